From an optimization exercise on the open Yosys and OpenROAD flow, aimed at small area, a short achievable clock period and few clock cycles; shortcuts taken in it are not production practice. Where RTL was checked, it was by simulation tests only, not by an equivalence proof against the original. Order is by start time. A run may have started before the one above it ended, and the first run may already hold edits. Some runs may be left out. An edit can pass the tests and still lose a function that they never use. Function not checked in runs 2 to 8, 13, 17 to 21 and 25: the RTL went through the layout flow alone. Power and IR drop assume default switching activity.

`run.sh`:
```
#!/bin/bash
# synth_recipe.tcl (not shown) runs the flow's synth.tcl, then flattens the netlist and writes it again
# the make line also repeats each setting of config.mk as NAME=value (left out here)
make -C /OpenROAD-flow-scripts/flow DESIGN_CONFIG=/design/flow/config.mk WORK_HOME=/design/flow/orfs CLKGATE_MAP_FILE= SYNTH_SCRIPT=/design/flow/synth_recipe.tcl finish
```
`config.mk`:
```
export PLATFORM = sky130hd
export DESIGN_NAME = cache
export DESIGN_NICKNAME = cache
export VERILOG_FILES = /design/flow/design.v
export SDC_FILE = /design/flow/constraint.sdc
export NUM_CORES = 4
export LEC_CHECK = 0
export CAP_MARGIN = 20
export CORE_MARGIN = 2
export CORE_UTILIZATION = 40
export SLEW_MARGIN = 20
```
`constraint.sdc`:
```
create_clock -name core_clock -period 6.0 [get_ports {clk}]
set_input_delay 1.2000 -clock core_clock [delete_from_list [all_inputs] [get_ports {clk}]]
set_output_delay 1.2000 -clock core_clock [all_outputs]
set_load 0.01 [all_outputs]
```
`design.v`:
```
module cache(
    clk,
    proc_reset,
    proc_read,
    proc_write,
    proc_addr,
    proc_rdata,
    proc_wdata,
    proc_stall,
    mem_read,
    mem_write,
    mem_addr,
    mem_rdata,
    mem_wdata,
    mem_ready
);
    input          clk;
    input          proc_reset;
    input          proc_read, proc_write;
    input   [29:0] proc_addr;   
    input   [31:0] proc_wdata;
    output         proc_stall;
    output reg [31:0] proc_rdata;
    input  [127:0] mem_rdata;
    input          mem_ready;
    output         mem_read, mem_write;
    output  [27:0] mem_addr;
    output [127:0] mem_wdata;
    reg [127:0] block0 [0:3]; 
    reg [127:0] block1 [0:3]; 
    reg valid0 [0:3];        
    reg valid1 [0:3];       
    reg dirty0 [0:3];        
    reg dirty1 [0:3];         
    reg [25:0] tag0 [0:3];   
    reg [25:0] tag1 [0:3];   
    reg LRU [0:3];             
    wire [25:0] tag_t;       
    wire [1:0] index;        
    wire [1:0] offset;     
    wire hit0, hit1, hit;   
    wire replace_way;          
    reg [2:0] state, nxt_state;
    reg replace_way_reg;     
    localparam IDLE = 3'b000, CHECK = 3'b001, READ = 3'b010, WRITE = 3'b011, UPDATE = 3'b100;
    always @(*) begin
        case(state)
            IDLE:    nxt_state = (proc_read || proc_write) ? CHECK : IDLE;
            CHECK:   nxt_state = hit ? IDLE : 
                                 (replace_way ? (valid1[index] && dirty1[index]) : 
                                                (valid0[index] && dirty0[index])) ? WRITE : READ;
            READ:    nxt_state = (mem_ready) ? (proc_read ? UPDATE : IDLE) : READ;
            WRITE:   nxt_state = (mem_ready) ? READ : WRITE;
            UPDATE:  nxt_state = IDLE;
            default: nxt_state = state;
        endcase
    end
    always @(posedge clk) begin
        if (proc_reset) begin
            state <= IDLE;
        end
        else begin 
            state <= nxt_state;
        end
    end
    assign tag_t = proc_addr[29:4];    
    assign index = proc_addr[3:2];      
    assign offset = proc_addr[1:0];   
    assign hit0 = valid0[index] && (tag0[index] == tag_t); 
    assign hit1 = valid1[index] && (tag1[index] == tag_t); 
    assign hit = hit0 || hit1;                           
    assign proc_stall = (nxt_state != IDLE);
    assign replace_way = ~LRU[index];  
    assign mem_read = (state == READ);
    assign mem_write = (state == WRITE);
    assign mem_addr = (state == WRITE) ? 
                      (replace_way_reg ? {tag1[index], index} : {tag0[index], index}) : 
                      proc_addr[29:2];
    assign mem_wdata = replace_way_reg ? block1[index] : block0[index];
    integer i;
    always @(posedge clk) begin
        if (proc_reset) begin
            for (i = 0; i < 4; i = i+1) begin
                valid0[i] <= 1'b0;
                valid1[i] <= 1'b0;
            end
        end
        else if (state == READ && mem_ready) begin 
            if (replace_way_reg) valid1[index] <= 1'b1;
            else valid0[index] <= 1'b1;
        end 
    end
    always @(posedge clk) begin
        if (proc_reset) begin
            for (i = 0; i < 4; i = i+1) begin
                dirty0[i] <= 1'b0;
                dirty1[i] <= 1'b0;
            end
        end
        else if (proc_write) begin
            if (state == IDLE && hit0) dirty0[index] <= 1'b1;
            else if (state == IDLE && hit1) dirty1[index] <= 1'b1;
            else if (state == READ && mem_ready) begin
                if (replace_way_reg) dirty1[index] <= 1'b1;
                else dirty0[index] <= 1'b1;
            end
        end
        else if (state == WRITE && mem_ready) begin
            if (replace_way_reg) dirty1[index] <= 1'b0;
            else dirty0[index] <= 1'b0;
        end
    end
    always @(posedge clk) begin
        if (proc_reset) begin
            for (i = 0; i < 4; i = i+1) begin
                tag0[i] <= 26'd0;
                tag1[i] <= 26'd0;
            end
        end
        else if (state == READ && mem_ready) begin
            if (replace_way_reg) tag1[index] <= tag_t;
            else tag0[index] <= tag_t;
        end
    end
    always @(posedge clk) begin
        if (proc_reset) begin
            for (i = 0; i < 4; i = i+1) begin
                LRU[i] <= 1'b0;
            end
        end
        else if (state == CHECK && hit) begin
            LRU[index] <= hit1 ? 1'b1 : 1'b0; 
        end
        else if (state == READ && mem_ready) begin
            LRU[index] <= replace_way_reg ? 1'b1 : 1'b0; 
        end
    end
    always @(posedge clk) begin
        if (proc_reset) begin
            for (i = 0; i < 4; i = i+1) begin
                block0[i] <= 128'd0;
            end
        end
        else if (proc_write && state == IDLE && hit0) begin
            case (offset)
                2'b00: block0[index][31:0] <= proc_wdata;
                2'b01: block0[index][63:32] <= proc_wdata;
                2'b10: block0[index][95:64] <= proc_wdata;
                2'b11: block0[index][127:96] <= proc_wdata;
            endcase
         end
        else if (state == READ && mem_ready && !replace_way_reg) begin
            if (proc_write) begin
                case (offset)
                    2'b00: block0[index] <= {mem_rdata[127:32], proc_wdata};
                    2'b01: block0[index] <= {mem_rdata[127:64], proc_wdata, mem_rdata[31:0]};
                    2'b10: block0[index] <= {mem_rdata[127:96], proc_wdata, mem_rdata[63:0]};
                    2'b11: block0[index] <= {proc_wdata, mem_rdata[95:0]};
                endcase
            end
            else begin
                block0[index] <= mem_rdata;
            end
        end
    end
    always @(posedge clk) begin
        if (proc_reset) begin
            for (i = 0; i < 4; i = i+1) begin
                block1[i] <= 128'd0;
            end
        end
        else if (proc_write && state == IDLE && hit1) begin
            case (offset)
                2'b00: block1[index][31:0] <= proc_wdata;
                2'b01: block1[index][63:32] <= proc_wdata;
                2'b10: block1[index][95:64] <= proc_wdata;
                2'b11: block1[index][127:96] <= proc_wdata;
            endcase
        end
        else if (state == READ && mem_ready && replace_way_reg) begin
            if (proc_write) begin
                case (offset)
                    2'b00: block1[index] <= {mem_rdata[127:32], proc_wdata};
                    2'b01: block1[index] <= {mem_rdata[127:64], proc_wdata, mem_rdata[31:0]};
                    2'b10: block1[index] <= {mem_rdata[127:96], proc_wdata, mem_rdata[63:0]};
                    2'b11: block1[index] <= {proc_wdata, mem_rdata[95:0]};
                endcase
            end
            else begin
                block1[index] <= mem_rdata;
            end
        end
    end
    always @(posedge clk) begin
        if (proc_reset) begin
            proc_rdata <= 32'd0;
        end 
        else if (proc_read && state == IDLE && hit) begin
            case (offset)
                2'b00: proc_rdata <= hit0 ? block0[index][31:0] : block1[index][31:0];
                2'b01: proc_rdata <= hit0 ? block0[index][63:32] : block1[index][63:32];
                2'b10: proc_rdata <= hit0 ? block0[index][95:64] : block1[index][95:64];
                2'b11: proc_rdata <= hit0 ? block0[index][127:96] : block1[index][127:96];
            endcase
        end
        else if (state == READ && mem_ready && proc_read) begin
            case (offset)
                2'b00: proc_rdata <= mem_rdata[31:0];
                2'b01: proc_rdata <= mem_rdata[63:32];
                2'b10: proc_rdata <= mem_rdata[95:64];
                2'b11: proc_rdata <= mem_rdata[127:96];
            endcase
        end
    end
    always @(posedge clk) begin
        if (proc_reset) begin
            replace_way_reg <= 1'b0;
        end
        else if (state == CHECK && !hit) begin
            replace_way_reg <= replace_way;
        end
    end
endmodule
```
==> results of run 1 <==
==> final timing paths <==
kind | from | endpoint | slack (ps)
max | proc_addr[3] | mem_wdata[16] | 540
min | state[1]$_SDFF_PP0_ | state[1]$_SDFF_PP0_ | 610
max reg2reg | replace_way_reg$_SDFFE_PP0P_ | tag1[1][13]$_SDFFCE_PN0P_ | 2000
min reg2reg | state[1]$_SDFF_PP0_ | state[1]$_SDFF_PP0_ | 610
==> metrics by stage <==
step | std cells | area, sq um
floorplan | 4577 | 62000
global placement | 6778 | 69100
detailed placement | 6778 | 69100
CTS | 7038 | 73800
global route | 7041 | 73800
finish | 7047 | 73800
==> synth_stat cells (4+ instances only) <==
cell type     n  area share
nor2b_1       7     0.00071
and3_1      151       0.015
clkbuf_1    309       0.019
buf_4         5     0.00061
nand2b_1     26      0.0026
dfxtp_1      36       0.012
edfxtp_1   1252        0.61
xnor2_2       4      0.0011
mux2i_1     143       0.023
buf_1        48      0.0029
nor3_1       30      0.0024
o2111ai_1     4     0.00057
buf_6        16      0.0029
a31oi_1       9     0.00091
a211oi_1     71      0.0086
nand4_1      12      0.0012
o21ai_0      45      0.0036
a21oi_1      17      0.0014
inv_1       203       0.012
or2_2        10      0.0010
nand2_1     455       0.028
nor2_1      891       0.054
a21o_1       14      0.0017
a32oi_1     160       0.023
mux4_2      400        0.15
xnor2_1      37      0.0052
o31ai_1       4     0.00048
a22oi_1      34      0.0041
and2_1       78      0.0079
o21ai_1      10     0.00081
buf_2        35      0.0028
nand3_1       9     0.00073
==> placed cells by master (no fill, tap or decap), types with 7 or more instances in the layout <==
cell type	count
and3_1	151
o21ai_0	42
mux2i_1	143
nand2_1	448
clkbuf_16	148
nand2b_2	17
and2_1	78
a32oi_1	160
diode_2	9
inv_6	8
clkinv_1	28
a22oi_1	34
clkinv_2	18
clkbuf_1	29
bufinv_16	13
clkbuf_8	11
or2_2	10
dfxtp_1	35
nor3_1	28
a21oi_1	16
mux4_2	400
nand3_1	9
xnor2_1	37
nor2_1	879
nand2b_1	9
a211oi_1	65
buf_4	146
nand2_2	7
edfxtp_1	1252
clkdlybuf4s50_1	379
o21ai_4	14
a21o_2	8
buf_12	41
nor2_4	11
inv_1	202
nand4_1	12
==> kinds of logic (layout without fill, tap and decap cells) <==
family          count (synthesis)  after routing  synth area share
compound gates                397            397            0.0497
xor+xnor                       42             42           0.00642
buf+inv                       619           1036            0.0404
flops                        1288           1288             0.618
mux                           545            545             0.169
other cells                     0              9                 0
simple gates                 1686           1686             0.116
==> cell type report <==
class / instances / area [sq um]
clock buffers: 187 / 3950
inverters: 206 / 778
well taps: 2044 / 2560
repair buffers: 570 / 5760
fillers: 13400 / 80000
clock inverters: 73 / 769
flip-flops and latches: 1288 / 38300
multi-input cells: 2670 / 21700
diodes: 9 / 22.5
==> critical path, delay by kind of cell <==
kind                   cells  cell delay (ps)
multiplexers               1              370
buffers and inverters      4             2230
AND/OR/NAND/NOR            2              340
==> layer usage <==
layer / part of all wire / up-vias / routed length [um]
met5: 0.00032 / - / 77
met3: 0.12 / 633 / 29300
met4: 0.053 / 12 / 12900
met2: 0.46 / 3437 / 111000
li1: - / 17700 / -
met1: 0.37 / 22700 / 89500
==> report_power, final <==
| part | leakage [uW] | total, uW | switching (uW) | internal, uW |
|---|---|---|---|---|
| Combinational | 0.0117 | 2680 | 1650 | 1030 |
| Clock | 0.00231 | 8960 | 3740 | 5220 |
| Sequential | 0.0132 | 10300 | 102 | 10200 |
==> run summary, run 1 <==
- The run finished with no timing, DRC or antenna violations.
- The floorplan has about 140 rows.
- The horizontal die dimension is between 300 and 400 um.
- The number of DRC violations after detailed routing is 0.
- In the finished design, the share of the clock period the worst path needs comes to 0.910.
- The met2 capacity usage during global routing is 0.470.
- Entering global routing, the biggest net connects 120 pins.
- The power consumption is between 20000 and 25000 uW.
- The maximum buffer depth of the clock tree is 3.
- The pin slew with the least headroom to its limit is around 1100 ps.
- The element type at the critical path start is an input port.
- The largest vdd supply drop is about 0.32 mV.
- The delay of the slowest cell on the worst path is just over 700 ps.
- The final net count is around 5100.
- The largest registers in the layout are block0 x512, block1 x512.
- The sequential share of the synthesized area is 0.618.
- Once detailed placement completed, the half-perimeter wirelength came to approximately 150 mm.
- The highest clock frequency the design can meet is around 180 MHz.
- The data arrival at the endpoint of the critical path is 4260 ps.
- In this run, the number of DRC markers left after iteration 0 of detailed routing was 6688.
- Synthesis instantiated 68 different standard cells from the library.
- The path category of the worst min-delay check is flip-flop to flip-flop.
- The routed wire length is 243 mm.
- Across the run, the number of max-cap violations was 0.
- The post-detailed-route via-to-cell ratio is ~6.3.
- Measured against its own limit, the worst slew margin works out to 0.274.
- During I/O placement, the number of pins put on the boundary was ~390.
- The total of cells resized after clock tree synthesis is 0.
- The residual overflow from global routing is 0.
- The maximum fanout count along the critical path is 49.
- For this run, the number of Yosys warnings is 1.
- The per-cell routed wire length is approximately 34 um.
- The clock latency reported for the late side of the worst-skew pair is 800 ps.
- Data on the critical path is required at its endpoint by 4800 ps.
- The max-slew violation count is 0.
- CTS built an H-tree with a depth of 4.
- The setup slack of the critical path after layout is ~540 ps.
- The wire length of the first global-routing pass is 336 mm.
- The cell depth of the worst min-delay path is 2.
- The vertical die dimension is approximately 400 um.
- At the end of routability-driven placement, the weighted congestion stood at 0.870.
- The TritonCTS clock tree is done.
- The count of buffers inserted at the top-level ports is roughly 390.
- The total power density per cell area is 297 mW/mm^2.
- In this run the standard cell core region covers ~0.15 sq mm.
- Synthesis handed over a netlist of between 4000 and 5000 instances.
- The minimum clock period after layout is between 5000 and 6000 ps.
- In this run, synthesis produced a sequential element count of 1288.
- Clock skew on the completed layout was measured at around 33 ps.
- The die area is around 0.16 sq mm.
- Setup repair after global routing left no endpoint under its margin.
- Clock-pin slew was measured on the worst setup and hold paths at around 60 ps.
- In the synthesized netlist the dominant register cell turns out to be edfxtp_1.
- For this run, global-route usage on met1 was measured as 0.404.
- After clock tree synthesis, the setup repair step added 0 buffers.
- The number of iterations in the first detailed-routing pass is 6.
- The overall routing resource usage is 0.304.
- Among all stages on the critical path, the largest delay is contributed by buf_4.
- In this run the static leakage power is between 0.02 and 0.03 uW.
- Relative to the synthesized area, the layout overhead comes to 19.1%.
- Setup violations remaining at the end of the flow were counted as 0.
- The overall via count from detail_route is roughly 44000.
- For the worst flop-to-flop path, the logic depth is 6.
- The tightest hold path in the finished design has a slack of about 600 ps.
- The tree is rooted in a clkbuf_16.
- The critical path goes through buf_8 > buf_4 > buf_4 > mux4_2 > nand2_1 > nand2_1 > clkdlybuf4s50_1.
- Counting the buffers created by CTS gives around 150.
- The setup TNS is 0 ps.
- The post-synth design cell area is 0.0620 sq mm.
- The async set-reset flop share out of synthesis is 0.
- The hold-fix buffer count after cts is 0.
- The pre-CTS setup slack is ~600 ps.
- Once layout is complete, the utilization of the core stands at 0.480.
- In the final layout, the share of cells above drive strength 1 is 0.181.
- The category of the most critical setup path is input port to output pin.
- The number of antenna violations at the first check in global routing is 16.
- The initial core utilization is 0.403.
- The critical path capture point type is an output pin.
- The number of hold violations in the final report is 0.
- In this run the most used layer during global routing was met2.
- The mean area per synthesized cell is ~14 sq um.
- Clock tree synthesis found a total of ~1300 sinks.
- The via count of the first global-routing pass came to approximately 43000.
- For met3 alone, demand over resource in global routing was 0.0732.
- Counting flops with a built-in enable in the synthesized netlist gives between 1000 and 1500.
- The number of antenna-violating nets in the routed design is 0.
Testbench counts, summed over its fixed seeds: cycles 152,918.
==> run 2: changes to the inputs <==
==> design.v (replaced) <==
module cache(
    clk,
    proc_reset,
    proc_read,
    proc_write,
    proc_addr,
    proc_rdata,
    proc_wdata,
    proc_stall,
    mem_read,
    mem_write,
    mem_addr,
    mem_rdata,
    mem_wdata,
    mem_ready
);
    input          clk;
    input          proc_reset;
    input          proc_read, proc_write;
    input   [29:0] proc_addr;   
    input   [31:0] proc_wdata;
    output         proc_stall;
    output  [31:0] proc_rdata;
    input  [127:0] mem_rdata;
    input          mem_ready;
    output         mem_read, mem_write;
    output  [27:0] mem_addr;
    output [127:0] mem_wdata;
    reg [127:0] block0 [0:3];
    reg [127:0] block1 [0:3];
    reg [25:0]  tag0 [0:3];
    reg [25:0]  tag1 [0:3];
    reg [3:0]   valid0, valid1;
    reg [3:0]   dirty0, dirty1;
    reg [3:0]   mru;                
    localparam IDLE = 2'd0, WB = 2'd1, RD = 2'd2;
    reg [1:0] state;
    wire [25:0] tag_t  = proc_addr[29:4];
    wire [1:0]  index  = proc_addr[3:2];
    wire [1:0]  offset = proc_addr[1:0];
    wire        req    = proc_read | proc_write;
    wire [25:0]  tag0_i = tag0[index];
    wire [25:0]  tag1_i = tag1[index];
    wire [127:0] blk0_i = block0[index];
    wire [127:0] blk1_i = block1[index];
    wire hit0 = valid0[index] && (tag0_i == tag_t);
    wire hit1 = valid1[index] && (tag1_i == tag_t);
    wire hit  = hit0 | hit1;
    wire victim   = ~mru[index];                   
    wire vic_dirty = victim ? (valid1[index] & dirty1[index])
                            : (valid0[index] & dirty0[index]);
    wire idle = (state == IDLE);
    wire fill = (state == RD) & mem_ready;
    wire miss = idle & req & ~hit;
    assign mem_write = (state == WB) | (miss & vic_dirty);
    assign mem_read  = (state == RD) | (miss & ~vic_dirty);
    assign proc_stall = idle ? (req & ~hit) : ~fill;
    wire wb_addr = (state == WB) | (idle & vic_dirty);
    assign mem_addr  = wb_addr ? {(victim ? tag1_i : tag0_i), index} : proc_addr[29:2];
    assign mem_wdata = victim ? blk1_i : blk0_i;
    wire [31:0] rd0 = blk0_i[offset*32 +: 32];
    wire [31:0] rd1 = blk1_i[offset*32 +: 32];
    wire [31:0] rdm = mem_rdata[offset*32 +: 32];
    assign proc_rdata = (state == RD) ? rdm : (hit1 ? rd1 : rd0);
    always @(posedge clk) begin
        if (proc_reset) state <= IDLE;
        else case (state)
            IDLE:    if (miss) state <= vic_dirty ? WB : RD;
            WB:      if (mem_ready) state <= RD;
            RD:      if (mem_ready) state <= IDLE;
            default: state <= IDLE;
        endcase
    end
    wire wr_hit = idle & proc_write;
    integer i;
    always @(posedge clk) begin
        if (proc_reset) begin
            valid0 <= 4'd0;
            valid1 <= 4'd0;
            dirty0 <= 4'd0;
            dirty1 <= 4'd0;
            mru    <= 4'd0;
        end else begin
            for (i = 0; i < 4; i = i + 1) begin
                if (index == i) begin
                    if (idle & req & hit) mru[i] <= hit1;
                    else if (fill) mru[i] <= victim;
                    if (fill) begin
                        if (victim) begin
                            valid1[i] <= 1'b1;
                            dirty1[i] <= proc_write;
                        end else begin
                            valid0[i] <= 1'b1;
                            dirty0[i] <= proc_write;
                        end
                    end else if (wr_hit) begin
                        if (hit0) dirty0[i] <= 1'b1;
                        if (hit1) dirty1[i] <= 1'b1;
                    end
                end
            end
        end
    end
    wire [127:0] wdata;
    genvar k;
    generate
        for (k = 0; k < 4; k = k + 1) begin : g_wd
            assign wdata[k*32 +: 32] = ((state == RD) && !(proc_write && offset == k))
                                       ? mem_rdata[k*32 +: 32] : proc_wdata;
        end
    endgenerate
    integer j, w;
    always @(posedge clk) begin
        for (j = 0; j < 4; j = j + 1) begin
            if (index == j) begin
                if (fill & ~victim) tag0[j] <= tag_t;
                if (fill &  victim) tag1[j] <= tag_t;
                for (w = 0; w < 4; w = w + 1) begin
                    if ((fill & ~victim) | (wr_hit & hit0 & (offset == w)))
                        block0[j][w*32 +: 32] <= wdata[w*32 +: 32];
                    if ((fill &  victim) | (wr_hit & hit1 & (offset == w)))
                        block1[j][w*32 +: 32] <= wdata[w*32 +: 32];
                end
            end
        end
    end
endmodule
==> run 2 against run 1 <==
Compared with the run above:
- still clean
- power shrank 6.9%
- hold slack lost 150 ps
- worst setup slack lost 480 ps
- sequential share of layout area grew 4.0 points
- clock-buffer cell count shrank 13
- critical path depth grew 6
- critical endpoint is now proc_rdata[14]
- highest routed layer unchanged
==> run summary, run 2 <==
- The highest clock frequency the design can meet was 168 MHz (-8.1%).
- The per-cell routed wire length came to 33.1 um (-4.0%).
- The setup TNS was 0 ps (unchanged).
- The mean area per synthesized cell is 18.0 sq um (+33%).
- By count the netlist is led by edfxtp_1, mux4_2, mux2_2.
- Setup repair after global routing left no endpoint under its margin.
- The maximum fanout count along the critical path is 22 (-55%).
- In this run the most critical hold path is launched from valid1[0]$_SDFFE_PP0P_.
- The residual overflow from global routing is 0 (unchanged).
- STA classifies the critical path startpoint as an input port.
- The register-to-register setup slack came to 1990 ps (about the same).
- The async set-reset flop share out of synthesis came to 0 (unchanged).
- The run finished with no timing, DRC or antenna violations.
- The overall routing resource usage came to 0.261 (-0.0431).
- The pre-CTS setup slack came to -259 ps (-851 ps).
- The post-detailed-route via-to-cell ratio is 5.96 (-5.5%).
- The half-perimeter wire length after placement is 123 mm (-18%).
- The die area is 0.138 sq mm (-13%).
- On the critical path, the stage with the largest delay is an instance of clkdlybuf4s50_1.
- edfxtp_1 is the most common cell in the netlist.
- The pin slew with the least headroom to its limit came to 1040 ps (-44.2 ps).
- The most instantiated flip-flop cell in the synthesis netlist is edfxtp_1.
- The area overhead of the layout relative to synthesis is 24.4%.
- The area share of and/or/nand/nor cells after synthesis is 0.0485 (-0.0676).
- The data required time of the worst path is 4800 ps (about the same).
- The path category of the worst min-delay check is flip-flop to flip-flop.
- The data arrival at the endpoint of the critical path is 4740 ps (+480 ps).
- The overall via count from detail_route is 32700 (-26%).
- The count of buffers inserted at the top-level ports is 385 (unchanged).
- The tree is rooted in a clkbuf_16.
- The number of distinct library cells after synthesis is 65 (-4.4%).
- The most common cell after layout, fill and taps aside is edfxtp_1.
- The clock edge transition at the registers on the reported setup and hold paths was 60 ps (about the same).
- The number of antenna-violating nets in the routed design is 0 (unchanged).
- The kind of cell with the highest combined delay along the critical path is buffers and inverters.
- The horizontal die dimension came to 371 um (-6.7%).
- The total power density per cell area came to 305 mW/mm^2 (+2.7%).
- The static leakage power is 0.0216 uW (-21%).
- The routed wire length is 182 mm (-25%).
- The final net count is 3803 (-25%).
- The initial detailed-routing violation count was 4336 (-35%).
- The area share of the leading cell type in the synthesized netlist is 0.687 (+0.0805).
- The count of buffer and inverter cells on the critical path is 6 (+2).
- The number of sinks on the clock net is 1254 (-2.6%).
- After synthesis, the largest family of logic cells by area is multiplexers.
- The worst slew margin relative to its limit is 0.302 (+0.0280).
- The number of enable-type register cells in the synthesized netlist is 1232 (-1.6%).
- The deepest level of the CTS H-tree is 4 (unchanged).
- The final critical-path share of the clock period is 0.990 (+0.0799).
- The count of warnings emitted by yosys is 5 (+4).
- The count of final setup violators came to 0 (unchanged).
- The critical path goes through buf_12 > mux4_2 > nor2b_1 > a2111o_1 > nor4_2 > buf_4 > nand4_4 > buf_12 > buf_12 > clkbuf_16 > a31oi_1 > nand4_1 > clkdlybuf4s50_1.
- The total I/O pin count is 386 (unchanged).
- The share of the synthesized netlist area taken by xor and xnor gates came to 0.00732 (+0.000900).
- The number of antenna violations at the first check in global routing is 27 (+11).
- The clock latency reported for the late side of the worst-skew pair is 760 ps (-40 ps).
- The standard cell core area is 0.133 sq mm (-13%).
- The TritonCTS clock tree is done.
- The vertical die dimension came to 371 um (-6.7%).
- The total number of placement rows is 134 (-6.9%).
- The library cells used most frequently in the layout, excluding fill and tap cells, are edfxtp_1, clkdlybuf4s50_1, mux4_2.
- The critical path capture point type is an output pin.
- The post-synth design cell area was 0.0538 sq mm (-13%).
- The pin count of the biggest net entering global routing is 105 (-13%).
- The number of DRC violations after detailed routing is 0 (unchanged).
- The biggest area contributor in the post-synthesis netlist is edfxtp_1.
- The minimum clock period after layout is 5940 ps (+480 ps).
- The sequential share of the synthesized area is 0.695 (+0.0770).
- The largest vdd supply drop is 0.249 mV (-22%).
- The number of buffers created by CTS is 136 (-6.2%).
- The max-capacitance violation count is 0 (unchanged).
- The most repeated library cell on the critical path is buf_12.
- In this run the worst setup path begins at proc_addr[3].
- The category of the most critical setup path is input port to output pin.
- The worst-case clock skew is 42.3 ps (+9.39 ps).
- The share of cells above drive strength 1 was 0.301 (+0.119).
- The worst hold slack came to 464 ps (-147 ps).
- The total of fill cells in the finished design is 11000 (-18%).
- The startpoint identified for the worst register-to-register timing path is tag0[3][5]$_DFFE_PP_.
- The multiplexer share of the synthesized area is 0.192 (+0.0228).
- By area the synthesized netlist is led by edfxtp_1, mux4_2, mux2_2.
- The setup slack of the critical path after layout is 60.5 ps (-480 ps).
- The max-slew violation count came to 0 (unchanged).
- The initial core utilization is 0.403 (+0.000671).
- The delay of the slowest cell on the worst path is 580 ps (-140 ps).
- The number of iterations in the first detailed-routing pass is 6 (unchanged).
- The number of cells produced by synthesis came to 2992 (-35%).
- The synthesis-stage register bit count is 1254 (-2.6%).
- The wire length of the first global-routing pass came to 250 mm (-26%).
- The number of hold violations in the final report came to 0 (unchanged).
- The via count of the first global-routing pass is 32000 (-26%).
- The post-synthesis share of cell area spent on full adders, half adders and majority gates is 0 (unchanged).
- The maximum buffer depth of the clock tree is 3 (unchanged).
- The routability-driven placement congestion ratio is 0.923 (+6.1%).
- The largest registers in the layout are block0 x512, block1 x512.
- The post-synthesis compound-gate area fraction is 0.0380 (-0.0118).
-- run 2: changes by cell type after synthesis, sizes merged, moves of 43 or more --
cell	previous run	this run
nor2	892	175
nand2	458	131
mux2	2	260
inv	204	12
clkbuf	309	120
a32oi	160	1
and3	151	34
mux4	400	298
mux2i	143	62
a31oi	9	89
and2	78	11
a211oi	71	9
a21oi	17	60
-- run 2: logic make-up (layout without fill, tap and decap cells) --
family	count (synthesis)	after routing
xor+xnor	45	45
mux	620	620
other cells	0	8
flops	1254	1254
simple gates	547	547
compound gates	313	313
buf+inv	213	936
-- run 2: path summary, 6_finish.rpt --
check,endpoint,depth (start not counted)
max,proc_rdata[14],13
min,valid1[0]$_SDFFE_PP0P_,2
max reg2reg,block0[0][86]$_DFFE_PP_,10
min reg2reg,valid1[0]$_SDFFE_PP0P_,2
-- run 2: area by class of cell --
type / instances / area, sq um / area share
Sequential cell: 1254 / 37400 / 0.559
Multi-Input combinational cell: 1525 / 15900 / 0.237
Inverter: 12 / 45.0 / 0.000673
Clock buffer: 174 / 3590 / 0.0536
Timing Repair Buffer: 679 / 6950 / 0.104
Clock inverter: 71 / 795 / 0.0119
Antenna cell: 8 / 20.0 / 0.000299
Tap cell: 1768 / 2210 / 0.0330
-- run 2: power breakdown --
group | total [uW] | switching [uW] | internal [uW]
clock network | 8260 | 3550 | 4710
logic | 2290 | 1350 | 943
registers | 9860 | 20.5 | 9840
total | 20400 | 4920 | 15500
-- run 2: repair_timing --
action / in CTS / in global routing
endpoints found under the setup margin: 32 / 31
gates cloned: 0 / 2
pin swaps: 1 / 0
gates resized for setup: 16 / 36
hold buffers: 0 / 0
buffers inserted: 1 / 0
-- run 2: routing by layer --
layer	GRT usage	vias up	share of wire
li1	-	13500	-
met1	0.349	16900	0.38
met2	0.416	1929	0.47
met3	0.0648	306	0.11
met4	0.0932	28	0.036
met5	0	-	0.00095
-- run 2: worst reg2reg max path, cell delays in order (launching register included) --
cell and delay [ps]:
edfxtp_1 390, mux4_2 530, and2b_1 180, or4_4 490, a2111oi_4 320, nand4b_2 230, buf_4 210, nor3_4 310
a21oi_1 380, nor2_4 400, buf_4 260
-- run 2: through the flow --
stage	std cells	area, sq um	total power (uW)	utilization
floorplan	2992	53800	11100	-
global placement	5235	62300	12300	0.467
CTS	5481	66700	20500	0.500
detailed placement	5235	62300	12300	0.467
global route	5484	66900	20900	0.502
finish	5491	66900	20400	0.502
==> run 3: changes to the inputs <==
--- a/config.mk
+++ b/config.mk
@@ -9,3 +9,4 @@
 export CORE_MARGIN = 2
 export CORE_UTILIZATION = 40
+export SETUP_SLACK_MARGIN = 1.8
 export SLEW_MARGIN = 20
==> run 3 against run 2 <==
Compared with the run above:
- still clean
- synthesized cell count unchanged
- hold slack improved by 6.5 ps
- via count increased by 5.6%
- critical path depth increased by 4
- largest cell class unchanged
- largest power group unchanged
==> run summary, run 3 <==
- The cell depth of the worst flop-to-flop path is 16 (+6).
- The deepest level of the CTS H-tree was 4 (unchanged).
- The max-capacitance violation count is 0 (unchanged).
- The number of DRC violations after detailed routing is 0 (unchanged).
- The largest registers in the layout are block0 x512, block1 x512.
- In this design, the critical path's most frequently occurring cell is buf_12.
- The routability-driven placement congestion ratio was 0.900 (-2.5%).
- The sequential share of the synthesized area was 0.695 (unchanged).
- The number of cells in the design after placement is 5211 (-0.46%).
- The die area came to 0.138 sq mm (unchanged).
- By area the synthesized netlist is led by edfxtp_1, mux4_2, mux2_2.
- The total I/O pin count is 386 (unchanged).
- The clock edge transition at the registers on the reported setup and hold paths is 60 ps (about the same).
- Setup repair after global routing could not meet its margin everywhere.
- The final design instance area without fill is 0.0714 sq mm (+6.7%).
- The delay of the slowest cell on the worst path is 570 ps (about the same).
- The cell area reported after detailed placement is 0.0628 sq mm (+0.92%).
- The number of cells produced by synthesis is 2992 (unchanged).
- The number of distinct library cells after synthesis is 65 (unchanged).
- In this run the critical register-to-register path is captured at block1[1][99]$_DFFE_PP_.
- The post-detailed-route via-to-cell ratio is 6.10 (+2.3%).
- The pin count of the biggest net entering global routing is 76 (-28%).
- The data arrival at the endpoint of the critical path came to 4590 ps (-150 ps).
- The initial core utilization is 0.403 (unchanged).
- In the layout the commonest cells are edfxtp_1, mux4_2, buf_4.
- The mean area per synthesized cell came to 18.0 sq um (unchanged).
- The horizontal die dimension is 371 um (unchanged).
- Among cell families on the critical path, the largest total delay comes from buffers and inverters.
- The highest clock frequency the design can meet came to 173 MHz (+2.6%).
- The data required time of the worst path is 4800 ps (about the same).
- Leaving out fill and tap cells, the most frequent cell in the layout is edfxtp_1.
- The vertical die dimension was 371 um (unchanged).
- The signal on the critical path passes through buf_16 > buf_6 > mux2i_1 > o2bb2ai_1 > a2111o_1 > nor4_4 > buf_4 > nand4_4 > buf_12 > buf_12 > buf_12 > buf_12 > buf_8 > nand3_2 > o21ai_1 > or4b_4 > buf_6.
- The number of antenna violations at the first check in global routing is 43 (+59%).
- STA classifies the critical path startpoint as an input port.
- The worst slew margin relative to its limit came to 0.352 (+0.0504).
- The startpoint identified for the worst register-to-register timing path is tag1[3][13]$_DFFE_PP_.
- The switching share of power was 0.248 (+0.00636).
- The power share of the sequential group is 0.481 (-0.002).
- The residual overflow from global routing was 0 (unchanged).
- The initial detailed-routing violation count came to 4722 (+8.9%).
- The number of hold violations in the final report is 0 (unchanged).
- The async set-reset flop share out of synthesis is 0 (unchanged).
- The portion of total power attributed to the clock network was 0.396 (-0.009).
- The count of non-filler cells in the finished layout was 5668 (+3.2%).
- The path category of the worst min-delay check is flip-flop to flip-flop.
- The total power density per cell area is 287 mW/mm^2 (-5.8%).
- The total of fill cells in the finished design is 10700 (-3.2%).
- The per-cell routed wire length is 35.3 um (+6.6%).
- The register-to-register setup slack is 1920 ps (-70 ps).
- The maximum fanout count along the critical path is 14 (-36%).
- The maximum buffer depth of the clock tree is 3 (unchanged).
- The clock latency reported for the late side of the worst-skew pair is 780 ps (+20 ps).
- In the post-synthesis netlist, the cell with the most instances is edfxtp_1.
- The count of final setup violators came to 0 (unchanged).
- The cell depth of the worst min-delay path is 2 (unchanged).
- The count of warnings emitted by yosys came to 5 (unchanged).
- The net switching power figure is 5080 uW (+3.2%).
- The number of sinks on the clock net came to 1254 (unchanged).
- The overall routing resource usage was 0.279 (+0.0176).
- The count of buffer and inverter cells on the critical path was 9 (+3).
- The pin slew with the least headroom to its limit is 968 ps (-73.7 ps).
- Among all flip-flop cells after synthesis, the most frequent one is edfxtp_1.
- The via count of the first global-routing pass is 33200 (+3.8%).
- The minimum clock period after layout is 5790 ps (-149 ps).
- The run finished with no timing, DRC or antenna violations.
- The static leakage power came to 0.0239 uW (+11%).
- The routed wire length is 200 mm (+10%).
- The path with the worst hold slack has its endpoint at valid0[1]$_SDFFE_PP0P_.
- The number of buffers created by CTS was 136 (unchanged).
- The overall via count from detail_route is 34600 (+5.6%).
- The final critical-path share of the clock period was 0.965 (-0.0248).
- The internal power component was 15400 uW (-0.34%).
- The final net count is 3972 (+4.4%).
- The standard cell core area is 0.133 sq mm (unchanged).
- By count the netlist is led by edfxtp_1, mux4_2, mux2_2.
- The count of buffers inserted at the top-level ports came to 385 (unchanged).
- The number of iterations in the first detailed-routing pass is 8 (+2).
- The share of cells above drive strength 1 is 0.419 (+0.118).
- The synthesis-stage register bit count came to 1254 (unchanged).
- The beginning of the worst hold path is valid0[1]$_SDFFE_PP0P_.
- The worst-case clock skew is 47.8 ps (+5.51 ps).
- The power consumption was 20500 uW (+0.51%).
- The total number of placement rows is 134 (unchanged).
- The half-perimeter wire length after placement was 123 mm (-0.23%).
- The worst setup path is of the input port to output pin kind.
- The area share of the leading cell type in the synthesized netlist is 0.687 (unchanged).
- The slowest cell on the critical path is or4b_4.
- The number of antenna-violating nets in the routed design is 0 (unchanged).
- The TritonCTS clock tree is done.
- The tree is rooted in a clkbuf_16.
- The worst hold slack is 470 ps (+6.54 ps).
- The biggest area contributor in the post-synthesis netlist is edfxtp_1.
- The combinational share of power is 0.124 (+0.012).
- The max-slew violation count is 0 (unchanged).
- The area overhead of the layout relative to synthesis is 32.7%.
- The largest vdd supply drop is 0.254 mV (+2.0%).
- The post-synth design cell area is 0.0538 sq mm (unchanged).
- The critical path capture point type is an output pin.
- The wire length of the first global-routing pass is 264 mm (+5.7%).
- The number of enable-type register cells in the synthesized netlist came to 1232 (unchanged).
- The end-of-flow core utilization is 0.535 (+0.0335).
run 3: cell families (layout without fill, tap and decap cells):
logic type,after synthesis,in the layout,synth area share
DFF,1254,1254,0.695
muxes,620,620,0.192
and+or+nand+nor,547,547,0.0485
AOI/OAI and AO/OA,313,313,0.0380
buffers and inverters,213,1109,0.0191
xor gates and xnor gates,45,45,0.00732
other,0,12,0
run 3: how the worst max path moves through the flow:
stage	from	endpoint	cells after the start
2_1_floorplan	proc_addr[3]	proc_rdata[20]	12
3_3_place_gp	proc_addr[3]	proc_rdata[12]	16
3_5_place_dp	proc_addr[3]	proc_rdata[12]	15
4_1_cts	proc_addr[3]	proc_rdata[12]	15
5_1_grt	proc_addr[3]	proc_rdata[23]	17
6_report	proc_addr[3]	proc_rdata[20]	17
run 3: metrics by stage:
stage	setup slack, ps	setup TNS (ps)
after floorplan	973	0
after global placement	-317	-1630
after detailed placement	-332	-1930
after CTS	249	0
after global routing	126	0
final	209	0
run 3: layout make-up:
class / instances / area, sq um / area share
Clock inverter: 77 / 712 / 0.00997
Sequential cell: 1254 / 37400 / 0.524
Multi-Input combinational cell: 1525 / 17500 / 0.245
Tap cell: 1768 / 2210 / 0.0310
Clock buffer: 172 / 3590 / 0.0503
Antenna cell: 12 / 30.0 / 0.000420
Timing Repair Buffer: 848 / 9910 / 0.139
Inverter: 12 / 45.0 / 0.000631
run 3: per-layer routing:
metal | wire length, um | vias up | share of wire | GRT usage
met5 | 362 | - | 0.0018 | 0
met4 | 11300 | 54 | 0.057 | 0.125
met3 | 21200 | 468 | 0.11 | 0.0670
met2 | 93900 | 2138 | 0.47 | 0.449
met1 | 73200 | 18000 | 0.37 | 0.358
li1 | - | 13900 | - | -
run 3: what timing repair did:
action | CTS | global route
gates cloned | 28 | 30
setup endpoints to repair | 863 | 874
pin swaps | 19 | 47
buffers inserted | 39 | 99
hold buffers | 0 | 0
gates resized for setup | 341 | 657
run 3: power groups by stage:
stage          registers, uW  logic (uW)  clock network [uW]
4_1_cts                 9860        2400                8210
3_3_place_gp           10000        2280                   0
2_1_floorplan          10000        1150                   0
5_1_grt                 9860        2620                8540
3_5_place_dp           10000        2280                   0
6_report                9860        2540                8120
run 3: worst register-to-register path: cells and delay by family (launching register included):
family | cells | cell delay (ps)
AND/OR/NAND/NOR | 5 | 870
buffers and inverters | 8 | 1290
multiplexers | 1 | 500
flip-flops | 1 | 390
AO/OA/AOI/OAI | 2 | 580
==> run 4: changes to the inputs <==
--- a/design.v
+++ b/design.v
@@ -44,6 +44,14 @@
     wire [127:0] blk0_i = block0[index];
     wire [127:0] blk1_i = block1[index];
-    wire hit0 = valid0[index] && (tag0_i == tag_t);
-    wire hit1 = valid1[index] && (tag1_i == tag_t);
+    wire [3:0] eq0, eq1;
+    genvar s;
+    generate
+        for (s = 0; s < 4; s = s + 1) begin : g_cmp
+            assign eq0[s] = valid0[s] && (tag0[s] == tag_t);
+            assign eq1[s] = valid1[s] && (tag1[s] == tag_t);
+        end
+    endgenerate
+    wire hit0 = eq0[index];
+    wire hit1 = eq1[index];
     wire hit  = hit0 | hit1;
     wire victim   = ~mru[index];                   
==> run 4 against run 3 <==
Compared with the run above:
- cell count shrank 3.0%
- first-iteration DRC count grew 23%
- highest routed layer unchanged
- largest power group unchanged
- worst setup slack gained 510 ps
- hold slack better by 53 ps
- clock power grew 2%
- still clean
- routed wire length grew 6.1%
==> run summary, run 4 <==
- The final critical-path share of the clock period is 0.880 (-0.0856).
- The via count of the first global-routing pass came to 33400 (+0.63%).
- The horizontal die dimension is 374 um (+0.89%).
- The number of DRC violations after detailed routing is 0 (unchanged).
- The net switching power figure is 5390 uW (+6.1%).
- The largest vdd supply drop is 0.228 mV (-10%).
- Leaving out fill and tap cells, the most frequent cell in the layout is edfxtp_1.
- The number of cells produced by synthesis came to 2902 (-3.0%).
- Setup repair after global routing could not meet its margin everywhere.
- The pre-CTS setup slack was -431 ps (-98.7 ps).
- TritonCTS built the clock tree.
- The residual overflow from global routing is 0 (unchanged).
- The minimum clock period after layout was 5280 ps (-514 ps).
- The deepest level of the CTS H-tree is 4 (unchanged).
- The post-synth design cell area is 0.0548 sq mm (+1.8%).
- The half-perimeter wire length after placement came to 133 mm (+8.1%).
- The vertical die dimension is 374 um (+0.89%).
- The launching point of the worst reg2reg path is tag1[3][8]$_DFFE_PP_.
- The hold-fix buffer count after cts is 0 (unchanged).
- The count of warnings emitted by yosys is 5 (unchanged).
- The overall routing resource usage came to 0.283 (+0.00398).
- The register-to-register setup slack came to 2230 ps (+310 ps).
- The number of enable-type register cells in the synthesized netlist is 1232 (unchanged).
- The number of iterations in the first detailed-routing pass is 7 (-1).
- The max-slew violation count is 0 (unchanged).
- The pin count of the biggest net entering global routing was 127 (+67%).
- The die area is 0.140 sq mm (+1.8%).
- The post-detailed-route via-to-cell ratio came to 6.37 (+4.6%).
- The switching share of power is 0.254 (+0.00693).
- The top cell types in the final layout, fill and taps aside, are edfxtp_1, mux4_2, mux2_2.
- The standard cell core area is 0.136 sq mm (+1.6%).
- The per-cell routed wire length came to 38.6 um (+9.3%).
- The multi-input logic area came to 0.0191 sq mm (+9.4%).
- The sequential share of the synthesized area was 0.683 (-0.0123).
- After synthesis, the cell types taking the most area are edfxtp_1, mux4_2, mux2_2.
- The final net count is 3790 (-4.6%).
- The element type at the critical path start is an input port.
- The clock edge transition at the registers on the reported setup and hold paths is 60 ps (about the same).
- The combinational share of power is 0.140 (+0.016).
- The cell depth of the worst flop-to-flop path is 12 (-4).
- The most instantiated flip-flop cell in the synthesis netlist is edfxtp_1.
- The data required time of the worst path is 4800 ps (about the same).
- The number of sinks on the clock net is 1254 (unchanged).
- In this run the most critical hold path is launched from dirty1[2]$_SDFFE_PP0P_.
- The number of distinct library cells after synthesis was 48 (-26%).
- The clock latency reported for the late side of the worst-skew pair is 780 ps (about the same).
- The total I/O pin count came to 386 (unchanged).
- The async set-reset flop share out of synthesis came to 0 (unchanged).
- The critical path capture point type is an output pin.
- The tightest min-delay check is of the flip-flop to flip-flop type.
- The routed wire length was 212 mm (+6.1%).
- The worst slew margin relative to its limit is 0.256 (-0.0966).
- The share of cells above drive strength 1 is 0.446 (+0.0270).
- The worst-case clock skew came to 48.2 ps (+0.412 ps).
- The largest registers in the layout are block0 x512, block1 x512.
- The synthesis-stage register bit count is 1254 (unchanged).
- The most frequent cell after synthesis is edfxtp_1.
- The number of hold violations in the final report is 0 (unchanged).
- The number of buffers created by CTS is 135 (-0.74%).
- The power share of the sequential group is 0.468 (-0.013).
- The maximum fanout count along the critical path is 22 (+8).
- The initial core utilization is 0.404 (+0.000662).
- The total number of placement rows is 135 (+0.75%).
- The cell depth of the worst min-delay path is 2 (unchanged).
- The flow ran to the end and the layout has no timing, DRC or antenna violations.
- The area of all sequential standard cells is 0.0374 sq mm (unchanged).
- The initial detailed-routing violation count came to 5798 (+23%).
- The critical path is of the input port to output pin type.
- The mean area per synthesized cell is 18.9 sq um (+5.0%).
- The endpoint of the most critical register-to-register path is block1[1][86]$_DFFE_PP_.
- The setup slack of the critical path after layout came to 723 ps (+514 ps).
- The count of final setup violators is 0 (unchanged).
- The number of antenna-violating nets in the routed design was 0 (unchanged).
- Counting instances in the post-synthesis netlist gives the leading cell types as edfxtp_1, mux4_2, mux2_2.
- The routability-driven placement congestion ratio is 0.902 (+0.21%).
- The pin slew with the least headroom to its limit came to 1110 ps (+146 ps).
- Compared with the post-synthesis result, the final layout area differs by 30.7%.
- The internal power component is 15800 uW (+2.3%).
- The highest clock frequency the design can meet is 189 MHz (+9.7%).
- The maximum buffer depth of the clock tree came to 3 (unchanged).
- The overall via count from detail_route is 35100 (+1.5%).
- The data arrival at the endpoint of the critical path is 4080 ps (-510 ps).
- The max-capacitance violation count was 0 (unchanged).
- The count of buffers inserted at the top-level ports is 385 (unchanged).
- The static leakage power is 0.0235 uW (-1.7%).
- The number of antenna violations at the first check in global routing is 21 (-51%).
- The total power density per cell area is 296 mW/mm^2 (+3.0%).
- The total of fill cells in the finished design is 10600 (-1.1%).
- edfxtp_1 takes more of the synthesized area than any other cell.
- The portion of total power attributed to the clock network was 0.392 (-0.004).
- The area share of the leading cell type in the synthesized netlist is 0.675 (-0.0121).
- Clock tree synthesis selected as its root buffer the cell clkbuf_16.
- The hold path endpoint is dirty1[2]$_SDFFE_PP0P_.
- The setup TNS came to 0 ps (unchanged).
- The wire length of the first global-routing pass is 274 mm (+3.9%).
## run 4: layer usage
layer / global-route usage / vias to the layer above / share of wire
li1: - / 13600 / -
met1: 0.389 / 18700 / 0.39
met2: 0.433 / 2406 / 0.46
met3: 0.0770 / 329 / 0.12
met4: 0.101 / 4 / 0.036
met5: 0 / - / 0.00013
## run 4: per-stage QoR
step           total power, uW  instance area, sq um  hold slack (ps)  instances   util
2_1_floorplan            11400                 56000              462       2902      -
3_3_place_gp             12700                 63200              498       5074  0.466
3_5_place_dp             12700                 63200              494       5074  0.466
4_1_cts                  21000                 69600              522       5388  0.513
5_1_grt                  21700                 71600              534       5490  0.528
6_report                 21200                 71600              523       5500  0.528
## run 4: worst max-delay path, cell delays in order
cell and delay (ps):
buf_6 100, buf_6 150, xor2_1 170, nor4_2 370
nand4_1 190, o22ai_2 260, a22oi_2 110, buf_12 170
buf_16 170, buf_12 170, buf_12 170, o221a_2 250
a22oi_2 250, o2111ai_2 140, buf_2 170
## run 4: how the worst max path moves through the flow
| stage | endpoint | start |
|---|---|---|
| 6_report | proc_rdata[26] | proc_addr[11] |
| 5_1_grt | proc_rdata[20] | proc_addr[17] |
| 4_1_cts | proc_rdata[17] | proc_addr[11] |
| 3_5_place_dp | proc_rdata[21] | proc_addr[7] |
| 3_3_place_gp | proc_rdata[21] | proc_addr[7] |
| 2_1_floorplan | block0[0][32]$_DFFE_PP_ | proc_addr[2] |
## run 4: timing repair
action,in CTS,in global routing
gates resized for setup,533,555
setup endpoints to repair,1140,341
pin swaps,104,69
gates cloned,11,38
setup buffers,59,57
## run 4: layout make-up
class | instances | area share
multi-input combinational | 1407 | 0.267
timing repair buffer | 766 | 0.116
inverter | 31 | 0.00162
sequential | 1254 | 0.523
antenna | 17 | 0.000594
tap | 1781 | 0.0311
clock inverter | 83 | 0.0119
clock buffer | 161 | 0.0488
## run 4: cells by family (layout without fill, tap and decap cells)
family	after synthesis	in the layout	share of synthesized area
other	0	17	0
muxes	593	593	0.185
AOI/OAI and AO/OA	377	377	0.0582
buffers and inverters	241	1041	0.0192
and+or+nand+nor	229	229	0.0215
DFF	1254	1254	0.683
xor gates and xnor gates	208	208	0.0332
## run 4: power groups by stage
stage	Combinational (uW)	Sequential, uW	Clock, uW
2_1_floorplan	1320	10100	0
3_3_place_gp	2570	10100	0
3_5_place_dp	2610	10100	0
4_1_cts	2750	9920	8350
5_1_grt	3060	9920	8680
6_report	2970	9920	8300
==> run 5: changes to the inputs <==
--- a/design.v
+++ b/design.v
@@ -70,5 +70,5 @@
     wire [31:0] rd1 = blk1_i[offset*32 +: 32];
     wire [31:0] rdm = mem_rdata[offset*32 +: 32];
-    assign proc_rdata = (state == RD) ? rdm : (hit1 ? rd1 : rd0);
+    assign proc_rdata = (state == RD) ? rdm : (hit0 ? rd0 : rd1);
     always @(posedge clk) begin
         if (proc_reset) state <= IDLE;
@@ -103,6 +103,6 @@
                         end
                     end else if (wr_hit) begin
-                        if (hit0) dirty0[i] <= 1'b1;
-                        if (hit1) dirty1[i] <= 1'b1;
+                        if (eq0[i]) dirty0[i] <= 1'b1;
+                        if (eq1[i]) dirty1[i] <= 1'b1;
                     end
                 end
@@ -125,7 +125,7 @@
                 if (fill &  victim) tag1[j] <= tag_t;
                 for (w = 0; w < 4; w = w + 1) begin
-                    if ((fill & ~victim) | (wr_hit & hit0 & (offset == w)))
+                    if ((fill & ~victim) | (wr_hit & eq0[j] & (offset == w)))
                         block0[j][w*32 +: 32] <= wdata[w*32 +: 32];
-                    if ((fill &  victim) | (wr_hit & hit1 & (offset == w)))
+                    if ((fill &  victim) | (wr_hit & eq1[j] & (offset == w)))
                         block1[j][w*32 +: 32] <= wdata[w*32 +: 32];
                 end
==> run 5 against run 4 <==
Compared with the run above:
- still clean on timing, DRC and antenna
- utilization rose by 2.1 points
- clock power fell by 2.7%
- global-route usage rose by 0.85 points
- clock skew fell by 2.6 ps
- first-iteration DRC count fell by 4.3%
- power fell by 1.1%
- sequential share of layout area fell by 2.8 points
- critical path type unchanged
- critical endpoint unchanged
==> run summary, run 5 <==
- The highest clock frequency the design can meet came to 181 MHz (-4.6%).
- The half-perimeter wire length after placement came to 141 mm (+6.1%).
- The multiplexer share of the synthesized area was 0.182 (-0.00237).
- The worst-case clock skew is 45.6 ps (-2.61 ps).
- In the layout the commonest cells are edfxtp_1, buf_4, mux4_2.
- The worst slew margin relative to its limit was 0.344 (+0.0878).
- The beginning of the worst hold path is mru[2]$_SDFFE_PP0P_.
- The routed wire length was 221 mm (+4.4%).
- The maximum fanout count along the critical path is 7 (-68%).
- The number of antenna-violating nets in the routed design is 0 (unchanged).
- The flow ran to the end and the layout has no timing, DRC or antenna violations.
- The number of DRC violations after detailed routing is 0 (unchanged).
- The final critical-path share of the clock period is 0.922 (+0.0420).
- The number of buffers created by CTS is 138 (+2.2%).
- The pre-CTS setup slack is -282 ps (+149 ps).
- The post-synth design cell area is 0.0557 sq mm (+1.6%).
- The number of hold violations in the final report is 0 (unchanged).
- In this run the clock root is driven by a clkbuf_16.
- The async set-reset flop share out of synthesis was 0 (unchanged).
- The post-synthesis compound-gate area fraction is 0.0533 (-0.00483).
- The number of distinct library cells after synthesis is 55 (+15%).
- The initial detailed-routing violation count is 5550 (-4.3%).
- The count of warnings emitted by yosys was 5 (unchanged).
- Setup repair after global routing could not meet its margin everywhere.
- By count the netlist is led by edfxtp_1, mux4_2, mux2_2.
- The cell area reported after detailed placement is 0.0655 sq mm (+3.6%).
- The max-capacitance violation count is 0 (unchanged).
- The vertical die dimension is 377 um (+0.81%).
- The clock latency reported for the late side of the worst-skew pair is 790 ps (about the same).
- The number of antenna violations at the first check in global routing is 51 (+140%).
- The delay of the slowest cell on the worst path is 380 ps (about the same).
- For this run, the leading register cell type out of synthesis is edfxtp_1.
- The post-detailed-route via-to-cell ratio was 6.33 (-0.68%).
- Yosys attributes the largest share of cell area to edfxtp_1, mux4_2, mux2_2.
- The number of enable-type register cells in the synthesized netlist came to 1232 (unchanged).
- The most frequent cell after synthesis is edfxtp_1.
- The power consumption is 21000 uW (-1.1%).
- The count of buffer and inverter cells on the critical path is 8 (+1).
- The overall routing resource usage was 0.291 (+0.00849).
- The via count of the first global-routing pass was 34600 (+3.7%).
- The final net count is 4220 (+11%).
- The horizontal die dimension is 377 um (+0.81%).
- The deepest level of the CTS H-tree is 4 (unchanged).
- The mean area per synthesized cell was 18.5 sq um (-2.1%).
- Broken down by cell family, the worst path's largest delay share belongs to buffers and inverters.
- The total number of placement rows is 136 (+0.74%).
- The slowest cell on the critical path is nor4_4.
- The critical path capture point type is an output pin.
- The largest vdd supply drop is 0.261 mV (+14%).
- The routability-driven placement congestion ratio is 0.994 (+10%).
- The area share of the leading cell type in the synthesized netlist is 0.664 (-0.0109).
- The share of the synthesized netlist area taken by xor and xnor gates is 0.0332 (-0.0000899).
- The most numerous cell type found on the critical path is buf_6.
- The residual overflow from global routing is 0 (unchanged).
- The wire length of the first global-routing pass is 285 mm (+3.7%).
- The total power density per cell area is 277 mW/mm^2 (-6.5%).
- The pin slew with the least headroom to its limit is 983 ps (-131 ps).
- The count of buffers inserted at the top-level ports came to 385 (unchanged).
- The overall via count from detail_route was 37600 (+7.3%).
- In the final layout, the registers with the most flip-flops are block0 x512, block1 x512.
- The final design instance area without fill is 0.0757 sq mm (+5.7%).
- The standard cell core area is 0.138 sq mm (+1.6%).
- The data required time of the worst path came to 4800 ps (about the same).
- The number of iterations in the first detailed-routing pass is 7 (unchanged).
- The initial core utilization is 0.404 (about the same).
- The number of sinks on the clock net is 1254 (unchanged).
- The synthesis-stage register bit count is 1254 (unchanged).
- TritonCTS built the clock tree.
- The hold-fix buffer count after cts is 0 (unchanged).
- Traced cell by cell, the critical path runs through buf_6 > buf_8 > xnor2_4 > buf_6 > nand4_1 > nor4_4 > a32oi_2 > o22a_4 > buf_12 > buf_12 > buf_6 > o221a_4 > a22oi_2 > buf_4 > o211ai_1 > buf_2.
- The most critical setup path has its startpoint at proc_addr[4].
- The area of all sequential standard cells is 0.0374 sq mm (unchanged).
- The multi-input logic area is 0.0201 sq mm (+5.2%).
- The tightest min-delay check is of the flip-flop to flip-flop type.
- The area overhead of the layout relative to synthesis is 35.9%.
- The total of fill cells in the finished design came to 10700 (+1.7%).
- The count of final setup violators was 0 (unchanged).
- The per-cell routed wire length came to 37.3 um (-3.3%).
- The maximum buffer depth of the clock tree was 3 (unchanged).
- The area share of and/or/nand/nor cells after synthesis is 0.0395 (+0.0180).
- The setup slack of the critical path after layout is 471 ps (-252 ps).
- The static leakage power came to 0.0258 uW (+9.7%).
- The category of the most critical setup path is input port to output pin.
- The share of cells above drive strength 1 is 0.465 (+0.0187).
- The launching point of the worst reg2reg path is tag0[1][18]$_DFFE_PP_.
- The minimum clock period after layout is 5530 ps (+252 ps).
- The number of cells produced by synthesis was 3014 (+3.9%).
- The data arrival at the endpoint of the critical path is 4330 ps (+250 ps).
- The library cell used most frequently in the layout, excluding fill and tap cells, is edfxtp_1.
- After synthesis, the largest family of logic cells by area is multiplexers.
- The post-synthesis share of cell area spent on full adders, half adders and majority gates is 0 (unchanged).
- The die area came to 0.142 sq mm (+1.6%).
- The total I/O pin count is 386 (unchanged).
- The sequential share of the synthesized area was 0.672 (-0.0111).
- STA classifies the critical path startpoint as an input port.
- The clock edge transition at the registers on the reported setup and hold paths was 60 ps (about the same).
- The cell type with the highest aggregate area in the netlist is edfxtp_1.
- The pin count of the biggest net entering global routing is 108 (-15%).
- The max-slew violation count is 0 (unchanged).
-- run 5: changes by cell type after synthesis, moves of 31 or more --
cell	before	now
nand4_1	9	91
or2_1	0	31
o221a_2	69	33
xnor2_1	12	186
and4b_1	0	32
xor2_1	196	23
o21ai_0	40	74
-- run 5: worst register-to-register path: cells and delay by family, from the launching register on --
| family | cells | cell delay [ps] |
|---|---|---|
| XOR/XNOR | 1 | 160 |
| buffers and inverters | 25 | 3290 |
| AO/OA/AOI/OAI | 1 | 240 |
| flip-flops | 1 | 430 |
| AND/OR/NAND/NOR | 4 | 710 |
-- run 5: through the flow --
step,std cells,utilization,hold slack [ps],setup TNS (ps)
finish,5940,0.549,464,0
global placement,5390,0.475,449,-3050
detailed placement,5390,0.475,454,-2440
global route,5930,0.549,481,0
CTS,5766,0.527,467,0
floorplan,3014,-,437,0
-- run 5: final timing paths --
| check | end | slack [ps] | depth (start not counted) |
|---|---|---|---|
| hold reg to reg | mru[2]$_SDFFE_PP0P_ | 460 | 1 |
| setup / recovery | proc_rdata[26] | 470 | 16 |
| setup reg to reg | block0[1][84]$_DFFE_PP_ | 830 | 31 |
| hold / removal | mru[2]$_SDFFE_PP0P_ | 460 | 1 |
-- run 5: timing repair --
item	4_1_cts	5_1_grt
pin swaps	141	59
endpoints found under the setup margin	189	318
setup buffers	117	115
resized for setup	613	540
cloned	14	43
-- run 5: power breakdown --
| group | internal (uW) | total, uW | switching [uW] | leakage (uW) |
|---|---|---|---|---|
| clock | 4540 | 8080 | 3540 | 0.00206 |
| combinational | 1300 | 2990 | 1690 | 0.0125 |
| sequential | 9850 | 9880 | 32.1 | 0.0113 |
| total | 15700 | 21000 | 5270 | 0.0258 |
-- run 5: logic make-up after synthesis --
logic type	Yosys count
compound gates	370
xor+xnor	210
buf+inv	219
flops	1254
mux	594
simple gates	367
-- run 5: cell type report --
type | instances | share of cell area
Timing Repair Buffer | 1081 | 0.154
Clock buffer | 174 | 0.0481
Antenna cell | 16 | 0.000529
Multi-Input combinational cell | 1541 | 0.266
Tap cell | 1794 | 0.0296
Clock inverter | 71 | 0.00780
Sequential cell | 1254 | 0.494
Inverter | 9 | 0.000446
-- run 5: per-layer routing --
metal  global-route usage  routed length (um)  vias to the layer above
met1                0.415               85500                    19600
met3               0.0888               29500                      423
li1                     -                   -                    14800
met4                0.100                8800                       32
met2                0.423               97500                     2743
met5                    0                 199                        -
==> run 6: changes to the inputs <==
--- a/config.mk
+++ b/config.mk
@@ -8,5 +8,7 @@
 export CAP_MARGIN = 20
 export CORE_MARGIN = 2
-export CORE_UTILIZATION = 40
+export CORE_UTILIZATION = 60
+export CTS_BUF_LIST = sky130_fd_sc_hd__clkbuf_8
+export CTS_CLUSTER_SIZE = 30
 export SETUP_SLACK_MARGIN = 1.8
 export SLEW_MARGIN = 20
==> run 6 against run 5 <==
Compared with the run above:
- clock power decreased by 11%
- power decreased by 3.8%
- die area decreased by 33%
- register-to-register slack improved by 470 ps
- clock-buffer cell count increased by 23
- worst setup slack got worse by 74 ps
- combinational power increased by 4%
- first-iteration DRC count increased by 29%
- critical path type unchanged
- critical endpoint is now proc_rdata[4]
- largest cell class unchanged
==> run summary, run 6 <==
- The largest total area in the synthesized netlist belongs to edfxtp_1.
- The element type at the critical path start is an input port.
- The post-synth design cell area is 0.0557 sq mm (unchanged).
- The path with the worst hold slack has its endpoint at mru[1]$_SDFFE_PP0P_.
- The residual overflow from global routing is 0 (unchanged).
- The half-perimeter wire length after placement is 137 mm (-2.9%).
- The largest registers in the layout are block0 x512, block1 x512.
- The TritonCTS clock tree is done.
- The share of the synthesized netlist area taken by xor and xnor gates is 0.0332 (unchanged).
- In the layout the commonest cells are edfxtp_1, buf_4, mux4_2.
- The most frequent cell after synthesis is edfxtp_1.
- The cell depth of the worst min-delay path was 1 (unchanged).
- The count of final setup violators came to 0 (unchanged).
- The pin count of the biggest net entering global routing is 99 (-8.3%).
- The multiplexer share of the synthesized area is 0.182 (unchanged).
- The largest vdd supply drop is 0.255 mV (-2.0%).
- The number of sinks on the clock net is 1254 (unchanged).
- The wire length of the first global-routing pass was 275 mm (-3.3%).
- The post-synthesis compound-gate area fraction is 0.0533 (unchanged).
- The highest clock frequency the design can meet is 178 MHz (-1.3%).
- The initial detailed-routing violation count came to 7133 (+29%).
- The critical path goes through buf_2 > buf_4 > xnor2_4 > nand4_1 > nor4_4 > a32oi_2 > o22a_4 > buf_12 > buf_16 > or2_1 > a311oi_2 > buf_4 > o211ai_1 > buf_2.
- The die area is 0.0953 sq mm (-33%).
- The initial core utilization is 0.607 (+0.203).
- STA classifies the critical path endpoint as an output pin.
- The max-slew violation count is 0 (unchanged).
- The total I/O pin count came to 386 (unchanged).
- The number of antenna-violating nets in the routed design is 0 (unchanged).
- The slowest cell on the critical path is nor4_4.
- The area overhead of the layout relative to synthesis is 35.6%.
- The static leakage power is 0.0264 uW (+2.5%).
- The async set-reset flop share out of synthesis came to 0 (unchanged).
- The run finished with no timing, DRC or antenna violations.
- The final net count is 4311 (+2.2%).
- The clock latency reported for the late side of the worst-skew pair came to 960 ps (+170 ps).
- The cell area reported after detailed placement is 0.0647 sq mm (-1.2%).
- The number of buffers created by CTS is 196 (+42%).
- The worst-case clock skew is 81.6 ps (+36.0 ps).
- The end-of-flow core utilization came to 0.823 (+0.273).
- The count of buffers inserted at the top-level ports is 385 (unchanged).
- The final design instance area without fill was 0.0755 sq mm (-0.27%).
- The via count of the first global-routing pass is 35800 (+3.2%).
- The launching point of the worst reg2reg path is tag0[1][3]$_DFFE_PP_.
- The delay of the slowest cell on the worst path was 400 ps (+20 ps).
- The per-cell routed wire length is 40.4 um (+8.4%).
- The final critical-path share of the clock period is 0.934 (+0.0124).
- The area share of the leading cell type in the synthesized netlist was 0.664 (unchanged).
- The standard cell core area was 0.0918 sq mm (-33%).
- Setup repair after global routing could not meet its margin everywhere.
- The post-synthesis share of cell area spent on full adders, half adders and majority gates was 0 (unchanged).
- The register-to-register setup slack is 1300 ps (+470 ps).
- Among all flip-flop cells after synthesis, the most frequent one is edfxtp_1.
- The number of antenna violations at the first check in global routing is 27 (-47%).
- The pre-CTS setup slack was -687 ps (-405 ps).
- The overall via count from detail_route is 39900 (+6.1%).
- The max-capacitance violation count is 0 (unchanged).
- The data required time of the worst path is 4800 ps (about the same).
- The vertical die dimension came to 309 um (-18%).
- The deepest level of the CTS H-tree is 4 (unchanged).
- Leaving out fill and tap cells, the most frequent cell in the layout is edfxtp_1.
- The share of cells above drive strength 1 was 0.470 (+0.00582).
- The number of cells on the critical path came to 14 (-2).
- The cell depth of the worst flop-to-flop path is 25 (-19%).
- The synthesis-stage register bit count is 1254 (unchanged).
- The number of cells produced by synthesis is 3014 (unchanged).
- The mean area per synthesized cell is 18.5 sq um (unchanged).
- The root cell of the clock tree is clkbuf_8.
- The total number of placement rows came to 111 (-18%).
- In the post-synthesis netlist, the biggest area contributors are edfxtp_1, mux4_2, mux2_2.
- The detailed-routing wirelength on met1 is 73.4 mm (-14%).
- In this run the top signal layer used is met5.
- The number of DRC violations after detailed routing came to 0 (unchanged).
- The total power density per cell area is 267 mW/mm^2 (-3.5%).
- The number of enable-type register cells in the synthesized netlist came to 1232 (unchanged).
- The maximum fanout count along the critical path is 5 (-2).
- The count of buffer and inverter cells on the critical path is 6 (-2).
- The endpoint of the most critical register-to-register path is block0[1][35]$_DFFE_PP_.
- The routed length on met2 came to 97.5 mm (about the same).
- The wire length on met3 came to 38.0 mm (+29%).
- The pin slew with the least headroom to its limit is 1140 ps (+160 ps).
- The post-detailed-route via-to-cell ratio is 7.21 (+14%).
- The minimum clock period after layout is 5600 ps (+74.4 ps).
- The count of warnings emitted by yosys came to 5 (unchanged).
- The setup TNS is 0 ps (unchanged).
- The routability-driven placement congestion ratio came to 1.02 (+2.5%).
- In this run the worst hold path is classified as flip-flop to flip-flop.
- The routed wire length is 224 mm (+1.1%).
- The cell family contributing the most delay on the critical path is buffers and inverters.
- The worst slew margin relative to its limit was 0.236 (-0.107).
- The horizontal die dimension is 309 um (-18%).
- The maximum buffer depth of the clock tree is 3 (unchanged).
- The number of distinct library cells after synthesis is 55 (unchanged).
- The sequential share of the synthesized area came to 0.672 (unchanged).
- The overall routing resource usage is 0.424 (+0.133).
- The total of fill cells in the finished design is 4320 (-60%).
- After synthesis, the most frequently instantiated cells are edfxtp_1, mux4_2, mux2_2.
- The category of the most critical setup path is input port to output pin.
- The number of iterations in the first detailed-routing pass is 8 (+1).
- The data arrival at the endpoint of the critical path was 4400 ps (+70 ps).
- The number of hold violations in the final report is 0 (unchanged).
- The clock edge transition at the registers on the reported setup and hold paths is 60 ps (about the same).
- The area share of and/or/nand/nor cells after synthesis is 0.0395 (unchanged).
- The startpoint identified for the worst hold timing path is mru[1]$_SDFFE_PP0P_.
- The setup slack of the critical path after layout is 397 ps (-74.4 ps).
- After synthesis, the largest family of logic cells by area is multiplexers.
## run 6: cell counts after synthesis
No cell type changed its count.
## run 6: stage by stage
| step | std cells | total power, uW | hold WS, ps |
|---|---|---|---|
| 2_1_floorplan | 3014 | 11300 | 437 |
| 3_3_place_gp | 4817 | 12500 | 445 |
| 3_5_place_dp | 4818 | 12600 | 460 |
| 4_1_cts | 5243 | 19600 | 474 |
| 5_1_grt | 5523 | 20500 | 537 |
| 6_report | 5536 | 20200 | 506 |
## run 6: timing repair
action,4_1_cts,5_1_grt
gates cloned,12,51
buffers inserted,65,215
hold endpoints to repair,0,0
setup endpoints to repair,349,318
hold buffers,0,0
pin swaps,80,105
gates resized for setup,436,618
## run 6: logic make-up after synthesis
kind of cell    after synthesis
mux                         594
buf+inv                     219
xor+xnor                    210
compound gates              370
simple gates                367
flops                      1254
## run 6: how the worst max path moves through the flow
| stage | slack, ps | from | endpoint |
|---|---|---|---|
| final | 400 | proc_addr[13] | proc_rdata[4] |
| after global routing | 420 | tag0[3][24]$_DFFE_PP_ | proc_rdata[4] |
| after CTS | 510 | tag0[1][12]$_DFFE_PP_ | proc_rdata[22] |
| after detailed placement | -690 | proc_addr[16] | proc_rdata[4] |
| after global placement | -780 | proc_addr[16] | proc_rdata[4] |
| after floorplan | 1010 | proc_addr[4] | block0[0][0]$_DFFE_PP_ |
## run 6: final cells by class
class                      count  area (sq um)  area share
antenna                       27          67.6    0.000895
sequential                  1254         37400       0.496
inverter                       9          33.8    0.000447
multi-input combinational   1543         20700       0.275
timing repair buffer        1112         11900       0.158
clock buffer                 197          2710      0.0359
tap                         1243          1560      0.0206
clock inverter               151          1060      0.0140
## run 6: per-layer routing
layer / GRT usage / vias up
li1: - / 15000
met1: 0.572 / 20100
met2: 0.604 / 4106
met3: 0.162 / 692
met4: 0.223 / 18
met5: 0 / -
## run 6: power by group
group          total [uW]  internal (uW)  switching [uW]
clock network        7180           3580            3600
registers            9890           9850            39.2
logic                3100           1330            1770
total               20200          14800            5410
## run 6: worst reg2reg max path: cells and delay by family (launching register included)
kind                      cells  cell delay (ps)
DFF                           1              480
xor gates and xnor gates      1              300
and+or+nand+nor               4              770
AOI/OAI and AO/OA             1              280
buffers and inverters        19             2570
==> run 7: changes to the inputs <==
==> design.v (replaced) <==
module cache(
    clk,
    proc_reset,
    proc_read,
    proc_write,
    proc_addr,
    proc_rdata,
    proc_wdata,
    proc_stall,
    mem_read,
    mem_write,
    mem_addr,
    mem_rdata,
    mem_wdata,
    mem_ready
);
    input          clk;
    input          proc_reset;
    input          proc_read, proc_write;
    input   [29:0] proc_addr;   
    input   [31:0] proc_wdata;
    output         proc_stall;
    output  [31:0] proc_rdata;
    input  [127:0] mem_rdata;
    input          mem_ready;
    output         mem_read, mem_write;
    output  [27:0] mem_addr;
    output [127:0] mem_wdata;
    reg [127:0] block0 [0:3];
    reg [127:0] block1 [0:3];
    reg [25:0]  tag0 [0:3];
    reg [25:0]  tag1 [0:3];
    reg [3:0]   valid0, valid1;
    reg [3:0]   dirty0, dirty1;
    reg [3:0]   mru;                
    reg s_wb, s_rd, s_done;
    reg hit_r, way_r;               
    reg [31:0]  rdata_r;
    reg [27:0]  maddr_r;
    reg [127:0] mwdata_r;
    wire s_idle = ~(s_wb | s_rd | s_done);
    wire [25:0] tag_t  = proc_addr[29:4];
    wire [1:0]  index  = proc_addr[3:2];
    wire [1:0]  offset = proc_addr[1:0];
    wire        req    = proc_read | proc_write;
    wire [3:0] eq0, eq1;
    genvar s;
    generate
        for (s = 0; s < 4; s = s + 1) begin : g_cmp
            assign eq0[s] = valid0[s] && (tag0[s] == tag_t);
            assign eq1[s] = valid1[s] && (tag1[s] == tag_t);
        end
    endgenerate
    wire hit0 = eq0[index];
    wire hit1 = eq1[index];
    wire hit  = hit0 | hit1;
    wire [25:0]  tag0_i = tag0[index];
    wire [25:0]  tag1_i = tag1[index];
    wire [127:0] blk0_i = block0[index];
    wire [127:0] blk1_i = block1[index];
    wire victim    = ~mru[index];                  
    wire vic_dirty = victim ? (valid1[index] & dirty1[index])
                            : (valid0[index] & dirty0[index]);
    wire fill = s_rd & mem_ready;
    assign proc_stall = ~s_done;
    assign proc_rdata = rdata_r;
    assign mem_write  = s_wb;
    assign mem_read   = s_rd;
    assign mem_addr   = maddr_r;
    assign mem_wdata  = mwdata_r;
    wire look = s_idle & req;
    always @(posedge clk) begin
        if (proc_reset) begin
            s_wb   <= 1'b0;
            s_rd   <= 1'b0;
            s_done <= 1'b0;
        end else begin
            s_wb   <= s_wb ? ~mem_ready : (look & ~hit & vic_dirty);
            s_rd   <= s_rd ? ~mem_ready : ((look & ~hit & ~vic_dirty) | (s_wb & mem_ready));
            s_done <= (look & hit) | fill;
        end
    end
    always @(posedge clk) begin
        hit_r <= s_idle & hit;
        way_r <= hit1;
    end
    wire [31:0] rd0 = blk0_i[offset*32 +: 32];
    wire [31:0] rd1 = blk1_i[offset*32 +: 32];
    wire [31:0] rdm = mem_rdata[offset*32 +: 32];
    always @(posedge clk) begin
        rdata_r  <= s_rd ? rdm : (hit0 ? rd0 : rd1);
        maddr_r  <= ((s_idle & vic_dirty) | (s_wb & ~mem_ready))
                    ? {(victim ? tag1_i : tag0_i), index} : proc_addr[29:2];
        mwdata_r <= victim ? blk1_i : blk0_i;
    end
    wire wr_hit = s_done & hit_r & proc_write;
    integer i;
    always @(posedge clk) begin
        if (proc_reset) begin
            valid0 <= 4'd0;
            valid1 <= 4'd0;
            dirty0 <= 4'd0;
            dirty1 <= 4'd0;
            mru    <= 4'd0;
        end else begin
            for (i = 0; i < 4; i = i + 1) begin
                if (index == i) begin
                    if (s_done & hit_r) mru[i] <= way_r;
                    else if (fill) mru[i] <= victim;
                    if (fill) begin
                        if (victim) begin
                            valid1[i] <= 1'b1;
                            dirty1[i] <= proc_write;
                        end else begin
                            valid0[i] <= 1'b1;
                            dirty0[i] <= proc_write;
                        end
                    end else if (wr_hit) begin
                        if (~way_r) dirty0[i] <= 1'b1;
                        if ( way_r) dirty1[i] <= 1'b1;
                    end
                end
            end
        end
    end
    wire [127:0] wdata;
    genvar k;
    generate
        for (k = 0; k < 4; k = k + 1) begin : g_wd
            assign wdata[k*32 +: 32] = (s_rd && !(proc_write && offset == k))
                                       ? mem_rdata[k*32 +: 32] : proc_wdata;
        end
    endgenerate
    integer j, w;
    always @(posedge clk) begin
        for (j = 0; j < 4; j = j + 1) begin
            if (index == j) begin
                if (fill & ~victim) tag0[j] <= tag_t;
                if (fill &  victim) tag1[j] <= tag_t;
                for (w = 0; w < 4; w = w + 1) begin
                    if ((fill & ~victim) | (wr_hit & ~way_r & (offset == w)))
                        block0[j][w*32 +: 32] <= wdata[w*32 +: 32];
                    if ((fill &  victim) | (wr_hit &  way_r & (offset == w)))
                        block1[j][w*32 +: 32] <= wdata[w*32 +: 32];
                end
            end
        end
    end
endmodule
--- a/config.mk
+++ b/config.mk
@@ -8,7 +8,5 @@
 export CAP_MARGIN = 20
 export CORE_MARGIN = 2
-export CORE_UTILIZATION = 60
-export CTS_BUF_LIST = sky130_fd_sc_hd__clkbuf_8
-export CTS_CLUSTER_SIZE = 30
-export SETUP_SLACK_MARGIN = 1.8
+export CORE_UTILIZATION = 40
+export SETUP_SLACK_MARGIN = 3.2
 export SLEW_MARGIN = 20
==> run 7 against run 6 <==
Compared with the run above:
- still clean on timing, DRC and antenna
- non-clock buffer count down 534
- clock power up 31%
- critical path depth unchanged
- cell count increased by 9.6%
- critical endpoint is now rdata_r[11]$_DFF_P_
==> run summary, run 7 <==
- CTS placed an instance of clkbuf_16 at the clock tree root.
- The most common cell after layout, fill and taps aside is edfxtp_1.
- The overall via count from detail_route was 36800 (-7.8%).
- The number of antenna-violating nets in the routed design was 0 (unchanged).
- The count of warnings emitted by yosys is 5 (unchanged).
- The routability-driven placement congestion ratio is 0.914 (-10%).
- From synthesis to final layout, the design area changed by 24.6%.
- The horizontal die dimension is 388 um (+26%).
- The TritonCTS clock tree is done.
- The number of buffers created by CTS was 154 (-21%).
- The data arrival at the endpoint of the critical path was 3850 ps (-550 ps).
- The most numerous cell type found on the critical path is buf_12.
- The final critical-path share of the clock period is 0.528 (-0.406).
- The deepest level of the CTS H-tree is 4 (unchanged).
- Setup repair after global routing could not meet its margin everywhere.
- The area share of the leading cell type in the synthesized netlist was 0.626 (-0.0378).
- The maximum buffer depth of the clock tree is 3 (unchanged).
- The slowest stage of the critical path is the o22a_4 cell.
- The share of cells above drive strength 1 is 0.268 (-0.202).
- Sorting the synthesized cells by area gives the leading types as edfxtp_1, mux4_2, dfxtp_1.
- The pin count of the biggest net entering global routing is 98 (-1.0%).
- The worst setup path is launched from an input port.
- The post-detailed-route via-to-cell ratio is 6.06 (-16%).
- The total I/O pin count is 386 (unchanged).
- The initial core utilization is 0.401 (-0.205).
- Sorting the synthesized cells by how often they occur yields edfxtp_1, mux4_2, o21ai_0.
- The setup TNS was 0 ps (unchanged).
- The vertical die dimension is 388 um (+26%).
- The count of non-filler cells in the finished layout is 6070 (+9.6%).
- The total power density per cell area is 314 mW/mm^2 (+18%).
- The synthesis-stage register bit count is 1445 (+15%).
- The clock latency reported for the late side of the worst-skew pair is 790 ps (-170 ps).
- The data required time of the worst path was 6680 ps (+1880 ps).
- The number of antenna violations at the first check in global routing came to 17 (-37%).
- STA classifies the critical path endpoint as a flip-flop.
- The count of final setup violators is 0 (unchanged).
- The highest clock frequency the design can meet came to 315 MHz (+77%).
- The number of distinct library cells after synthesis is 48 (-13%).
- The total number of placement rows was 141 (+27%).
- The die area is 0.151 sq mm (+58%).
- The number of hold violations in the final report is 0 (unchanged).
- The total of fill cells in the finished design is 12200 (+180%).
- The largest vdd supply drop is 0.245 mV (-4.1%).
- The mean area per synthesized cell is 17.0 sq um (-8.2%).
- In the final layout, the registers with the most flip-flops are block0 x512, block1 x512, mwdata_r x128.
- The number of cells produced by synthesis is 3482 (+16%).
- The cell type with the highest aggregate area in the netlist is edfxtp_1.
- The residual overflow from global routing is 0 (unchanged).
- The max-capacitance violation count came to 0 (unchanged).
- The post-synth design cell area is 0.0591 sq mm (+6.0%).
- The overall routing resource usage is 0.275 (-0.149).
- Walking the worst path, the cells encountered are buf_6 > buf_8 > xor2_1 > nor2_1 > nand4_1 > o22a_4 > a2bb2oi_4 > buf_12 > buf_12 > buf_12 > buf_16 > o211ai_1 > nand4_1 > or2_1.
- The number of sinks on the clock net is 1445 (+15%).
- The delay of the slowest cell on the worst path came to 340 ps (-60 ps).
- The initial detailed-routing violation count is 4887 (-31%).
- The final net count is 4202 (-2.5%).
- The per-cell routed wire length came to 34.7 um (-14%).
- The async set-reset flop share out of synthesis is 0 (unchanged).
- The standard cell core area is 0.147 sq mm (+60%).
- The sequential share of the synthesized area is 0.699 (+0.0265).
- The max-slew violation count is 0 (unchanged).
- The library cells used most frequently in the layout, excluding fill and tap cells, are edfxtp_1, mux4_2, dfxtp_1.
- The hold-fix buffer count after cts is 0 (unchanged).
- The worst-case clock skew is 34.1 ps (-47.6 ps).
- The worst slew margin relative to its limit is 0.370 (+0.134).
- The routed wire length is 211 mm (-5.8%).
- The most frequent cell after synthesis is edfxtp_1.
- The pin slew with the least headroom to its limit is 935 ps (-208 ps).
- The maximum fanout count along the critical path is 8 (+3).
- The number of enable-type register cells in the synthesized netlist is 1232 (unchanged).
- The wire length of the first global-routing pass is 288 mm (+4.5%).
- The minimum clock period after layout came to 3170 ps (-2430 ps).
- The path category of the worst min-delay check is flip-flop to flip-flop.
- The clock edge transition at the registers on the reported setup and hold paths is 60 ps (about the same).
- The count of buffers inserted at the top-level ports is 385 (unchanged).
- The half-perimeter wire length after placement is 127 mm (-7.5%).
- The via count of the first global-routing pass is 36200 (+1.4%).
- The static leakage power is 0.0247 uW (-6.5%).
- The number of cells in the design after placement is 5682 (+18%).
- The number of DRC violations after detailed routing was 0 (unchanged).
- The category of the most critical setup path is input port to flip-flop.
- The number of iterations in the first detailed-routing pass came to 6 (-2).
- For this run, the leading register cell type out of synthesis is edfxtp_1.
- The flow ran to the end and the layout has no timing, DRC or antenna violations.
run 7: cell count changes after synthesis, moves of 34 or more:
cell      before  now
o221ai_1      94    0
nand2_1       54  143
dfxtp_1       22  213
xnor2_1      186    6
nand4_1       91   43
mux2_2       256  160
inv_1          9  134
xor2_1        23  202
o21ai_0       74  253
a21oi_1        9  148
nor2_1        35   69
o211ai_1      32  124
run 7: power breakdown:
part	leakage, uW	switching, uW	internal, uW	total, uW
combinational	0.00940	1450	818	2270
clock	0.00242	4070	5360	9430
sequential	0.0129	119	11300	11400
total	0.0247	5640	17500	23100
run 7: path summary, 6_finish.rpt:
check                                             from                endpoint  slack [ps]  depth (start not counted)
worst min-delay path            valid0[1]$_SDFFE_PP0P_  valid0[1]$_SDFFE_PP0P_         510                          2
worst max register to register   tag0[3][19]$_DFFE_PP_     rdata_r[11]$_DFF_P_        2920                         12
worst min register to register  valid0[1]$_SDFFE_PP0P_  valid0[1]$_SDFFE_PP0P_         510                          2
worst max-delay path                     proc_addr[21]     rdata_r[11]$_DFF_P_        2830                         14
run 7: per-layer routing:
metal | track usage | routed length [um]
met1 | 0.358 | 78100
met2 | 0.434 | 98400
met3 | 0.0685 | 22800
met4 | 0.131 | 11400
met5 | 0 | 120
run 7: area by class of cell:
class | count | area, sq um | area share
clock inverters | 84 | 818 | 0.0111
inverters | 134 | 507 | 0.00688
well taps | 1930 | 2410 | 0.0328
multi-input cells | 1694 | 17600 | 0.239
repair buffers | 578 | 6800 | 0.0924
diodes | 5 | 12.5 | 0.000170
clock buffers | 200 | 4160 | 0.0565
flip-flops and latches | 1445 | 41300 | 0.561
run 7: through the flow:
stage / total power (uW) / hold slack (ps) / setup slack (ps) / util / area (sq um)
final: 23100 / 513 / 2830 / 0.500 / 73600
after global routing: 23700 / 534 / 2780 / 0.500 / 73600
after CTS: 23200 / 510 / 2900 / 0.497 / 73100
after detailed placement: 13800 / 498 / 826 / 0.448 / 65900
after global placement: 13800 / 488 / 858 / 0.448 / 65900
after floorplan: 12700 / 453 / 2610 / - / 60100
run 7: cells by family after synthesis:
logic type / count (synthesis) / share of synthesized area
buf+inv: 346 / 0.0259
xor+xnor: 208 / 0.0308
mux: 499 / 0.154
flops: 1445 / 0.699
compound gates: 590 / 0.0586
simple gates: 394 / 0.0325
run 7: timing repair:
action                                  in CTS  in global routing
endpoints found under the setup margin    2482               1280
hold endpoints to repair                     0                  0
gates cloned                                40                  2
resized for setup                          605                116
buffers inserted                            51                  6
pin swaps                                   92                 49
run 7: critical path, delay by kind of cell:
kind            cells  cell delay, ps
xor+xnor            1             150
simple gates        4             770
buf+inv             6             840
compound gates      3             850
==> run 8: changes to the inputs <==
--- a/config.mk
+++ b/config.mk
@@ -9,4 +9,4 @@
 export CORE_MARGIN = 2
 export CORE_UTILIZATION = 40
-export SETUP_SLACK_MARGIN = 3.2
+export SETUP_SLACK_MARGIN = 3.6
 export SLEW_MARGIN = 20
==> run 8 against run 7 <==
Compared with the run above:
- die area stayed put
- worst setup slack worse by 180 ps
- highest routed layer unchanged
- critical endpoint is now rdata_r[29]$_DFF_P_
- global-route usage is 5.8 points higher
==> run summary, run 8 <==
- The end-of-flow core utilization was 0.560 (+0.0599).
- The routed wire length came to 264 mm (+25%).
- The count of warnings emitted by yosys was 5 (unchanged).
- The final net count is 4539 (+8.0%).
- The largest vdd supply drop was 0.377 mV (+54%).
- The post-detailed-route via-to-cell ratio was 6.43 (+6.1%).
- The most repeated library cell on the critical path is buf_12.
- The overall via count from detail_route came to 41300 (+12%).
- The pin slew with the least headroom to its limit is 1150 ps (+219 ps).
- The library cells used most frequently in the layout, excluding fill and tap cells, are edfxtp_1, mux4_2, buf_6.
- The clock latency reported for the late side of the worst-skew pair is 850 ps (+60 ps).
- The mean area per synthesized cell was 17.0 sq um (unchanged).
- The critical path is of the input port to flip-flop type.
- The worst-case clock skew is 47.0 ps (+12.9 ps).
- The delay of the slowest cell on the worst path is 360 ps (+20 ps).
- The number of enable-type register cells in the synthesized netlist is 1232 (unchanged).
- The share of cells above drive strength 1 is 0.425 (+0.156).
- The max-capacitance violation count is 0 (unchanged).
- The worst setup path is captured at a flip-flop.
- The worst slew margin relative to its limit was 0.231 (-0.140).
- For this run, the leading register cell type out of synthesis is edfxtp_1.
- The number of iterations in the first detailed-routing pass was 8 (+2).
- The pin count of the biggest net entering global routing is 75 (-23%).
- The hold-fix buffer count after cts is 0 (unchanged).
- STA classifies the critical path startpoint as an input port.
- The cell family contributing the most delay on the critical path is compound AO/OA/AOI/OAI gates.
- The synthesis-stage register bit count is 1445 (unchanged).
- The number of hold violations in the final report was 0 (unchanged).
- The setup TNS is 0 ps (unchanged).
- CTS placed an instance of clkbuf_16 at the clock tree root.
- The number of antenna violations at the first check in global routing is 33 (+16).
- The total number of placement rows is 141 (unchanged).
- The number of buffers created by CTS was 157 (+1.9%).
- Ranked by total cell area, the synthesized netlist is headed by edfxtp_1, mux4_2, dfxtp_1.
- The area overhead of the layout relative to synthesis is 39.5%.
- The die area is 0.151 sq mm (unchanged).
- The number of cells produced by synthesis is 3482 (unchanged).
- The count of buffer and inverter cells on the critical path is 5 (-1).
- The number of distinct library cells after synthesis is 48 (unchanged).
- The flow ran to the end and the layout has no timing, DRC or antenna violations.
- The count of final setup violators is 0 (unchanged).
- The share of the synthesized netlist area taken by xor and xnor gates is 0.0308 (unchanged).
- Leaving out fill and tap cells, the most frequent cell in the layout is edfxtp_1.
- The initial core utilization was 0.401 (unchanged).
- The post-synthesis compound-gate area fraction is 0.0586 (unchanged).
- The minimum clock period after layout was 3350 ps (+176 ps).
- The area share of the leading cell type in the synthesized netlist is 0.626 (unchanged).
- Counting instances in the post-synthesis netlist gives the leading cell types as edfxtp_1, mux4_2, o21ai_0.
- The final critical-path share of the clock period is 0.558 (+0.0294).
- The overall routing resource usage is 0.333 (+0.0581).
- The cell type with the highest aggregate area in the netlist is edfxtp_1.
- The data required time of the worst path is 6730 ps (+50 ps).
- The number of sinks on the clock net is 1445 (unchanged).
- The maximum fanout count along the critical path is 9 (+1).
- The deepest level of the CTS H-tree is 4 (unchanged).
- The post-synth design cell area is 0.0591 sq mm (unchanged).
- The most frequent cell after synthesis is edfxtp_1.
- Setup repair after global routing could not meet its margin everywhere.
- The clock edge transition at the registers on the reported setup and hold paths is 70 ps (about the same).
- The async set-reset flop share out of synthesis came to 0 (unchanged).
- The slowest cell on the critical path is nor4_4.
- The wire length of the first global-routing pass was 338 mm (+18%).
- The routability-driven placement congestion ratio was 0.930 (+1.8%).
- The horizontal die dimension is 388 um (unchanged).
- The multiplexer share of the synthesized area is 0.154 (unchanged).
- The cell area reported after detailed placement came to 0.0667 sq mm (+1.2%).
- The number of DRC violations after detailed routing was 0 (unchanged).
- The data arrival at the endpoint of the critical path is 4070 ps (+220 ps).
- The per-cell routed wire length was 41.1 um (+18%).
- The post-synthesis share of cell area spent on full adders, half adders and majority gates was 0 (unchanged).
- The final design instance area without fill is 0.0824 sq mm (+12%).
- The total I/O pin count is 386 (unchanged).
- The number of antenna-violating nets in the routed design is 0 (unchanged).
- The worst hold path belongs to the class flip-flop to flip-flop.
- The critical path goes through buf_12 > xor2_4 > nor4_4 > nand4_1 > o22a_1 > a2bb2oi_4 > buf_12 > buf_16 > buf_12 > buf_16 > o21ai_1 > a41oi_1 > or2_1.
- The total power density per cell area was 293 mW/mm^2 (-6.8%).
- The residual overflow from global routing is 0 (unchanged).
- The vertical die dimension is 388 um (unchanged).
- The area share of and/or/nand/nor cells after synthesis is 0.0325 (unchanged).
- TritonCTS built the clock tree.
- The highest clock frequency the design can meet is 299 MHz (-5.3%).
- The count of buffers inserted at the top-level ports came to 385 (unchanged).
- The half-perimeter wire length after placement was 137 mm (+8.0%).
- The maximum buffer depth of the clock tree was 3 (unchanged).
- The initial detailed-routing violation count is 7110 (+45%).
- The dominant combinational cell family by area after synthesis is multiplexers.
- The static leakage power is 0.0283 uW (+14%).
- The via count of the first global-routing pass came to 38900 (+7.3%).
- The sequential share of the synthesized area is 0.699 (unchanged).
- In the final layout, the registers with the most flip-flops are block0 x512, block1 x512, mwdata_r x128.
- The max-slew violation count was 0 (unchanged).
- The standard cell core area came to 0.147 sq mm (unchanged).
run 8: cell counts after synthesis:
No cell type changed its count.
run 8: worst register-to-register path, stage by stage, from the launching register on:
cell and delay [ps]:
edfxtp_1 470, xor2_4 200, nor4_4 360, nand4_1 190, o22a_1 300, a2bb2oi_4 230
buf_12 200, buf_16 180, buf_12 160, buf_16 130, o21ai_1 280, a41oi_1 240
or2_1 290
run 8: final cells by class:
class,count,area [sq um]
Sequential cell,1445,41500
Multi-Input combinational cell,1694,19000
Antenna cell,12,30.0
Tap cell,1930,2410
Fill cell,11000,64700
Inverter,134,503
Clock buffer,215,4400
Clock inverter,76,702
Timing Repair Buffer,912,13900
run 8: metal layers:
metal,global-route usage,part of all wire
met5,0.0147,0.0017
met3,0.135,0.16
met1,0.426,0.34
met4,0.187,0.075
met2,0.479,0.42
run 8: final timing paths:
kind	from	endpoint	slack, ps	depth (start not counted)
worst max-delay path	proc_addr[27]	rdata_r[29]$_DFF_P_	2650	13
worst min-delay path	valid1[2]$_SDFFE_PP0P_	valid1[2]$_SDFFE_PP0P_	520	2
worst max register to register	tag0[2][23]$_DFFE_PP_	rdata_r[29]$_DFF_P_	2680	12
worst min register to register	valid1[2]$_SDFFE_PP0P_	valid1[2]$_SDFFE_PP0P_	520	2
run 8: timing repair:
action,in CTS,in global routing
gates resized for setup,1873,259
gates cloned,145,26
setup buffers,212,46
pin swaps,117,84
setup endpoints to repair,2658,2025
run 8: logic make-up after synthesis:
logic type             count (synthesis)
AO/OA/AOI/OAI                        590
multiplexers                         499
AND/OR/NAND/NOR                      394
buffers and inverters                346
XOR/XNOR                             208
flip-flops                          1445
run 8: power breakdown:
part	internal (uW)	switching (uW)	leakage, uW
Combinational	1160	1780	0.0129
Clock	5520	4200	0.00249
Sequential	11300	158	0.0129
Total	18000	6130	0.0283
run 8: per-stage QoR:
stage | cells | hold slack [ps] | total power, uW | setup slack, ps
global route | 6411 | 545 | 24600 | 2740
floorplan | 3482 | 453 | 12900 | 2610
finish | 6418 | 519 | 24100 | 2650
global placement | 5685 | 487 | 14000 | 1240
CTS | 6334 | 508 | 23900 | 2960
detailed placement | 5686 | 491 | 14000 | 1190
==> run 9: changes to the inputs <==
--- a/design.v
+++ b/design.v
@@ -88,6 +88,8 @@
     wire [31:0] rd1 = blk1_i[offset*32 +: 32];
     wire [31:0] rdm = mem_rdata[offset*32 +: 32];
+    wire [31:0] cand0 = s_rd ? rdm : rd0;
+    wire [31:0] cand1 = s_rd ? rdm : rd1;
     always @(posedge clk) begin
-        rdata_r  <= s_rd ? rdm : (hit0 ? rd0 : rd1);
+        rdata_r  <= hit0 ? cand0 : cand1;
         maddr_r  <= ((s_idle & vic_dirty) | (s_wb & ~mem_ready))
                     ? {(victim ? tag1_i : tag0_i), index} : proc_addr[29:2];
--- a/config.mk
+++ b/config.mk
@@ -9,4 +9,4 @@
 export CORE_MARGIN = 2
 export CORE_UTILIZATION = 40
-export SETUP_SLACK_MARGIN = 3.6
+export SETUP_SLACK_MARGIN = 3.4
 export SLEW_MARGIN = 20
==> run 9 against run 8 <==
Compared with the run above:
- still clean
- critical path depth decreased by 8
- first-iteration DRC count decreased by 52%
- register-to-register slack improved by 740 ps
- area after synthesis decreased by 1.3%
- via count decreased by 24%
- cell count decreased by 14%
==> run summary, run 9 <==
- The residual overflow from global routing is 0 (unchanged).
- The half-perimeter wire length after placement is 109 mm (-20%).
- The count of buffer and inverter cells on the critical path is 3 (-2).
- Leaving out fill and tap cells, the most frequent cells in the layout are edfxtp_1, mux4_2, mux2_2.
- The async set-reset flop share out of synthesis is 0 (unchanged).
- The post-synth design cell area is 0.0583 sq mm (-1.3%).
- The worst register-to-register path begins at mru[0]$_SDFFE_PP0P_.
- The area of all sequential standard cells came to 0.0414 sq mm (-0.41%).
- The multi-input logic area is 0.0172 sq mm (-9.2%).
- The sequential share of the synthesized area is 0.708 (+0.00907).
- The number of antenna violations at the first check in global routing is 1 (-97%).
- The total power density per cell area was 323 mW/mm^2 (+10%).
- The share of cells above drive strength 1 is 0.398 (-0.0269).
- The beginning of the worst hold path is valid1[2]$_SDFFE_PP0P_.
- The per-cell routed wire length is 32.6 um (-21%).
- The worst setup path is launched from an input port.
- The number of buffers created by CTS was 154 (-1.9%).
- The final net count is 3653 (-20%).
- The kind of cell adding the most delay to the critical path is multiplexers.
- The overall routing resource usage is 0.238 (-0.0957).
- The flow ran to the end and the layout has no timing, DRC or antenna violations.
- The data required time of the worst path came to 6640 ps (-90 ps).
- The static leakage power was 0.0238 uW (-16%).
- The final critical-path share of the clock period came to 0.458 (-0.100).
- The initial detailed-routing violation count came to 3381 (-52%).
- The number of cells produced by synthesis is 2904 (-17%).
- The pre-CTS setup slack came to 1170 ps (-21.2 ps).
- The count of final setup violators is 0 (unchanged).
- The setup TNS came to 0 ps (unchanged).
- The largest registers in the layout are block0 x512, block1 x512, mwdata_r x128.
- The worst slew margin relative to its limit was 0.330 (+0.0991).
- The count of non-filler cells in the finished layout is 5508 (-14%).
- By area the synthesized netlist is led by edfxtp_1, mux4_2, dfxtp_1.
- The maximum buffer depth of the clock tree is 3 (unchanged).
- The signal on the critical path passes through buf_16 > mux4_4 > buf_4 > buf_12 > mux2_2.
- The via count of the first global-routing pass is 31700 (-18%).
- The root cell of the clock tree is clkbuf_16.
- The total number of placement rows was 140 (-0.71%).
- The wire length of the first global-routing pass was 245 mm (-28%).
- The count of warnings emitted by yosys is 5 (unchanged).
- By instance count, the leading cell after synthesis is edfxtp_1.
- The data arrival at the endpoint of the critical path is 3390 ps (-680 ps).
- The register-to-register setup slack is 3420 ps (+740 ps).
- The max-capacitance violation count is 0 (unchanged).
- The synthesis-stage register bit count is 1445 (unchanged).
- The cell depth of the worst flop-to-flop path was 4 (-8).
- The category of the most critical setup path is input port to flip-flop.
- The number of antenna-violating nets in the routed design was 0 (unchanged).
- The highest clock frequency the design can meet is 364 MHz (+22%).
- The die area is 0.149 sq mm (-1.3%).
- The pin count of the biggest net entering global routing came to 97 (+29%).
- The minimum clock period after layout is 2750 ps (-600 ps).
- The standard cell core area is 0.145 sq mm (-1.3%).
- The pin slew with the least headroom to its limit is 1010 ps (-149 ps).
- The largest vdd supply drop is 0.198 mV (-47%).
- The max-slew violation count is 0 (unchanged).
- Of all cell types, the one taking the most synthesized area is edfxtp_1.
- The total I/O pin count is 386 (unchanged).
- The cell depth of the worst min-delay path was 2 (unchanged).
- The total of fill cells in the finished design is 11700 (+6.6%).
- The worst hold slack is 498 ps (-21.0 ps).
- The mean area per synthesized cell came to 20.1 sq um (+18%).
- The area share of the leading cell type in the synthesized netlist is 0.634 (+0.00813).
- The worst register-to-register path ends at mwdata_r[42]$_DFF_P_.
- In this run the worst hold path is classified as flip-flop to flip-flop.
- By count the netlist is led by edfxtp_1, mux4_2, mux2_2.
- The initial core utilization was 0.402 (about the same).
- The worst-case clock skew is 45.4 ps (-1.54 ps).
- Setup repair after global routing could not meet its margin everywhere.
- The number of iterations in the first detailed-routing pass is 6 (-2).
- The number of sinks on the clock net came to 1445 (unchanged).
- The number of enable-type register cells in the synthesized netlist came to 1232 (unchanged).
- STA classifies the critical path endpoint as a flip-flop.
- The post-detailed-route via-to-cell ratio is 5.66 (-12%).
- The clock edge transition at the registers on the reported setup and hold paths came to 50 ps (-20 ps).
- Compared with the post-synthesis result, the final layout area differs by 23.8%.
- The routed wire length is 179 mm (-32%).
- The slowest cell on the critical path is mux4_4.
- The deepest level of the CTS H-tree was 4 (unchanged).
- The count of buffers inserted at the top-level ports came to 385 (unchanged).
- The delay of the slowest cell on the worst path was 730 ps (+370 ps).
- The vertical die dimension is 386 um (-0.64%).
- The horizontal die dimension came to 386 um (-0.64%).
- The routability-driven placement congestion ratio is 0.865 (-6.9%).
- The hold-fix buffer count after cts is 0 (unchanged).
- The overall via count from detail_route was 31200 (-24%).
- The path with the worst hold slack has its endpoint at valid1[2]$_SDFFE_PP0P_.
- The maximum fanout count along the critical path is 96 (+87).
- The most common cell after layout, fill and taps aside is edfxtp_1.
- The number of hold violations in the final report is 0 (unchanged).
- Among all flip-flop cells after synthesis, the most frequent one is edfxtp_1.
- The clock latency reported for the late side of the worst-skew pair was 820 ps (-30 ps).
- TritonCTS built the clock tree.
- The number of distinct library cells after synthesis is 36 (-25%).
- The number of cells in the design after placement is 5118 (-10%).
- The setup slack of the critical path after layout was 3250 ps (+600 ps).
- The number of DRC violations after detailed routing is 0 (unchanged).
==> run 9: power by group <==
part	switching, uW	internal (uW)	total (uW)	leakage, uW
Clock	4100	5410	9510	0.00245
Sequential	109	11300	11400	0.0129
Combinational	1360	988	2350	0.00847
Total	5570	17700	23300	0.0238
==> run 9: cell type report <==
cell class | instances | area share
flip-flops and latches | 1445 | 0.573
multi-input cells | 1283 | 0.239
repair buffers | 570 | 0.0837
clock buffers | 212 | 0.0581
well taps | 1917 | 0.0332
clock inverters | 76 | 0.0130
inverters | 4 | 0.000208
diodes | 1 | 0.0000347
==> run 9: worst max path at each step <==
stage            startpoint                 endpoint  slack [ps]  cells after the start
2_1_floorplan  proc_addr[2]   block0[0][0]$_DFFE_PP_        2790                      5
3_3_place_gp   proc_addr[2]  block0[0][57]$_DFFE_PP_        1210                      6
3_5_place_dp   proc_addr[2]  block0[0][57]$_DFFE_PP_        1170                      6
4_1_cts        proc_addr[2]       rdata_r[6]$_DFF_P_        3330                      7
5_1_grt        proc_addr[2]       maddr_r[3]$_DFF_P_        3330                     11
6_report       proc_addr[2]     mwdata_r[42]$_DFF_P_        3250                      5
==> run 9: repair_timing <==
item / in CTS / in global routing
endpoints found under the setup margin: 2658 / 641
pin swaps: 30 / 11
cloned: 16 / 11
gates resized for setup: 966 / 99
setup buffers: 65 / 9
==> run 9: logic make-up (layout without fill, tap and decap cells) <==
logic type	count (synthesis)	in the layout	share of synthesized area
other	0	1	0
multiplexers	722	723	0.216
XOR/XNOR	208	208	0.0312
AND/OR/NAND/NOR	246	246	0.0196
AO/OA/AOI/OAI	106	106	0.0101
buffers and inverters	177	862	0.0150
flip-flops	1445	1445	0.708
==> run 9: per-stage QoR <==
stage	cell area (sq um)	total power (uW)	util
floorplan	59400	12800	-
global placement	65100	13900	0.448
detailed placement	65100	13900	0.448
CTS	71600	23400	0.493
global route	72200	24000	0.497
finish	72200	23300	0.497
==> run 9: tightest hold or removal path: cells and delay by family (launching register included) <==
| kind | cells | cell delay, ps |
|---|---|---|
| AND/OR/NAND/NOR | 2 | 120 |
| flip-flops | 1 | 340 |
==> run 9: per-layer routing <==
metal | part of all wire | wire length [um] | global-route usage
met5 | 0 | 0 | 0
met4 | 0.030 | 5360 | 0.0728
met3 | 0.062 | 11200 | 0.0412
met2 | 0.50 | 89200 | 0.393
met1 | 0.41 | 73800 | 0.322
Testbench counts for the RTL of run 9, summed over its fixed seeds: cycles 145,525.
==> run 10: changes to the inputs <==
--- a/config.mk
+++ b/config.mk
@@ -9,4 +9,7 @@
 export CORE_MARGIN = 2
 export CORE_UTILIZATION = 40
+export CTS_CLUSTER_DIAMETER = 80
+export CTS_CLUSTER_SIZE = 20
 export SETUP_SLACK_MARGIN = 3.4
 export SLEW_MARGIN = 20
+export TNS_END_PERCENT = 10
==> run 10 against run 9 <==
Compared with the run above:
- global-route usage increased by 0.13 points
- cell count decreased by 1.1%
- non-clock buffer count increased by 48
- clock-buffer cell count decreased by 71
- fmax decreased by 3.4%
- combinational power increased by 5%
- largest cell class unchanged
- area after synthesis unchanged
- synthesized cell count unchanged
- die area unchanged
- sequential share of layout area increased by 0.69 points
- first-iteration DRC count increased by 21%
- highest routed layer is now met5
==> run summary, run 10 <==
- The clock latency reported for the late side of the worst-skew pair is 740 ps (-80 ps).
- The deepest level of the CTS H-tree was 3 (-1).
- The max-slew violation count is 0 (unchanged).
- The maximum buffer depth of the clock tree is 3 (unchanged).
- The final critical-path share of the clock period was 0.473 (+0.0159).
- The endpoint of the most critical register-to-register path is maddr_r[4]$_DFF_P_.
- The most instantiated flip-flop cell in the synthesis netlist is edfxtp_1.
- The count of buffers inserted at the top-level ports was 385 (unchanged).
- The number of antenna-violating nets in the routed design is 0 (unchanged).
- The mean area per synthesized cell is 20.1 sq um (unchanged).
- The highest clock frequency the design can meet was 352 MHz (-3.4%).
- The count of final setup violators was 0 (unchanged).
- The number of antenna violations at the first check in global routing is 11 (+10).
- Setup repair after global routing could not meet its margin everywhere.
- The pin slew with the least headroom to its limit is 1260 ps (+256 ps).
- The library cell used most frequently in the layout, excluding fill and tap cells, is edfxtp_1.
- Compared with the post-synthesis result, the final layout area differs by 22.1%.
- The worst setup path is captured at a flip-flop.
- The initial core utilization came to 0.402 (unchanged).
- The horizontal die dimension came to 386 um (unchanged).
- The setup path with the least slack is of type input port to flip-flop.
- The most frequent cell after synthesis is edfxtp_1.
- The largest registers in the layout are block0 x512, block1 x512, mwdata_r x128.
- The wire length of the first global-routing pass is 247 mm (+0.82%).
- TritonCTS built the clock tree.
- The total number of placement rows is 140 (unchanged).
- The static leakage power is 0.0231 uW (-3.0%).
- The run finished with no timing, DRC or antenna violations.
- The area share of the leading cell type in the synthesized netlist is 0.634 (unchanged).
- The initial detailed-routing violation count is 4077 (+21%).
- The data required time of the worst path is 6580 ps (-60 ps).
- The number of hold violations in the final report came to 0 (unchanged).
- The number of cells produced by synthesis is 2904 (unchanged).
- The via count of the first global-routing pass was 31300 (-1.2%).
- After synthesis, the cell types taking the most area are edfxtp_1, mux4_2, dfxtp_1.
- The per-cell routed wire length is 33.7 um (+3.3%).
- The worst slew margin relative to its limit is 0.152 (-0.177).
- The sequential share of the synthesized area came to 0.708 (unchanged).
- The register-to-register setup slack was 3200 ps (-220 ps).
- The die area is 0.149 sq mm (unchanged).
- The cell depth of the worst flop-to-flop path is 6 (+2).
- The biggest area contributor in the post-synthesis netlist is edfxtp_1.
- The worst-case clock skew was 60.0 ps (+14.6 ps).
- The number of buffers created by CTS is 89 (-42%).
- The top cell types in the final layout, fill and taps aside, are edfxtp_1, mux4_2, clkdlybuf4s50_1.
- The maximum fanout count along the critical path is 12 (-88%).
- The overall routing resource usage was 0.239 (+0.00133).
- The final net count was 3642 (-0.30%).
- The pin count of the biggest net entering global routing is 62 (-36%).
- The largest vdd supply drop is 0.196 mV (-1.0%).
- The minimum clock period after layout is 2840 ps (+95.3 ps).
- The element type at the critical path start is an input port.
- The total power density per cell area came to 286 mW/mm^2 (-11%).
- The standard cell core area is 0.145 sq mm (unchanged).
- In this run the clock root is driven by a clkbuf_16.
- The half-perimeter wire length after placement is 109 mm (-0.36%).
- The max-capacitance violation count is 0 (unchanged).
- The launching point of the worst reg2reg path is s_rd$_SDFF_PP0_.
- The routed wire length is 183 mm (+2.1%).
- The min-delay analysis places its worst path in the category flip-flop to flip-flop.
- The async set-reset flop share out of synthesis is 0 (unchanged).
- The share of cells above drive strength 1 is 0.340 (-0.0580).
- The count of warnings emitted by yosys is 5 (unchanged).
- The synthesis-stage register bit count is 1445 (unchanged).
- The total of fill cells in the finished design came to 11600 (-0.85%).
- The cell depth of the worst min-delay path is 2 (unchanged).
- The routability-driven placement congestion ratio is 0.939 (+8.5%).
- The post-detailed-route via-to-cell ratio came to 5.85 (+3.3%).
- The number of distinct library cells after synthesis was 36 (unchanged).
- The number of enable-type register cells in the synthesized netlist is 1232 (unchanged).
- The number of cells in the design after placement came to 5119 (+0.020%).
- The clock edge transition at the registers on the reported setup and hold paths is 90 ps (+40 ps).
- The setup TNS was 0 ps (unchanged).
- The area of all sequential standard cells is 0.0413 sq mm (-0.14%).
- The data arrival at the endpoint of the critical path is 3420 ps (+30 ps).
- The total I/O pin count was 386 (unchanged).
- For hold timing, the worst endpoint is valid1[2]$_SDFFE_PP0P_.
- The post-synth design cell area came to 0.0583 sq mm (unchanged).
- The count of non-filler cells in the finished layout is 5445 (-1.1%).
- The number of DRC violations after detailed routing came to 0 (unchanged).
- The residual overflow from global routing came to 0 (unchanged).
- The number of iterations in the first detailed-routing pass is 6 (unchanged).
- The number of sinks on the clock net is 1445 (unchanged).
- The vertical die dimension came to 386 um (unchanged).
- The beginning of the worst hold path is valid1[2]$_SDFFE_PP0P_.
- The overall via count from detail_route was 31900 (+2.1%).
- The multi-input logic area is 0.0173 sq mm (+0.40%).
- By count the netlist is led by edfxtp_1, mux4_2, mux2_2.
run 10: cell counts after synthesis:
Identical to the previous run, type by type.
run 10: cell type report:
type	count	area share
Multi-Input combinational cell	1289	0.243
Sequential cell	1445	0.580
Inverter	4	0.000211
Antenna cell	5	0.000176
Clock inverter	26	0.00423
Clock buffer	141	0.0355
Timing Repair Buffer	618	0.103
Tap cell	1917	0.0337
run 10: stage by stage:
step | area [sq um] | setup WS, ps | hold slack (ps) | utilization | power [uW]
6_report | 71200 | 3160 | 517 | 0.490 | 20400
5_1_grt | 71200 | 3130 | 532 | 0.490 | 21000
4_1_cts | 70600 | 3130 | 516 | 0.486 | 20400
3_5_place_dp | 65000 | 1290 | 503 | 0.448 | 13900
3_3_place_gp | 65000 | 1090 | 495 | 0.447 | 13900
2_1_floorplan | 58700 | 2790 | 454 | - | 12800
run 10: cells by family after synthesis:
| group | Yosys count | share of synthesized area |
|---|---|---|
| AND/OR/NAND/NOR | 246 | 0.0196 |
| AO/OA/AOI/OAI | 106 | 0.0101 |
| XOR/XNOR | 208 | 0.0312 |
| buffers and inverters | 177 | 0.0150 |
| multiplexers | 722 | 0.216 |
| flip-flops | 1445 | 0.708 |
run 10: worst max-delay path, stage by stage:
cell     delay [ps]
buf_16          120
mux4_4          740
buf_12          180
o21ai_4         320
a21oi_4         110
buf_12          220
o21ai_0         520
run 10: worst max path at each step:
stage,cells after the start,slack [ps],to,startpoint
global route,2,3130,proc_stall,s_done$_SDFF_PP0_
global placement,9,1090,rdata_r[18]$_DFF_P_,proc_addr[20]
CTS,1,3130,mem_wdata[100],mwdata_r[100]$_DFF_P_
finish,7,3160,maddr_r[4]$_DFF_P_,proc_addr[2]
detailed placement,7,1290,rdata_r[5]$_DFF_P_,proc_addr[3]
floorplan,8,2790,block0[0][0]$_DFFE_PP_,proc_addr[3]
run 10: per-layer routing:
| metal | vias to the layer above | wire length (um) | global-route usage |
|---|---|---|---|
| met4 | 6 | 5460 | 0.0685 |
| met3 | 238 | 16500 | 0.0436 |
| met2 | 1740 | 88100 | 0.387 |
| met5 | - | 36 | 0 |
| li1 | 12900 | - | - |
| met1 | 17000 | 73200 | 0.332 |
run 10: where the power goes:
part           switching (uW)  total, uW  internal, uW  leakage [uW]
sequential                104      11400         11300        0.0129
clock                    3460       6510          3040       0.00136
combinational            1380       2460          1080       0.00886
run 10: what timing repair did:
action                                  in CTS  in global routing
endpoints found under the setup margin    2652               2107
pin swaps                                   58                  7
gates resized for setup                    409                 44
buffers inserted                            96                 15
hold endpoints to repair                     0                  0
gates cloned                                31                 12
hold buffers                                 0                  0
==> run 11: changes to the inputs <==
--- a/design.v
+++ b/design.v
@@ -55,11 +55,17 @@
     wire hit1 = eq1[index];
     wire hit  = hit0 | hit1;
-    wire [25:0]  tag0_i = tag0[index];
-    wire [25:0]  tag1_i = tag1[index];
     wire [127:0] blk0_i = block0[index];
     wire [127:0] blk1_i = block1[index];
-    wire victim    = ~mru[index];                  
-    wire vic_dirty = victim ? (valid1[index] & dirty1[index])
-                            : (valid0[index] & dirty0[index]);
+    wire [3:0]  vdirty_s;
+    wire [25:0] vtag_s [0:3];
+    generate
+        for (s = 0; s < 4; s = s + 1) begin : g_vic
+            assign vdirty_s[s] = mru[s] ? (valid0[s] & dirty0[s]) : (valid1[s] & dirty1[s]);
+            assign vtag_s[s]   = mru[s] ? tag0[s] : tag1[s];
+        end
+    endgenerate
+    wire        victim    = ~mru[index];           
+    wire        vic_dirty = vdirty_s[index];
+    wire [25:0] vtag_i    = vtag_s[index];
     wire fill = s_rd & mem_ready;
     assign proc_stall = ~s_done;
@@ -93,5 +99,5 @@
         rdata_r  <= hit0 ? cand0 : cand1;
         maddr_r  <= ((s_idle & vic_dirty) | (s_wb & ~mem_ready))
-                    ? {(victim ? tag1_i : tag0_i), index} : proc_addr[29:2];
+                    ? {vtag_i, index} : proc_addr[29:2];
         mwdata_r <= victim ? blk1_i : blk0_i;
     end
@@ -109,7 +115,7 @@
                 if (index == i) begin
                     if (s_done & hit_r) mru[i] <= way_r;
-                    else if (fill) mru[i] <= victim;
+                    else if (fill) mru[i] <= ~mru[i];
                     if (fill) begin
-                        if (victim) begin
+                        if (~mru[i]) begin
                             valid1[i] <= 1'b1;
                             dirty1[i] <= proc_write;
@@ -138,10 +144,10 @@
         for (j = 0; j < 4; j = j + 1) begin
             if (index == j) begin
-                if (fill & ~victim) tag0[j] <= tag_t;
-                if (fill &  victim) tag1[j] <= tag_t;
+                if (fill &  mru[j]) tag0[j] <= tag_t;
+                if (fill & ~mru[j]) tag1[j] <= tag_t;
                 for (w = 0; w < 4; w = w + 1) begin
-                    if ((fill & ~victim) | (wr_hit & ~way_r & (offset == w)))
+                    if ((fill &  mru[j]) | (wr_hit & ~way_r & (offset == w)))
                         block0[j][w*32 +: 32] <= wdata[w*32 +: 32];
-                    if ((fill &  victim) | (wr_hit &  way_r & (offset == w)))
+                    if ((fill & ~mru[j]) | (wr_hit &  way_r & (offset == w)))
                         block1[j][w*32 +: 32] <= wdata[w*32 +: 32];
                 end
--- a/config.mk
+++ b/config.mk
@@ -13,3 +13,2 @@
 export SETUP_SLACK_MARGIN = 3.4
 export SLEW_MARGIN = 20
-export TNS_END_PERCENT = 10
==> run 11 against run 10 <==
Compared with the run above:
- largest power group unchanged
- critical endpoint is now tag0[3][8]$_DFFE_PP_
- cell area increased by 2.3%
- clock skew decreased by 12 ps
- non-clock buffer count increased by 35
==> run summary, run 11 <==
- The count of final setup violators is 0 (unchanged).
- The max-capacitance violation count is 0 (unchanged).
- The total number of placement rows is 141 (+0.71%).
- The number of antenna violations at the first check in global routing is 13 (+2).
- The overall via count from detail_route came to 35300 (+11%).
- The library cells used most frequently in the layout, excluding fill and tap cells, are edfxtp_1, mux4_2, mux2_2.
- The most critical setup path has its endpoint at tag0[3][8]$_DFFE_PP_.
- The data required time of the worst path is 6280 ps (-300 ps).
- The setup TNS is 0 ps (unchanged).
- The number of cells in the design after placement came to 5438 (+6.2%).
- The vertical die dimension is 389 um (+0.89%).
- The maximum fanout count along the critical path was 13 (+1).
- The post-synthesis compound-gate area fraction is 0.0339 (+0.0238).
- The pin slew with the least headroom to its limit is 1020 ps (-245 ps).
- Setup repair after global routing could not meet its margin everywhere.
- The number of cells produced by synthesis was 3237 (+11%).
- The count of warnings emitted by yosys is 5 (unchanged).
- The final net count came to 3985 (+9.4%).
- The routed wire length came to 212 mm (+16%).
- The area growth from synthesis to layout is 22.8%.
- The number of hold violations in the final report was 0 (unchanged).
- The total I/O pin count is 386 (unchanged).
- The number of DRC violations after detailed routing is 0 (unchanged).
- The worst-case clock skew was 48.1 ps (-11.9 ps).
- The multiplexer share of the synthesized area is 0.189 (-0.0278).
- The mean area per synthesized cell is 18.3 sq um (-8.7%).
- The minimum clock period after layout came to 2670 ps (-173 ps).
- After synthesis, the most frequently instantiated cells are edfxtp_1, mux4_2, mux2_2.
- The number of iterations in the first detailed-routing pass was 5 (-1).
- The pin count of the biggest net entering global routing is 70 (+13%).
- For this run, the leading register cell type out of synthesis is edfxtp_1.
- The via count of the first global-routing pass is 34600 (+10%).
- The wire length of the first global-routing pass is 284 mm (+15%).
- The post-detailed-route via-to-cell ratio is 6.09 (+4.1%).
- By area the synthesized netlist is led by edfxtp_1, mux4_2, dfxtp_1.
- The worst register-to-register path begins at mru[3]$_SDFFE_PP0P_.
- The worst hold slack came to 473 ps (-44.5 ps).
- The maximum buffer depth of the clock tree is 3 (unchanged).
- The data arrival at the endpoint of the critical path is 2940 ps (-480 ps).
- The area share of the leading cell type in the synthesized netlist is 0.623 (-0.0112).
- The share of the synthesized netlist area taken by xor and xnor gates is 0.0307 (-0.000552).
- In this run the worst hold path is classified as flip-flop to flip-flop.
- The static leakage power came to 0.0237 uW (+2.4%).
- In the final layout, the registers with the most flip-flops are block0 x512, block1 x512, mwdata_r x128.
- The initial detailed-routing violation count is 5067 (+24%).
- The clock edge transition at the registers on the reported setup and hold paths is 80 ps (about the same).
- The number of antenna-violating nets in the routed design was 0 (unchanged).
- The worst setup path is launched from an input port.
- The initial core utilization is 0.402 (+0.000923).
- The category of the most critical setup path is input port to flip-flop.
- The critical path capture point type is a flip-flop.
- TritonCTS built the clock tree.
- The per-cell routed wire length is 36.6 um (+8.8%).
- The share of cells above drive strength 1 is 0.333 (-0.00669).
- The number of sinks on the clock net is 1445 (unchanged).
- The hold-fix buffer count after cts is 0 (unchanged).
- The final critical-path share of the clock period is 0.445 (-0.0288).
- The power consumption came to 20500 uW (+0.66%).
- The cell depth of the worst flop-to-flop path is 5 (-1).
- The synthesis-stage register bit count is 1445 (unchanged).
- The end-of-flow core utilization is 0.494 (+0.00368).
- After synthesis, the largest family of logic cells by area is multiplexers.
- The register-to-register setup slack was 3410 ps (+210 ps).
- The die area is 0.151 sq mm (+1.8%).
- The number of distinct library cells after synthesis is 50 (+39%).
- The residual overflow from global routing is 0 (unchanged).
- edfxtp_1 is the most common cell in the netlist.
- edfxtp_1 takes more of the synthesized area than any other cell.
- The half-perimeter wire length after placement is 121 mm (+11%).
- The flow ran to the end and the layout has no timing, DRC or antenna violations.
- The async set-reset flop share out of synthesis is 0 (unchanged).
- The clock latency reported for the late side of the worst-skew pair came to 740 ps (about the same).
- The largest vdd supply drop is 0.222 mV (+13%).
- The number of enable-type register cells in the synthesized netlist is 1232 (unchanged).
- The horizontal die dimension is 389 um (+0.89%).
- The overall routing resource usage is 0.272 (+0.0327).
- The root cell of the clock tree is clkbuf_16.
- The critical path launch point is mem_ready.
- The sequential share of the synthesized area is 0.695 (-0.0125).
- The deepest level of the CTS H-tree came to 3 (unchanged).
- The post-synth design cell area is 0.0594 sq mm (+1.8%).
- The worst slew margin relative to its limit came to 0.320 (+0.168).
- The post-synthesis share of cell area spent on full adders, half adders and majority gates is 0 (unchanged).
- The standard cell core area is 0.147 sq mm (+1.6%).
- The number of buffers created by CTS is 92 (+3.4%).
- The total power density per cell area is 281 mW/mm^2 (-1.6%).
- In this run the critical register-to-register path is captured at mwdata_r[43]$_DFF_P_.
- The area share of and/or/nand/nor cells after synthesis is 0.0319 (+0.0123).
- The count of buffers inserted at the top-level ports came to 385 (unchanged).
- The count of non-filler cells in the finished layout is 5800 (+6.5%).
- Leaving out fill and tap cells, the most frequent cell in the layout is edfxtp_1.
- The max-slew violation count was 0 (unchanged).
- The routability-driven placement congestion ratio is 0.948 (+0.95%).
- The highest clock frequency the design can meet is 375 MHz (+6.5%).
==> run 11: cell count changes after synthesis, moves of 32 or more <==
cell	change
a22o_1	+32
mux2i_1	+47
mux4_2	-84
nand2b_1	+33
nor3_1	+35
o21ai_1	-35
o22ai_1	+50
==> run 11: layer usage <==
metal	vias up	global-route usage	part of all wire
met3	315	0.0433	0.095
li1	14100	-	-
met4	6	0.0856	0.032
met1	18700	0.388	0.41
met2	2153	0.429	0.47
met5	-	0	0.00021
==> run 11: what timing repair did <==
item	CTS	global route
endpoints found under the setup margin	2551	603
pin swaps	54	29
gates resized for setup	694	87
cloned	35	13
buffers inserted	111	29
==> run 11: logic make-up (layout without fill, tap and decap cells) <==
family                    Yosys count  count (layout)
muxes                             685             686
buffers and inverters             248             877
and+or+nand+nor                   385             385
AOI/OAI and AO/OA                 266             266
DFF                              1445            1445
xor gates and xnor gates          208             208
other                               0               3
==> run 11: metrics by stage <==
| stage | area (sq um) | worst slack (ps) |
|---|---|---|
| global placement | 66300 | 1390 |
| global route | 72900 | 3320 |
| CTS | 72000 | 3330 |
| finish | 72900 | 3330 |
| floorplan | 60400 | 2920 |
| detailed placement | 66300 | 1340 |
==> run 11: how the worst min path moves through the flow <==
stage / from / to / cells after the start
floorplan: valid0[2]$_SDFFE_PP0P_ / valid0[2]$_SDFFE_PP0P_ / 2
global placement: valid0[2]$_SDFFE_PP0P_ / valid0[2]$_SDFFE_PP0P_ / 2
detailed placement: valid0[2]$_SDFFE_PP0P_ / valid0[2]$_SDFFE_PP0P_ / 2
CTS: valid0[2]$_SDFFE_PP0P_ / valid0[2]$_SDFFE_PP0P_ / 2
global route: valid0[2]$_SDFFE_PP0P_ / valid0[2]$_SDFFE_PP0P_ / 2
finish: valid0[2]$_SDFFE_PP0P_ / valid0[2]$_SDFFE_PP0P_ / 2
==> run 11: final cells by class <==
type / count / area (sq um)
Fill cell: 12100 / 74600
Antenna cell: 3 / 7.51
Clock inverter: 28 / 307
Tap cell: 1930 / 2410
Sequential cell: 1445 / 41400
Inverter: 45 / 199
Timing Repair Buffer: 653 / 7590
Multi-Input combinational cell: 1545 / 18300
Timing Repair inverter: 8 / 60.1
Clock buffer: 143 / 2560
==> run 11: report_power, final <==
part / internal (uW) / switching [uW]
Sequential: 11300 / 141
Clock: 3040 / 3570
Combinational: 1050 / 1440
==> run 11: worst max-delay path, cell delays in order <==
cell	delay, ps
clkdlybuf4s15_1	390
and2_2	440
nand3_4	280
clkinvlp_4	600
Testbench counts for the RTL of run 11, summed over its fixed seeds: cycles 145,525.
==> run 12: changes to the inputs <==
--- a/config.mk
+++ b/config.mk
@@ -8,7 +8,7 @@
 export CAP_MARGIN = 20
 export CORE_MARGIN = 2
-export CORE_UTILIZATION = 40
+export CORE_UTILIZATION = 50
 export CTS_CLUSTER_DIAMETER = 80
 export CTS_CLUSTER_SIZE = 20
-export SETUP_SLACK_MARGIN = 3.4
+export SETUP_SLACK_MARGIN = 3.5
 export SLEW_MARGIN = 20
==> run 12 against run 11 <==
Compared with the run above:
- clock-buffer cell count up 1
- sequential power about the same
- global-route usage up 7.2 points
- non-clock buffer count up 31
- hold slack better by 16 ps
- clock skew down 19 ps
- sequential share of layout area down 0.24 points
- register-to-register slack better by 110 ps
- sequential cell count unchanged
- die area down 20%
- power down 2.1%
- via count up 0.50%
- largest cell class unchanged
- highest routed layer unchanged
==> run summary, run 12 <==
- The flow ran to the end and the layout has no timing, DRC or antenna violations.
- The area share of the leading cell type in the synthesized netlist was 0.623 (unchanged).
- The number of antenna violations at the first check in global routing is 16 (+3).
- The async set-reset flop share out of synthesis is 0 (unchanged).
- For this run, the leading register cell type out of synthesis is edfxtp_1.
- The die area came to 0.121 sq mm (-20%).
- The critical path ends at mem_read.
- The number of hold violations in the final report is 0 (unchanged).
- The clock edge transition at the registers on the reported setup and hold paths was 90 ps (about the same).
- For this design, the slowest cell found on the critical path is dfxtp_4.
- The horizontal die dimension is 349 um (-10%).
- The cell depth of the worst min-delay path is 2 (unchanged).
- TritonCTS built the clock tree.
- The total power density per cell area is 274 mW/mm^2 (-2.4%).
- The wire length of the first global-routing pass is 285 mm (+0.29%).
- The sequential share of the synthesized area came to 0.695 (unchanged).
- The final critical-path share of the clock period came to 0.442 (-0.00279).
- By area the synthesized netlist is led by edfxtp_1, mux4_2, dfxtp_1.
- The share of cells above drive strength 1 is 0.358 (+0.0250).
- The total I/O pin count is 386 (unchanged).
- The most frequent cell after synthesis is edfxtp_1.
- The count of buffers inserted at the top-level ports came to 385 (unchanged).
- In the final layout, the registers with the most flip-flops are block0 x512, block1 x512, mwdata_r x128.
- The setup TNS is 0 ps (unchanged).
- The top routing layer in use is met5.
- The register-to-register setup slack is 3520 ps (+110 ps).
- The cell sitting at the root of the clock tree is a clkbuf_16.
- The most repeated library cell on the critical path is buf_12.
- The half-perimeter wire length after placement is 126 mm (+3.9%).
- The mean area per synthesized cell is 18.3 sq um (unchanged).
- The number of iterations in the first detailed-routing pass is 6 (+1).
- The number of enable-type register cells in the synthesized netlist came to 1232 (unchanged).
- The final net count is 4011 (+0.65%).
- The vertical die dimension is 349 um (-10%).
- The number of antenna-violating nets in the routed design came to 0 (unchanged).
- The residual overflow from global routing came to 0 (unchanged).
- The count of warnings emitted by yosys is 5 (unchanged).
- Setup repair after global routing could not meet its margin everywhere.
- The number of distinct library cells after synthesis is 50 (unchanged).
- The overall via count from detail_route is 35500 (+0.50%).
- The post-synth design cell area is 0.0594 sq mm (unchanged).
- The data required time of the worst path is 4800 ps (-1480 ps).
- The post-detailed-route via-to-cell ratio came to 6.54 (+7.4%).
- The minimum clock period after layout came to 2650 ps (-16.8 ps).
- The via count of the first global-routing pass was 34600 (+0.16%).
- The number of buffers created by CTS is 83 (-9.8%).
- The max-slew violation count is 0 (unchanged).
- The delay of the slowest cell on the worst path came to 360 ps (-240 ps).
- The most critical setup path has its startpoint at s_rd$_SDFF_PP0_.
- The critical path capture point type is an output pin.
- The initial core utilization was 0.503 (+0.101).
- The worst slew margin relative to its limit is 0.317 (-0.00329).
- The count of final setup violators is 0 (unchanged).
- The clock latency reported for the late side of the worst-skew pair is 700 ps (-40 ps).
- The max-capacitance violation count is 0 (unchanged).
- The pin count of the biggest net entering global routing is 61 (-13%).
- The pin slew with the least headroom to its limit is 1020 ps (+4.92 ps).
- The routed wire length came to 212 mm (-0.27%).
- The cell depth of the worst flop-to-flop path is 7 (+2).
- The initial detailed-routing violation count is 4677 (-7.7%).
- The category of the most critical setup path is flip-flop to output pin.
- The number of sinks on the clock net is 1445 (unchanged).
- The most common cell after layout, fill and taps aside is edfxtp_1.
- By count the netlist is led by edfxtp_1, mux4_2, mux2_2.
- From synthesis to final layout, the design area changed by 23.1%.
- The largest vdd supply drop was 0.211 mV (-5.1%).
- The total number of placement rows is 126 (-11%).
- The worst register-to-register path begins at s_rd$_SDFF_PP0_.
- The signal on the critical path passes through buf_12 > buf_12 > buf_6.
- The static leakage power is 0.0239 uW (+1.2%).
- The data arrival at the endpoint of the critical path came to 1450 ps (-1490 ps).
- The maximum fanout count along the critical path is 2 (-11).
- The number of DRC violations after detailed routing is 0 (unchanged).
- The worst-case clock skew is 29.3 ps (-18.9 ps).
- The total of fill cells in the finished design is 8368 (-31%).
- The routability-driven placement congestion ratio was 0.925 (-2.3%).
- The deepest level of the CTS H-tree was 3 (unchanged).
- The standard cell core area is 0.118 sq mm (-20%).
- The number of cells produced by synthesis is 3237 (unchanged).
- The power consumption is 20100 uW (-2.1%).
- The highest clock frequency the design can meet is 377 MHz (+0.63%).
- The synthesis-stage register bit count is 1445 (unchanged).
- The maximum buffer depth of the clock tree is 3 (unchanged).
- In the layout the commonest cells are edfxtp_1, mux4_2, mux2_2.
- The per-cell routed wire length is 39.0 um (+6.6%).
- The worst setup path is launched from a flip-flop.
- The overall routing resource usage is 0.344 (+0.0717).
- The routed length on met2 came to 100 mm (+1.4%).
- The detailed-routing wirelength on met1 is 83.5 mm (-3.5%).
- The wire length on met3 is 20.5 mm (+1.7%).
- The worst hold path belongs to the class flip-flop to flip-flop.
- The hold-fix buffer count after cts is 0 (unchanged).
- The cell type with the highest aggregate area in the netlist is edfxtp_1.
- The endpoint of the most critical register-to-register path is block1[3][7]$_DFFE_PP_.
run 12: final cells by class:
| class | instances | area (sq um) | area share |
|---|---|---|---|
| tap | 1536 | 1920 | 0.0263 |
| multi-input combinational | 1549 | 18900 | 0.259 |
| clock inverter | 7 | 90.1 | 0.00123 |
| timing repair inverter | 8 | 60.1 | 0.000822 |
| inverter | 45 | 203 | 0.00277 |
| clock buffer | 144 | 2340 | 0.0320 |
| sequential | 1445 | 41300 | 0.566 |
| antenna | 10 | 25.0 | 0.000342 |
| timing repair buffer | 684 | 8170 | 0.112 |
run 12: cell families after synthesis:
kind of cell | count (synthesis) | share of synthesized area
AO/OA/AOI/OAI | 266 | 0.0339
flip-flops | 1445 | 0.695
buffers and inverters | 248 | 0.0198
XOR/XNOR | 208 | 0.0307
AND/OR/NAND/NOR | 385 | 0.0319
multiplexers | 685 | 0.189
run 12: per-layer routing:
layer,vias to the layer above,track usage
met1,18900,0.474
met4,14,0.114
met5,-,0
met2,2078,0.547
li1,14100,-
met3,345,0.0739
run 12: how the worst min path moves through the flow:
stage / end / slack [ps] / startpoint
after CTS: valid0[3]$_SDFFE_PP0P_ / 490 / valid0[3]$_SDFFE_PP0P_
after detailed placement: valid0[3]$_SDFFE_PP0P_ / 460 / valid0[3]$_SDFFE_PP0P_
final: valid0[3]$_SDFFE_PP0P_ / 490 / valid0[3]$_SDFFE_PP0P_
after global placement: valid0[3]$_SDFFE_PP0P_ / 460 / valid0[3]$_SDFFE_PP0P_
after global routing: valid0[3]$_SDFFE_PP0P_ / 510 / valid0[3]$_SDFFE_PP0P_
after floorplan: valid0[2]$_SDFFE_PP0P_ / 440 / valid0[2]$_SDFFE_PP0P_
run 12: repair_timing:
item | CTS | global route
gates cloned | 45 | 6
endpoints found under the setup margin | 2658 | 639
pin swaps | 76 | 38
resized for setup | 958 | 117
buffers inserted | 139 | 41
run 12: power by group:
part / internal, uW / total [uW] / switching [uW]
sequential: 11300 / 11300 / 95.8
combinational: 1150 / 2720 / 1560
clock: 2720 / 6000 / 3280
run 12: stage by stage:
step                 util  instances  area [sq um]  hold slack [ps]  worst slack (ps)
CTS                 0.610       5371         72000              490              3320
finish              0.620       5428         73100              489              3350
global placement    0.558       5035         65800              463              1140
global route        0.620       5424         73100              511              3320
floorplan               -       3237         60700              439              2920
detailed placement  0.559       5036         65900              465              1110
run 12: worst max-delay path: cells and delay by family, from the launching register on:
kind | cells | cell delay [ps]
buffers and inverters | 3 | 390
flip-flops | 1 | 360
==> run 13: changes to the inputs <==
--- a/design.v
+++ b/design.v
@@ -68,5 +68,5 @@
     wire        vic_dirty = vdirty_s[index];
     wire [25:0] vtag_i    = vtag_s[index];
-    wire fill = s_rd & mem_ready;
+    wire fill = s_done & ~hit_r;
     assign proc_stall = ~s_done;
     assign proc_rdata = rdata_r;
@@ -84,5 +84,5 @@
             s_wb   <= s_wb ? ~mem_ready : (look & ~hit & vic_dirty);
             s_rd   <= s_rd ? ~mem_ready : ((look & ~hit & ~vic_dirty) | (s_wb & mem_ready));
-            s_done <= (look & hit) | fill;
+            s_done <= (look & hit) | (s_rd & mem_ready);
         end
     end
@@ -100,5 +100,5 @@
         maddr_r  <= ((s_idle & vic_dirty) | (s_wb & ~mem_ready))
                     ? {vtag_i, index} : proc_addr[29:2];
-        mwdata_r <= victim ? blk1_i : blk0_i;
+        mwdata_r <= s_rd ? mem_rdata : (victim ? blk1_i : blk0_i);
     end
     wire wr_hit = s_done & hit_r & proc_write;
@@ -136,6 +136,6 @@
     generate
         for (k = 0; k < 4; k = k + 1) begin : g_wd
-            assign wdata[k*32 +: 32] = (s_rd && !(proc_write && offset == k))
-                                       ? mem_rdata[k*32 +: 32] : proc_wdata;
+            assign wdata[k*32 +: 32] = (!hit_r && !(proc_write && offset == k))
+                                       ? mwdata_r[k*32 +: 32] : proc_wdata;
         end
     endgenerate
--- a/config.mk
+++ b/config.mk
@@ -8,7 +8,7 @@
 export CAP_MARGIN = 20
 export CORE_MARGIN = 2
-export CORE_UTILIZATION = 50
+export CORE_UTILIZATION = 40
 export CTS_CLUSTER_DIAMETER = 80
 export CTS_CLUSTER_SIZE = 20
-export SETUP_SLACK_MARGIN = 3.5
+export SETUP_SLACK_MARGIN = 3.4
 export SLEW_MARGIN = 20
==> run 13 against run 12 <==
Compared with the run above:
- still clean on timing, DRC and antenna
- sequential share of layout area up 0.080 points
- sequential cell count unchanged
- sequential power about the same
- global-route usage down 6.7 points
- worst setup slack worse by 86 ps
- fmax down 3.1%
- critical path type is now input port to flip-flop
==> run summary, run 13 <==
- The total I/O pin count came to 386 (unchanged).
- The total number of placement rows came to 142 (+13%).
- The count of non-filler cells in the finished layout is 6045 (+11%).
- The setup slack of the critical path after layout is 3260 ps (-85.9 ps).
- The most instantiated flip-flop cell in the synthesis netlist is edfxtp_1.
- The area share of the leading cell type in the synthesized netlist is 0.615 (-0.00839).
- The worst slew margin relative to its limit is 0.319 (+0.00204).
- Clock tree synthesis selected as its root buffer the cell clkbuf_16.
- The data required time of the worst path is 6590 ps (+1790 ps).
- The TritonCTS clock tree is done.
- The total power density per cell area was 281 mW/mm^2 (+2.3%).
- The initial core utilization is 0.402 (-0.101).
- The cell depth of the worst flop-to-flop path is 8 (+1).
- The final critical-path share of the clock period is 0.456 (+0.0143).
- The via count of the first global-routing pass is 35300 (+1.8%).
- The half-perimeter wire length after placement is 139 mm (+10%).
- The worst-case clock skew was 61.0 ps (+31.7 ps).
- The routability-driven placement congestion ratio is 0.972 (+5.1%).
- The switching share of power is 0.253 (+0.00684).
- The sequential share of the synthesized area came to 0.686 (-0.00935).
- The minimum clock period after layout is 2740 ps (+85.9 ps).
- The layer with the highest usage is met2.
- The met2 capacity usage during global routing is 0.433 (-0.114).
- The vertical die dimension was 392 um (+12%).
- The final design instance area without fill is 0.0733 sq mm (+0.21%).
- The count of final setup violators came to 0 (unchanged).
- The number of distinct library cells after synthesis is 54 (+8.0%).
- The horizontal die dimension is 392 um (+12%).
- The portion of total power attributed to the clock network was 0.318 (+0.019).
- In this run the worst hold path is classified as flip-flop to flip-flop.
- The number of cells in the design after placement is 5734 (+14%).
- Setup repair after global routing could not meet its margin everywhere.
- The setup TNS came to 0 ps (unchanged).
- The combinational share of power was 0.121 (-0.014).
- The cell type with the highest aggregate area in the netlist is edfxtp_1.
- The data arrival at the endpoint of the critical path is 3330 ps (+1880 ps).
- The number of buffers created by CTS is 89 (+7.2%).
- The share of cells above drive strength 1 is 0.312 (-0.0458).
- The max-capacitance violation count is 0 (unchanged).
- The die area was 0.154 sq mm (+26%).
- The initial detailed-routing violation count is 4668 (-0.19%).
- The async set-reset flop share out of synthesis is 0 (unchanged).
- The number of hold violations in the final report was 0 (unchanged).
- The clock latency reported for the late side of the worst-skew pair is 760 ps (+60 ps).
- The largest vdd supply drop is 0.222 mV (+5.4%).
- The pin slew with the least headroom to its limit is 1020 ps (-3.62 ps).
- The number of antenna violations at the first check in global routing came to 17 (+1).
- The number of iterations in the first detailed-routing pass is 5 (-1).
- The standard cell core area is 0.150 sq mm (+27%).
- The net switching power figure is 5200 uW (+5.4%).
- The post-synth design cell area is 0.0602 sq mm (+1.4%).
- The max-slew violation count came to 0 (unchanged).
- The highest clock frequency the design can meet is 365 MHz (-3.1%).
- The number of cells produced by synthesis is 3469 (+7.2%).
- The run finished with no timing, DRC or antenna violations.
- Sorting the synthesized cells by how often they occur yields edfxtp_1, mux4_2, mux2i_1.
- The critical path capture point type is a flip-flop.
- The area overhead of the layout relative to synthesis is 21.7%.
- The pre-CTS setup slack is 1400 ps (+284 ps).
- The cell area reported after detailed placement was 0.0672 sq mm (+2.1%).
- The category of the most critical setup path is input port to flip-flop.
- The residual overflow from global routing was 0 (unchanged).
- The power share of the sequential group is 0.561 (-0.005).
- The cell depth of the worst min-delay path was 2 (unchanged).
- The final net count is 4148 (+3.4%).
- The number of enable-type register cells in the synthesized netlist is 1232 (unchanged).
- The synthesis-stage register bit count is 1445 (unchanged).
- The library cells used most frequently in the layout, excluding fill and tap cells, are edfxtp_1, mux4_2, mux2i_1.
- The post-detailed-route via-to-cell ratio is 6.05 (-7.5%).
- The internal power component is 15400 uW (+1.6%).
- After synthesis, the cell types taking the most area are edfxtp_1, mux4_2, dfxtp_1.
- The met1 usage came to 0.393 (-0.0808).
- The routed wire length is 217 mm (+2.3%).
- Among all cell types in the netlist, the one instantiated most often is edfxtp_1.
- The per-cell routed wire length is 35.9 um (-8.1%).
- The element type at the critical path start is an input port.
- The most common cell after layout, fill and taps aside is edfxtp_1.
- The maximum fanout count along the critical path is 5 (+3).
- The global-route met3 utilization came to 0.0482 (-0.0257).
- The deepest level of the CTS H-tree is 3 (unchanged).
- The wire length of the first global-routing pass came to 292 mm (+2.5%).
- The overall via count from detail_route is 36500 (+3.0%).
- The count of buffers inserted at the top-level ports is 385 (unchanged).
- The pin count of the biggest net entering global routing is 175 (+190%).
- The clock edge transition at the registers on the reported setup and hold paths is 90 ps (about the same).
- The number of sinks on the clock net is 1445 (unchanged).
- The mean area per synthesized cell is 17.3 sq um (-5.4%).
- The static leakage power is 0.0234 uW (-2.4%).
- The count of warnings emitted by yosys came to 5 (unchanged).
- The hold-fix buffer count after cts is 0 (unchanged).
- The number of antenna-violating nets in the routed design was 0 (unchanged).
- The maximum buffer depth of the clock tree is 3 (unchanged).
- The number of DRC violations after detailed routing was 0 (unchanged).
- The overall routing resource usage was 0.277 (-0.0667).
- In the final layout, the registers with the most flip-flops are block0 x512, block1 x512, mwdata_r x128.
==> run 13: cell types whose count changed in the layout (fill, tap and decap cells not counted), moves of 43 or more <==
cell	change
mux2i_1	+128
o21ai_0	+122
mux2_4	-83
nand2_1	+70
xor2_1	-69
clkdlybuf4s15_1	-59
a221oi_1	+50
dfxtp_1	-45
mux2_2	-45
xnor2_2	+43
==> run 13: cell families (layout without fill, tap and decap cells) <==
kind of cell / after synthesis / in the layout / share of synthesized area
flops: 1445 / 1445 / 0.686
buf+inv: 244 / 793 / 0.0206
other cells: 0 / 4 / 0
xor+xnor: 211 / 211 / 0.0307
mux: 654 / 655 / 0.172
simple gates: 486 / 488 / 0.0396
compound gates: 429 / 433 / 0.0515
==> run 13: layer usage <==
layer  wire (um)  up-vias
li1            -    14900
met3       19900      281
met1       88600    19400
met2      101000     1967
met4        7400        2
met5          10        -
==> run 13: timing repair <==
| action | in CTS | in global routing |
|---|---|---|
| gates resized for setup | 1011 | 52 |
| cloned | 29 | 7 |
| setup endpoints to repair | 2641 | 365 |
| buffers inserted | 93 | 15 |
| hold endpoints to repair | 0 | 0 |
| pin swaps | 54 | 28 |
==> run 13: final cells by class <==
cell class / instances / area [sq um]
Clock buffer: 135 / 2430
Clock inverter: 28 / 379
Inverter: 14 / 85.1
Fill cell: 12500 / 76300
Multi-Input combinational cell: 1787 / 19700
Tap cell: 2016 / 2520
Timing Repair Buffer: 609 / 6610
Antenna cell: 4 / 10.0
Sequential cell: 1445 / 41500
Timing Repair inverter: 7 / 52.6
==> run 13: power by group through the flow <==
stage                     combinational (uW)  clock (uW)  sequential, uW
final                                   2500        6530           11500
after CTS                               2440        6620           11500
after global routing                    2620        6970           11600
after floorplan                         1190           0           11700
after detailed placement                2340           0           11800
after global placement                  2310           0           11800
==> run 13: final timing paths <==
check | startpoint | to | slack [ps]
worst max-delay path | proc_addr[7] | s_rd$_SDFF_PP0_ | 3260
worst min register to register | valid0[2]$_SDFFE_PP0P_ | valid0[2]$_SDFFE_PP0P_ | 490
worst max register to register | tag0[2][15]$_DFFE_PP_ | rdata_r[5]$_DFF_P_ | 3460
worst min-delay path | valid0[2]$_SDFFE_PP0P_ | valid0[2]$_SDFFE_PP0P_ | 490
==> run 13: through the flow <==
stage	util	power [uW]	hold WS, ps
3_3_place_gp	0.449	14100	463
4_1_cts	0.486	20600	487
5_1_grt	0.490	21100	508
2_1_floorplan	-	12900	434
6_report	0.490	20600	489
3_5_place_dp	0.450	14100	471
==> run 13: worst max-delay path, stage by stage <==
cell and delay [ps]:
buf_2 130, buf_12 150, buf_4 150, xor2_1 190, nor4_1 690, nand4bb_1 210
o22ai_1 200, a311o_1 290, o32ai_1 120
==> run 14: changes to the inputs <==
--- a/design.v
+++ b/design.v
@@ -68,5 +68,5 @@
     wire        vic_dirty = vdirty_s[index];
     wire [25:0] vtag_i    = vtag_s[index];
-    wire fill = s_done & ~hit_r;
+    wire fill = s_rd & mem_ready;
     assign proc_stall = ~s_done;
     assign proc_rdata = rdata_r;
@@ -84,5 +84,5 @@
             s_wb   <= s_wb ? ~mem_ready : (look & ~hit & vic_dirty);
             s_rd   <= s_rd ? ~mem_ready : ((look & ~hit & ~vic_dirty) | (s_wb & mem_ready));
-            s_done <= (look & hit) | (s_rd & mem_ready);
+            s_done <= (look & hit) | fill;
         end
     end
@@ -100,5 +100,5 @@
         maddr_r  <= ((s_idle & vic_dirty) | (s_wb & ~mem_ready))
                     ? {vtag_i, index} : proc_addr[29:2];
-        mwdata_r <= s_rd ? mem_rdata : (victim ? blk1_i : blk0_i);
+        mwdata_r <= victim ? blk1_i : blk0_i;
     end
     wire wr_hit = s_done & hit_r & proc_write;
@@ -136,6 +136,6 @@
     generate
         for (k = 0; k < 4; k = k + 1) begin : g_wd
-            assign wdata[k*32 +: 32] = (!hit_r && !(proc_write && offset == k))
-                                       ? mwdata_r[k*32 +: 32] : proc_wdata;
+            assign wdata[k*32 +: 32] = (s_rd && !(proc_write && offset == k))
+                                       ? mem_rdata[k*32 +: 32] : proc_wdata;
         end
     endgenerate
==> flow/run.sh (new file) <==
#!/bin/bash
# The standard layout, with plain buf_2 cells as the port buffers instead of
# the delay cells buffer_ports picks by default.
set -euo pipefail
export BUFFER_PORTS_ARGS="-buffer_cell sky130_fd_sc_hd__buf_2"
bash standard.sh finish > orfs_make.log 2>&1
==> standard.sh (new file) <==
#!/bin/bash
# synth_recipe.tcl (not shown) runs the flow's synth.tcl, then flattens the netlist and writes it again
# the make line also repeats each setting of config.mk as NAME=value (left out here)
make -C /OpenROAD-flow-scripts/flow DESIGN_CONFIG=/design/flow/config.mk WORK_HOME=/design/flow/orfs CLKGATE_MAP_FILE= SYNTH_SCRIPT=/design/flow/synth_recipe.tcl "${@:-finish}"
removed: run.sh
==> run 14 against run 13 <==
Compared with the run above:
- via count fell by 5.4%
- non-clock buffer count fell by 59
- highest routed layer unchanged
- synthesized cell count fell by 6.7%
- clock-buffer cell count did not move
- area after synthesis fell by 1.3%
- routed wire length fell by 6.0%
- critical path depth fell by 3
- register-to-register slack got worse by 40 ps
- fmax rose by 2.4%
- utilization fell by 2.0 points
- sequential power barely moved
- cell count fell by 5.8%
==> run summary, run 14 <==
- The launching point of the worst reg2reg path is s_rd$_SDFF_PP0_.
- The async set-reset flop share out of synthesis is 0 (unchanged).
- In the layout the commonest cells are edfxtp_1, buf_2, mux4_2.
- In the synthesized netlist the dominant register cell turns out to be edfxtp_1.
- Traced cell by cell, the critical path runs through buf_4 > nor2b_4 > buf_6 > a21boi_4 > buf_4 > mux2_2.
- The setup path with the least slack is of type input port to flip-flop.
- The number of iterations in the first detailed-routing pass was 5 (unchanged).
- In the post-synthesis netlist, the biggest area contributors are edfxtp_1, mux4_2, dfxtp_1.
- The wire length of the first global-routing pass came to 274 mm (-6.2%).
- The overall routing resource usage was 0.262 (-0.0145).
- The horizontal die dimension came to 389 um (-0.67%).
- The slowest stage of the critical path is the mux2_2 cell.
- The number of cells produced by synthesis was 3237 (-6.7%).
- The maximum fanout count along the critical path is 18 (+13).
- The sequential share of the synthesized area is 0.695 (+0.00935).
- The static leakage power is 0.0226 uW (-3.2%).
- The library cell used most frequently in the layout, excluding fill and tap cells, is edfxtp_1.
- The element type at the critical path start is an input port.
- The critical path launch point is proc_addr[1].
- In the final layout, the registers with the most flip-flops are block0 x512, block1 x512, mwdata_r x128.
- The number of hold violations in the final report is 0 (unchanged).
- Compared with the post-synthesis result, the final layout area differs by 16.8%.
- The setup slack of the critical path after layout is 3330 ps (+64.3 ps).
- The max-slew violation count is 0 (unchanged).
- The routed wire length is 204 mm (-6.0%).
- The delay of the slowest cell on the worst path is 430 ps (-260 ps).
- The critical path ends at block0[0][67]$_DFFE_PP_.
- The final net count was 3879 (-6.5%).
- The via count of the first global-routing pass came to 33400 (-5.4%).
- The synthesis-stage register bit count is 1445 (unchanged).
- The number of antenna violations at the first check in global routing came to 15 (-2).
- The worst-case clock skew is 47.3 ps (-13.7 ps).
- The total number of placement rows is 141 (-0.70%).
- The number of buffers created by CTS came to 91 (+2.2%).
- The tightest min-delay check is of the flip-flop to flip-flop type.
- The count of buffers inserted at the top-level ports is 385 (unchanged).
- The deepest level of the CTS H-tree is 3 (unchanged).
- The pin slew with the least headroom to its limit came to 876 ps (-142 ps).
- Among all cell types in the netlist, the one instantiated most often is edfxtp_1.
- The number of enable-type register cells in the synthesized netlist is 1232 (unchanged).
- The max-capacitance violation count is 0 (unchanged).
- The biggest area contributor in the post-synthesis netlist is edfxtp_1.
- The final critical-path share of the clock period is 0.445 (-0.0107).
- The most numerous cell type found on the critical path is buf_4.
- The data arrival at the endpoint of the critical path is 3120 ps (-210 ps).
- The number of antenna-violating nets in the routed design was 0 (unchanged).
- The setup TNS is 0 ps (unchanged).
- The maximum buffer depth of the clock tree is 3 (unchanged).
- By count the netlist is led by edfxtp_1, mux4_2, mux2_2.
- The per-cell routed wire length is 35.8 um (-0.28%).
- The overall via count from detail_route is 34600 (-5.4%).
- The clock edge transition at the registers on the reported setup and hold paths came to 80 ps (about the same).
- The area share of the leading cell type in the synthesized netlist is 0.623 (+0.00839).
- TritonCTS built the clock tree.
- The initial core utilization is 0.402 (about the same).
- The worst hold slack came to 471 ps (-18.4 ps).
- The endpoint of the most critical register-to-register path is block0[1][75]$_DFFE_PP_.
- The flow ran to the end and the layout has no timing, DRC or antenna violations.
- The pin count of the biggest net entering global routing is 67 (-62%).
- The pre-CTS setup slack was 1580 ps (+182 ps).
- The root cell of the clock tree is clkbuf_16.
- The residual overflow from global routing is 0 (unchanged).
- The number of distinct library cells after synthesis came to 50 (-7.4%).
- The vertical die dimension is 389 um (-0.67%).
- The end-of-flow core utilization is 0.470 (-0.0197).
- The minimum clock period after layout came to 2670 ps (-64.3 ps).
- The standard cell core area is 0.147 sq mm (-1.4%).
- The initial detailed-routing violation count came to 4782 (+2.4%).
- Setup repair after global routing could not meet its margin everywhere.
- The highest clock frequency the design can meet is 374 MHz (+2.4%).
- The count of warnings emitted by yosys is 5 (unchanged).
- The clock latency reported for the late side of the worst-skew pair came to 750 ps (about the same).
- The mean area per synthesized cell is 18.3 sq um (+5.7%).
- The total power density per cell area is 294 mW/mm^2 (+4.5%).
- The routability-driven placement congestion ratio is 0.899 (-7.5%).
- The number of DRC violations after detailed routing is 0 (unchanged).
- The total I/O pin count is 386 (unchanged).
- The share of cells above drive strength 1 is 0.381 (+0.0683).
- The register-to-register setup slack is 3420 ps (-40 ps).
- The post-detailed-route via-to-cell ratio is 6.07 (+0.36%).
- The number of sinks on the clock net was 1445 (unchanged).
- The half-perimeter wire length after placement is 117 mm (-15%).
- STA classifies the critical path endpoint as a flip-flop.
- The largest vdd supply drop is 0.261 mV (+17%).
- The die area was 0.151 sq mm (-1.3%).
- The post-synth design cell area is 0.0594 sq mm (-1.3%).
- The data required time of the worst path is 6450 ps (-140 ps).
- The count of final setup violators is 0 (unchanged).
- The cell depth of the worst flop-to-flop path is 5 (-3).
- The worst slew margin relative to its limit is 0.416 (+0.0970).
- The hold-fix buffer count after cts was 0 (unchanged).
[run 14: changes by cell type after synthesis, sizes merged, moves of 30 or more]
cell,change
o221ai,+31
xor2,+88
mux4,+31
nand4,-38
nor2b,-33
nand2,-64
mux2i,-128
o21ai,-122
a22o,-33
a21oi,+32
a221oi,-62
xnor2,-91
mux2,+128
nand2b,+30
[run 14: per-layer routing]
| metal | track usage | vias to the layer above | wire length [um] |
|---|---|---|---|
| met4 | 0.0765 | 6 | 6530 |
| met3 | 0.0466 | 284 | 18500 |
| met2 | 0.411 | 1915 | 94200 |
| li1 | - | 13900 | - |
| met1 | 0.376 | 18500 | 84400 |
| met5 | 0 | - | 34 |
[run 14: per-stage QoR]
stage,area [sq um],power [uW],cells
floorplan,60400,12800,3237
global placement,64100,13700,5426
detailed placement,64100,13700,5427
CTS,68900,20400,5678
global route,69300,20900,5692
finish,69300,20300,5696
[run 14: layout make-up]
type,instances,area [sq um]
antenna,6,15.0
tap,1930,2410
clock buffer,135,2580
clock inverter,34,388
inverter,45,199
multi-input combinational,1547,17900
timing repair inverter,4,30.0
timing repair buffer,550,4450
fill,12500,78200
sequential,1445,41300
[run 14: where the power goes]
group	switching [uW]	internal (uW)
Sequential	131	11200
Combinational	1390	856
Clock	3560	3160
Total	5080	15300
[run 14: worst min-delay path by stage]
stage                           start                      to  slack [ps]  cells past startpoint
2_1_floorplan  valid0[2]$_SDFFE_PP0P_  valid0[2]$_SDFFE_PP0P_         440                      2
3_3_place_gp   valid0[3]$_SDFFE_PP0P_  valid0[3]$_SDFFE_PP0P_         460                      2
3_5_place_dp   valid0[3]$_SDFFE_PP0P_  valid0[3]$_SDFFE_PP0P_         460                      2
4_1_cts        valid0[3]$_SDFFE_PP0P_  valid0[3]$_SDFFE_PP0P_         470                      2
5_1_grt        valid0[1]$_SDFFE_PP0P_  valid0[1]$_SDFFE_PP0P_         500                      2
6_report       valid0[3]$_SDFFE_PP0P_  valid0[3]$_SDFFE_PP0P_         470                      2
[run 14: cells by family after synthesis]
kind of cell / Yosys count / share of synthesized area
xor gates and xnor gates: 208 / 0.0307
DFF: 1445 / 0.695
buffers and inverters: 248 / 0.0198
muxes: 685 / 0.189
and+or+nand+nor: 385 / 0.0319
AOI/OAI and AO/OA: 266 / 0.0339
[run 14: critical path: cells and delay by family]
kind	cells	cell delay, ps
buffers and inverters	3	960
muxes	1	430
and+or+nand+nor	1	290
AOI/OAI and AO/OA	1	170
[run 14: what timing repair did]
item,4_1_cts,5_1_grt
setup endpoints to repair,2466,206
pin swaps,27,13
gates resized for setup,157,47
buffers inserted,64,5
gates cloned,18,7
Testbench counts for the RTL of run 14, summed over its fixed seeds: cycles 145,525.
==> run 15: changes to the inputs <==
--- a/config.mk
+++ b/config.mk
@@ -9,6 +9,6 @@
 export CORE_MARGIN = 2
 export CORE_UTILIZATION = 40
-export CTS_CLUSTER_DIAMETER = 80
-export CTS_CLUSTER_SIZE = 20
+export CTS_CLUSTER_DIAMETER = 100
+export CTS_CLUSTER_SIZE = 25
 export SETUP_SLACK_MARGIN = 3.4
 export SLEW_MARGIN = 20
==> run 15 against run 14 <==
Compared with the run above:
- area after synthesis did not move
- sequential cell count did not move
- synthesized cell count did not move
- critical path type unchanged
- largest cell class unchanged
- highest routed layer unchanged
==> run summary, run 15 <==
- The total I/O pin count was 386 (unchanged).
- The overall via count from detail_route is 34400 (-0.32%).
- The half-perimeter wire length after placement is 117 mm (unchanged).
- The vertical die dimension was 389 um (unchanged).
- The data required time of the worst path is 6430 ps (-20 ps).
- The count of final setup violators came to 0 (unchanged).
- The residual overflow from global routing is 0 (unchanged).
- The data arrival at the endpoint of the critical path was 3110 ps (about the same).
- The synthesis-stage register bit count was 1445 (unchanged).
- The number of enable-type register cells in the synthesized netlist is 1232 (unchanged).
- The cell area reported after detailed placement is 0.0641 sq mm (unchanged).
- The maximum buffer depth of the clock tree is 3 (unchanged).
- The setup TNS is 0 ps (unchanged).
- The static leakage power was 0.0223 uW (-1.5%).
- The TritonCTS clock tree is done.
- The hold-fix buffer count after cts came to 0 (unchanged).
- The wire length of the first global-routing pass is 274 mm (about the same).
- The share of cells above drive strength 1 came to 0.377 (-0.00311).
- In the layout the commonest cells are edfxtp_1, buf_2, mux4_2.
- The initial core utilization came to 0.402 (unchanged).
- The overall routing resource usage is 0.263 (+0.000419).
- The worst slew margin relative to its limit is 0.415 (-0.000845).
- The worst-case clock skew is 40.7 ps (-6.64 ps).
- The minimum clock period after layout is 2680 ps (+5.13 ps).
- The sequential share of the synthesized area is 0.695 (unchanged).
- The per-cell routed wire length is 36.1 um (+0.88%).
- The run finished with no timing, DRC or antenna violations.
- The initial detailed-routing violation count is 4609 (-3.6%).
- The routed wire length is 204 mm (+0.35%).
- The most common cell in the synthesized netlist is edfxtp_1.
- The area share of the leading cell type in the synthesized netlist came to 0.623 (unchanged).
- The final design instance area without fill came to 0.0687 sq mm (-0.94%).
- The number of distinct library cells after synthesis is 50 (unchanged).
- The number of DRC violations after detailed routing is 0 (unchanged).
- The max-capacitance violation count is 0 (unchanged).
- The die area came to 0.151 sq mm (unchanged).
- The number of cells produced by synthesis came to 3237 (unchanged).
- Sorting the synthesized cells by area gives the leading types as edfxtp_1, mux4_2, dfxtp_1.
- The max-slew violation count was 0 (unchanged).
- The post-detailed-route via-to-cell ratio is 6.08 (+0.21%).
- The power consumption is 19300 uW (-5.2%).
- The routability-driven placement congestion ratio came to 0.899 (unchanged).
- The deepest level of the CTS H-tree is 3 (unchanged).
- The most instantiated flip-flop cell in the synthesis netlist is edfxtp_1.
- The path category of the worst min-delay check is flip-flop to flip-flop.
- The commonest cells after synthesis are edfxtp_1, mux4_2, mux2_2.
- The total power density per cell area is 281 mW/mm^2 (-4.3%).
- The number of buffers created by CTS came to 70 (-23%).
- The standard cell core area is 0.147 sq mm (unchanged).
- The number of antenna violations at the first check in global routing was 15 (unchanged).
- The total number of placement rows is 141 (unchanged).
- The area overhead of the layout relative to synthesis is 15.7%.
- The setup path with the least slack is of type input port to flip-flop.
- edfxtp_1 takes more of the synthesized area than any other cell.
- Setup repair after global routing could not meet its margin everywhere.
- The number of hold violations in the final report is 0 (unchanged).
- The final critical-path share of the clock period is 0.446 (+0.000855).
- The clock latency reported for the late side of the worst-skew pair is 730 ps (-20 ps).
- The highest clock frequency the design can meet is 373 MHz (-0.19%).
- The maximum fanout count along the critical path is 18 (unchanged).
- The count of warnings emitted by yosys is 5 (unchanged).
- The largest registers in the layout are block0 x512, block1 x512, mwdata_r x128.
- The number of antenna-violating nets in the routed design is 0 (unchanged).
- The via count of the first global-routing pass is 33100 (-0.82%).
- The number of iterations in the first detailed-routing pass is 5 (unchanged).
- The critical path capture point type is a flip-flop.
- The setup slack of the critical path after layout is 3320 ps (-5.13 ps).
- The final net count is 3868 (-0.28%).
- The library cell used most frequently in the layout, excluding fill and tap cells, is edfxtp_1.
- The root cell of the clock tree is clkbuf_16.
- The horizontal die dimension was 389 um (unchanged).
- The largest vdd supply drop was 0.178 mV (-32%).
- The number of sinks on the clock net was 1445 (unchanged).
- The clock edge transition at the registers on the reported setup and hold paths is 100 ps (+20 ps).
- The count of buffers inserted at the top-level ports is 385 (unchanged).
- The pin count of the biggest net entering global routing was 67 (unchanged).
- The pre-CTS setup slack is 1580 ps (unchanged).
- The post-synth design cell area is 0.0594 sq mm (unchanged).
- The pin slew with the least headroom to its limit came to 877 ps (+1.27 ps).
- The async set-reset flop share out of synthesis is 0 (unchanged).
- The mean area per synthesized cell is 18.3 sq um (unchanged).
- The element type at the critical path start is an input port.
run 15: layer usage:
metal | track usage | routed length [um] | vias to the layer above
li1 | - | - | 13800
met5 | 0 | 61 | -
met2 | 0.411 | 93600 | 1970
met1 | 0.377 | 83800 | 18400
met3 | 0.0485 | 19700 | 290
met4 | 0.0749 | 7250 | 10
run 15: report_power, final:
part           total, uW  leakage (uW)  switching, uW  internal, uW
registers          11400        0.0129            127         11200
logic               2260       0.00838           1400           862
clock network       5650       0.00103           3300          2360
total              19300        0.0223           4820         14500
run 15: worst paths after layout:
check                           slack (ps)                       to                    from  cells past startpoint
worst max-delay path                  3320  block0[0][67]$_DFFE_PP_            proc_addr[1]                      6
worst min-delay path                   480   valid0[3]$_SDFFE_PP0P_  valid0[3]$_SDFFE_PP0P_                      2
worst max register to register        3390       maddr_r[5]$_DFF_P_     mru[0]$_SDFFE_PP0P_                      7
worst min register to register         480   valid0[3]$_SDFFE_PP0P_  valid0[3]$_SDFFE_PP0P_                      2
run 15: worst max-delay path, stage by stage:
cell      delay, ps
buf_4           300
nor2b_4         290
buf_6           390
a21boi_4        170
buf_4           250
mux2_2          430
run 15: logic make-up (layout without fill, tap and decap cells):
family,count (synthesis),after routing,synth area share
and+or+nand+nor,385,385,0.0319
AOI/OAI and AO/OA,266,267,0.0339
muxes,685,687,0.189
xor gates and xnor gates,208,208,0.0307
DFF,1445,1445,0.695
other,0,6,0
buffers and inverters,248,738,0.0198
run 15: per-stage QoR:
step	utilization	std cells	hold slack (ps)
global route	0.465	5661	509
finish	0.465	5666	475
CTS	0.462	5639	476
detailed placement	0.435	5427	462
floorplan	-	3237	439
global placement	0.435	5426	456
run 15: repair_timing:
item	in CTS	in global routing
gates cloned	20	7
setup buffers	63	14
pin swaps	31	12
gates resized for setup	169	49
setup endpoints to repair	2465	581
run 15: cell type report:
type,instances,area [sq um]
Fill cell,12500,78800
Sequential cell,1445,41300
Multi-Input combinational cell,1547,18000
Timing Repair Buffer,558,4530
Tap cell,1930,2410
Clock buffer,115,1980
Inverter,45,199
Clock inverter,14,181
Timing Repair inverter,6,45.0
Antenna cell,6,15.0
==> run 16: changes to the inputs <==
==> flow/run.sh (replaced) <==
#!/bin/bash
# The standard layout, with plain buf_2 cells as the port buffers instead of
# the delay cells buffer_ports picks by default, and with timing repair free
# to resize a cell to any drive strength (not only to the same footprint).
set -euo pipefail
export BUFFER_PORTS_ARGS="-buffer_cell sky130_fd_sc_hd__buf_2"
bash standard.sh MATCH_CELL_FOOTPRINT=0 finish > orfs_make.log 2>&1
--- a/config.mk
+++ b/config.mk
@@ -9,6 +9,6 @@
 export CORE_MARGIN = 2
 export CORE_UTILIZATION = 40
-export CTS_CLUSTER_DIAMETER = 100
-export CTS_CLUSTER_SIZE = 25
+export CTS_CLUSTER_DIAMETER = 80
+export CTS_CLUSTER_SIZE = 20
 export SETUP_SLACK_MARGIN = 3.4
 export SLEW_MARGIN = 20
==> run 16 against run 15 <==
Compared with the run above:
- still clean
- combinational power hardly changed
- die area stayed put
- hold slack better by 32 ps
- global-route usage is 0.62 points lower
- power is 4.6% higher
- sequential share of layout area is 0.93 points lower
- largest cell class unchanged
==> run summary, run 16 <==
- The run finished with no timing, DRC or antenna violations.
- The TritonCTS clock tree is done.
- The power share of the sequential group is 0.563 (-0.027).
- The max-slew violation count is 0 (unchanged).
- The multi-input logic area is 0.0184 sq mm (+2.2%).
- The number of antenna violations at the first check in global routing is 12 (-3).
- The number of cells produced by synthesis is 3237 (unchanged).
- The cell depth of the worst min-delay path is 2 (unchanged).
- The residual overflow from global routing is 0 (unchanged).
- In the final layout, the registers with the most flip-flops are block0 x512, block1 x512, mwdata_r x128.
- The maximum buffer depth of the clock tree is 3 (unchanged).
- The deepest level of the CTS H-tree is 3 (unchanged).
- The static leakage power came to 0.0228 uW (+2.0%).
- The vertical die dimension is 389 um (unchanged).
- The data required time of the worst path is 6600 ps (+170 ps).
- The worst-case clock skew is 57.0 ps (+16.3 ps).
- The path category of the worst min-delay check is flip-flop to flip-flop.
- The standard cell core area is 0.147 sq mm (unchanged).
- The post-detailed-route via-to-cell ratio is 6.08 (about the same).
- The routed wire length is 200 mm (-2.4%).
- Setup repair after global routing could not meet its margin everywhere.
- The element type at the critical path start is an input port.
- In the layout the commonest cells are edfxtp_1, buf_2, mux4_2.
- The register-to-register setup slack is 3290 ps (-100 ps).
- The delay of the slowest cell on the worst path is 360 ps (-70 ps).
- The overall via count from detail_route was 34700 (+0.64%).
- By instance count, the leading cell after synthesis is edfxtp_1.
- Walking the worst path, the cells encountered are buf_16 > xor2_4 > nor4_4 > nand4_1 > o22ai_4 > buf_6 > buf_6 > buf_6 > buf_6 > a22o_4 > clkbuf_16 > a21oi_2.
- The internal power component is 15100 uW (+4.4%).
- The wire length of the first global-routing pass is 271 mm (-1.2%).
- The number of sinks on the clock net is 1445 (unchanged).
- The power consumption was 20200 uW (+4.6%).
- The share of cells above drive strength 1 came to 0.391 (+0.0138).
- The launching point of the worst reg2reg path is tag0[0][18]$_DFFE_PP_.
- The highest clock frequency the design can meet was 358 MHz (-4.2%).
- The net switching power figure is 5080 uW (+5.3%).
- The number of hold violations in the final report is 0 (unchanged).
- The number of distinct library cells after synthesis is 50 (unchanged).
- The number of DRC violations after detailed routing is 0 (unchanged).
- The cell type with the highest aggregate area in the netlist is edfxtp_1.
- The pin count of the biggest net entering global routing is 123 (+84%).
- By area the synthesized netlist is led by edfxtp_1, mux4_2, dfxtp_1.
- The combinational share of power is 0.114 (-0.003).
- The half-perimeter wire length after placement was 119 mm (+1.4%).
- The final net count is 3889 (+0.54%).
- The portion of total power attributed to the clock network is 0.323 (+0.030).
- The mean area per synthesized cell is 18.3 sq um (unchanged).
- The number of iterations in the first detailed-routing pass is 7 (+2).
- The initial detailed-routing violation count is 4437 (-3.7%).
- The total number of placement rows is 141 (unchanged).
- The number of antenna-violating nets in the routed design came to 0 (unchanged).
- The area of all sequential standard cells is 0.0413 sq mm (about the same).
- The die area is 0.151 sq mm (unchanged).
- The clock latency reported for the late side of the worst-skew pair is 730 ps (about the same).
- The endpoint of the most critical register-to-register path is rdata_r[20]$_DFF_P_.
- The overall routing resource usage is 0.257 (-0.00615).
- The count of buffer and inverter cells on the critical path was 6 (+3).
- In this run the most critical hold path is launched from valid0[2]$_SDFFE_PP0P_.
- The pin slew with the least headroom to its limit is 826 ps (-51.1 ps).
- The total of fill cells in the finished design is 12400 (-0.73%).
- The routability-driven placement congestion ratio is 0.904 (+0.49%).
- The worst slew margin relative to its limit came to 0.448 (+0.0329).
- The maximum fanout count along the critical path is 8 (-10).
- The synthesis-stage register bit count is 1445 (unchanged).
- The horizontal die dimension came to 389 um (unchanged).
- Grouping stages by cell kind, the critical path spends the most delay in buffers and inverters.
- The minimum clock period after layout is 2800 ps (+117 ps).
- The via count of the first global-routing pass is 33400 (+1.1%).
- The cell depth of the worst flop-to-flop path is 11 (+4).
- The total I/O pin count is 386 (unchanged).
- The largest individual stage delay along the critical path comes from the cell nor4_4.
- The count of buffers inserted at the top-level ports is 385 (unchanged).
- The area share of the leading cell type in the synthesized netlist is 0.623 (unchanged).
- Clock tree synthesis selected as its root buffer the cell clkbuf_16.
- The per-cell routed wire length was 35.0 um (-3.0%).
- After synthesis, the most frequently instantiated cells are edfxtp_1, mux4_2, mux2_2.
- The data arrival at the endpoint of the critical path was 3400 ps (+290 ps).
- The count of warnings emitted by yosys is 5 (unchanged).
- The count of final setup violators is 0 (unchanged).
- The number of buffers created by CTS came to 90 (+29%).
- The final critical-path share of the clock period is 0.466 (+0.0195).
- The clock edge transition at the registers on the reported setup and hold paths came to 90 ps (about the same).
- The setup TNS is 0 ps (unchanged).
- The number of enable-type register cells in the synthesized netlist came to 1232 (unchanged).
- The post-synth design cell area came to 0.0594 sq mm (unchanged).
- The category of the most critical setup path is input port to flip-flop.
- The sequential share of the synthesized area is 0.695 (unchanged).
- The largest vdd supply drop is 0.222 mV (+25%).
- The most instantiated flip-flop cell in the synthesis netlist is edfxtp_1.
- STA classifies the critical path endpoint as a flip-flop.
- The async set-reset flop share out of synthesis is 0 (unchanged).
- The switching share of power is 0.252 (+0.00170).
- The area overhead of the layout relative to synthesis is 17.4%.
- The initial core utilization came to 0.402 (unchanged).
- The max-capacitance violation count was 0 (unchanged).
- The total power density per cell area is 289 mW/mm^2 (+3.0%).
- For hold timing, the worst endpoint is valid0[2]$_SDFFE_PP0P_.
- Counting stages on the worst path, the most repeated cell is buf_6.
- The most common cell after layout, fill and taps aside is edfxtp_1.
## run 16: cell counts after synthesis
Identical to the previous run, type by type.
## run 16: final cells by class
cell class / instances / area share
Timing Repair inverter: 6 / 0.000646
Clock buffer: 144 / 0.0360
Antenna cell: 2 / 0.0000718
Clock inverter: 24 / 0.00458
Inverter: 45 / 0.00285
Timing Repair Buffer: 561 / 0.0652
Tap cell: 1930 / 0.0346
Sequential cell: 1445 / 0.592
Multi-Input combinational cell: 1545 / 0.264
## run 16: power by group through the flow
stage | logic [uW] | registers, uW | clock network (uW)
final | 2290 | 11400 | 6530
after CTS | 2230 | 11400 | 6610
after floorplan | 1200 | 11600 | 0
after detailed placement | 2090 | 11600 | 0
after global routing | 2390 | 11400 | 6950
after global placement | 2080 | 11600 | 0
## run 16: worst max-delay path by stage
stage                  startpoint                       end  slack, ps  cells past startpoint
finish              proc_addr[22]       rdata_r[20]$_DFF_P_       3200                     12
detailed placement   proc_addr[1]   block1[0][18]$_DFFE_PP_       1520                      5
floorplan            proc_addr[2]    block0[0][0]$_DFFE_PP_       2950                      7
CTS                  proc_addr[3]       rdata_r[16]$_DFF_P_       3230                      8
global placement     proc_addr[1]  block1[3][106]$_DFFE_PP_       1420                      5
global route        proc_addr[22]       rdata_r[26]$_DFF_P_       3200                     12
## run 16: tightest hold or removal path: cells and delay by family (launching register included)
| kind | cells | cell delay (ps) |
|---|---|---|
| flip-flops | 1 | 350 |
| buffers and inverters | 1 | 60 |
| AO/OA/AOI/OAI | 1 | 50 |
## run 16: repair_timing
action / CTS / global route
gates cloned: 22 / 5
hold buffers: 0 / 0
gates resized for setup: 233 / 71
endpoints found under the setup margin: 2464 / 365
buffers inserted: 69 / 9
pin swaps: 45 / 21
## run 16: cell families (layout without fill, tap and decap cells)
group / Yosys count / in the layout / synth area share
muxes: 685 / 686 / 0.189
and+or+nand+nor: 385 / 385 / 0.0319
xor gates and xnor gates: 208 / 208 / 0.0307
DFF: 1445 / 1445 / 0.695
AOI/OAI and AO/OA: 266 / 266 / 0.0339
buffers and inverters: 248 / 780 / 0.0198
other: 0 / 2 / 0
## run 16: metrics by stage
step	cells	setup WS (ps)	hold slack (ps)	util	area, sq um
2_1_floorplan	3237	2950	439	-	60400
3_3_place_gp	5424	1420	486	0.436	64300
3_5_place_dp	5427	1520	486	0.436	64400
4_1_cts	5686	3230	499	0.469	69200
5_1_grt	5701	3200	514	0.473	69700
6_report	5702	3200	508	0.473	69700
## run 16: metal layers
metal / track usage / wire length (um) / up-vias
met4: 0.0660 / 5130 / 10
li1: - / - / 13900
met2: 0.392 / 90800 / 2082
met3: 0.0529 / 20900 / 234
met1: 0.375 / 82700 / 18500
met5: 0 / 68 / -
==> run 17: changes to the inputs <==
--- a/design.v
+++ b/design.v
@@ -89,5 +89,5 @@
     always @(posedge clk) begin
         hit_r <= s_idle & hit;
-        way_r <= hit1;
+        way_r <= s_rd ? victim : hit1;
     end
     wire [31:0] rd0 = blk0_i[offset*32 +: 32];
@@ -102,5 +102,5 @@
         mwdata_r <= victim ? blk1_i : blk0_i;
     end
-    wire wr_hit = s_done & hit_r & proc_write;
+    wire wr_done = s_done & proc_write;
     integer i;
     always @(posedge clk) begin
@@ -119,10 +119,10 @@
                         if (~mru[i]) begin
                             valid1[i] <= 1'b1;
-                            dirty1[i] <= proc_write;
+                            dirty1[i] <= 1'b0;
                         end else begin
                             valid0[i] <= 1'b1;
-                            dirty0[i] <= proc_write;
+                            dirty0[i] <= 1'b0;
                         end
-                    end else if (wr_hit) begin
+                    end else if (wr_done) begin
                         if (~way_r) dirty0[i] <= 1'b1;
                         if ( way_r) dirty1[i] <= 1'b1;
@@ -132,12 +132,5 @@
         end
     end
-    wire [127:0] wdata;
-    genvar k;
-    generate
-        for (k = 0; k < 4; k = k + 1) begin : g_wd
-            assign wdata[k*32 +: 32] = (s_rd && !(proc_write && offset == k))
-                                       ? mem_rdata[k*32 +: 32] : proc_wdata;
-        end
-    endgenerate
+    wire [127:0] wdata = s_rd ? mem_rdata : {4{proc_wdata}};
     integer j, w;
     always @(posedge clk) begin
@@ -147,7 +140,7 @@
                 if (fill & ~mru[j]) tag1[j] <= tag_t;
                 for (w = 0; w < 4; w = w + 1) begin
-                    if ((fill &  mru[j]) | (wr_hit & ~way_r & (offset == w)))
+                    if ((fill &  mru[j]) | (wr_done & ~way_r & (offset == w)))
                         block0[j][w*32 +: 32] <= wdata[w*32 +: 32];
-                    if ((fill & ~mru[j]) | (wr_hit &  way_r & (offset == w)))
+                    if ((fill & ~mru[j]) | (wr_done &  way_r & (offset == w)))
                         block1[j][w*32 +: 32] <= wdata[w*32 +: 32];
                 end
==> flow/run.sh (replaced) <==
#!/bin/bash
# The standard layout, with plain buf_2 cells as the port buffers instead of
# the delay cells buffer_ports picks by default.
set -euo pipefail
export BUFFER_PORTS_ARGS="-buffer_cell sky130_fd_sc_hd__buf_2"
bash standard.sh finish > orfs_make.log 2>&1
==> run 17 against run 16 <==
Compared with the run above:
- still clean
- sequential share of layout area increased by 1.2 points
- die area shrank 1.0%
- synthesized cell count rose by 6.4%
- cell area fell by 1.9%
- critical path type unchanged
==> run summary, run 17 <==
- The flow ran to the end and the layout has no timing, DRC or antenna violations.
- The routed wire length is 196 mm (-1.5%).
- The routability-driven placement congestion ratio is 1.01 (+12%).
- The post-detailed-route via-to-cell ratio is 5.99 (-1.5%).
- The layer with the highest usage is met2.
- In the final layout, the registers with the most flip-flops are block0 x512, block1 x512, mwdata_r x128.
- The post-synthesis share of cell area spent on full adders, half adders and majority gates is 0 (unchanged).
- The area share of and/or/nand/nor cells after synthesis came to 0.0533 (+0.0214).
- The worst hold slack was 485 ps (-23.0 ps).
- The data required time of the worst path came to 6620 ps (+20 ps).
- The count of buffers inserted at the top-level ports is 385 (unchanged).
- The vertical die dimension is 387 um (-0.50%).
- TritonCTS built the clock tree.
- The end-of-flow core utilization is 0.469 (-0.00340).
- The largest vdd supply drop came to 0.213 mV (-4.1%).
- The clock latency reported for the late side of the worst-skew pair is 750 ps (+20 ps).
- The horizontal die dimension came to 387 um (-0.50%).
- The share of cells above drive strength 1 is 0.320 (-0.0712).
- The data arrival at the endpoint of the critical path came to 3370 ps (-30 ps).
- The pre-CTS setup slack is 1330 ps (-197 ps).
- The async set-reset flop share out of synthesis came to 0 (unchanged).
- Leaving out fill and tap cells, the most frequent cell in the layout is edfxtp_1.
- The top cell types in the final layout, fill and taps aside, are edfxtp_1, nand2_1, buf_2.
- The pin count of the biggest net entering global routing came to 93 (-24%).
- The overall via count from detail_route is 35200 (+1.5%).
- The post-synth design cell area is 0.0588 sq mm (-1.0%).
- The die area is 0.150 sq mm (-1.0%).
- The max-slew violation count was 0 (unchanged).
- The maximum buffer depth of the clock tree is 3 (unchanged).
- By instance count, the leading cell after synthesis is edfxtp_1.
- The initial detailed-routing violation count came to 4907 (+11%).
- The power share of the sequential group is 0.563 (about the same).
- The worst slew margin relative to its limit came to 0.285 (-0.163).
- The element type at the critical path start is an input port.
- The overall routing resource usage is 0.256 (-0.000915).
- The multiplexer share of the synthesized area is 0.154 (-0.0345).
- The count of warnings emitted by yosys is 5 (unchanged).
- The half-perimeter wire length after placement was 122 mm (+2.7%).
- The setup slack of the critical path after layout is 3240 ps (+38.4 ps).
- The per-cell routed wire length is 33.5 um (-4.4%).
- The mean area per synthesized cell is 17.1 sq um (-7.0%).
- The met1 usage came to 0.344 (-0.0312).
- The number of iterations in the first detailed-routing pass is 5 (-2).
- The max-capacitance violation count is 0 (unchanged).
- The met2 capacity usage during global routing was 0.411 (+0.0189).
- The critical path capture point type is a flip-flop.
- The synthesis-stage register bit count is 1445 (unchanged).
- The pin slew with the least headroom to its limit is 1070 ps (+247 ps).
- The clock edge transition at the registers on the reported setup and hold paths came to 90 ps (about the same).
- The deepest level of the CTS H-tree is 3 (unchanged).
- Setup repair after global routing could not meet its margin everywhere.
- The combinational share of power is 0.126 (+0.012).
- The wire length of the first global-routing pass is 269 mm (-0.77%).
- The global-route met3 utilization came to 0.0569 (+0.00399).
- The dominant combinational cell family by area after synthesis is multiplexers.
- The final critical-path share of the clock period is 0.459 (-0.00640).
- The post-synthesis compound-gate area fraction is 0.0425 (+0.00859).
- The number of antenna violations at the first check in global routing is 11 (-1).
- The category of the most critical setup path is input port to flip-flop.
- The standard cell core area is 0.146 sq mm (-1.2%).
- Relative to the synthesized area, the layout overhead comes to 16.4%.
- The share of the synthesized netlist area taken by xor and xnor gates is 0.0310 (+0.000312).
- The worst-case clock skew was 43.8 ps (-13.2 ps).
- The number of hold violations in the final report is 0 (unchanged).
- The residual overflow from global routing is 0 (unchanged).
- The total number of placement rows was 140 (-0.71%).
- The number of buffers created by CTS is 88 (-2.2%).
- The final net count came to 4074 (+4.8%).
- By area the synthesized netlist is led by edfxtp_1, mux4_2, dfxtp_1.
- The number of distinct library cells after synthesis was 47 (-6.0%).
- The net switching power figure is 5350 uW (+5.4%).
- The initial core utilization came to 0.403 (+0.000720).
- The portion of total power attributed to the clock network is 0.311 (-0.012).
- The total of fill cells in the finished design is 12400 (+0.18%).
- The tightest min-delay check is of the flip-flop to flip-flop type.
- The number of cells produced by synthesis is 3445 (+6.4%).
- The number of DRC violations after detailed routing is 0 (unchanged).
- The cell type with the highest aggregate area in the netlist is edfxtp_1.
- The number of sinks on the clock net was 1445 (unchanged).
- The number of enable-type register cells in the synthesized netlist is 1232 (unchanged).
- The area share of the leading cell type in the synthesized netlist is 0.630 (+0.00634).
- The highest clock frequency the design can meet is 363 MHz (+1.4%).
- The root cell of the clock tree is clkbuf_16.
- The static leakage power is 0.0229 uW (+0.43%).
- The sequential share of the synthesized area is 0.702 (+0.00708).
- The internal power component is 15300 uW (+1.2%).
- The total I/O pin count came to 386 (unchanged).
- The minimum clock period after layout is 2760 ps (-38.4 ps).
- The number of antenna-violating nets in the routed design is 0 (unchanged).
- The count of final setup violators came to 0 (unchanged).
- The maximum fanout count along the critical path is 17 (+9).
- Ranked by instance count, the synthesized netlist is headed by edfxtp_1, nand2_1, mux4_2.
- The most used flip-flop cell after synthesis is edfxtp_1.
- The hold-fix buffer count after cts came to 0 (unchanged).
- The switching share of power was 0.259 (+0.00765).
- The total power density per cell area came to 302 mW/mm^2 (+4.3%).
- The setup TNS is 0 ps (unchanged).
- The via count of the first global-routing pass is 33800 (+0.97%).
run 17: cell type report:
class                           instances  area [sq um]  area share
Antenna cell                            1          2.50   0.0000366
Clock buffer                          141          2470      0.0362
Clock inverter                         23           300     0.00439
Inverter                               12          80.1     0.00117
Multi-Input combinational cell       1779         17600       0.258
Sequential cell                      1445         41300       0.604
Tap cell                             1917          2400      0.0351
Timing Repair Buffer                  548          4170      0.0610
Timing Repair inverter                  5          37.5    0.000549
run 17: per-layer routing:
metal,share of wire,wire length [um]
met1,0.39,76000
met4,0.038,7450
met3,0.10,19700
met2,0.47,93200
met5,0.00031,61
run 17: worst paths after layout:
kind                          start                     end  slack [ps]  cells after the start
max                   proc_addr[11]     rdata_r[23]$_DFF_P_        3240                      8
min          dirty0[1]$_SDFFE_PP0P_  dirty0[1]$_SDFFE_PP0P_         480                      2
max reg2reg   tag0[1][14]$_DFFE_PP_     rdata_r[30]$_DFF_P_        3310                      8
min reg2reg  dirty0[1]$_SDFFE_PP0P_  dirty0[1]$_SDFFE_PP0P_         480                      2
run 17: through the flow:
stage,instances,area (sq um),total power [uW]
2_1_floorplan,3445,59800,13200
3_3_place_gp,5603,63500,14200
3_5_place_dp,5604,63500,14200
4_1_cts,5844,67900,20700
5_1_grt,5870,68400,21200
6_report,5871,68400,20600
run 17: worst max-delay path, stage by stage:
cell,delay [ps]
buf_4,240
xor2_1,190
nor4_1,350
nand3_1,220
o32ai_4,460
a22o_4,360
buf_8,210
a211oi_2,90
run 17: logic make-up after synthesis:
family	after synthesis
simple gates	712
flops	1445
xor+xnor	208
mux	526
compound gates	326
buf+inv	228
run 17: what timing repair did:
action | CTS | global route
endpoints found under the hold margin | 0 | 0
gates resized for setup | 140 | 50
cloned | 24 | 3
setup buffers | 52 | 23
pin swaps | 30 | 15
setup endpoints to repair | 1665 | 169
run 17: power by group through the flow:
stage	clock network, uW	logic, uW	registers, uW
after floorplan	0	1330	11900
after global placement	0	2330	11900
after detailed placement	0	2370	11900
after CTS	6520	2540	11600
after global routing	6860	2720	11600
final	6420	2600	11600
==> run 18: changes to the inputs <==
--- a/config.mk
+++ b/config.mk
@@ -9,6 +9,6 @@
 export CORE_MARGIN = 2
 export CORE_UTILIZATION = 40
-export CTS_CLUSTER_DIAMETER = 80
-export CTS_CLUSTER_SIZE = 20
+export CTS_CLUSTER_DIAMETER = 90
+export CTS_CLUSTER_SIZE = 22
 export SETUP_SLACK_MARGIN = 3.4
 export SLEW_MARGIN = 20
==> run 18 against run 17 <==
Compared with the run above:
- clock skew shrank 7.9 ps
- critical endpoint is now rdata_r[30]$_DFF_P_
- area after synthesis unchanged
- highest routed layer unchanged
- still clean on timing, DRC and antenna
- hold slack is essentially flat
- critical path type unchanged
- die area stayed put
==> run summary, run 18 <==
- The total power density per cell area is 296 mW/mm^2 (-2.1%).
- The via count of the first global-routing pass is 33900 (+0.26%).
- The most instantiated flip-flop cell in the synthesis netlist is edfxtp_1.
- The clock edge transition at the registers on the reported setup and hold paths is 90 ps (about the same).
- The setup slack of the critical path after layout is 3270 ps (+26.3 ps).
- TritonCTS built the clock tree.
- The count of warnings emitted by yosys was 5 (unchanged).
- The die area is 0.150 sq mm (unchanged).
- The post-synth design cell area is 0.0588 sq mm (unchanged).
- In the final layout, the registers with the most flip-flops are block0 x512, block1 x512, mwdata_r x128.
- The async set-reset flop share out of synthesis is 0 (unchanged).
- The number of cells produced by synthesis came to 3445 (unchanged).
- The number of enable-type register cells in the synthesized netlist is 1232 (unchanged).
- The hold-fix buffer count after cts is 0 (unchanged).
- The root buffer cell chosen for the clock tree is clkbuf_16.
- The data arrival at the endpoint of the critical path is 3340 ps (-30 ps).
- The number of iterations in the first detailed-routing pass is 6 (+1).
- The count of buffers inserted at the top-level ports is 385 (unchanged).
- The final critical-path share of the clock period is 0.455 (-0.00438).
- The number of buffers created by CTS is 77 (-13%).
- The commonest cells after synthesis are edfxtp_1, nand2_1, mux4_2.
- The maximum fanout count along the critical path was 6 (-11).
- The half-perimeter wire length after placement came to 122 mm (unchanged).
- The total I/O pin count is 386 (unchanged).
- Setup repair after global routing could not meet its margin everywhere.
- The total of fill cells in the finished design is 12400 (+0.024%).
- The most common cell after layout, fill and taps aside is edfxtp_1.
- The pin count of the biggest net entering global routing is 93 (unchanged).
- The cell type with the highest aggregate area in the netlist is edfxtp_1.
- The pre-CTS setup slack came to 1330 ps (unchanged).
- Compared with the post-synthesis result, the final layout area differs by 16.0%.
- The largest vdd supply drop is 0.200 mV (-6.3%).
- The endpoint identified for the worst register-to-register timing path is rdata_r[30]$_DFF_P_.
- The horizontal die dimension is 387 um (unchanged).
- The area share of the leading cell type in the synthesized netlist came to 0.630 (unchanged).
- The overall routing resource usage is 0.257 (+0.00125).
- The worst slew margin relative to its limit is 0.268 (-0.0169).
- The share of cells above drive strength 1 is 0.315 (-0.00462).
- The residual overflow from global routing is 0 (unchanged).
- The number of distinct library cells after synthesis came to 47 (unchanged).
- The minimum clock period after layout is 2730 ps (-26.3 ps).
- The register-to-register setup slack came to 3280 ps (-30 ps).
- The cell depth of the worst min-delay path came to 2 (unchanged).
- The hold path endpoint is dirty0[1]$_SDFFE_PP0P_.
- The routability-driven placement congestion ratio is 1.01 (unchanged).
- The maximum buffer depth of the clock tree is 3 (unchanged).
- The initial detailed-routing violation count is 4429 (-9.7%).
- By instance count, the leading cell after synthesis is edfxtp_1.
- The run finished with no timing, DRC or antenna violations.
- The path class of the tightest hold or removal check is flip-flop to flip-flop.
- Sorting the synthesized cells by area gives the leading types as edfxtp_1, mux4_2, dfxtp_1.
- The deepest level of the CTS H-tree came to 3 (unchanged).
- The setup TNS is 0 ps (unchanged).
- The standard cell core area was 0.146 sq mm (unchanged).
- In the layout the commonest cells are edfxtp_1, nand2_1, buf_2.
- The sequential share of the synthesized area is 0.702 (unchanged).
- The number of antenna-violating nets in the routed design is 0 (unchanged).
- The post-detailed-route via-to-cell ratio is 5.97 (-0.39%).
- The overall via count from detail_route is 35000 (-0.61%).
- The number of hold violations in the final report is 0 (unchanged).
- The clock latency reported for the late side of the worst-skew pair was 730 ps (-20 ps).
- The launching point of the worst reg2reg path is tag0[1][6]$_DFFE_PP_.
- The wire length of the first global-routing pass is 270 mm (+0.43%).
- The max-capacitance violation count came to 0 (unchanged).
- The final net count is 4069 (-0.12%).
- The vertical die dimension is 387 um (unchanged).
- The startpoint identified for the worst hold timing path is dirty0[1]$_SDFFE_PP0P_.
- The number of sinks on the clock net is 1445 (unchanged).
- The synthesis-stage register bit count is 1445 (unchanged).
- STA classifies the critical path startpoint as an input port.
- The number of DRC violations after detailed routing is 0 (unchanged).
- The data required time of the worst path is 6610 ps (about the same).
- The total number of placement rows is 140 (unchanged).
- The worst setup path is captured at a flip-flop.
- The max-slew violation count is 0 (unchanged).
- The cell depth of the worst flop-to-flop path was 8 (unchanged).
- The routed wire length is 197 mm (about the same).
- The per-cell routed wire length was 33.6 um (+0.30%).
- The count of final setup violators came to 0 (unchanged).
- The mean area per synthesized cell is 17.1 sq um (unchanged).
- The static leakage power is 0.0227 uW (-0.53%).
- The initial core utilization is 0.403 (unchanged).
- The number of antenna violations at the first check in global routing came to 11 (unchanged).
- The worst-case clock skew came to 35.8 ps (-7.94 ps).
- The pin slew with the least headroom to its limit is 1100 ps (+25.3 ps).
- The critical path is of the input port to flip-flop type.
- The highest clock frequency the design can meet is 366 MHz (+0.96%).
-- run 18: report_power, final --
group	switching (uW)	internal (uW)	total [uW]
Combinational	1770	839	2610
Sequential	135	11500	11600
Clock	3330	2590	5920
Total	5240	14900	20200
-- run 18: layout make-up --
cell class	instances	area, sq um	share of cell area
Clock inverter	9	146	0.00215
Timing Repair Buffer	554	4380	0.0642
Multi-Input combinational cell	1779	17600	0.259
Antenna cell	3	7.51	0.000110
Sequential cell	1445	41300	0.605
Inverter	12	80.1	0.00117
Timing Repair inverter	5	37.5	0.000550
Clock buffer	134	2210	0.0325
Tap cell	1917	2400	0.0352
-- run 18: what timing repair did --
item | in CTS | in global routing
pin swaps | 32 | 15
setup buffers | 59 | 19
gates resized for setup | 160 | 45
setup endpoints to repair | 1602 | 406
cloned | 28 | 2
hold endpoints to repair | 0 | 0
-- run 18: worst max-delay path, stage by stage --
cell and delay, ps:
buf_16 120, xor2_2 150, or4_4 530, or4_4 440, o22ai_4 170, buf_12 200
buf_16 180, mux2i_1 200, o211ai_1 110
-- run 18: logic make-up (layout without fill, tap and decap cells) --
family                 Yosys count  count (layout)  share of synthesized area
AO/OA/AOI/OAI                  326             326                     0.0425
XOR/XNOR                       208             208                     0.0310
buffers and inverters          228             714                     0.0169
flip-flops                    1445            1445                      0.702
multiplexers                   526             528                      0.154
other                            0               3                          0
AND/OR/NAND/NOR                712             717                     0.0533
-- run 18: metrics by stage --
stage          power, uW  hold slack (ps)  instances  utilization  area (sq um)
3_5_place_dp       14200              469       5604        0.436         63500
2_1_floorplan      13200              439       3445            -         59800
3_3_place_gp       14200              461       5603        0.436         63500
6_report           20200              484       5858        0.468         68200
5_1_grt            20700              505       5856        0.468         68200
4_1_cts            20200              482       5834        0.465         67800
-- run 18: worst max-delay path by stage --
stage | startpoint | to | slack, ps | cells past startpoint
after floorplan | proc_addr[2] | tag1[0][0]$_DFFE_PP_ | 2880 | 7
after global placement | proc_addr[9] | rdata_r[22]$_DFF_P_ | 1400 | 8
after detailed placement | proc_addr[9] | rdata_r[23]$_DFF_P_ | 1330 | 8
after CTS | tag0[1][6]$_DFFE_PP_ | rdata_r[26]$_DFF_P_ | 3300 | 8
after global routing | proc_addr[3] | rdata_r[23]$_DFF_P_ | 3250 | 8
final | proc_addr[10] | rdata_r[30]$_DFF_P_ | 3270 | 9
-- run 18: per-layer routing --
| layer | GRT usage | part of all wire |
|---|---|---|
| met3 | 0.0542 | 0.098 |
| met5 | 0 | 0.00023 |
| met1 | 0.344 | 0.39 |
| met4 | 0.0910 | 0.040 |
| met2 | 0.416 | 0.47 |
==> run 19: changes to the inputs <==
==> flow/run.sh (replaced) <==
#!/bin/bash
# The standard layout, with plain buf_2 cells as the port buffers instead of
# the delay cells buffer_ports picks by default, and without the timing
# repair before placement (the synthesis buffers are removed instead).
set -euo pipefail
export BUFFER_PORTS_ARGS="-buffer_cell sky130_fd_sc_hd__buf_2"
bash standard.sh REMOVE_ABC_BUFFERS=1 finish > orfs_make.log 2>&1
--- a/config.mk
+++ b/config.mk
@@ -9,6 +9,6 @@
 export CORE_MARGIN = 2
 export CORE_UTILIZATION = 40
-export CTS_CLUSTER_DIAMETER = 90
-export CTS_CLUSTER_SIZE = 22
+export CTS_CLUSTER_DIAMETER = 80
+export CTS_CLUSTER_SIZE = 20
 export SETUP_SLACK_MARGIN = 3.4
 export SLEW_MARGIN = 20
==> run 19 against run 18 <==
Compared with the run above:
- critical path depth rose by 1
- routed wire length up 0.46%
- hold slack got worse by 3.1 ps
- power up 3.0%
- utilization rose by 0.79 points
- sequential cell count unchanged
- cell count is 0.92% higher
- cell area is 1.7% higher
- clock skew is 40 ps higher
- synthesized cell count unchanged
- via count is 0.95% higher
- critical endpoint is now rdata_r[0]$_DFF_P_
==> run summary, run 19 <==
- The run finished with no timing, DRC or antenna violations.
- The worst-case clock skew is 75.6 ps (+39.8 ps).
- The worst slew margin relative to its limit came to 0.336 (+0.0679).
- The library cell used most frequently in the layout, excluding fill and tap cells, is edfxtp_1.
- The vertical die dimension is 387 um (unchanged).
- The initial detailed-routing violation count is 4610 (+4.1%).
- The highest clock frequency the design can meet came to 366 MHz (about the same).
- The total number of placement rows is 140 (unchanged).
- The count of final setup violators is 0 (unchanged).
- The count of buffers inserted at the top-level ports is 385 (unchanged).
- The largest registers in the layout are block0 x512, block1 x512, mwdata_r x128.
- The element type at the critical path start is an input port.
- The cell depth of the worst flop-to-flop path is 9 (+1).
- By count the netlist is led by edfxtp_1, nand2_1, mux4_2.
- The setup TNS is 0 ps (unchanged).
- The maximum buffer depth of the clock tree is 3 (unchanged).
- The via count of the first global-routing pass is 34400 (+1.5%).
- The pre-CTS setup slack is 1570 ps (+248 ps).
- The setup slack of the critical path after layout is 3270 ps (-1.14 ps).
- Among all stages on the critical path, the largest delay is contributed by or4_4.
- Setup repair after global routing could not meet its margin everywhere.
- The sequential share of the synthesized area is 0.702 (unchanged).
- The routed wire length is 197 mm (+0.46%).
- The final net count is 4108 (+0.96%).
- The max-slew violation count is 0 (unchanged).
- The total I/O pin count is 386 (unchanged).
- The horizontal die dimension was 387 um (unchanged).
- The delay of the slowest cell on the worst path is 530 ps (about the same).
- The number of buffers created by CTS was 89 (+16%).
- The most instantiated flip-flop cell in the synthesis netlist is edfxtp_1.
- STA classifies the critical path endpoint as a flip-flop.
- The number of antenna violations at the first check in global routing is 19 (+8).
- The post-synth design cell area is 0.0588 sq mm (unchanged).
- The launching point of the worst reg2reg path is tag0[1][12]$_DFFE_PP_.
- The final critical-path share of the clock period was 0.455 (about the same).
- The data required time of the worst path is 6660 ps (+50 ps).
- The share of cells above drive strength 1 is 0.331 (+0.0159).
- The initial core utilization is 0.403 (unchanged).
- The number of iterations in the first detailed-routing pass is 5 (-1).
- The minimum clock period after layout is 2730 ps (+1.14 ps).
- In this run the critical register-to-register path is captured at rdata_r[0]$_DFF_P_.
- Following the worst setup path forward leads to its endpoint at rdata_r[0]$_DFF_P_.
- The number of sinks on the clock net is 1445 (unchanged).
- The number of distinct library cells after synthesis is 47 (unchanged).
- The synthesis-stage register bit count is 1445 (unchanged).
- The path category of the worst min-delay check is flip-flop to flip-flop.
- The total power density per cell area was 299 mW/mm^2 (+1.3%).
- The register-to-register setup slack is 3360 ps (+80 ps).
- The pin count of the biggest net entering global routing is 82 (-12%).
- The clock edge transition at the registers on the reported setup and hold paths is 80 ps (about the same).
- The number of cells on the critical path is 10 (+1).
- Compared with the post-synthesis result, the final layout area differs by 18.0%.
- The most frequent cell after synthesis is edfxtp_1.
- The count of warnings emitted by yosys is 5 (unchanged).
- The kind of cell adding the most delay to the critical path is simple AND/OR/NAND/NOR gates.
- The maximum fanout count along the critical path is 7 (+1).
- The residual overflow from global routing is 0 (unchanged).
- The overall via count from detail_route is 35300 (+0.95%).
- The pin slew with the least headroom to its limit is 996 ps (-102 ps).
- The number of antenna-violating nets in the routed design is 0 (unchanged).
- Of all cell types, the one taking the most synthesized area is edfxtp_1.
- The deepest level of the CTS H-tree is 3 (unchanged).
- The half-perimeter wire length after placement is 122 mm (about the same).
- The count of buffer and inverter cells on the critical path came to 4 (+1).
- The category of the most critical setup path is input port to flip-flop.
- The number of enable-type register cells in the synthesized netlist was 1232 (unchanged).
- The number of hold violations in the final report came to 0 (unchanged).
- The die area was 0.150 sq mm (unchanged).
- The wire length of the first global-routing pass is 270 mm (about the same).
- Tracing the worst setup path back leads to its startpoint at proc_addr[16].
- By area the synthesized netlist is led by edfxtp_1, mux4_2, dfxtp_1.
- The overall routing resource usage came to 0.255 (-0.00143).
- The per-cell routed wire length came to 33.4 um (-0.46%).
- The standard cell core area is 0.146 sq mm (unchanged).
- The number of DRC violations after detailed routing is 0 (unchanged).
- The mean area per synthesized cell is 17.1 sq um (unchanged).
- The root cell of the clock tree is clkbuf_16.
- The number of cells produced by synthesis is 3445 (unchanged).
- In the layout the commonest cells are edfxtp_1, nand2_1, buf_2.
- The TritonCTS clock tree is done.
- Traced cell by cell, the critical path runs through buf_16 > xor2_4 > or4_4 > or4_4 > o22ai_4 > buf_12 > buf_12 > buf_16 > o22ai_1 > a211oi_2.
- The routability-driven placement congestion ratio is 1.03 (+1.9%).
- The clock latency reported for the late side of the worst-skew pair is 740 ps (about the same).
- The async set-reset flop share out of synthesis came to 0 (unchanged).
- The static leakage power came to 0.0232 uW (+1.9%).
- The post-detailed-route via-to-cell ratio is 5.97 (about the same).
- The data arrival at the endpoint of the critical path is 3390 ps (+50 ps).
- The max-capacitance violation count was 0 (unchanged).
- The largest vdd supply drop is 0.225 mV (+13%).
- The area share of the leading cell type in the synthesized netlist is 0.630 (unchanged).
-- run 19: repair_timing --
item / 4_1_cts / 5_1_grt
cloned: 17 / 9
gates resized for setup: 223 / 100
buffers inserted: 58 / 40
pin swaps: 57 / 13
hold buffers: 0 / 0
setup endpoints to repair: 1414 / 568
-- run 19: where the power goes --
part           leakage [uW]  internal (uW)  switching [uW]
Combinational       0.00889            870            1740
Sequential           0.0129          11500             143
Clock               0.00135           3030            3470
-- run 19: tightest hold or removal path, cell delays in order, from the launching register on --
cell     delay (ps)
dfxtp_1         330
nand2_1          60
a21oi_1          50
-- run 19: kinds of logic after synthesis --
logic type,after synthesis,share of synthesized area
and+or+nand+nor,712,0.0533
muxes,526,0.154
xor gates and xnor gates,208,0.0310
buffers and inverters,228,0.0169
AOI/OAI and AO/OA,326,0.0425
DFF,1445,0.702
-- run 19: worst min path at each step --
| stage | startpoint | to | slack, ps | cells past startpoint |
|---|---|---|---|---|
| after detailed placement | valid0[0]$_SDFFE_PP0P_ | valid0[0]$_SDFFE_PP0P_ | 460 | 2 |
| final | dirty0[3]$_SDFFE_PP0P_ | dirty0[3]$_SDFFE_PP0P_ | 480 | 2 |
| after CTS | valid0[0]$_SDFFE_PP0P_ | valid0[0]$_SDFFE_PP0P_ | 470 | 2 |
| after global routing | dirty0[3]$_SDFFE_PP0P_ | dirty0[3]$_SDFFE_PP0P_ | 510 | 2 |
| after floorplan | valid0[3]$_SDFFE_PP0P_ | valid0[3]$_SDFFE_PP0P_ | 430 | 2 |
| after global placement | valid0[0]$_SDFFE_PP0P_ | valid0[0]$_SDFFE_PP0P_ | 450 | 2 |
-- run 19: layout make-up --
cell class / count / area [sq um]
Tap cell: 1917 / 2400
Fill cell: 12300 / 76400
Clock buffer: 142 / 2490
Timing Repair Buffer: 587 / 4900
Multi-Input combinational cell: 1778 / 17800
Inverter: 12 / 63.8
Antenna cell: 5 / 12.5
Sequential cell: 1445 / 41300
Clock inverter: 26 / 348
-- run 19: metal layers --
metal  GRT usage  routed length, um
met2       0.415              94000
met3      0.0541              18800
met1       0.347              78600
met4      0.0733               6000
met5           0                 93
-- run 19: per-stage QoR --
stage / area (sq um) / hold WS [ps] / utilization / std cells / total power, uW
after floorplan: 57800 / 433 / - / 3229 / 13000
after global placement: 63300 / 454 / 0.434 / 5610 / 14200
after detailed placement: 63400 / 461 / 0.435 / 5615 / 14200
after CTS: 68200 / 473 / 0.468 / 5858 / 20700
after global routing: 69300 / 509 / 0.476 / 5911 / 21300
final: 69300 / 481 / 0.476 / 5912 / 20700
==> run 20: changes to the inputs <==
--- a/design.v
+++ b/design.v
@@ -34,10 +34,10 @@
     reg [3:0]   dirty0, dirty1;
     reg [3:0]   mru;                
-    reg s_wb, s_rd, s_done;
+    reg s_wb, s_rd, s_done, s_fix;
     reg hit_r, way_r;               
     reg [31:0]  rdata_r;
     reg [27:0]  maddr_r;
     reg [127:0] mwdata_r;
-    wire s_idle = ~(s_wb | s_rd | s_done);
+    wire s_idle = ~(s_wb | s_rd | s_done | s_fix);
     wire [25:0] tag_t  = proc_addr[29:4];
     wire [1:0]  index  = proc_addr[3:2];
@@ -76,4 +76,6 @@
     assign mem_wdata  = mwdata_r;
     wire look = s_idle & req;
+    wire mru_i    = mru[index];
+    wire lru_read = proc_read & (hit1 ^ mru_i);
     always @(posedge clk) begin
         if (proc_reset) begin
@@ -81,12 +83,14 @@
             s_rd   <= 1'b0;
             s_done <= 1'b0;
+            s_fix  <= 1'b0;
         end else begin
             s_wb   <= s_wb ? ~mem_ready : (look & ~hit & vic_dirty);
             s_rd   <= s_rd ? ~mem_ready : ((look & ~hit & ~vic_dirty) | (s_wb & mem_ready));
-            s_done <= (look & hit) | fill;
+            s_done <= (look & hit & ~lru_read) | s_fix | fill;
+            s_fix  <= look & hit & lru_read;
         end
     end
     always @(posedge clk) begin
-        hit_r <= s_idle & hit;
+        hit_r <= (s_idle | s_fix) & hit;
         way_r <= s_rd ? victim : hit1;
     end
@@ -94,8 +98,7 @@
     wire [31:0] rd1 = blk1_i[offset*32 +: 32];
     wire [31:0] rdm = mem_rdata[offset*32 +: 32];
-    wire [31:0] cand0 = s_rd ? rdm : rd0;
-    wire [31:0] cand1 = s_rd ? rdm : rd1;
+    wire        rsel  = s_fix ? way_r : mru_i;
     always @(posedge clk) begin
-        rdata_r  <= hit0 ? cand0 : cand1;
+        rdata_r  <= s_rd ? rdm : (rsel ? rd1 : rd0);
         maddr_r  <= ((s_idle & vic_dirty) | (s_wb & ~mem_ready))
                     ? {vtag_i, index} : proc_addr[29:2];
==> flow/run.sh (replaced) <==
#!/bin/bash
# The standard layout, with plain buf_2 cells as the port buffers instead of
# the delay cells buffer_ports picks by default.
set -euo pipefail
export BUFFER_PORTS_ARGS="-buffer_cell sky130_fd_sc_hd__buf_2"
bash standard.sh finish > orfs_make.log 2>&1
--- a/config.mk
+++ b/config.mk
@@ -9,6 +9,6 @@
 export CORE_MARGIN = 2
 export CORE_UTILIZATION = 40
-export CTS_CLUSTER_DIAMETER = 80
-export CTS_CLUSTER_SIZE = 20
+export CTS_CLUSTER_DIAMETER = 90
+export CTS_CLUSTER_SIZE = 22
 export SETUP_SLACK_MARGIN = 3.4
 export SLEW_MARGIN = 20
==> run 20 against run 19 <==
Compared with the run above:
- still clean on timing, DRC and antenna
- die area is 0.16% higher
- critical path depth fell by 1
- first-iteration DRC count grew 5.2%
- global-route usage rose by 0.24 points
- fmax decreased by 18%
- routed wire length increased by 0.62%
- critical endpoint is now rdata_r[13]$_DFF_P_
- largest cell class unchanged
==> run summary, run 20 <==
- The data required time of the worst path is 6600 ps (-60 ps).
- The beginning of the worst hold path is dirty0[2]$_SDFFE_PP0P_.
- The routability-driven placement congestion ratio is 0.941 (-8.5%).
- The count of non-filler cells in the finished layout was 5702 (-3.6%).
- The number of cells in the design after placement is 5448 (-3.0%).
- In the synthesized netlist the dominant register cell turns out to be edfxtp_1.
- The worst register-to-register path ends at rdata_r[13]$_DFF_P_.
- The final critical-path share of the clock period is 0.552 (+0.0968).
- The count of warnings emitted by yosys was 5 (unchanged).
- The total power density per cell area is 288 mW/mm^2 (-3.9%).
- The count of final setup violators came to 0 (unchanged).
- The number of hold violations in the final report is 0 (unchanged).
- TritonCTS built the clock tree.
- edfxtp_1 takes more of the synthesized area than any other cell.
- The post-synth design cell area came to 0.0589 sq mm (+0.16%).
- The max-slew violation count is 0 (unchanged).
- The number of enable-type register cells in the synthesized netlist is 1232 (unchanged).
- The initial core utilization is 0.403 (about the same).
- The half-perimeter wire length after placement was 123 mm (+0.74%).
- The critical path is of the input port to flip-flop type.
- The total of fill cells in the finished design is 12300 (+0.16%).
- The maximum buffer depth of the clock tree came to 3 (unchanged).
- The final net count was 3909 (-4.8%).
- The vertical die dimension came to 388 um (about the same).
- Setup repair after global routing could not meet its margin everywhere.
- The setup TNS is 0 ps (unchanged).
- The number of antenna violations at the first check in global routing is 26 (+7).
- The horizontal die dimension is 388 um (about the same).
- The per-cell routed wire length was 34.9 um (+4.3%).
- The number of buffers created by CTS came to 78 (-12%).
- The residual overflow from global routing is 0 (unchanged).
- The sequential share of the synthesized area came to 0.701 (-0.000794).
- The largest vdd supply drop is 0.214 mV (-4.8%).
- The most common cell after layout, fill and taps aside is edfxtp_1.
- The minimum clock period after layout is 3310 ps (+581 ps).
- The max-capacitance violation count was 0 (unchanged).
- The clock edge transition at the registers on the reported setup and hold paths is 90 ps (about the same).
- The cell depth of the worst flop-to-flop path is 8 (-1).
- The number of iterations in the first detailed-routing pass is 6 (+1).
- The synthesis-stage register bit count is 1446 (+0.069%).
- The number of cells produced by synthesis is 3279 (-4.8%).
- In the post-synthesis netlist, the cell with the most instances is edfxtp_1.
- The via count of the first global-routing pass is 32100 (-6.5%).
- The worst slew margin relative to its limit came to 0.241 (-0.0944).
- The post-detailed-route via-to-cell ratio came to 5.88 (-1.4%).
- The worst register-to-register path begins at mru[3]$_SDFFE_PP0P_.
- The static leakage power is 0.0231 uW (-0.52%).
- The pin count of the biggest net entering global routing is 117 (+43%).
- The top cell types in the final layout, fill and taps aside, are edfxtp_1, buf_2, mux4_2.
- Yosys attributes the largest share of cell area to edfxtp_1, mux4_2, dfxtp_1.
- The overall routing resource usage is 0.258 (+0.00244).
- The area share of the leading cell type in the synthesized netlist is 0.629 (-0.00102).
- The largest registers in the layout are block0 x512, block1 x512, mwdata_r x128.
- The number of antenna-violating nets in the routed design is 0 (unchanged).
- Relative to the synthesized area, the layout overhead comes to 16.2%.
- The initial detailed-routing violation count is 4848 (+5.2%).
- The overall via count from detail_route is 33600 (-4.9%).
- The flow ran to the end and the layout has no timing, DRC or antenna violations.
- The async set-reset flop share out of synthesis is 0 (unchanged).
- The highest clock frequency the design can meet is 302 MHz (-18%).
- The standard cell core area is 0.146 sq mm (+0.12%).
- The data arrival at the endpoint of the critical path is 3910 ps (+520 ps).
- The worst-case clock skew is 55.1 ps (-20.5 ps).
- The element type at the critical path start is an input port.
- The mean area per synthesized cell is 17.9 sq um (+5.2%).
- The area of all sequential standard cells was 0.0413 sq mm (about the same).
- The share of cells above drive strength 1 was 0.353 (+0.0214).
- The cell sitting at the root of the clock tree is a clkbuf_16.
- The number of DRC violations after detailed routing is 0 (unchanged).
- The path category of the worst min-delay check is flip-flop to flip-flop.
- The clock latency reported for the late side of the worst-skew pair is 710 ps (-30 ps).
- The hold-fix buffer count after cts is 0 (unchanged).
- The pin slew with the least headroom to its limit is 1130 ps (+135 ps).
- The maximum fanout count along the critical path is 22 (+15).
- The register-to-register setup slack came to 2860 ps (-500 ps).
- The deepest level of the CTS H-tree is 3 (unchanged).
- The routed wire length is 199 mm (+0.62%).
- The wire length of the first global-routing pass is 269 mm (-0.32%).
- Tracing the worst setup path back leads to its startpoint at proc_addr[3].
- The total I/O pin count is 386 (unchanged).
- The number of sinks on the clock net is 1446 (+0.069%).
- The total number of placement rows is 140 (unchanged).
- The worst setup path is captured at a flip-flop.
- The die area came to 0.150 sq mm (+0.16%).
- In the synthesized netlist, the cells that appear most often are edfxtp_1, mux4_2, nand2_1.
- The critical path ends at rdata_r[13]$_DFF_P_.
- The count of buffers inserted at the top-level ports is 385 (unchanged).
- The multi-input logic area was 0.0178 sq mm (about the same).
- The number of distinct library cells after synthesis was 36 (-23%).
-- run 20: cell count changes after synthesis, moves of 11 or more --
cell / delta
a221oi_1: -63
mux2_2: +59
nor2_1: -40
mux2_1: +100
clkbuf_1: -20
o22ai_1: -28
xor2_1: +12
nand2_1: -105
nand2b_1: +29
buf_2: +16
a22o_1: -65
a211oi_2: -30
mux4_2: +32
xnor2_1: -11
-- run 20: where the power goes --
group	switching (uW)	leakage [uW]	internal, uW
Sequential	166	0.0129	11300
Combinational	1460	0.00900	825
Clock	3340	0.00113	2570
Total	4960	0.0231	14700
-- run 20: metal layers --
| metal | GRT usage | vias to the layer above | share of wire |
|---|---|---|---|
| li1 | - | 13700 | - |
| met1 | 0.350 | 17700 | 0.39 |
| met2 | 0.413 | 1778 | 0.47 |
| met3 | 0.0506 | 272 | 0.091 |
| met4 | 0.0965 | 20 | 0.042 |
| met5 | 0 | - | 0.00058 |
-- run 20: worst max-delay path, stage by stage --
cell	delay, ps
buf_16	210
mux4_4	490
mux2i_4	230
buf_12	210
buf_12	160
buf_16	160
mux2_4	310
mux4_2	550
mux2_4	300
-- run 20: cells by family (layout without fill, tap and decap cells) --
logic type,Yosys count,after routing,share of synthesized area
DFF,1446,1446,0.701
muxes,715,715,0.196
and+or+nand+nor,565,568,0.0436
xor gates and xnor gates,209,209,0.0311
buffers and inverters,208,704,0.0147
AOI/OAI and AO/OA,136,137,0.0131
other,0,6,0
-- run 20: cell type report --
class	count	area share
clock buffers	133	0.0320
multi-input cells	1629	0.261
inverters	14	0.00121
clock inverters	12	0.00262
diodes	6	0.000219
well taps	1917	0.0351
repair inverters	5	0.000512
flip-flops and latches	1446	0.604
repair buffers	540	0.0636
-- run 20: what timing repair did --
| item | in CTS | in global routing |
|---|---|---|
| hold endpoints to repair | 0 | 0 |
| pin swaps | 15 | 12 |
| cloned | 27 | 6 |
| setup buffers | 56 | 14 |
| gates resized for setup | 148 | 87 |
| setup endpoints to repair | 1962 | 206 |
-- run 20: worst min path at each step --
stage	slack [ps]	to	cells past startpoint
6_report	480	dirty0[2]$_SDFFE_PP0P_	2
4_1_cts	480	dirty0[2]$_SDFFE_PP0P_	2
3_3_place_gp	460	dirty0[3]$_SDFFE_PP0P_	2
5_1_grt	510	dirty0[2]$_SDFFE_PP0P_	2
2_1_floorplan	440	valid0[0]$_SDFFE_PP0P_	2
3_5_place_dp	470	dirty0[2]$_SDFFE_PP0P_	2
-- run 20: metrics by stage --
stage	util	total power [uW]	setup slack [ps]	cell area, sq um	hold slack (ps)
5_1_grt	0.469	20200	2730	68400	508
4_1_cts	0.465	19700	2770	67800	481
6_report	0.469	19700	2690	68400	484
3_5_place_dp	0.436	13700	1210	63600	469
3_3_place_gp	0.436	13700	1240	63600	456
2_1_floorplan	-	12800	2500	59800	439
==> run 21: changes to the inputs <==
--- a/config.mk
+++ b/config.mk
@@ -9,6 +9,6 @@
 export CORE_MARGIN = 2
 export CORE_UTILIZATION = 40
-export CTS_CLUSTER_DIAMETER = 90
-export CTS_CLUSTER_SIZE = 22
+export CTS_CLUSTER_DIAMETER = 80
+export CTS_CLUSTER_SIZE = 20
 export SETUP_SLACK_MARGIN = 3.4
 export SLEW_MARGIN = 20
==> run 21 against run 20 <==
Compared with the run above:
- still clean on timing, DRC and antenna
- hold slack gained 0.75 ps
- die area did not move
- utilization is 0.23 points higher
==> run summary, run 21 <==
- The highest clock frequency the design can meet is 306 MHz (+1.3%).
- The number of DRC violations after detailed routing came to 0 (unchanged).
- The number of hold violations in the final report is 0 (unchanged).
- The setup slack of the critical path after layout came to 2730 ps (+43.0 ps).
- The count of buffers inserted at the top-level ports is 385 (unchanged).
- The count of final setup violators was 0 (unchanged).
- The async set-reset flop share out of synthesis is 0 (unchanged).
- The largest registers in the layout are block0 x512, block1 x512, mwdata_r x128.
- The die area is 0.150 sq mm (unchanged).
- The number of enable-type register cells in the synthesized netlist came to 1232 (unchanged).
- The via count of the first global-routing pass is 32300 (+0.48%).
- The maximum buffer depth of the clock tree is 3 (unchanged).
- The sequential share of the synthesized area is 0.701 (unchanged).
- The count of warnings emitted by yosys was 5 (unchanged).
- The total power density per cell area is 296 mW/mm^2 (+3.1%).
- TritonCTS built the clock tree.
- The initial core utilization is 0.403 (unchanged).
- The data arrival at the endpoint of the critical path is 3900 ps (about the same).
- The deepest level of the CTS H-tree is 3 (unchanged).
- The standard cell core area came to 0.146 sq mm (unchanged).
- The number of distinct library cells after synthesis was 36 (unchanged).
- The area share of the leading cell type in the synthesized netlist is 0.629 (unchanged).
- The multiplexer share of the synthesized area is 0.196 (unchanged).
- The worst setup path is of the input port to flip-flop kind.
- The routability-driven placement congestion ratio is 0.941 (unchanged).
- The clock edge transition at the registers on the reported setup and hold paths is 90 ps (about the same).
- The final critical-path share of the clock period is 0.545 (-0.00717).
- The area share of and/or/nand/nor cells after synthesis is 0.0436 (unchanged).
- The register-to-register setup slack was 2890 ps (+30 ps).
- The count of buffer and inverter cells on the critical path is 4 (unchanged).
- The cell area reported after detailed placement is 0.0636 sq mm (unchanged).
- The post-synth design cell area is 0.0589 sq mm (unchanged).
- The vertical die dimension is 388 um (unchanged).
- The most repeated library cell on the critical path is buf_12.
- The max-slew violation count came to 0 (unchanged).
- The total I/O pin count is 386 (unchanged).
- The number of iterations in the first detailed-routing pass is 6 (unchanged).
- The critical path goes through buf_16 > mux4_4 > mux2i_4 > buf_12 > buf_12 > clkbuf_16 > mux2_1 > mux4_2 > mux2_2.
- The static leakage power was 0.0231 uW (+0.37%).
- The max-capacitance violation count is 0 (unchanged).
- The element type at the critical path start is an input port.
- Clock tree synthesis selected as its root buffer the cell clkbuf_16.
- The half-perimeter wire length after placement is 123 mm (unchanged).
- The met2 capacity usage during global routing is 0.417 (+0.00349).
- The worst slew margin relative to its limit came to 0.404 (+0.162).
- The mean area per synthesized cell is 17.9 sq um (unchanged).
- The share of cells above drive strength 1 is 0.354 (+0.00167).
- The post-synthesis compound-gate area fraction is 0.0131 (unchanged).
- The kind of cell adding the most delay to the critical path is multiplexers.
- The horizontal die dimension is 388 um (unchanged).
- The initial detailed-routing violation count is 4309 (-11%).
- The final net count is 3917 (+0.20%).
- The most instantiated flip-flop cell in the synthesis netlist is edfxtp_1.
- The end-of-flow core utilization is 0.471 (+0.00228).
- The number of sinks on the clock net is 1446 (unchanged).
- The routed wire length was 198 mm (-0.25%).
- By area, the combinational part of the netlist is dominated by multiplexers.
- The pin count of the biggest net entering global routing is 117 (unchanged).
- The power consumption is 20400 uW (+3.6%).
- The cell depth of the worst min-delay path is 2 (unchanged).
- The clock latency reported for the late side of the worst-skew pair is 730 ps (+20 ps).
- The share of the synthesized netlist area taken by xor and xnor gates is 0.0311 (unchanged).
- Setup repair after global routing could not meet its margin everywhere.
- Sorting the synthesized cells by area gives the leading types as edfxtp_1, mux4_2, dfxtp_1.
- The residual overflow from global routing is 0 (unchanged).
- The commonest cells after synthesis are edfxtp_1, mux4_2, nand2_1.
- The wire length of the first global-routing pass came to 269 mm (about the same).
- The global-route met3 utilization is 0.0526 (+0.00192).
- The largest vdd supply drop came to 0.234 mV (+9.1%).
- The met1 usage is 0.348 (-0.00200).
- The data required time of the worst path is 6630 ps (+30 ps).
- The number of antenna-violating nets in the routed design is 0 (unchanged).
- After global routing, the most crowded layer is met2.
- The slowest cell on the critical path is mux4_4.
- The number of cells produced by synthesis is 3279 (unchanged).
- The cell depth of the worst flop-to-flop path is 8 (unchanged).
- The per-cell routed wire length is 34.6 um (-0.60%).
- The post-detailed-route via-to-cell ratio is 5.85 (-0.64%).
- The post-synthesis share of cell area spent on full adders, half adders and majority gates is 0 (unchanged).
- The number of buffers created by CTS was 90 (+15%).
- The path category of the worst min-delay check is flip-flop to flip-flop.
- The pre-CTS setup slack is 1210 ps (unchanged).
- The pin slew with the least headroom to its limit is 894 ps (-238 ps).
- The number of antenna violations at the first check in global routing came to 21 (-19%).
- The synthesis-stage register bit count is 1446 (unchanged).
- The library cells used most frequently in the layout, excluding fill and tap cells, are edfxtp_1, buf_2, mux4_2.
- The library cell used most frequently in the layout, excluding fill and tap cells, is edfxtp_1.
- The most frequent cell after synthesis is edfxtp_1.
- The maximum fanout count along the critical path was 8 (-64%).
- The setup TNS is 0 ps (unchanged).
- The overall routing resource usage came to 0.258 (+0.000338).
- The total number of placement rows is 140 (unchanged).
- The worst-case clock skew is 52.1 ps (-3.03 ps).
- The final design instance area without fill is 0.0687 sq mm (+0.49%).
- The critical path capture point type is a flip-flop.
- The delay of the slowest cell on the worst path is 650 ps (+100 ps).
- The overall via count from detail_route was 33500 (-0.29%).
- The number of cells on the critical path came to 9 (unchanged).
- The area overhead of the layout relative to synthesis is 16.8%.
- The synthesized design spends more area on one cell type than any other, namely edfxtp_1.
- The minimum clock period after layout is 3270 ps (-43.0 ps).
- The flow ran to the end and the layout has no timing, DRC or antenna violations.
[run 21: cell counts after synthesis]
No cell type changed its count.
[run 21: path summary, 6_finish.rpt]
| path | from | endpoint |
|---|---|---|
| worst max-delay path | proc_addr[2] | rdata_r[30]$_DFF_P_ |
| worst min-delay path | dirty0[0]$_SDFFE_PP0P_ | dirty0[0]$_SDFFE_PP0P_ |
| worst max register to register | mru[3]$_SDFFE_PP0P_ | rdata_r[30]$_DFF_P_ |
| worst min register to register | dirty0[0]$_SDFFE_PP0P_ | dirty0[0]$_SDFFE_PP0P_ |
[run 21: area by class of cell]
type                       instances  area, sq um
timing repair buffer             535         4200
timing repair inverter             6         45.0
tap                             1917         2400
fill                           12300        77200
clock buffer                     140         2520
inverter                          14         82.6
clock inverter                    25          377
sequential                      1446        41300
antenna                           10         25.0
multi-input combinational       1629        17700
[run 21: logic make-up after synthesis]
group	Yosys count
buffers and inverters	208
AOI/OAI and AO/OA	136
muxes	715
and+or+nand+nor	565
xor gates and xnor gates	209
DFF	1446
[run 21: routing by layer]
layer / vias up / share of wire
met4: 14 / 0.040
met2: 1681 / 0.48
met5: - / 0.00048
li1: 13800 / -
met1: 17700 / 0.39
met3: 264 / 0.091
[run 21: per-stage QoR]
| stage | hold slack (ps) | std cells |
|---|---|---|
| final | 485 | 5722 |
| after floorplan | 439 | 3279 |
| after detailed placement | 469 | 5448 |
| after global placement | 456 | 5447 |
| after CTS | 480 | 5694 |
| after global routing | 508 | 5713 |
[run 21: worst register-to-register path, stage by stage, from the launching register on]
cell and delay, ps:
dfxtp_2 410, mux4_4 660, mux2i_4 230, buf_12 240, buf_12 170, clkbuf_16 200, mux2_1 330, mux4_2 500
mux2_2 290
[run 21: what timing repair did]
action                                  4_1_cts  5_1_grt
setup buffers                                57       11
gates resized for setup                     161       69
endpoints found under the setup margin     1913      344
cloned                                       24        7
hold buffers                                  0        0
pin swaps                                    16        8
[run 21: where the power goes]
part	switching (uW)	internal, uW	total [uW]	leakage [uW]
clock	3480	3150	6630	0.00139
combinational	1450	810	2260	0.00882
sequential	167	11300	11500	0.0129
total	5100	15300	20400	0.0231
==> run 22: changes to the inputs <==
--- a/design.v
+++ b/design.v
@@ -95,7 +95,8 @@
         way_r <= s_rd ? victim : hit1;
     end
-    wire [31:0] rd0 = blk0_i[offset*32 +: 32];
-    wire [31:0] rd1 = blk1_i[offset*32 +: 32];
-    wire [31:0] rdm = mem_rdata[offset*32 +: 32];
+    wire [31:0] rd0, rd1, rdm;
+    cache_word u_word0 (.blk(blk0_i),    .offset(offset), .word(rd0));
+    cache_word u_word1 (.blk(blk1_i),    .offset(offset), .word(rd1));
+    cache_word u_wordm (.blk(mem_rdata), .offset(offset), .word(rdm));
     wire        rsel  = s_fix ? way_r : mru_i;
     always @(posedge clk) begin
@@ -152,2 +153,9 @@
     end
 endmodule
+module cache_word (
+    input  [127:0] blk,
+    input    [1:0] offset,
+    output  [31:0] word
+);
+    assign word = blk[offset*32 +: 32];
+endmodule
--- a/config.mk
+++ b/config.mk
@@ -9,6 +9,8 @@
 export CORE_MARGIN = 2
 export CORE_UTILIZATION = 40
-export CTS_CLUSTER_DIAMETER = 80
-export CTS_CLUSTER_SIZE = 20
-export SETUP_SLACK_MARGIN = 3.4
+export CTS_CLUSTER_DIAMETER = 90
+export CTS_CLUSTER_SIZE = 22
+export SETUP_SLACK_MARGIN = 3.5
 export SLEW_MARGIN = 20
+export SYNTH_HIERARCHICAL = 1
+export SYNTH_MINIMUM_KEEP_SIZE = 0
==> run 22 against run 21 <==
Compared with the run above:
- synthesized cell count shrank 1.5%
- die area is 0.31% lower
- power is 4.5% lower
- sequential share of layout area up 0.48 points
- combinational power fell by 5%
- non-clock buffer count rose by 29
- cell area fell by 0.84%
- routed wire length decreased by 8.2%
- clock-buffer cell count down 4
- critical path depth down 3
- largest power group unchanged
==> run summary, run 22 <==
- The standard cell core area is 0.146 sq mm (-0.24%).
- The horizontal die dimension is 387 um (-0.15%).
- The number of sinks on the clock net is 1446 (unchanged).
- The number of iterations in the first detailed-routing pass is 6 (unchanged).
- The max-slew violation count is 0 (unchanged).
- The static leakage power is 0.0228 uW (-1.7%).
- The die area is 0.150 sq mm (-0.31%).
- The sequential share of the synthesized area is 0.704 (+0.00220).
- The area overhead of the layout relative to synthesis is 16.2%.
- The data arrival at the endpoint of the critical path is 2860 ps (-1040 ps).
- The worst-case clock skew is 50.1 ps (-2.01 ps).
- The setup TNS is 0 ps (unchanged).
- The top cell types in the final layout, fill and taps aside, are edfxtp_1, mux4_2, buf_2.
- The met2 capacity usage during global routing is 0.377 (-0.0401).
- The maximum fanout count along the critical path is 14 (+6).
- The total power density per cell area is 286 mW/mm^2 (-3.7%).
- The overall via count from detail_route was 33100 (-1.1%).
- The signal on the critical path passes through buf_16 > buf_16 > buf_4 > nand2b_4 > or3_4 > clkinvlp_2.
- The share of cells above drive strength 1 is 0.338 (-0.0160).
- The mean area per synthesized cell was 18.2 sq um (+1.2%).
- Counting stages on the worst path, the most repeated cell is buf_16.
- The layer with the highest usage is met2.
- The deepest level of the CTS H-tree is 3 (unchanged).
- The post-synth design cell area is 0.0587 sq mm (-0.31%).
- The run finished with no timing, DRC or antenna violations.
- The clock latency reported for the late side of the worst-skew pair is 720 ps (about the same).
- The number of hold violations in the final report came to 0 (unchanged).
- The slowest cell on the critical path is clkinvlp_2.
- The worst slew margin relative to its limit was 0.363 (-0.0408).
- The max-capacitance violation count came to 0 (unchanged).
- The minimum clock period after layout was 2650 ps (-619 ps).
- The number of cells in the design after placement is 5404 (-0.81%).
- The worst hold slack is 494 ps (+8.60 ps).
- The power consumption is 19500 uW (-4.5%).
- The post-detailed-route via-to-cell ratio was 5.83 (-0.30%).
- The category of the most critical setup path is input port to flip-flop.
- The per-cell routed wire length is 32.1 um (-7.5%).
- The wire length of the first global-routing pass came to 251 mm (-6.7%).
- The initial core utilization came to 0.403 (about the same).
- The area share of the leading cell type in the synthesized netlist is 0.631 (+0.00197).
- The routed wire length is 182 mm (-8.2%).
- The delay of the slowest cell on the worst path was 710 ps (+60 ps).
- The count of non-filler cells in the finished layout is 5678 (-0.77%).
- Counting instances in the post-synthesis netlist gives the leading cell types as edfxtp_1, mux4_2, nand2_1.
- The number of distinct library cells after synthesis was 47 (+31%).
- In the final layout, the registers with the most flip-flops are block0 x512, block1 x512, mwdata_r x128.
- The largest vdd supply drop is 0.221 mV (-5.7%).
- The pin count of the biggest net entering global routing came to 96 (-18%).
- The vertical die dimension is 387 um (-0.15%).
- The final net count is 3888 (-0.74%).
- The via count of the first global-routing pass is 32400 (+0.25%).
- The most frequent cell after synthesis is edfxtp_1.
- Setup repair after global routing could not meet its margin everywhere.
- The hold-fix buffer count after cts is 0 (unchanged).
- The element type at the critical path start is an input port.
- The half-perimeter wire length after placement came to 108 mm (-13%).
- The cell type with the highest aggregate area in the netlist is edfxtp_1.
- The highest clock frequency the design can meet came to 377 MHz (+23%).
- The number of antenna violations at the first check in global routing came to 10 (-52%).
- The total I/O pin count is 386 (unchanged).
- The synthesis-stage register bit count is 1446 (unchanged).
- Ranked by total cell area, the synthesized netlist is headed by edfxtp_1, mux4_2, dfxtp_1.
- The data required time of the worst path is 6210 ps (-420 ps).
- Clock tree synthesis selected as its root buffer the cell clkbuf_16.
- The count of warnings emitted by yosys is 11 (+6).
- The async set-reset flop share out of synthesis came to 0 (unchanged).
- The total number of placement rows is 140 (unchanged).
- The worst setup path is captured at a flip-flop.
- The most instantiated flip-flop cell in the synthesis netlist is edfxtp_1.
- The global-route met3 utilization is 0.0537 (+0.00109).
- The final critical-path share of the clock period was 0.442 (-0.103).
- The routability-driven placement congestion ratio is 0.893 (-5.2%).
- The clock edge transition at the registers on the reported setup and hold paths came to 100 ps (about the same).
- The TritonCTS clock tree is done.
- The path category of the worst min-delay check is flip-flop to flip-flop.
- The number of cells produced by synthesis is 3231 (-1.5%).
- The count of buffers inserted at the top-level ports is 385 (unchanged).
- The pin slew with the least headroom to its limit is 956 ps (+61.4 ps).
- The number of DRC violations after detailed routing was 0 (unchanged).
- The number of antenna-violating nets in the routed design is 0 (unchanged).
- The overall routing resource usage came to 0.238 (-0.0206).
- The number of buffers created by CTS was 78 (-13%).
- The initial detailed-routing violation count was 4711 (+9.3%).
- The maximum buffer depth of the clock tree is 3 (unchanged).
- The number of enable-type register cells in the synthesized netlist came to 1232 (unchanged).
- The count of final setup violators is 0 (unchanged).
- The residual overflow from global routing is 0 (unchanged).
- The met1 usage is 0.331 (-0.0162).
- The most common cell after layout, fill and taps aside is edfxtp_1.
==> run 22: cell count changes after synthesis, sizes merged, moves of 26 or more <==
| cell | before | now |
|---|---|---|
| buf | 86 | 115 |
| clkbuf | 108 | 76 |
| mux2 | 288 | 128 |
| mux2i | 105 | 137 |
| mux4 | 322 | 354 |
| nand2 | 280 | 306 |
==> run 22: stage by stage <==
step	util	worst slack (ps)	cell area, sq um
4_1_cts	0.464	3350	67600
3_3_place_gp	0.433	1690	63000
2_1_floorplan	-	2990	59600
6_report	0.468	3350	68200
3_5_place_dp	0.433	1660	63000
5_1_grt	0.468	3320	68200
==> run 22: report_power, final <==
part | total [uW] | switching, uW | leakage [uW] | internal (uW)
Clock | 5930 | 3320 | 0.00114 | 2610
Sequential | 11400 | 94.2 | 0.0129 | 11300
Combinational | 2140 | 1350 | 0.00867 | 785
==> run 22: Yosys stat by module (local to each module, per instance) <==
module	cells	copies in the design	area (sq um)	flip-flops and latches
cache	3114	1	56200	1446
cache_word	39	3	815	0
==> run 22: layout make-up <==
class	instances	area (sq um)
repair buffers	564	4860
diodes	2	5.00
clock inverters	10	161
inverters	13	81.3
flip-flops and latches	1446	41300
well taps	1917	2400
repair inverters	8	57.6
clock buffers	136	2230
multi-input cells	1582	17000
fillers	12200	77400
==> run 22: what timing repair did <==
| action | 4_1_cts | 5_1_grt |
|---|---|---|
| buffers inserted | 66 | 22 |
| resized for setup | 154 | 71 |
| endpoints found under the setup margin | 1487 | 517 |
| pin swaps | 28 | 14 |
| cloned | 33 | 5 |
==> run 22: cells by family (layout without fill, tap and decap cells) <==
family | Yosys count | count (layout) | share of synthesized area
flip-flops | 1446 | 1446 | 0.704
buffers and inverters | 204 | 731 | 0.0189
other | 0 | 2 | 0
XOR/XNOR | 209 | 209 | 0.0313
multiplexers | 619 | 619 | 0.184
AO/OA/AOI/OAI | 161 | 162 | 0.0159
AND/OR/NAND/NOR | 592 | 592 | 0.0458
==> run 22: path summary, 6_finish.rpt <==
path,startpoint,to,slack (ps),depth (start not counted)
min,dirty0[0]$_SDFFE_PP0P_,dirty0[0]$_SDFFE_PP0P_,490,2
min reg2reg,dirty0[0]$_SDFFE_PP0P_,dirty0[0]$_SDFFE_PP0P_,490,2
max reg2reg,mru[2]$_SDFFE_PP0P_,rdata_r[17]$_DFF_P_,3470,8
max,proc_addr[2],tag1[1][22]$_DFFE_PP_,3350,6
==> run 22: routing by layer <==
layer  part of all wire  vias to the layer above
met5            0.00052                        -
met1               0.41                    17500
met4              0.026                       14
met3               0.10                      231
met2               0.47                     1723
li1                   -                    13700
==> run 22: worst max-delay path, delay by kind of cell <==
kind                   cells  cell delay, ps
buffers and inverters      4            1130
and+or+nand+nor            2             500
Testbench counts for the RTL of run 22, summed over its fixed seeds: cycles 145,974.
==> run 23: changes to the inputs <==
--- a/config.mk
+++ b/config.mk
@@ -9,7 +9,7 @@
 export CORE_MARGIN = 2
 export CORE_UTILIZATION = 40
-export CTS_CLUSTER_DIAMETER = 90
-export CTS_CLUSTER_SIZE = 22
-export SETUP_SLACK_MARGIN = 3.5
+export CTS_CLUSTER_DIAMETER = 80
+export CTS_CLUSTER_SIZE = 20
+export SETUP_SLACK_MARGIN = 3.4
 export SLEW_MARGIN = 20
 export SYNTH_HIERARCHICAL = 1
==> run 23 against run 22 <==
Compared with the run above:
- register-to-register slack is essentially flat
- combinational power shrank 4%
- non-clock buffer count shrank 50
- clock skew shrank 5.3 ps
- hold slack lost 6.1 ps
- sequential share of layout area grew 0.53 points
- cell area shrank 0.94%
- sequential power is essentially flat
- die area is the same
- sequential cell count is the same
- fmax shrank 0.21%
- synthesized cell count is the same
- largest cell class unchanged
==> run summary, run 23 <==
- The endpoint of the most critical register-to-register path is rdata_r[3]$_DFF_P_.
- In this run the worst setup path begins at proc_addr[2].
- The TritonCTS clock tree is done.
- The number of buffers created by CTS is 91 (+17%).
- The highest clock frequency the design can meet is 377 MHz (-0.21%).
- After synthesis, the cell types taking the most area are edfxtp_1, mux4_2, dfxtp_1.
- The clock latency reported for the late side of the worst-skew pair is 730 ps (about the same).
- The number of cells produced by synthesis was 3231 (unchanged).
- The pin slew with the least headroom to its limit was 837 ps (-119 ps).
- The element type at the critical path start is an input port.
- The sequential share of the synthesized area is 0.704 (unchanged).
- The routability-driven placement congestion ratio came to 0.866 (-3.0%).
- The largest registers in the layout are block0 x512, block1 x512, mwdata_r x128.
- The number of iterations in the first detailed-routing pass is 6 (unchanged).
- Setup repair after global routing could not meet its margin everywhere.
- The pre-CTS setup slack is 1760 ps (+102 ps).
- The cell depth of the worst flop-to-flop path is 9 (+1).
- The count of buffers inserted at the top-level ports was 385 (unchanged).
- By area, the combinational part of the netlist is dominated by multiplexers.
- The mean area per synthesized cell was 18.2 sq um (unchanged).
- The area share of and/or/nand/nor cells after synthesis was 0.0458 (unchanged).
- The count of warnings emitted by yosys is 11 (unchanged).
- The worst register-to-register path begins at mru[2]$_SDFFE_PP0P_.
- The die area is 0.150 sq mm (unchanged).
- The routed wire length is 175 mm (-4.1%).
- The flow ran to the end and the layout has no timing, DRC or antenna violations.
- The clock edge transition at the registers on the reported setup and hold paths is 80 ps (-20 ps).
- The overall routing resource usage is 0.227 (-0.0102).
- The synthesis-stage register bit count came to 1446 (unchanged).
- The hold-fix buffer count after cts is 0 (unchanged).
- The count of final setup violators is 0 (unchanged).
- The register-to-register setup slack is 3470 ps (about the same).
- Leaving out fill and tap cells, the most frequent cells in the layout are edfxtp_1, buf_2, mux4_2.
- The final net count is 3847 (-1.1%).
- In this run the worst setup path terminates at rdata_r[1]$_DFF_P_.
- The area of all sequential standard cells came to 0.0413 sq mm (about the same).
- The multiplexer share of the synthesized area is 0.184 (unchanged).
- The initial core utilization was 0.403 (unchanged).
- The number of distinct library cells after synthesis is 47 (unchanged).
- The standard cell core area is 0.146 sq mm (unchanged).
- CTS placed an instance of clkbuf_16 at the clock tree root.
- The per-cell routed wire length is 30.9 um (-3.7%).
- The async set-reset flop share out of synthesis is 0 (unchanged).
- The number of antenna violations at the first check in global routing is 16 (+6).
- The number of enable-type register cells in the synthesized netlist came to 1232 (unchanged).
- The maximum fanout count along the critical path is 28 (+14).
- The setup slack of the critical path after layout is 3340 ps (-5.67 ps).
- The total power density per cell area is 298 mW/mm^2 (+4.3%).
- The number of antenna-violating nets in the routed design came to 0 (unchanged).
- The power consumption is 20100 uW (+3.3%).
- The wire length of the first global-routing pass is 243 mm (-3.4%).
- The most frequent cell after synthesis is edfxtp_1.
- The number of sinks on the clock net is 1446 (unchanged).
- The critical path in this run is classified as input port to flip-flop.
- Leaving out fill and tap cells, the most frequent cell in the layout is edfxtp_1.
- STA classifies the critical path endpoint as a flip-flop.
- The residual overflow from global routing is 0 (unchanged).
- The cell area reported after detailed placement is 0.0630 sq mm (about the same).
- The total of fill cells in the finished design is 12300 (+0.17%).
- The static leakage power is 0.0226 uW (-0.85%).
- The data required time of the worst path is 6620 ps (+410 ps).
- The post-synthesis share of cell area spent on full adders, half adders and majority gates is 0 (unchanged).
- The total number of placement rows is 140 (unchanged).
- The multi-input logic area is 0.0169 sq mm (-0.79%).
- The largest vdd supply drop came to 0.217 mV (-1.8%).
- The minimum clock period after layout came to 2660 ps (+5.67 ps).
- The cell type with the highest aggregate area in the netlist is edfxtp_1.
- The max-capacitance violation count was 0 (unchanged).
- The share of the synthesized netlist area taken by xor and xnor gates is 0.0313 (unchanged).
- The worst-case clock skew was 44.8 ps (-5.25 ps).
- The setup TNS was 0 ps (unchanged).
- The cell depth of the worst min-delay path is 2 (unchanged).
- The final design instance area without fill is 0.0675 sq mm (-0.94%).
- The initial detailed-routing violation count is 3538 (-25%).
- The half-perimeter wire length after placement is 105 mm (-2.2%).
- The horizontal die dimension is 387 um (unchanged).
- The area share of the leading cell type in the synthesized netlist is 0.631 (unchanged).
- The post-synth design cell area came to 0.0587 sq mm (unchanged).
- The total I/O pin count is 386 (unchanged).
- The end-of-flow core utilization is 0.464 (-0.00441).
- The max-slew violation count came to 0 (unchanged).
- The vertical die dimension was 387 um (unchanged).
- The deepest level of the CTS H-tree is 3 (unchanged).
- The most used flip-flop cell after synthesis is edfxtp_1.
- The post-detailed-route via-to-cell ratio is 5.75 (-1.4%).
- The overall via count from detail_route is 32500 (-1.8%).
- The via count of the first global-routing pass is 31900 (-1.5%).
- The number of DRC violations after detailed routing is 0 (unchanged).
- The pin count of the biggest net entering global routing is 67 (-30%).
- From synthesis to final layout, the design area changed by 15.1%.
- The worst slew margin relative to its limit was 0.442 (+0.0791).
- The data arrival at the endpoint of the critical path came to 3270 ps (+410 ps).
- The share of cells above drive strength 1 is 0.327 (-0.0115).
- The maximum buffer depth of the clock tree is 3 (unchanged).
- The post-synthesis compound-gate area fraction is 0.0159 (unchanged).
- The number of hold violations in the final report is 0 (unchanged).
- The final critical-path share of the clock period came to 0.443 (+0.000945).
- The worst hold path belongs to the class flip-flop to flip-flop.
- After synthesis, the most frequently instantiated cells are edfxtp_1, mux4_2, nand2_1.
[run 23: cell types whose count changed in the layout (fill, tap and decap cells not counted), sizes merged, moves of 2 or more]
cell	before	now
bufinv	0	2
clkinv	4	9
inv	11	24
diode	2	8
nand2b	34	36
clkinvlp	16	12
buf	536	491
bufbuf	10	8
[run 23: worst max-delay path: stages]
cell and delay (ps):
buf_16 120, buf_12 190, buf_16 270, mux4_2 600, mux4_2 490, mux2i_2 280, o21ai_1 90
[run 23: what timing repair did]
action                                  in CTS  in global routing
gates cloned                                17                  7
buffers inserted                            40                  7
resized for setup                           91                 31
pin swaps                                   20                  4
endpoints found under the setup margin    1400                184
[run 23: per-stage QoR]
| step | cells | hold WS [ps] |
|---|---|---|
| 2_1_floorplan | 3231 | 439 |
| 3_3_place_gp | 5404 | 462 |
| 3_5_place_dp | 5405 | 473 |
| 4_1_cts | 5632 | 488 |
| 5_1_grt | 5646 | 510 |
| 6_report | 5654 | 488 |
[run 23: worst min path at each step]
stage / from / end
5_1_grt: dirty0[0]$_SDFFE_PP0P_ / dirty0[0]$_SDFFE_PP0P_
2_1_floorplan: valid0[0]$_SDFFE_PP0P_ / valid0[0]$_SDFFE_PP0P_
4_1_cts: dirty0[0]$_SDFFE_PP0P_ / dirty0[0]$_SDFFE_PP0P_
3_3_place_gp: dirty0[0]$_SDFFE_PP0P_ / dirty0[0]$_SDFFE_PP0P_
3_5_place_dp: dirty0[3]$_SDFFE_PP0P_ / dirty0[3]$_SDFFE_PP0P_
6_report: dirty0[0]$_SDFFE_PP0P_ / dirty0[0]$_SDFFE_PP0P_
[run 23: kinds of logic after synthesis]
group           Yosys count
compound gates          161
xor+xnor                209
buf+inv                 204
flops                  1446
mux                     619
simple gates            592
[run 23: per-module statistics from Yosys, one instance, submodules excluded]
| module | flip-flops and latches | cells inside | times used |
|---|---|---|---|
| cache | 1446 | 3114 | 1 |
| cache_word | 0 | 39 | 3 |
[run 23: area by class of cell]
| cell class | count | area share |
|---|---|---|
| Clock inverter | 32 | 0.00561 |
| Multi-Input combinational cell | 1584 | 0.250 |
| Antenna cell | 8 | 0.000296 |
| Inverter | 13 | 0.00117 |
| Clock buffer | 138 | 0.0382 |
| Timing Repair Buffer | 514 | 0.0570 |
| Timing Repair inverter | 2 | 0.000222 |
| Sequential cell | 1446 | 0.612 |
| Tap cell | 1917 | 0.0355 |
[run 23: power breakdown]
part | total [uW] | internal, uW | switching [uW]
clock network | 6680 | 3170 | 3510
logic | 2050 | 740 | 1310
registers | 11400 | 11300 | 75.5
total | 20100 | 15200 | 4900
[run 23: metal layers]
layer	global-route usage	vias up	wire, um
li1	-	13600	-
met1	0.315	17100	70800
met2	0.365	1581	83200
met3	0.0480	234	16000
met4	0.0627	16	4490
met5	0	-	103
==> run 24: changes to the inputs <==
==> flow/run.sh (replaced) <==
#!/bin/bash
# The standard layout, with plain buf_2 cells as the port buffers instead of
# the delay cells buffer_ports picks by default, and with timing repair free
# to resize a cell to any drive strength (not only to the same footprint).
set -euo pipefail
export BUFFER_PORTS_ARGS="-buffer_cell sky130_fd_sc_hd__buf_2"
bash standard.sh MATCH_CELL_FOOTPRINT=0 finish > orfs_make.log 2>&1
==> run 24 against run 23 <==
Compared with the run above:
- global-route usage grew 0.22 points
- fmax grew 0.22%
- worst setup slack gained 5.8 ps
- area after synthesis is the same
- register-to-register slack gained 30 ps
- clock skew shrank 6.6 ps
- first-iteration DRC count grew 0.71%
- critical path type unchanged
- critical endpoint is now s_done$_SDFF_PP0_
==> run summary, run 24 <==
- The run finished with no timing, DRC or antenna violations.
- The cell depth of the worst min-delay path is 2 (unchanged).
- The worst hold slack was 496 ps (+8.49 ps).
- Leaving out fill and tap cells, the most frequent cells in the layout are edfxtp_1, buf_2, mux4_2.
- In this run the critical register-to-register path is captured at block1[3][32]$_DFFE_PP_.
- The static leakage power came to 0.0225 uW (-0.47%).
- The via count of the first global-routing pass is 32100 (+0.86%).
- The minimum clock period after layout is 2650 ps (-5.85 ps).
- The total of fill cells in the finished design came to 12300 (+0.47%).
- The worst slew margin relative to its limit came to 0.425 (-0.0169).
- The area share of the leading cell type in the synthesized netlist is 0.631 (unchanged).
- The initial detailed-routing violation count is 3563 (+0.71%).
- The clock latency reported for the late side of the worst-skew pair is 720 ps (about the same).
- The number of distinct library cells after synthesis is 47 (unchanged).
- The total I/O pin count is 386 (unchanged).
- The startpoint identified for the worst register-to-register timing path is s_rd$_SDFF_PP0_.
- The half-perimeter wire length after placement is 106 mm (+0.66%).
- The routability-driven placement congestion ratio came to 0.906 (+4.5%).
- The hold-fix buffer count after cts is 0 (unchanged).
- The data required time of the worst path was 6630 ps (about the same).
- The residual overflow from global routing is 0 (unchanged).
- The final net count is 3850 (+0.078%).
- The highest clock frequency the design can meet was 377 MHz (+0.22%).
- The number of cells produced by synthesis is 3231 (unchanged).
- The number of hold violations in the final report is 0 (unchanged).
- The post-synth design cell area is 0.0587 sq mm (unchanged).
- The count of buffers inserted at the top-level ports is 385 (unchanged).
- The largest registers in the layout are block0 x512, block1 x512, mwdata_r x128.
- The deepest level of the CTS H-tree is 3 (unchanged).
- The overall routing resource usage is 0.230 (+0.00217).
- The max-capacitance violation count is 0 (unchanged).
- The number of iterations in the first detailed-routing pass is 6 (unchanged).
- The startpoint identified for the worst hold timing path is dirty0[0]$_SDFFE_PP0P_.
- The overall via count from detail_route is 32500 (-0.065%).
- By count the netlist is led by edfxtp_1, mux4_2, nand2_1.
- The standard cell core area is 0.146 sq mm (unchanged).
- The synthesis-stage register bit count is 1446 (unchanged).
- From synthesis to final layout, the design area changed by 14.7%.
- Setup repair after global routing could not meet its margin everywhere.
- The die area is 0.150 sq mm (unchanged).
- The count of non-filler cells in the finished layout was 5646 (-0.14%).
- The number of antenna violations at the first check in global routing is 8 (-8).
- The final design instance area without fill is 0.0673 sq mm (-0.34%).
- The element type at the critical path start is an input port.
- The number of buffers created by CTS is 88 (-3.3%).
- The final critical-path share of the clock period is 0.442 (-0.000975).
- The path category of the worst min-delay check is flip-flop to flip-flop.
- The critical path capture point type is a flip-flop.
- The count of final setup violators is 0 (unchanged).
- The number of DRC violations after detailed routing is 0 (unchanged).
- The vertical die dimension is 387 um (unchanged).
- The number of cells in the design after placement was 5411 (+0.11%).
- The pin slew with the least headroom to its limit was 862 ps (+25.3 ps).
- The critical path launch point is proc_addr[17].
- The total number of placement rows came to 140 (unchanged).
- The hold path endpoint is dirty0[0]$_SDFFE_PP0P_.
- The mean area per synthesized cell came to 18.2 sq um (unchanged).
- The maximum buffer depth of the clock tree came to 3 (unchanged).
- The cell depth of the worst flop-to-flop path is 4 (-5).
- The clock edge transition at the registers on the reported setup and hold paths is 90 ps (about the same).
- The wire length of the first global-routing pass is 244 mm (+0.76%).
- Among all flip-flop cells after synthesis, the most frequent one is edfxtp_1.
- The per-cell routed wire length is 31.2 um (+0.94%).
- The setup TNS came to 0 ps (unchanged).
- The total power density per cell area is 294 mW/mm^2 (-1.5%).
- The TritonCTS clock tree is done.
- The category of the most critical setup path is input port to flip-flop.
- The async set-reset flop share out of synthesis is 0 (unchanged).
- The data arrival at the endpoint of the critical path is 3280 ps (about the same).
- The largest vdd supply drop is 0.258 mV (+19%).
- The number of antenna-violating nets in the routed design came to 0 (unchanged).
- Yosys attributes the largest share of cell area to edfxtp_1, mux4_2, dfxtp_1.
- The most common cell in the synthesized netlist is edfxtp_1.
- The horizontal die dimension came to 387 um (unchanged).
- The pin count of the biggest net entering global routing was 165 (+150%).
- The root cell of the clock tree is clkbuf_16.
- The post-detailed-route via-to-cell ratio came to 5.75 (about the same).
- The number of sinks on the clock net is 1446 (unchanged).
- The biggest area contributor in the post-synthesis netlist is edfxtp_1.
- The register-to-register setup slack is 3500 ps (+30 ps).
- The sequential share of the synthesized area is 0.704 (unchanged).
- The cell area reported after detailed placement is 0.0631 sq mm (+0.18%).
- The multi-input logic area is 0.0169 sq mm (about the same).
- The worst-case clock skew is 38.2 ps (-6.61 ps).
- The count of warnings emitted by yosys was 11 (unchanged).
- The most common cell after layout, fill and taps aside is edfxtp_1.
- The routed wire length was 176 mm (+0.80%).
- The initial core utilization is 0.403 (unchanged).
- The max-slew violation count came to 0 (unchanged).
- The share of cells above drive strength 1 was 0.325 (-0.00152).
- The maximum fanout count along the critical path is 17 (-39%).
- The number of enable-type register cells in the synthesized netlist is 1232 (unchanged).
- The area of all sequential standard cells is 0.0413 sq mm (about the same).
## run 24: cell counts after synthesis
Identical to the previous run, type by type.
## run 24: cell families (layout without fill, tap and decap cells)
| group | Yosys count | count (layout) | synth area share |
|---|---|---|---|
| flops | 1446 | 1446 | 0.704 |
| compound gates | 161 | 163 | 0.0159 |
| mux | 619 | 619 | 0.184 |
| buf+inv | 204 | 699 | 0.0189 |
| other cells | 0 | 1 | 0 |
| xor+xnor | 209 | 209 | 0.0313 |
| simple gates | 592 | 592 | 0.0458 |
## run 24: worst max path at each step
stage                               endpoint  slack, ps  cells after the start
CTS                       rdata_r[3]$_DFF_P_       3270                      7
global route               s_done$_SDFF_PP0_       3340                      8
finish                     s_done$_SDFF_PP0_       3350                      8
detailed placement        rdata_r[4]$_DFF_P_       1690                      6
global placement    block1[1][108]$_DFFE_PP_       1660                      5
floorplan               tag0[3][0]$_DFFE_PP_       2990                      6
## run 24: critical path, cell delays in order
cell and delay [ps]:
buf_2 370, xor2_1 240, nor4_1 450, nand4_1 280
o22ai_1 230, nor2_1 100, xnor2_2 160, a311oi_2 250
## run 24: modules after synthesis, one instance, submodules excluded
| module | area [sq um] | flip-flops and latches |
|---|---|---|
| cache_word | 815 | 0 |
| cache | 56200 | 1446 |
## run 24: timing repair
item / in CTS / in global routing
gates cloned: 14 / 7
resized for setup: 84 / 47
pin swaps: 14 / 5
hold endpoints to repair: 0 / 0
setup buffers: 39 / 11
endpoints found under the setup margin: 1438 / 410
## run 24: per-layer routing
metal / share of wire / track usage
met5: 0.00045 / 0
met4: 0.028 / 0.0648
met3: 0.094 / 0.0509
met2: 0.47 / 0.368
met1: 0.41 / 0.316
## run 24: stage by stage
| stage | utilization | total power [uW] | setup slack, ps |
|---|---|---|---|
| 2_1_floorplan | - | 12800 | 2990 |
| 3_3_place_gp | 0.433 | 13500 | 1660 |
| 3_5_place_dp | 0.434 | 13500 | 1690 |
| 4_1_cts | 0.459 | 19900 | 3270 |
| 5_1_grt | 0.462 | 20400 | 3340 |
| 6_report | 0.462 | 19800 | 3350 |
## run 24: area by class of cell
class	count	share of cell area
antenna	1	0.0000372
clock buffer	141	0.0363
clock inverter	22	0.00398
inverter	13	0.00117
multi-input combinational	1583	0.251
sequential	1446	0.614
tap	1917	0.0356
timing repair buffer	519	0.0573
timing repair inverter	4	0.000409
## run 24: report_power, final
| part | switching (uW) | leakage [uW] | internal (uW) | total [uW] |
|---|---|---|---|---|
| Sequential | 88.9 | 0.0129 | 11300 | 11400 |
| Clock | 3410 | 0.00130 | 2930 | 6340 |
| Combinational | 1300 | 0.00822 | 717 | 2020 |
==> run 25: changes to the inputs <==
--- a/design.v
+++ b/design.v
@@ -141,6 +141,6 @@
         for (j = 0; j < 4; j = j + 1) begin
             if (index == j) begin
-                if (fill &  mru[j]) tag0[j] <= tag_t;
-                if (fill & ~mru[j]) tag1[j] <= tag_t;
+                if (fill &  mru[j]) tag0[j] <= maddr_r[27:2];
+                if (fill & ~mru[j]) tag1[j] <= maddr_r[27:2];
                 for (w = 0; w < 4; w = w + 1) begin
                     if ((fill &  mru[j]) | (wr_done & ~way_r & (offset == w)))
==> flow/run.sh (replaced) <==
#!/bin/bash
# The standard layout, with plain buf_2 cells as the port buffers instead of
# the delay cells buffer_ports picks by default.
set -euo pipefail
export BUFFER_PORTS_ARGS="-buffer_cell sky130_fd_sc_hd__buf_2"
bash standard.sh finish > orfs_make.log 2>&1
==> run 25 against run 24 <==
Compared with the run above:
- highest routed layer unchanged
- still clean on timing, DRC and antenna
- clock power up 2%
- largest cell class unchanged
- critical path depth unchanged
- worst setup slack better by 1.3 ps
==> run summary, run 25 <==
- The combinational share of power is 0.104 (+0.002).
- The overall via count from detail_route is 32800 (+1.0%).
- The data required time of the worst path was 6650 ps (+20 ps).
- The routed wire length was 180 mm (+2.5%).
- The portion of total power attributed to the clock network came to 0.323 (+0.002).
- The multi-input logic area is 0.0169 sq mm (+0.12%).
- The number of cells produced by synthesis was 3231 (unchanged).
- The total power density per cell area is 294 mW/mm^2 (+0.26%).
- The tree is rooted in a clkbuf_16.
- The number of iterations in the first detailed-routing pass is 5 (-1).
- The count of final setup violators is 0 (unchanged).
- The number of antenna-violating nets in the routed design was 0 (unchanged).
- Tracing the worst setup path back leads to its startpoint at proc_addr[9].
- The number of hold violations in the final report is 0 (unchanged).
- TritonCTS built the clock tree.
- The area of all sequential standard cells came to 0.0413 sq mm (+0.11%).
- The maximum fanout count along the critical path is 9 (-8).
- The number of antenna violations at the first check in global routing is 24 (+16).
- The mean area per synthesized cell is 18.2 sq um (unchanged).
- The static leakage power is 0.0226 uW (+0.84%).
- The setup TNS is 0 ps (unchanged).
- The standard cell core area is 0.146 sq mm (unchanged).
- The half-perimeter wire length after placement is 111 mm (+4.3%).
- The largest registers in the layout are block0 x512, block1 x512, mwdata_r x128.
- The share of cells above drive strength 1 came to 0.336 (+0.0106).
- The highest clock frequency the design can meet is 378 MHz (about the same).
- Sorting the synthesized cells by area gives the leading types as edfxtp_1, mux4_2, dfxtp_1.
- For this run, the leading register cell type out of synthesis is edfxtp_1.
- The number of distinct library cells after synthesis is 47 (unchanged).
- Compared with the post-synthesis result, the final layout area differs by 15.5%.
- The number of buffers created by CTS is 88 (unchanged).
- The initial core utilization was 0.403 (unchanged).
- The count of buffers inserted at the top-level ports is 385 (unchanged).
- In this run the critical register-to-register path is launched from mru[2]$_SDFFE_PP0P_.
- The worst-case clock skew is 56.8 ps (+18.6 ps).
- In the layout the commonest cells are edfxtp_1, buf_2, mux4_2.
- The total of fill cells in the finished design came to 12300 (-0.065%).
- The path category of the worst min-delay check is flip-flop to flip-flop.
- The number of sinks on the clock net is 1446 (unchanged).
- The via count of the first global-routing pass is 32100 (-0.072%).
- The max-capacitance violation count is 0 (unchanged).
- The post-synth design cell area is 0.0587 sq mm (unchanged).
- The total number of placement rows is 140 (unchanged).
- Setup repair after global routing could not meet its margin everywhere.
- The initial detailed-routing violation count is 4256 (+19%).
- The count of warnings emitted by yosys is 11 (unchanged).
- The die area is 0.150 sq mm (unchanged).
- The total I/O pin count is 386 (unchanged).
- The synthesis-stage register bit count is 1446 (unchanged).
- The per-cell routed wire length is 31.8 um (+2.0%).
- Sorting the synthesized cells by how often they occur yields edfxtp_1, mux4_2, nand2_1.
- The number of DRC violations after detailed routing was 0 (unchanged).
- The horizontal die dimension is 387 um (unchanged).
- The post-detailed-route via-to-cell ratio is 5.78 (+0.50%).
- The run finished with no timing, DRC or antenna violations.
- The residual overflow from global routing is 0 (unchanged).
- The maximum buffer depth of the clock tree is 3 (unchanged).
- The clock edge transition at the registers on the reported setup and hold paths came to 90 ps (about the same).
- The minimum clock period after layout was 2650 ps (-1.32 ps).
- The hold-fix buffer count after cts is 0 (unchanged).
- The internal power component is 15100 uW (+0.75%).
- The number of enable-type register cells in the synthesized netlist is 1232 (unchanged).
- The routability-driven placement congestion ratio is 0.903 (-0.25%).
- The power share of the sequential group is 0.573 (-0.004).
- The end-of-flow core utilization is 0.465 (+0.00299).
- The switching share of power is 0.244 (+0.00120).
- STA classifies the critical path endpoint as a flip-flop.
- The final critical-path share of the clock period is 0.441 (about the same).
- The sequential share of the synthesized area came to 0.704 (unchanged).
- The pin slew with the least headroom to its limit is 902 ps (+40.1 ps).
- The element type at the critical path start is an input port.
- The most frequent cell after synthesis is edfxtp_1.
- The worst slew margin relative to its limit is 0.398 (-0.0267).
- The vertical die dimension is 387 um (unchanged).
- The pin count of the biggest net entering global routing was 62 (-62%).
- The net switching power figure came to 4870 uW (+1.4%).
- The data arrival at the endpoint of the critical path was 3300 ps (+20 ps).
- The clock latency reported for the late side of the worst-skew pair is 740 ps (+20 ps).
- The overall routing resource usage is 0.234 (+0.00447).
- The area share of the leading cell type in the synthesized netlist was 0.631 (unchanged).
- The cell type with the highest aggregate area in the netlist is edfxtp_1.
- The category of the most critical setup path is input port to flip-flop.
- Leaving out fill and tap cells, the most frequent cell in the layout is edfxtp_1.
- The deepest level of the CTS H-tree is 3 (unchanged).
- The largest vdd supply drop is 0.221 mV (-14%).
- The wire length of the first global-routing pass is 248 mm (+1.4%).
- The async set-reset flop share out of synthesis is 0 (unchanged).
- The beginning of the worst hold path is dirty0[0]$_SDFFE_PP0P_.
- The max-slew violation count was 0 (unchanged).
- The final net count was 3875 (+0.65%).
[run 25: layout make-up]
type,count,area share
clock inverters,18,0.00375
clock buffers,145,0.0374
inverters,13,0.00116
well taps,1917,0.0354
repair inverters,7,0.000776
flip-flops and latches,1446,0.610
diodes,6,0.000222
multi-input cells,1583,0.250
repair buffers,541,0.0608
[run 25: per-module statistics from Yosys (local to each module, per instance)]
module / cells / flip-flops and latches / copies in the design
cache: 3114 / 1446 / 1
cache_word: 39 / 0 / 3
[run 25: repair_timing]
| item | 4_1_cts | 5_1_grt |
|---|---|---|
| gates resized for setup | 117 | 27 |
| cloned | 21 | 8 |
| setup endpoints to repair | 1591 | 139 |
| setup buffers | 64 | 9 |
| pin swaps | 19 | 5 |
[run 25: worst paths after layout]
| check | end | slack, ps | cells after the start |
|---|---|---|---|
| worst max-delay path | s_done$_SDFF_PP0_ | 3350 | 8 |
| worst min-delay path | dirty0[0]$_SDFFE_PP0P_ | 480 | 2 |
| worst max register to register | mwdata_r[114]$_DFF_P_ | 3400 | 5 |
| worst min register to register | dirty0[0]$_SDFFE_PP0P_ | 480 | 2 |
[run 25: kinds of logic (layout without fill, tap and decap cells)]
kind of cell	count (synthesis)	count (layout)	share of synthesized area
flops	1446	1446	0.704
mux	619	620	0.184
simple gates	592	592	0.0458
xor+xnor	209	209	0.0313
buf+inv	204	724	0.0189
compound gates	161	162	0.0159
other cells	0	6	0
[run 25: power groups by stage]
| stage | clock network, uW | registers [uW] | logic (uW) |
|---|---|---|---|
| after floorplan | 0 | 11700 | 1100 |
| after detailed placement | 0 | 11700 | 1860 |
| final | 6440 | 11400 | 2070 |
| after CTS | 6540 | 11400 | 2030 |
| after global placement | 0 | 11700 | 1850 |
| after global routing | 6900 | 11400 | 2190 |
[run 25: metrics by stage]
step | hold WS (ps) | cell area (sq um) | setup slack (ps) | power, uW | cells
2_1_floorplan | 439 | 59600 | 2990 | 12800 | 3231
3_3_place_gp | 455 | 63000 | 1550 | 13500 | 5405
3_5_place_dp | 466 | 63000 | 1520 | 13500 | 5405
4_1_cts | 480 | 67300 | 3360 | 20000 | 5653
5_1_grt | 507 | 67700 | 3360 | 20500 | 5673
6_report | 477 | 67700 | 3350 | 19900 | 5676
[run 25: worst max-delay path, cell delays in order]
cell and delay [ps]:
buf_2 240, xor2_1 170, nor4_1 480, nand4_1 340, o22ai_1 320, nor4_4 100
o21a_1 210, a311oi_2 220
[run 25: routing by layer]
| layer | GRT usage | routed length [um] | vias to the layer above |
|---|---|---|---|
| met5 | 0 | 179 | - |
| met4 | 0.0667 | 4910 | 28 |
| met3 | 0.0623 | 17800 | 254 |
| met2 | 0.369 | 84100 | 1586 |
| met1 | 0.320 | 73400 | 17300 |
| li1 | - | - | 13600 |

## re-timing with driven ports
Ports are ideal in the flow. The routed layouts listed here were re-timed in OpenROAD.
Step 1 sets driving cells, clkbuf_16 on the clock port and buf_2 on the other inputs (assumed; they add their load-dependent delay and slew).
Step 2 also shifts input and output timing later by t, the mid clock arrival at the registers, as if the neighbouring blocks saw the same clock.
Three values: no drivers, after step 1, after step 2; two values: the first two.
| run | t, ns | slack for setup (ns) | hold slack, ns | slew at the worst register clock pin (ns) |
|---|---|---|---|---|
| run 1 | 0.864 | 0.540 / 0.488 / 0.488 | 0.611 / 0.611 / 0.611 | 0.06 / 0.06 |
| run 2 | 0.835 | 0.060 / -0.004 / -0.004 | 0.464 / 0.464 / 0.464 | 0.07 / 0.07 |
| run 3 | 0.846 | 0.209 / -0.057 / -0.057 | 0.470 / 0.470 / 0.470 | 0.07 / 0.07 |
| run 4 | 0.843 | 0.723 / 0.690 / 0.690 | 0.523 / 0.523 / 0.523 | 0.07 / 0.07 |
| run 5 | 0.845 | 0.471 / 0.435 / -0.289 | 0.464 / 0.464 / 0.464 | 0.06 / 0.06 |
| run 6 | 0.992 | 0.397 / 0.359 / 0.289 | 0.506 / 0.506 / 0.506 | 0.08 / 0.08 |
| run 7 | 0.863 | 2.830 / 2.733 / 1.869 | 0.513 / 0.513 / 0.513 | 0.07 / 0.07 |
| run 8 | 0.907 | 2.654 / 2.664 / 1.756 | 0.519 / 0.519 / 0.519 | 0.07 / 0.07 |
| run 9 | 0.879 | 3.254 / 3.059 / 2.179 | 0.498 / 0.498 / 0.498 | 0.06 / 0.06 |
| run 10 | 0.799 | 3.159 / 3.067 / 2.268 | 0.517 / 0.517 / 0.517 | 0.09 / 0.09 |
| run 11 | 0.803 | 3.332 / 3.220 / 2.417 | 0.473 / 0.473 / 0.473 | 0.09 / 0.09 |
| run 12 | 0.770 | 3.349 / 3.161 / 2.391 | 0.489 / 0.489 / 0.489 | 0.09 / 0.09 |
| run 13 | 0.806 | 3.263 / 3.122 / 2.316 | 0.489 / 0.489 / 0.489 | 0.09 / 0.09 |
| run 14 | 0.806 | 3.327 / 3.211 / 2.405 | 0.471 / 0.471 / 0.471 | 0.09 / 0.09 |
| run 15 | 0.791 | 3.322 / 3.233 / 2.442 | 0.475 / 0.475 / 0.475 | 0.12 / 0.12 |
| run 16 | 0.780 | 3.205 / 2.971 / 2.190 | 0.508 / 0.508 / 0.508 | 0.09 / 0.09 |
| run 17 | 0.808 | 3.243 / 3.163 / 2.355 | 0.485 / 0.485 / 0.485 | 0.09 / 0.09 |
| run 18 | 0.796 | 3.270 / 3.182 / 2.386 | 0.484 / 0.484 / 0.484 | 0.10 / 0.10 |
| run 19 | 0.787 | 3.268 / 3.125 / 2.338 | 0.481 / 0.481 / 0.481 | 0.09 / 0.09 |
| run 20 | 0.758 | 2.688 / 2.441 / 1.683 | 0.484 / 0.484 / 0.484 | 0.10 / 0.10 |
| run 21 | 0.786 | 2.731 / 2.481 / 1.695 | 0.485 / 0.485 / 0.485 | 0.09 / 0.09 |
| run 22 | 0.772 | 3.350 / 3.080 / 2.308 | 0.494 / 0.494 / 0.494 | 0.10 / 0.10 |
| run 23 | 0.780 | 3.344 / 3.123 / 2.344 | 0.488 / 0.488 / 0.488 | 0.09 / 0.09 |
| run 24 | 0.789 | 3.350 / 3.074 / 2.285 | 0.496 / 0.496 / 0.496 | 0.09 / 0.09 |
| run 25 | 0.785 | 3.351 / 3.198 / 2.413 | 0.477 / 0.477 / 0.477 | 0.09 / 0.09 |
With both steps, setup timing fails in run 2, run 3 and run 5, where it was met with ideal ports. The setup slack of run 9, which loses most, moves by -0.195 ns with the drivers and by -1.075 ns with both steps.
